This is an optimization exercise on Yosys and OpenROAD, whose aim is small area, not a production implementation. At most, simulation tests tie the RTL to the original design; equivalence was not proved. Order is by start time. A run may have started before the one above it ended, and the first run may already hold edits. Not every run is shown, and edits may drop behaviour that the tests do not exercise. Function not checked in runs 3 and 4: the RTL went through the layout flow alone.

--- flow/design.v ---
module FrequencyDetector(MAX10_CLK1_50, KEY, HEX0, HEX1, HEX2, HEX3, HEX4, HEX5, LEDR, SW, GPIO);
	input MAX10_CLK1_50;
	input [1:0] KEY;  
	output reg [6:0] HEX0, HEX1, HEX2, HEX3, HEX4, HEX5;  
	output reg [9:0] LEDR;
	input [9:0] SW;
	input [34:0] GPIO;
	reg [26:0] output_frequency;
	reg [26:0] output_pulse_width;
	reg [26:0] full_width_count;
	reg [26:0] num_pulse_width;
	reg [26:0] num_period_width;
	reg [26:0] count_pos_pos;
	reg [26:0] count_pos_neg;	
	reg[3:0] digit0, digit1, digit2, digit3, digit4, digit5;
	reg edgeFront, edgeBack, edgePos, edgeNeg;
	always @ (posedge MAX10_CLK1_50)
	begin
		if (SW[1] == 1) begin
			count_pos_pos <= 0;
			count_pos_neg <= 0;
			output_frequency <= 0;
			output_pulse_width <= 0;
			num_period_width <= 0;
			full_width_count <= 0;
			num_pulse_width <= 0;
			num_period_width <= 0;
			digit0 <= 0;
			digit1 <= 0;
			digit2 <= 0;
			digit3 <= 0;
			digit4 <= 0;
			digit5 <= 0;
			LEDR <= 8'b000000000;
		end
		else begin
			count_pos_pos <= count_pos_pos + 1;
			full_width_count <= count_pos_pos;
			count_pos_neg <= count_pos_neg + 1;
			if (count_pos_pos > 50000000) begin
				count_pos_pos <= 0; end
			if (count_pos_neg > 50000000) begin
				count_pos_neg <= 0; end
			if (SW[0] > 0) begin
				edgeFront <= KEY[1]; end
			else begin
				edgeFront <= ~GPIO[0]; end
			edgeBack <= edgeFront;
			edgePos <= (~edgeFront) & edgeBack;
			edgeNeg <= edgeFront & (~edgeBack);
			if (edgeNeg) begin
				num_pulse_width <= count_pos_neg;
			end
			if (edgePos) begin
				count_pos_neg <= 0;
				count_pos_pos <= 0;
				num_period_width <= full_width_count;
			end
			output_pulse_width <= (num_period_width == 0) ? 0 : (100 * num_pulse_width) / num_period_width;
			digit0 <= output_pulse_width / 100;
			digit1 <= (output_pulse_width / 10) % 10;
			digit2 <= output_pulse_width % 10;
			output_frequency <= (num_period_width == 0) ? 0 : 50000000 / num_period_width;
			if (output_frequency >= 1000000) begin
				digit3 <= output_frequency / 100000000;
				digit4 <= (output_frequency / 10000000) % 10;
				digit5 <= (output_frequency % 10000000)/1000000;
				LEDR[2] <= 0;
				LEDR[1] <= 0;
				LEDR[0] <= 1;end
			else if (output_frequency >= 1000) begin
				digit3 <= output_frequency / 100000;
				digit4 <= (output_frequency / 10000) % 10;
				digit5 <= (output_frequency % 10000)/1000;
				LEDR[2] <= 0;
				LEDR[1] <= 1;
				LEDR[0] <= 0;end
			else begin
				digit3 <= output_frequency / 100;
				digit4 <= (output_frequency / 10) % 10;
				digit5 <= output_frequency % 10;
				LEDR[2] <= 1;
				LEDR[1] <= 0;
				LEDR[0] <= 0;
			end
		end
	end
	always @ (posedge MAX10_CLK1_50)
	begin
		case(digit2)
		0:	HEX0[6:0] = 7'b1000000;
		1: HEX0[6:0] = 7'b1111001;
		2:	HEX0[6:0] = 7'b0100100;
		3:	HEX0[6:0] = 7'b0110000;
		4:	HEX0[6:0] = 7'b0011001;
		5:	HEX0[6:0] = 7'b0010010;
		6:	HEX0[6:0] = 7'b0000010;
		7:	HEX0[6:0] = 7'b1111000;
		8:	HEX0[6:0] = 7'b0000000;
		9:	HEX0[6:0] = 7'b0011000;
		default:	HEX0[6:0] = 7'b1111110;
	endcase
	case(digit1)
		0:	HEX1[6:0] = 7'b1000000;
		1: HEX1[6:0] = 7'b1111001;
		2:	HEX1[6:0] = 7'b0100100;
		3:	HEX1[6:0] = 7'b0110000;
		4:	HEX1[6:0] = 7'b0011001;
		5:	HEX1[6:0] = 7'b0010010;
		6:	HEX1[6:0] = 7'b0000010;
		7:	HEX1[6:0] = 7'b1111000;
		8:	HEX1[6:0] = 7'b0000000;
		9:	HEX1[6:0] = 7'b0011000;
		default:	HEX1[6:0] = 7'b1111110;
	endcase
	case(digit0)
		0:	HEX2[6:0] = 7'b1000000;
		1: HEX2[6:0] = 7'b1111001;
		2:	HEX2[6:0] = 7'b0100100;
		3:	HEX2[6:0] = 7'b0110000;
		4:	HEX2[6:0] = 7'b0011001;
		5:	HEX2[6:0] = 7'b0010010;
		6:	HEX2[6:0] = 7'b0000010;
		7:	HEX2[6:0] = 7'b1111000;
		8:	HEX2[6:0] = 7'b0000000;
		9:	HEX2[6:0] = 7'b0011000;
		default:	HEX2[6:0] = 7'b1111110;
	endcase
	case(digit5)
		0:	HEX3[6:0] = 7'b1000000;
		1: HEX3[6:0] = 7'b1111001;
		2:	HEX3[6:0] = 7'b0100100;
		3:	HEX3[6:0] = 7'b0110000;
		4:	HEX3[6:0] = 7'b0011001;
		5:	HEX3[6:0] = 7'b0010010;
		6:	HEX3[6:0] = 7'b0000010;
		7:	HEX3[6:0] = 7'b1111000;
		8:	HEX3[6:0] = 7'b0000000;
		9:	HEX3[6:0] = 7'b0011000;
		default:	HEX3[6:0] = 7'b1111110;
	endcase
	case(digit4)
		0:	HEX4[6:0] = 7'b1000000;
		1: HEX4[6:0] = 7'b1111001;
		2:	HEX4[6:0] = 7'b0100100;
		3:	HEX4[6:0] = 7'b0110000;
		4:	HEX4[6:0] = 7'b0011001;
		5:	HEX4[6:0] = 7'b0010010;
		6:	HEX4[6:0] = 7'b0000010;
		7:	HEX4[6:0] = 7'b1111000;
		8:	HEX4[6:0] = 7'b0000000;
		9:	HEX4[6:0] = 7'b0011000;
		default:	HEX4[6:0] = 7'b1111110;
	endcase
	case(digit3)
		0:	HEX5[6:0] = 7'b1000000;
		1: HEX5[6:0] = 7'b1111001;
		2:	HEX5[6:0] = 7'b0100100;
		3:	HEX5[6:0] = 7'b0110000;
		4:	HEX5[6:0] = 7'b0011001;
		5:	HEX5[6:0] = 7'b0010010;
		6:	HEX5[6:0] = 7'b0000010;
		7:	HEX5[6:0] = 7'b1111000;
		8:	HEX5[6:0] = 7'b0000000;
		9:	HEX5[6:0] = 7'b0011000;
		default:	HEX4[6:0] = 7'b1111110;
	endcase
	end
endmodule
--- flow/run.sh ---
#!/bin/bash
# synth_recipe.tcl (not shown) runs the flow's synth.tcl, then flattens the netlist and writes it again
# the make line also repeats each setting of config.mk as NAME=value (left out here)
make -C /OpenROAD-flow-scripts/flow DESIGN_CONFIG=/design/flow/config.mk WORK_HOME=/design/flow/orfs CLKGATE_MAP_FILE= SYNTH_SCRIPT=/design/flow/synth_recipe.tcl finish
--- flow/config.mk ---
export PLATFORM = sky130hd
export DESIGN_NAME = FrequencyDetector
export DESIGN_NICKNAME = FrequencyDetector
export VERILOG_FILES = /design/flow/design.v
export SDC_FILE = /design/flow/constraint.sdc
export NUM_CORES = 4
export LEC_CHECK = 0
export CAP_MARGIN = 20
export CORE_MARGIN = 2
export CORE_UTILIZATION = 40
export SLEW_MARGIN = 20
--- flow/constraint.sdc ---
create_clock -name core_clock -period 115.0 [get_ports {MAX10_CLK1_50}]
set_input_delay 23.0000 -clock core_clock [delete_from_list [all_inputs] [get_ports {MAX10_CLK1_50}]]
set_output_delay 23.0000 -clock core_clock [all_outputs]
set_load 0.01 [all_outputs]
==> results of run 1 <==
per-layer routing:
metal  global-route usage (%)  vias up
li1                         -    64500
met1                     32.2    58500
met2                     40.7     2835
met3                     1.58      459
met4                     6.60        0
met5                        0        -
flip-flops by register name, indices dropped and copies added, names as in the netlist, 3 cells and up:
register	count
HEX2	7
num_period_width	27
HEX5	7
HEX0	7
HEX4	7
full_width_count	27
digit3	4
HEX1	7
HEX3	7
LEDR	3
digit5	4
num_pulse_width	27
digit4	4
count_pos_pos	27
digit0	4
count_pos_neg	27
digit2	4
output_pulse_width	27
digit1	4
output_frequency	27
cells in the final DEF (no fill, tap or decap), types with 114 or more instances in the layout:
master and instances:
nor2_1 2073, ha_1 1608, nand2_1 1543, a21oi_1 1519
o21ai_0 1022, xnor2_1 936, inv_1 779, a21o_1 606
xor2_1 575, nor3_1 572, buf_4 460, nand3_1 400
o21a_1 393, nand2b_1 389, o31ai_1 304, mux2_2 279
nor2b_1 267, and2_1 253, dfxtp_1 249, mux2i_1 236
nand4_1 195, a211oi_1 155, a31oi_1 155, or3_1 150
and3_1 144, nor4_1 123, o211ai_1 123, or2_2 114
layout make-up:
cell class	instances	area, um^2	share of cell area (%)
timing repair buffer	530	4230	3.30
inverter	818	3100	2.41
sequential	262	5360	4.18
clock buffer	47	1020	0.799
clock inverter	20	246	0.192
antenna	6	15.0	0.0117
tap	3939	4930	3.84
multi-input combinational	15900	109000	85.3
metrics by stage:
stage / TNS (ps) / hold slack, ps / util [%] / std cells
after floorplan: 0 / 414 / - / 17600
after global placement: 0 / 432 / 42.4 / 21400
after detailed placement: 0 / 439 / 42.4 / 21400
after CTS: 0 / 458 / 42.8 / 21500
after global routing: -318 / 468 / 43.2 / 21500
final: 0 / 449 / 43.2 / 21500
cell families (layout without fill, tap and decap cells):
group	after synthesis	in the layout	synth area share, %
AOI/OAI and AO/OA	5531	5531	30.5
muxes	530	530	4.79
adders and majority gates	1666	1666	17.6
other	1	20	0.00314
buffers and inverters	1481	1415	4.76
DFF	262	262	4.49
xor gates and xnor gates	1521	1521	11.2
and+or+nand+nor	6632	6633	26.7
what timing repair did:
action,CTS,global route
gates resized for setup,0,240
setup endpoints to repair,0,5
setup buffers,0,37
==> impl_results.rst, run 1 <==
.. list-table::
   :header-rows: 1

   * - Metric
     - Value
   * - End point of the most critical hold path
     - num_period_width[1]
   * - R2R setup slack
     - 8490 ps
   * - Top delay family on crit path
     - compound AO/OA/AOI/OAI gates
   * - Hold crit path type
     - register to register
   * - Number of endpoints with negative hold slack in the final report
     - 0
   * - Vertical die dimension
     - 550 um
   * - Post-detailed-placement half-perimeter wirelength
     - 295 mm
   * - Final #Nets
     - 19200
   * - Die width
     - 550 um
   * - Final slew viol count
     - 0
   * - Launch instance of the worst register-to-register path
     - num_period_width[24]
   * - Final count of negative-setup-slack endpoints
     - 0
   * - Clock insertion delay at the later pin of the skew report
     - 680 ps
   * - TritonCTS clock tree
     - built
   * - Worst clock skew
     - 70.8 ps
   * - Worst path slowest cell
     - or3b_2
   * - Residual DRC count
     - 0
   * - Worst setup startpoint
     - num_period_width[24]
   * - Number of stages on the worst setup path
     - 612
   * - R2r endpoint
     - output_frequency[0]
   * - Met1 Routed Length
     - 176 mm
   * - Area growth, synth to finish
     - 7.60%
   * - CP peak stage delay
     - 580 ps
   * - Vias per cell
     - 5.87
   * - Number of buffers inserted by port buffering
     - 49
   * - Initial antenna violation count
     - 5
   * - Fraction of the cycle the final worst path needs
     - 92.6%
   * - Element type at the critical path start
     - register
   * - Vias in the first global route
     - 117000
   * - Worst rel slew slack
     - 9.82%
   * - Routed wire length on met2
     - 172 mm
   * - Die Area
     - 303000 um^2
   * - Cell with the most instances after synthesis
     - nor2_1
   * - Worst hold start
     - full_width_count[1]
   * - Cells on worst reg2reg path
     - 612
   * - Initial Utilization
     - 40.2%
   * - Library cell appearing most often on the critical path
     - o21a_1
   * - Fraction of final layout cells sized beyond drive strength 1
     - 7.61%
   * - Worst hold path cell count
     - 2
   * - RSZ-0062 raised after global routing
     - true
   * - Pin count of the biggest net entering global routing
     - 124
   * - Clock transition at the register clock pins on the worst setup and hold paths after CTS
     - 70 ps
   * - Cts bufs inserted
     - 37
   * - Pre-CTS setup slack
     - 3180 ps
   * - CP max FO
     - 23
   * - Run status
     - no timing/DRC/antenna violations
   * - Setup slack of the critical path after layout
     - 8490 ps
   * - Quantity of hold-fixing buffers added after cts
     - 0
   * - Number of maximum-capacitance violations
     - 0
   * - Synthesis Warnings
     - 1
   * - Aggregate global-route resource usage
     - 23.9%
   * - Core Footprint
     - 297000 um^2
   * - First-pass GRT wire length
     - 609 mm
   * - Number of storage elements in the synthesis netlist
     - 262
   * - Fraction of the yosys area taken by sequential cells
     - 4.49%
   * - Required time of the critical path
     - 115490 ps
   * - Design Area, Final
     - 128000 um^2
   * - Mean post-synth cell area
     - 6.77 um^2
   * - Final routed wirelength across all metal layers
     - 377 mm
   * - Placed Instance Area
     - 126000 um^2
   * - Detailed-route wire length per cell
     - 17.5 um
   * - Maximum achievable frequency
     - 0.00939 GHz
   * - # H-tree levels
     - 2
   * - Antenna-violating nets left
     - 0
   * - Initial DRC count
     - 8771
   * - Critical Path Sink
     - output_frequency[0]
   * - Critical path arrival
     - 107000 ps
   * - Via total after detailed routing
     - 126000
   * - Synth async-reset ratio
     - 0%
   * - Post-synth top area cell
     - ha_1
   * - Most common flop cell mapped by yosys
     - dfxtp_1
   * - Clock period minus worst slack
     - 106510 ps
   * - Mapped Area
     - 119000 um^2
   * - Kind of end point of the critical path
     - register
   * - Top metal layer carrying routed signals
     - met4
   * - Most instantiated cells after synthesis
     - nor2_1 (2087), ha_1 (1608), nand2_1 (1554)
   * - Critical path buffers and inverters
     - 22
   * - Leftover overflow at the end of global routing
     - 0
   * - Synthesized instance count
     - 17600
   * - Transition at the pin with the smallest max-transition slack
     - 1340 ps
   * - Number of buffers on the longest clock path
     - 3
   * - Area contributors post-synth
     - ha_1 (17%), xnor2_1 (6.9%), nor2_1 (6.6%), a21oi_1 (6.5%), nand2_1 (4.9%)
   * - Amount of wire on met3 after detailed routing
     - 18.0 mm
   * - Gp weighted congestion
     - 0.958
   * - I/O pin total
     - 100
   * - Buffer cell driving the clock tree root
     - clkbuf_16
   * - Number of optimization iterations in the first detailed-route pass
     - 6
   * - Num rows
     - 200
   * - Post-synthesis cell type count
     - 153
   * - Clock sink count
     - 262
   * - Area fraction of the dominant cell type after synthesis
     - 16.9%
   * - Critical path class
     - register to register
   * - Number of enable-type register cells in the synthesized netlist
     - 11
   * - Fill cell total of the finished layout
     - 31300
Power of run 1 is not shown: the default activity estimate is doubtful for this run.
==> run 2: changes to the inputs <==
==> flow/design.v (replaced) <==
module FrequencyDetector(MAX10_CLK1_50, KEY, HEX0, HEX1, HEX2, HEX3, HEX4, HEX5, LEDR, SW, GPIO);
	input MAX10_CLK1_50;
	input [1:0] KEY;
	output [6:0] HEX0, HEX1, HEX2, HEX3, HEX4, HEX5;
	output [9:0] LEDR;
	input [9:0] SW;
	input [34:0] GPIO;
	wire clk = MAX10_CLK1_50;
	wire rst = SW[1];
	wire sig = SW[0] ? KEY[1] : ~GPIO[0];
	reg ef, eb, ep;
	reg [25:0] cnt, P, W;
	wire [25:0] cnt_inc = (cnt > 26'd50000000) ? 26'd0 : cnt + 26'd1;
	wire [25:0] cnt_nx = ep ? 26'd0 : cnt_inc;
	always @(posedge clk) begin
		if (rst) begin
			cnt <= 26'd0;
			P <= 26'd0;
			W <= 26'd0;
		end else begin
			ef <= sig;
			eb <= ef;
			ep <= ~ef & eb;
			cnt <= cnt_nx;
			if (~ef & eb) P <= cnt;
			if (ef & ~eb) W <= cnt_nx;
		end
	end
	reg [5:0] st;			 
	always @(posedge clk) st <= st + 6'd1;
	wire ph = st[5];
	wire [4:0] t = st[4:0];
	wire first = (t == 5'd0);
	wire pnz = |P;
	wire mhz = pnz & (P <= 26'd50);
	wire khz = (P > 26'd50) & (P <= 26'd50000);
	wire hz = ~mhz & ~khz;
	wire [31:0] N = mhz ? 32'd50 : khz ? 32'd50000 : 32'd50000000;
	wire nbit = N[~t];
	wire wb = (t >= 5'd2 && t <= 5'd27) ? W[t - 5'd2] : 1'b0;
	reg [3:0] dl;
	reg [1:0] cy;
	wire [2:0] xs = wb + dl[2] + dl[3] + (first ? 2'd0 : cy);
	always @(posedge clk) begin
		dl <= {dl[2:0], wb};
		cy <= xs[2:1];
	end
	reg [31:0] ring;
	always @(posedge clk) ring <= {ph ? ring[0] : xs[0], ring[31:1]};
	wire [15:0] odd = {ring[31], ring[29], ring[27], ring[25], ring[23], ring[21], ring[19], ring[17],
	                   ring[15], ring[13], ring[11], ring[9], ring[7], ring[5], ring[3], ring[1]};
	wire rbit = odd[~t[3:0]];
	wire x = ph ? rbit : nbit;
	reg [25:0] R;
	wire [26:0] T = {(first ? 26'd0 : R), x};
	wire [27:0] D = {1'b0, T} - {2'b0, P};
	wire ge = ~D[27] & pnz;
	always @(posedge clk) R <= ge ? D[25:0] : T[25:0];
	wire q = ge & ~(ph & (t < 5'd5));	 
	reg [3:0] r1, r2, h;
	wire [4:0] a1 = {(first ? 4'd0 : r1), q};
	wire g1 = (a1 >= 5'd10);
	wire [4:0] b1 = g1 ? a1 - 5'd10 : a1;
	wire [4:0] a2 = {(first ? 4'd0 : r2), g1};
	wire g2 = (a2 >= 5'd10);
	wire [4:0] b2 = g2 ? a2 - 5'd10 : a2;
	always @(posedge clk) begin
		r1 <= b1[3:0];
		r2 <= b2[3:0];
		h <= {h[2:0], g2};
	end
	reg [3:0] d0, d1, d2, d3, d4, d5;
	reg [2:0] led;
	always @(posedge clk) begin
		if (first) begin
			if (ph) begin
				d5 <= r1;
				d4 <= r2;
				d3 <= h;
				led <= rst ? 3'b000 : {hz, khz, mhz};
			end else begin
				d2 <= r1;
				d1 <= r2;
				d0 <= h;
			end
		end
	end
	function [6:0] seg;
		input [3:0] d;
		seg = (d == 4'd0) ? 7'b1000000 :
		      (d == 4'd1) ? 7'b1111001 :
		      (d == 4'd2) ? 7'b0100100 :
		      (d == 4'd3) ? 7'b0110000 :
		      (d == 4'd4) ? 7'b0011001 :
		      (d == 4'd5) ? 7'b0010010 :
		      (d == 4'd6) ? 7'b0000010 :
		      (d == 4'd7) ? 7'b1111000 :
		      (d == 4'd8) ? 7'b0000000 :
		      (d == 4'd9) ? 7'b0011000 : 7'b1111110;
	endfunction
	assign HEX0 = seg(d2);
	assign HEX1 = seg(d1);
	assign HEX2 = seg(d0);
	assign HEX3 = seg(d5);
	assign HEX4 = seg(d4);
	assign HEX5 = seg(d3);
	assign LEDR = {7'b0000000, led};
endmodule
==> run 2 against run 1 <==
Effect of this change:
- utilization is 3.4 points higher
- still clean on timing, DRC and antenna
- clock-buffer cell count shrank 29
- synthesized area decreased by 92%
- largest cell class unchanged
- critical path type is now register to output pin
- worst setup slack gained 81000 ps
- hold slack got worse by 120 ps
- die area fell by 92%
- register-to-register slack better by 100000 ps
- first-iteration DRC count decreased by 96%
- wire length fell by 95%
- clock skew decreased by 60 ps
- highest routed layer unchanged
- cell area down 92%
- maximum frequency grew to 4.2 times the previous value
==> impl_results.rst, run 2 <==
.. list-table::
   :header-rows: 1

   * - Metric
     - Value
   * - Number of endpoints with negative hold slack in the final report
     - 0 (unchanged)
   * - Number of optimization iterations in the first detailed-route pass
     - 5 (-1)
   * - Most utilized layer in the global route result
     - met2
   * - Critical path buffers and inverters
     - 2 (-91%)
   * - Final routed wirelength across all metal layers
     - 18.3 mm (-95%)
   * - Worst clock skew
     - 10.8 ps (-60.0 ps)
   * - Number of flip-flops under the largest register name
     - 32
   * - Fraction of the cycle the final worst path needs
     - 21.8% (-71 points)
   * - Run status
     - no timing/DRC/antenna violations
   * - Post-detailed-placement half-perimeter wirelength
     - 13.2 mm (-96%)
   * - Post-synth top area cell
     - dfxtp_1
   * - Antenna-violating nets left
     - 0 (unchanged)
   * - CP peak stage delay
     - 480 ps (-100 ps)
   * - Number of setup buffers added after CTS
     - 0 (unchanged)
   * - Number of maximum-capacitance violations
     - 0 (unchanged)
   * - Most frequent standard cell in the layout excluding fill and tap cells
     - dfxtp_1
   * - Final slew viol count
     - 0 (unchanged)
   * - Placed Instance Area
     - 9970 um^2 (-92%)
   * - Design Area, Final
     - 10600 um^2 (-92%)
   * - Worst Hold Slack
     - 327 ps (-122 ps)
   * - Initial antenna violation count
     - 0 (-5)
   * - GR Util met2
     - 24.9% (-16 points)
   * - Met3 GRT Util
     - 2.94% (+1.4 points)
   * - Number of enable-type register cells in the synthesized netlist
     - 30 (+19)
   * - Most frequent cells in the layout
     - dfxtp_1 (160), nand2_1 (143), a21oi_1 (104), nor2_1 (80), inv_1 (56)
   * - Hold crit path type
     - register to register
   * - Pin count of the biggest net entering global routing
     - 34 (-73%)
   * - Critical path arrival
     - 2090 ps (-104910 ps)
   * - Maximum achievable frequency
     - 0.0399 GHz (+320%)
   * - Worst path slowest cell
     - edfxtp_1
   * - Fraction of final layout cells sized beyond drive strength 1
     - 8.95% (+1.3 points)
   * - Num rows
     - 55 (-73%)
   * - Number of buffers inserted by port buffering
     - 49 (unchanged)
   * - Number of storage elements in the synthesis netlist
     - 190 (-27%)
   * - Synth async-reset ratio
     - 0% (unchanged)
   * - Setup slack of the critical path after layout
     - 89910 ps (+81420 ps)
   * - Synthesis Warnings
     - 1 (unchanged)
   * - Quantity of hold-fixing buffers added after cts
     - 0 (unchanged)
   * - Area fraction of the dominant cell type after synthesis
     - 34.3% (+17 points)
   * - Fin Setup TNS
     - 0 ps (unchanged)
   * - Via total after detailed routing
     - 6950 (-94%)
   * - Cell with the most instances after synthesis
     - dfxtp_1
   * - CP max FO
     - 7 (-70%)
   * - Clock period minus worst slack
     - 25090 ps (-81420 ps)
   * - Residual DRC count
     - 0 (unchanged)
   * - Most instantiated cells after synthesis
     - dfxtp_1 (160), nand2_1 (143), a21oi_1 (104)
   * - Clock insertion delay at the later pin of the skew report
     - 440 ps (-240 ps)
   * - I/O pin total
     - 100 (unchanged)
   * - Die Area
     - 24600 um^2 (-92%)
   * - Final count of negative-setup-slack endpoints
     - 0 (unchanged)
   * - Clock sink count
     - 190 (-27%)
   * - Vias in the first global route
     - 6375 (-95%)
   * - Final #Nets
     - 1149 (-94%)
   * - TritonCTS clock tree
     - built
   * - Gp weighted congestion
     - 0.795 (-17%)
   * - Buffer cell driving the clock tree root
     - clkbuf_16
   * - Pre-CTS setup slack
     - 90210 ps (+87030 ps)
   * - Fraction of the yosys area taken by sequential cells
     - 44.0% (+40 points)
   * - Critical path class
     - register to output pin
   * - # H-tree levels
     - 4 (+2)
   * - Kind of end point of the critical path
     - output pin
   * - Number of inserted diodes
     - 0 (-6)
   * - Vias per cell
     - 5.01 (-15%)
   * - First-pass GRT wire length
     - 31.1 mm (-95%)
   * - Detailed-route wire length per cell
     - 13.2 um (-25%)
   * - Post-synthesis cell type count
     - 71 (-54%)
   * - RSZ-0062 raised after global routing
     - false
   * - Leftover overflow at the end of global routing
     - 0 (unchanged)
   * - Element type at the critical path start
     - register
   * - Aggregate global-route resource usage
     - 15.6% (-8.2 points)
   * - Transition at the pin with the smallest max-transition slack
     - 952 ps (-393 ps)
   * - Mean post-synth cell area
     - 8.94 um^2 (+32%)
   * - Post-CTS resize count
     - 0 (unchanged)
   * - Clock transition at the register clock pins on the worst setup and hold paths after CTS
     - 80 ps (about the same)
   * - Core Footprint
     - 22800 um^2 (-92%)
   * - Synthesized instance count
     - 1043 (-94%)
   * - Cell-by-cell listing of the critical path
     - inv_1 -> mux2_2 -> o21a_1 -> clkdlybuf4s50_1
   * - Area growth, synth to finish
     - 13.9%
   * - Required time of the critical path
     - 92000 ps (-23490 ps)
   * - Initial DRC count
     - 368 (-96%)
   * - Vertical die dimension
     - 157 um (-72%)
   * - Most common flop cell mapped by yosys
     - dfxtp_1
   * - Cts bufs inserted
     - 17 (-54%)
   * - Area contributors post-synth
     - dfxtp_1 (34%), edfxtp_1 (9.7%), nand2_1 (5.8%), a21oi_1 (5.6%), ha_1 (5.1%)
   * - M1 GR Usage
     - 21.5% (-11 points)
   * - Register with the most flip-flops
     - ring
   * - Mapped Area
     - 9330 um^2 (-92%)
   * - Top delay family on crit path
     - buffers and inverters
   * - Number of buffers on the longest clock path
     - 2 (-1)
   * - Worst rel slew slack
     - 36.5% (+27 points)
   * - Initial Utilization
     - 41.0% (+0.77 points)
   * - Die width
     - 157 um (-72%)
-- run 2: cell types whose count changed in the layout (fill, tap and decap cells not counted), sizes merged, moves of 476 or more --
cell   change
a21o     -597
a21oi   -1452
buf      -476
ha      -1570
inv      -736
nand2   -1413
nor2    -2010
nor3     -578
o21ai   -1103
xnor2    -903
xor2     -561
-- run 2: per-stage QoR --
stage          utilization, %  instances
2_1_floorplan               -       1049
3_3_place_gp             43.8       1354
6_report                 46.6       1386
5_1_grt                  46.6       1386
3_5_place_dp             43.8       1354
4_1_cts                  46.6       1386
-- run 2: cell families after synthesis --
kind of cell | Yosys count | share of synthesized area, %
simple gates | 360 | 18.1
compound gates | 247 | 16.6
flops | 190 | 44.0
buf+inv | 119 | 5.49
xor+xnor | 54 | 5.07
fa+ha+maj | 41 | 5.74
mux | 31 | 5.02
other cells | 1 | 0.0402
-- run 2: path summary, 6_finish.rpt --
path | startpoint | endpoint | slack, ps | depth (start not counted)
max | d0[1] | HEX2[3] | 89910 | 4
min | ring[12] | ring[11] | 330 | 0
max reg2reg | st[1] | R[5] | 110030 | 14
min reg2reg | ring[12] | ring[11] | 330 | 0
-- run 2: layout make-up --
cell class                      instances  area, um^2
Multi-Input combinational cell        740        4740
Sequential cell                       190        4100
Inverter                               57         214
Timing Repair Buffer                   54         528
Tap cell                              313         392
Fill cell                            2169       12200
Clock buffer                           18         450
Clock inverter                         14         200
-- run 2: layer usage --
layer,up-vias,share of wire [%]
li1,3636,-
met1,3207,52
met2,92,44
met3,15,2.6
met4,0,1.1
met5,-,0
Power of run 2 is not shown: the default activity estimate is doubtful for this run.
==> run 3: changes to the inputs <==
--- a/flow/design.v
+++ b/flow/design.v
@@ -55,4 +55,14 @@
 	wire [26:0] T = {(first ? 26'd0 : R), x};
-	wire [27:0] D = {1'b0, T} - {2'b0, P};
-	wire ge = ~D[27] & pnz;
+	wire [27:0] b;			 
+	wire [26:0] D;
+	assign b[0] = 1'b0;
+	genvar i;
+	generate
+		for (i = 0; i < 27; i = i + 1) begin : sub
+			wire p = (i < 26) ? P[i] : 1'b0;
+			assign D[i] = T[i] ^ p ^ b[i];
+			assign b[i + 1] = (~T[i] & p) | (~(T[i] ^ p) & b[i]);
+		end
+	endgenerate
+	wire ge = ~b[27] & pnz;
 	always @(posedge clk) R <= ge ? D[25:0] : T[25:0];
==> flow/flow/run.sh (new file) <==
#!/bin/bash
# Standard ORFS layout, with two changes: port buffers use the smallest
# buffer cell, and clock tree synthesis inserts no dummy loads.
set -euo pipefail
export BUFFER_PORTS_ARGS="-buffer_cell sky130_fd_sc_hd__buf_1"
export CTS_ARGS="-sink_clustering_enable -repair_clock_nets -dont_use_dummy_load -buf_list {sky130_fd_sc_hd__clkbuf_8}"
bash standard.sh > make_flow.log 2>&1
==> flow/standard.sh (new file) <==
#!/bin/bash
# synth_recipe.tcl (not shown) runs the flow's synth.tcl, then flattens the netlist and writes it again
# the make line also repeats each setting of config.mk as NAME=value (left out here)
make -C /OpenROAD-flow-scripts/flow DESIGN_CONFIG=/design/flow/config.mk WORK_HOME=/design/flow/orfs CLKGATE_MAP_FILE= SYNTH_SCRIPT=/design/flow/synth_recipe.tcl "${@:-finish}"
removed: flow/run.sh
==> run 3 against run 2 <==
Effect of this change:
- wire length is 15% lower
- hold slack better by 0.99 ps
- clock skew is 22 ps higher
- utilization is 3.0 points lower
- cell count is 16% lower
- via count is 16% lower
- critical endpoint is now HEX1[3]
- first-iteration DRC count is 13% lower
- largest cell class is now flip-flops and latches
- global-route usage is 0.78 points lower
- non-clock buffer count is 2 lower
==> impl_results.rst, run 3 <==
.. list-table::
   :header-rows: 1

   * - Metric
     - Value
   * - Final routed wirelength across all metal layers
     - 15.5 mm (-15%)
   * - Number of storage elements in the synthesis netlist
     - 190 (unchanged)
   * - Met3 GRT Util
     - 3.01% (+0.071 points)
   * - Initial antenna violation count
     - 0 (unchanged)
   * - Hold crit path type
     - register to register
   * - Mapped Area
     - 8370 um^2 (-10%)
   * - CP max FO
     - 7 (unchanged)
   * - Critical path arrival
     - 1760 ps (-330 ps)
   * - Run status
     - no timing/DRC/antenna violations
   * - Register with the most flip-flops
     - ring
   * - Number of flip-flops under the largest register name
     - 32 (unchanged)
   * - Vertical die dimension
     - 149 um (-5.1%)
   * - Vias in the first global route
     - 5359 (-16%)
   * - Leftover overflow at the end of global routing
     - 0 (unchanged)
   * - Die width
     - 149 um (-5.1%)
   * - Most common flop cell mapped by yosys
     - dfxtp_1
   * - Kind of end point of the critical path
     - output pin
   * - Residual DRC count
     - 0 (unchanged)
   * - Clock sink count
     - 190 (unchanged)
   * - Number of endpoints with negative hold slack in the final report
     - 0 (unchanged)
   * - Die Area
     - 22100 um^2 (-10%)
   * - Num rows
     - 52 (-5.5%)
   * - Clock transition at the register clock pins on the worst setup and hold paths after CTS
     - 100 ps (+20 ps)
   * - Most frequent standard cell in the layout excluding fill and tap cells
     - dfxtp_1
   * - Fin Setup TNS
     - 0 ps (unchanged)
   * - Most utilized layer in the global route result
     - met2
   * - Clock period minus worst slack
     - 24760 ps (-332 ps)
   * - Storage cell area
     - 4100 um^2 (unchanged)
   * - Number of maximum-capacitance violations
     - 0 (unchanged)
   * - Most frequent cells in the layout
     - dfxtp_1 (160), nand2_1 (152), o21ai_0 (72), a21oi_1 (62), nor2_1 (58)
   * - Area contributors post-synth
     - dfxtp_1 (38%), edfxtp_1 (11%), nand2_1 (6.8%), fa_1 (6.5%), o21ai_0 (4.3%)
   * - Maximum achievable frequency
     - 0.0404 GHz (+1.3%)
   * - Post-CTS resize count
     - 0 (unchanged)
   * - Buffer cell driving the clock tree root
     - clkbuf_8
   * - Post-synthesis cell type count
     - 60 (-15%)
   * - Post-synth top area cell
     - dfxtp_1
   * - Number of buffers on the longest clock path
     - 2 (unchanged)
   * - GR Util met2
     - 22.0% (-2.9 points)
   * - Final slew viol count
     - 0 (unchanged)
   * - Fraction of the cycle the final worst path needs
     - 21.5% (-0.29 points)
   * - Number of inserted diodes
     - 0 (unchanged)
   * - Synthesized instance count
     - 878 (-16%)
   * - Aggregate global-route resource usage
     - 14.8% (-0.78 points)
   * - Fraction of final layout cells sized beyond drive strength 1
     - 4.83% (-4.1 points)
   * - Pin count of the biggest net entering global routing
     - 67 (+97%)
   * - Initial Utilization
     - 41.1% (+0.15 points)
   * - Gp weighted congestion
     - 0.816 (+2.6%)
   * - Number of buffers inserted by port buffering
     - 49 (unchanged)
   * - Clock insertion delay at the later pin of the skew report
     - 460 ps (+20 ps)
   * - Critical path class
     - register to output pin
   * - Most instantiated cells after synthesis
     - dfxtp_1 (160), nand2_1 (152), o21ai_0 (72)
   * - Final #Nets
     - 980 (-15%)
   * - I/O pin total
     - 100 (unchanged)
   * - Cts bufs inserted
     - 17 (unchanged)
   * - Number of enable-type register cells in the synthesized netlist
     - 30 (unchanged)
   * - Number of optimization iterations in the first detailed-route pass
     - 5 (unchanged)
   * - Worst rel slew slack
     - 36.3% (-0.17 points)
   * - Detailed-route wire length per cell
     - 13.4 um (+1.5%)
   * - Mean post-synth cell area
     - 9.53 um^2 (+6.6%)
   * - Fraction of the yosys area taken by sequential cells
     - 49.0% (+5.0 points)
   * - TritonCTS clock tree
     - built
   * - Transition at the pin with the smallest max-transition slack
     - 952 ps (+0.0980 ps)
   * - Element type at the critical path start
     - register
   * - M1 GR Usage
     - 21.5% (about the same)
   * - Antenna-violating nets left
     - 0 (unchanged)
   * - Via total after detailed routing
     - 5870 (-16%)
   * - Cell with the most instances after synthesis
     - dfxtp_1
   * - Core Footprint
     - 20400 um^2 (-11%)
   * - Synthesis Warnings
     - 1 (unchanged)
   * - Area of the multi-input gates
     - 3900 um^2 (-18%)
   * - Synth async-reset ratio
     - 0% (unchanged)
   * - RSZ-0062 raised after global routing
     - false
   * - Number of setup buffers added after CTS
     - 0 (unchanged)
   * - Initial DRC count
     - 322 (-13%)
   * - Final count of negative-setup-slack endpoints
     - 0 (unchanged)
   * - Area fraction of the dominant cell type after synthesis
     - 38.3% (+3.9 points)
   * - Quantity of hold-fixing buffers added after cts
     - 0 (unchanged)
   * - Vias per cell
     - 5.06 (+0.92%)
   * - # H-tree levels
     - 4 (unchanged)
   * - Fill cell total of the finished layout
     - 1994 (-8.1%)
   * - Area growth, synth to finish
     - 6.17%
   * - Post-detailed-placement half-perimeter wirelength
     - 10.9 mm (-17%)
   * - Worst clock skew
     - 32.8 ps (+22.0 ps)
   * - Required time of the critical path
     - 92000 ps (about the same)
   * - First-pass GRT wire length
     - 26.5 mm (-15%)
==> run 3: per-stage QoR <==
step | setup slack, ps | hold WS [ps] | instances | area (um^2) | utilization (%)
floorplan | 90750 | 310 | 884 | 8390 | -
global placement | 90400 | 311 | 1143 | 8650 | 42.5
detailed placement | 90340 | 312 | 1143 | 8650 | 42.5
CTS | 90210 | 322 | 1160 | 8890 | 43.6
global route | 90140 | 330 | 1160 | 8890 | 43.6
finish | 90240 | 328 | 1160 | 8890 | 43.6
==> run 3: layout make-up <==
cell class,count,area share [%]
inverters,27,1.14
multi-input cells,604,43.9
clock buffers,17,2.63
flip-flops and latches,190,46.2
repair buffers,52,2.32
well taps,270,3.80
==> run 3: worst paths after layout <==
| path | endpoint | startpoint | slack, ps | depth (start not counted) |
|---|---|---|---|---|
| setup reg to reg | r2[1] | P[10] | 101010 | 38 |
| setup / recovery | HEX1[3] | d1[1] | 90240 | 4 |
| hold reg to reg | ring[5] | ring[6] | 330 | 0 |
| hold / removal | ring[5] | ring[6] | 330 | 0 |
==> run 3: critical path, stage by stage (launching register included) <==
cell and delay, ps:
edfxtp_1 490, inv_1 180, mux2_2 350, o21a_1 160, buf_1 120
==> run 3: per-layer routing <==
| metal | share of wire, % | routed length [um] |
|---|---|---|
| met5 | 0 | 0 |
| met2 | 43 | 6730 |
| met4 | 1.9 | 298 |
| met3 | 4.0 | 618 |
| met1 | 51 | 7900 |
==> run 3: kinds of logic (layout without fill, tap and decap cells) <==
| family | after synthesis | count (layout) | share of synthesized area (%) |
|---|---|---|---|
| flops | 190 | 190 | 49.0 |
| buf+inv | 90 | 96 | 4.60 |
| xor+xnor | 36 | 36 | 3.77 |
| simple gates | 327 | 327 | 17.6 |
| fa+ha+maj | 40 | 40 | 8.40 |
| compound gates | 177 | 177 | 12.6 |
| other cells | 1 | 7 | 0.0448 |
| mux | 17 | 17 | 3.87 |
Power of run 3 is not shown: the default activity estimate is doubtful for this run.
==> run 4: changes to the inputs <==
==> flow/flow/run.sh (replaced) <==
#!/bin/bash
# Standard ORFS layout, with two changes: port buffers use the smallest
# buffer cell, and clock tree synthesis inserts no dummy loads.
set -euo pipefail
export BUFFER_PORTS_ARGS="-buffer_cell sky130_fd_sc_hd__buf_1"
export CTS_ARGS="-sink_clustering_enable -repair_clock_nets -dont_use_dummy_load -buf_list {sky130_fd_sc_hd__clkbuf_4 sky130_fd_sc_hd__clkbuf_8}"
bash standard.sh > make_flow.log 2>&1
==> run 4 against run 3 <==
Effect of this change:
- die area unchanged
- sequential cell count did not move
- synthesized cell count did not move
- register-to-register slack about the same
- first-iteration DRC count unchanged
- wire length stayed put
- critical endpoint unchanged
- largest cell class unchanged
==> impl_results.rst, run 4 <==
.. list-table::
   :header-rows: 1

   * - Metric
     - Value
   * - Cts bufs inserted
     - 17 (unchanged)
   * - CP peak stage delay
     - 490 ps (about the same)
   * - Critical path buffers and inverters
     - 2 (unchanged)
   * - Residual DRC count
     - 0 (unchanged)
   * - Required time of the critical path
     - 92000 ps (about the same)
   * - Hold crit path type
     - register to register
   * - Most instantiated cells after synthesis
     - dfxtp_1 (160), nand2_1 (152), o21ai_0 (72)
   * - Die width
     - 149 um (unchanged)
   * - TritonCTS clock tree
     - built
   * - Vias in the first global route
     - 5359 (unchanged)
   * - Synthesized instance count
     - 878 (unchanged)
   * - Vias per cell
     - 5.06 (unchanged)
   * - Final count of negative-setup-slack endpoints
     - 0 (unchanged)
   * - Kind of end point of the critical path
     - output pin
   * - Worst clock skew
     - 32.8 ps (unchanged)
   * - Antenna-violating nets left
     - 0 (unchanged)
   * - Buffer cell driving the clock tree root
     - clkbuf_8
   * - Post-detailed-placement half-perimeter wirelength
     - 10.9 mm (unchanged)
   * - Area fraction of the dominant cell type after synthesis
     - 38.3% (unchanged)
   * - Number of flip-flops under the largest register name
     - 32 (unchanged)
   * - Number of optimization iterations in the first detailed-route pass
     - 5 (unchanged)
   * - Number of setup buffers added after CTS
     - 0 (unchanged)
   * - Number of inserted diodes
     - 0 (unchanged)
   * - Most frequent standard cell in the layout excluding fill and tap cells
     - dfxtp_1
   * - Worst Hold Slack
     - 328 ps (unchanged)
   * - Worst rel slew slack
     - 36.3% (unchanged)
   * - Area contributors post-synth
     - dfxtp_1 (38%), edfxtp_1 (11%), nand2_1 (6.8%), fa_1 (6.5%), o21ai_0 (4.3%)
   * - Gp weighted congestion
     - 0.816 (unchanged)
   * - CP max FO
     - 7 (unchanged)
   * - Mapped Area
     - 8370 um^2 (unchanged)
   * - Final #Nets
     - 980 (unchanged)
   * - I/O pin total
     - 100 (unchanged)
   * - Element type at the critical path start
     - register
   * - Detailed-route wire length per cell
     - 13.4 um (unchanged)
   * - Fin Setup TNS
     - 0 ps (unchanged)
   * - Area growth, synth to finish
     - 6.17% (unchanged)
   * - Via total after detailed routing
     - 5870 (unchanged)
   * - Storage cell area
     - 4100 um^2 (unchanged)
   * - Die Area
     - 22100 um^2 (unchanged)
   * - Aggregate global-route resource usage
     - 14.8% (unchanged)
   * - First-pass GRT wire length
     - 26.5 mm (unchanged)
   * - Worst path slowest cell
     - edfxtp_1
   * - Mean post-synth cell area
     - 9.53 um^2 (unchanged)
   * - Area of the multi-input gates
     - 3900 um^2 (unchanged)
   * - Clock sink count
     - 190 (unchanged)
   * - Final routed wirelength across all metal layers
     - 15.5 mm (unchanged)
   * - Leftover overflow at the end of global routing
     - 0 (unchanged)
   * - Register with the most flip-flops
     - ring
   * - Clock transition at the register clock pins on the worst setup and hold paths after CTS
     - 100 ps (about the same)
   * - Number of storage elements in the synthesis netlist
     - 190 (unchanged)
   * - Number of endpoints with negative hold slack in the final report
     - 0 (unchanged)
   * - Critical path arrival
     - 1760 ps (about the same)
   * - Post-synthesis cell type count
     - 60 (unchanged)
   * - Post-CTS resize count
     - 0 (unchanged)
   * - Final slew viol count
     - 0 (unchanged)
   * - Initial antenna violation count
     - 0 (unchanged)
   * - Quantity of hold-fixing buffers added after cts
     - 0 (unchanged)
   * - Fill cell total of the finished layout
     - 1994 (unchanged)
   * - Cell with the most instances after synthesis
     - dfxtp_1
   * - Num rows
     - 52 (unchanged)
   * - Maximum achievable frequency
     - 0.0404 GHz (unchanged)
   * - Initial DRC count
     - 322 (unchanged)
   * - Number of enable-type register cells in the synthesized netlist
     - 30 (unchanged)
   * - Fraction of final layout cells sized beyond drive strength 1
     - 4.83% (unchanged)
   * - Pin count of the biggest net entering global routing
     - 67 (unchanged)
   * - Cell-by-cell listing of the critical path
     - inv_1 -> mux2_2 -> o21a_1 -> buf_1
   * - Vertical die dimension
     - 149 um (unchanged)
   * - Clock insertion delay at the later pin of the skew report
     - 460 ps (about the same)
   * - Transition at the pin with the smallest max-transition slack
     - 952 ps (unchanged)
   * - Initial Utilization
     - 41.1% (unchanged)
   * - RSZ-0062 raised after global routing
     - false
   * - Number of buffers on the longest clock path
     - 2 (unchanged)
   * - Fraction of the yosys area taken by sequential cells
     - 49.0% (unchanged)
   * - Top delay family on crit path
     - flip-flops
   * - Most frequent cells in the layout
     - dfxtp_1 (160), nand2_1 (152), o21ai_0 (72), a21oi_1 (62), nor2_1 (58)
   * - # H-tree levels
     - 4 (unchanged)
   * - Synthesis Warnings
     - 1 (unchanged)
   * - Number of buffers inserted by port buffering
     - 49 (unchanged)
   * - Most common flop cell mapped by yosys
     - dfxtp_1
   * - Core Footprint
     - 20400 um^2 (unchanged)
   * - Number of maximum-capacitance violations
     - 0 (unchanged)
   * - Fraction of the cycle the final worst path needs
     - 21.5% (unchanged)
   * - Clock period minus worst slack
     - 24760 ps (unchanged)
   * - Post-synth top area cell
     - dfxtp_1
   * - Synth async-reset ratio
     - 0% (unchanged)
   * - Run status
     - no timing/DRC/antenna violations
   * - Critical path class
     - register to output pin
run 4: cell counts after synthesis:
Identical to the previous run, type by type.
run 4: area by class of cell:
class,count,area share [%]
sequential,190,46.2
tap,270,3.80
inverter,27,1.14
clock buffer,17,2.63
multi-input combinational,604,43.9
timing repair buffer,52,2.32
run 4: per-layer routing:
| metal | share of wire (%) | track usage (%) |
|---|---|---|
| met5 | 0 | 0 |
| met4 | 1.9 | 5.48 |
| met3 | 4.0 | 3.01 |
| met2 | 43 | 22.0 |
| met1 | 51 | 21.5 |
run 4: kinds of logic (layout without fill, tap and decap cells):
| kind of cell | Yosys count | in the layout | synth area share, % |
|---|---|---|---|
| AND/OR/NAND/NOR | 327 | 327 | 17.6 |
| flip-flops | 190 | 190 | 49.0 |
| multiplexers | 17 | 17 | 3.87 |
| other | 1 | 7 | 0.0448 |
| XOR/XNOR | 36 | 36 | 3.77 |
| adder cells (fa/ha/maj) | 40 | 40 | 8.40 |
| buffers and inverters | 90 | 96 | 4.60 |
| AO/OA/AOI/OAI | 177 | 177 | 12.6 |
run 4: metrics by stage:
step                worst slack, ps  instances  utilization [%]  area [um^2]
floorplan                     90750        884                -         8390
global placement              90400       1143             42.5         8650
detailed placement            90340       1143             42.5         8650
CTS                           90210       1160             43.6         8890
global route                  90140       1160             43.6         8890
finish                        90240       1160             43.6         8890
run 4: worst paths after layout:
kind	to	from	slack [ps]	depth (start not counted)
min reg2reg	ring[5]	ring[6]	330	0
max	HEX1[3]	d1[1]	90240	4
max reg2reg	r2[1]	P[10]	101010	38
min	ring[5]	ring[6]	330	0
Power of run 4 is not shown: the default activity estimate is doubtful for this run.
==> run 5: changes to the inputs <==
--- a/flow/design.v
+++ b/flow/design.v
@@ -12,10 +12,20 @@
 	reg [25:0] cnt, P, W;
-	wire [25:0] cnt_inc = (cnt > 26'd50000000) ? 26'd0 : cnt + 26'd1;
-	wire [25:0] cnt_nx = ep ? 26'd0 : cnt_inc;
+	reg pz, wz;
+	wire wrap = ((cnt & 26'd50000001) == 26'd50000001);
+	wire clr = rst | ep | wrap;
+	wire [26:0] ci;			 
+	wire [25:0] cnt_nx;		 
+	assign ci[0] = 1'b1;
+	genvar i;
+	generate
+		for (i = 0; i < 26; i = i + 1) begin : inc
+			assign cnt_nx[i] = ~clr & (cnt[i] ^ ci[i]);
+			assign ci[i + 1] = cnt[i] & ci[i];
+		end
+	endgenerate
+	wire ldp = ~rst & ~ef & eb;
+	wire ldw = ~rst & ef & ~eb;
 	always @(posedge clk) begin
-		if (rst) begin
-			cnt <= 26'd0;
-			P <= 26'd0;
-			W <= 26'd0;
-		end else begin
+		cnt <= cnt_nx;
+		if (~rst) begin
 			ef <= sig;
@@ -23,6 +33,7 @@
 			ep <= ~ef & eb;
-			cnt <= cnt_nx;
-			if (~ef & eb) P <= cnt;
-			if (ef & ~eb) W <= cnt_nx;
 		end
+		if (ldp) P <= cnt;
+		if (ldw) W <= cnt_nx;
+		if (rst | ldp) pz <= rst;
+		if (rst | ldw) wz <= rst;
 	end
@@ -33,5 +44,5 @@
 	wire first = (t == 5'd0);
-	wire pnz = |P;
+	wire pnz = ~pz & (|P);
 	wire mhz = pnz & (P <= 26'd50);
-	wire khz = (P > 26'd50) & (P <= 26'd50000);
+	wire khz = ~pz & (P > 26'd50) & (P <= 26'd50000);
 	wire hz = ~mhz & ~khz;
@@ -39,3 +50,3 @@
 	wire nbit = N[~t];
-	wire wb = (t >= 5'd2 && t <= 5'd27) ? W[t - 5'd2] : 1'b0;
+	wire wb = (t >= 5'd2 && t <= 5'd27) ? (W[t - 5'd2] & ~wz) : 1'b0;
 	reg [3:0] dl;
@@ -58,3 +69,2 @@
 	assign b[0] = 1'b0;
-	genvar i;
 	generate
@@ -70,11 +80,9 @@
 	reg [3:0] r1, r2, h;
-	wire [4:0] a1 = {(first ? 4'd0 : r1), q};
-	wire g1 = (a1 >= 5'd10);
-	wire [4:0] b1 = g1 ? a1 - 5'd10 : a1;
-	wire [4:0] a2 = {(first ? 4'd0 : r2), g1};
-	wire g2 = (a2 >= 5'd10);
-	wire [4:0] b2 = g2 ? a2 - 5'd10 : a2;
+	wire g1, g2;
+	wire [2:0] m1, m2;
+	stage10 s1(.r(r1), .clr(first), .g(g1), .m(m1));
+	stage10 s2(.r(r2), .clr(first), .g(g2), .m(m2));
 	always @(posedge clk) begin
-		r1 <= b1[3:0];
-		r2 <= b2[3:0];
+		r1 <= {m1, q};
+		r2 <= {m2, g1};
 		h <= {h[2:0], g2};
@@ -110,9 +118,34 @@
 	endfunction
-	assign HEX0 = seg(d2);
-	assign HEX1 = seg(d1);
+	function [6:0] segd;
+		input [3:0] d;
+		reg A, B, C, D;
+		begin
+			{A, B, C, D} = d;
+			segd[0] = (~A & ~B & ~C & D) | (B & ~C & ~D);
+			segd[1] = B & (C ^ D);
+			segd[2] = ~B & C & ~D;
+			segd[3] = (~B & ~C & D) | (B & ~C & ~D) | (B & C & D);
+			segd[4] = D | (B & ~C);
+			segd[5] = (~A & ~B & D) | (~B & C) | (C & D);
+			segd[6] = (~A & ~B & ~C) | (B & C & D);
+		end
+	endfunction
+	assign HEX0 = segd(d2);
+	assign HEX1 = segd(d1);
 	assign HEX2 = seg(d0);
-	assign HEX3 = seg(d5);
-	assign HEX4 = seg(d4);
-	assign HEX5 = seg(d3);
+	assign HEX3 = segd(d5);
+	assign HEX4 = segd(d4);
+	assign HEX5 = segd(d3);
 	assign LEDR = {7'b0000000, led};
 endmodule
+module stage10(r, clr, g, m);
+	input [3:0] r;
+	input clr;
+	output g;
+	output [2:0] m;
+	wire A = r[3], B = r[2], C = r[1], D = r[0];
+	assign g = ~clr & (A | (B & D) | (B & C));
+	assign m[2] = ~clr & ((B & ~C & ~D) | (A & D));
+	assign m[1] = ~clr & ((~B & C) | (B & C & D) | (A & ~D));
+	assign m[0] = ~clr & ((~A & ~B & D) | (B & C & ~D) | (A & ~D));
+endmodule
==> flow/run.sh (new file) <==
#!/bin/bash
# synth_recipe.tcl (not shown) runs the flow's synth.tcl, then flattens the netlist and writes it again
# the make line also repeats each setting of config.mk as NAME=value (left out here)
make -C /OpenROAD-flow-scripts/flow DESIGN_CONFIG=/design/flow/config.mk WORK_HOME=/design/flow/orfs CLKGATE_MAP_FILE= SYNTH_SCRIPT=/design/flow/synth_recipe.tcl finish
--- a/flow/config.mk
+++ b/flow/config.mk
@@ -10,2 +10,3 @@
 export CORE_UTILIZATION = 40
+export CTS_BUF_LIST = sky130_fd_sc_hd__clkbuf_8
 export SLEW_MARGIN = 20
removed: flow/flow/run.sh
removed: flow/standard.sh
==> run 5 against run 4 <==
Effect of this change:
- still clean
- wire length fell by 14%
- worst setup slack got worse by 350 ps
- non-clock buffer count rose by 1
- die area fell by 4.2%
- utilization rose by 3.0 points
- register-to-register slack improved by 830 ps
- maximum frequency fell by 1.4%
- via count fell by 21%
- critical path depth did not move
- sequential cell count rose by 2
- first-iteration DRC count fell by 21%
- critical endpoint is now HEX2[3]
- largest cell class unchanged
- highest routed layer unchanged
==> impl_results.rst, run 5 <==
.. list-table::
   :header-rows: 1

   * - Metric
     - Value
   * - Number of setup buffers added after CTS
     - 0 (unchanged)
   * - Leftover overflow at the end of global routing
     - 0 (unchanged)
   * - Detailed-route wire length per cell
     - 14.0 um (+4.5%)
   * - Initial antenna violation count
     - 0 (unchanged)
   * - Fin Setup TNS
     - 0 ps (unchanged)
   * - Initial Utilization
     - 41.0% (-0.094 points)
   * - Register with the most flip-flops
     - ring
   * - Pin count of the biggest net entering global routing
     - 30 (-55%)
   * - Worst clock skew
     - 15.5 ps (-17.3 ps)
   * - Run status
     - no timing/DRC/antenna violations
   * - Area contributors post-synth
     - edfxtp_1 (32%), dfxtp_1 (27%), fa_1 (6.8%), ha_1 (5.9%), mux2i_1 (3.4%)
   * - Number of enable-type register cells in the synthesized netlist
     - 84 (+180%)
   * - Die Area
     - 21200 um^2 (-4.2%)
   * - Fill cell total of the finished layout
     - 1778 (-11%)
   * - Fraction of the cycle the final worst path needs
     - 21.8% (+0.31 points)
   * - Via total after detailed routing
     - 4611 (-21%)
   * - Core Footprint
     - 19500 um^2 (-4.1%)
   * - Aggregate global-route resource usage
     - 13.2% (-1.6 points)
   * - Worst path slowest cell
     - edfxtp_1
   * - Clock insertion delay at the later pin of the skew report
     - 460 ps (about the same)
   * - # H-tree levels
     - 4 (unchanged)
   * - Transition at the pin with the smallest max-transition slack
     - 992 ps (+39.9 ps)
   * - Kind of end point of the critical path
     - output pin
   * - Number of maximum-capacitance violations
     - 0 (unchanged)
   * - Number of endpoints with negative hold slack in the final report
     - 0 (unchanged)
   * - Quantity of hold-fixing buffers added after cts
     - 0 (unchanged)
   * - Hold crit path type
     - register to register
   * - Final count of negative-setup-slack endpoints
     - 0 (unchanged)
   * - Die width
     - 145 um (-2.1%)
   * - Worst rel slew slack
     - 33.8% (-2.5 points)
   * - Number of storage elements in the synthesis netlist
     - 192 (+1.1%)
   * - Most frequent standard cell in the layout excluding fill and tap cells
     - dfxtp_1
   * - CP max FO
     - 7 (unchanged)
   * - Num rows
     - 51 (-1.9%)
   * - Number of inserted diodes
     - 0 (unchanged)
   * - Post-CTS resize count
     - 0 (unchanged)
   * - Vias per cell
     - 4.85 (-4.2%)
   * - First-pass GRT wire length
     - 22.4 mm (-15%)
   * - Fraction of final layout cells sized beyond drive strength 1
     - 7.87% (+3.0 points)
   * - Synthesized instance count
     - 628 (-28%)
   * - RSZ-0062 raised after global routing
     - false
   * - Critical path class
     - register to output pin
   * - Clock sink count
     - 192 (+1.1%)
   * - Cell-by-cell listing of the critical path
     - inv_1 -> mux2_2 -> o21a_1 -> clkdlybuf4s50_1
   * - Number of buffers inserted by port buffering
     - 49 (unchanged)
   * - Final routed wirelength across all metal layers
     - 13.3 mm (-14%)
   * - Area growth, synth to finish
     - 13.7%
   * - Initial DRC count
     - 255 (-21%)
   * - Critical path buffers and inverters
     - 2 (unchanged)
   * - Most common flop cell mapped by yosys
     - dfxtp_1
   * - CP peak stage delay
     - 490 ps (about the same)
   * - I/O pin total
     - 100 (unchanged)
   * - Cts bufs inserted
     - 17 (unchanged)
   * - Worst hold start
     - ring[16]
   * - Number of flip-flops under the largest register name
     - 32 (unchanged)
   * - Clock transition at the register clock pins on the worst setup and hold paths after CTS
     - 90 ps (about the same)
   * - Required time of the critical path
     - 92000 ps (about the same)
   * - Top delay family on crit path
     - buffers and inverters
   * - TritonCTS clock tree
     - built
   * - Antenna-violating nets left
     - 0 (unchanged)
   * - Number of optimization iterations in the first detailed-route pass
     - 4 (-1)
   * - Most instantiated cells after synthesis
     - dfxtp_1 (108), edfxtp_1 (84), nand2_1 (55)
   * - Mapped Area
     - 8010 um^2 (-4.3%)
   * - Buffer cell driving the clock tree root
     - clkbuf_8
   * - Fraction of the yosys area taken by sequential cells
     - 58.5% (+9.5 points)
   * - Area fraction of the dominant cell type after synthesis
     - 31.5% (-6.8 points)
   * - Synth async-reset ratio
     - 0% (unchanged)
   * - Critical path arrival
     - 2110 ps (+350 ps)
   * - Number of buffers on the longest clock path
     - 2 (unchanged)
   * - Mean post-synth cell area
     - 12.7 um^2 (+34%)
   * - Synthesis Warnings
     - 1 (unchanged)
   * - Clock period minus worst slack
     - 25110 ps (+353 ps)
   * - Final slew viol count
     - 0 (unchanged)
   * - Element type at the critical path start
     - register
   * - Post-detailed-placement half-perimeter wirelength
     - 9.90 mm (-9.0%)
   * - Residual DRC count
     - 0 (unchanged)
   * - Gp weighted congestion
     - 0.829 (+1.6%)
   * - Most frequent cells in the layout
     - dfxtp_1 (108), edfxtp_1 (84), nand2_1 (55), clkdlybuf4s50_1 (49), ha_1 (38)
   * - Vertical die dimension
     - 145 um (-2.1%)
   * - Worst setup startpoint
     - d0[1]
   * - Cell with the most instances after synthesis
     - dfxtp_1
   * - Final #Nets
     - 786 (-20%)
   * - Post-synthesis cell type count
     - 53 (-12%)
   * - Maximum achievable frequency
     - 0.0398 GHz (-1.4%)
   * - Launch instance of the worst register-to-register path
     - P[16]
   * - Vias in the first global route
     - 4588 (-14%)
   * - Post-synth top area cell
     - edfxtp_1
-- run 5: cell count changes after synthesis, moves of 13 or more --
cell	before	now
ha_1	13	38
nand2_1	152	55
mux2i_1	2	27
clkbuf_1	48	18
a21oi_1	62	21
nand3_1	45	17
xor2_1	15	2
dfxtp_1	160	108
nor2_1	58	29
xnor2_1	21	6
o21ai_0	72	16
and2_1	6	34
edfxtp_1	30	84
-- run 5: cell families after synthesis --
| kind of cell | share of synthesized area, % |
|---|---|
| buffers and inverters | 3.22 |
| multiplexers | 6.47 |
| XOR/XNOR | 0.875 |
| adder cells (fa/ha/maj) | 12.7 |
| AND/OR/NAND/NOR | 11.1 |
| flip-flops | 58.5 |
| other | 0.0468 |
| AO/OA/AOI/OAI | 7.11 |
-- run 5: layout make-up --
cell class | count | area (um^2) | share of cell area (%)
Sequential cell | 192 | 4680 | 51.4
Multi-Input combinational cell | 383 | 3100 | 34.0
Timing Repair Buffer | 53 | 520 | 5.72
Tap cell | 265 | 332 | 3.64
Clock buffer | 18 | 248 | 2.72
Clock inverter | 14 | 128 | 1.40
Inverter | 26 | 97.6 | 1.07
-- run 5: layer usage --
metal / GRT usage [%] / up-vias / share of wire, %
met1: 16.8 / 2184 / 47
li1: - / 2315 / -
met2: 21.5 / 89 / 47
met4: 6.03 / 0 / 2.9
met5: 0 / - / 0
met3: 3.29 / 23 / 3.0
-- run 5: stage by stage --
step	hold WS (ps)	utilization, %	cells	setup slack, ps	area (um^2)
4_1_cts	337	46.6	951	89840	9100
2_1_floorplan	310	-	634	90290	8030
3_3_place_gp	310	44.7	919	89940	8730
3_5_place_dp	313	44.7	919	89890	8730
5_1_grt	338	46.6	951	89760	9110
6_report	335	46.6	951	89890	9110
-- run 5: final timing paths --
| check | end | slack, ps | depth (start not counted) |
|---|---|---|---|
| hold reg to reg | ring[15] | 340 | 0 |
| hold / removal | ring[15] | 340 | 0 |
| setup / recovery | HEX2[3] | 89890 | 4 |
| setup reg to reg | R[0] | 101840 | 36 |
Power of run 5 is not shown: the default activity estimate is doubtful for this run.
==> run 6: changes to the inputs <==
==> flow/flow/run.sh (new file) <==
#!/bin/bash
# The standard ORFS layout (standard.sh), with two changes made through
# ORFS's own variables: the port buffers use the smallest buffer cell, and
# clock tree synthesis uses clkbuf_8 and inserts no dummy loads.
# make's full output goes to make_flow.log; ORFS keeps each step's log
# under orfs/logs/.
set -euo pipefail
export BUFFER_PORTS_ARGS="-buffer_cell sky130_fd_sc_hd__buf_1"
export CTS_ARGS="-sink_clustering_enable -repair_clock_nets -dont_use_dummy_load -buf_list {sky130_fd_sc_hd__clkbuf_8}"
bash standard.sh > make_flow.log 2>&1
==> flow/standard.sh (new file) <==
#!/bin/bash
# synth_recipe.tcl (not shown) runs the flow's synth.tcl, then flattens the netlist and writes it again
# the make line also repeats each setting of config.mk as NAME=value (left out here)
make -C /OpenROAD-flow-scripts/flow DESIGN_CONFIG=/design/flow/config.mk WORK_HOME=/design/flow/orfs CLKGATE_MAP_FILE= SYNTH_SCRIPT=/design/flow/synth_recipe.tcl "${@:-finish}"
--- a/flow/config.mk
+++ b/flow/config.mk
@@ -10,3 +10,2 @@
 export CORE_UTILIZATION = 40
-export CTS_BUF_LIST = sky130_fd_sc_hd__clkbuf_8
 export SLEW_MARGIN = 20
removed: flow/run.sh
==> run 6 against run 5 <==
Effect of this change:
- maximum frequency grew 1.6%
- synthesized cell count is the same
- via count shrank 1.2%
- largest cell class unchanged
- highest routed layer unchanged
==> impl_results.rst, run 6 <==
.. list-table::
   :header-rows: 1

   * - Metric
     - Value
   * - Run status
     - no timing/DRC/antenna violations
   * - Post-synth top area cell
     - edfxtp_1
   * - Area fraction of the dominant cell type after synthesis
     - 31.5% (unchanged)
   * - Number of optimization iterations in the first detailed-route pass
     - 6 (+2)
   * - RSZ-0062 raised after global routing
     - false
   * - Core Footprint
     - 19500 um^2 (unchanged)
   * - R2r endpoint
     - R[0]
   * - Synthesized instance count
     - 628 (unchanged)
   * - Initial Utilization
     - 41.0% (unchanged)
   * - Hold crit path type
     - register to register
   * - Initial antenna violation count
     - 0 (unchanged)
   * - Synthesis Warnings
     - 1 (unchanged)
   * - Post-synthesis cell type count
     - 53 (unchanged)
   * - Required time of the critical path
     - 92000 ps (about the same)
   * - Number of inserted diodes
     - 0 (unchanged)
   * - Final #Nets
     - 787 (+0.13%)
   * - Worst rel slew slack
     - 35.2% (+1.4 points)
   * - Quantity of hold-fixing buffers added after cts
     - 0 (unchanged)
   * - Fin Setup TNS
     - 0 ps (unchanged)
   * - Critical path buffers and inverters
     - 2 (unchanged)
   * - Final routed wirelength across all metal layers
     - 13.1 mm (-1.9%)
   * - Element type at the critical path start
     - register
   * - Number of endpoints with negative hold slack in the final report
     - 0 (unchanged)
   * - Worst hold path cell count
     - 0 (unchanged)
   * - Cells on worst reg2reg path
     - 36 (unchanged)
   * - Number of maximum-capacitance violations
     - 0 (unchanged)
   * - Fraction of the yosys area taken by sequential cells
     - 58.5% (unchanged)
   * - Area of the multi-input gates
     - 3100 um^2 (unchanged)
   * - Worst clock skew
     - 42.9 ps (+27.4 ps)
   * - R2R setup slack
     - 101790 ps (-50 ps)
   * - Transition at the pin with the smallest max-transition slack
     - 969 ps (-23.2 ps)
   * - Num rows
     - 51 (unchanged)
   * - Most instantiated cells after synthesis
     - dfxtp_1 (108), edfxtp_1 (84), nand2_1 (55)
   * - Maximum achievable frequency
     - 0.0404 GHz (+1.6%)
   * - Most frequent cells in the layout
     - dfxtp_1 (108), edfxtp_1 (84), nand2_1 (55), buf_1 (49), ha_1 (38)
   * - Gp weighted congestion
     - 0.803 (-3.2%)
   * - Mapped Area
     - 8010 um^2 (unchanged)
   * - Fraction of final layout cells sized beyond drive strength 1
     - 6.25% (-1.6 points)
   * - Cell with the most instances after synthesis
     - dfxtp_1
   * - Worst path slowest cell
     - edfxtp_1
   * - Launch instance of the worst register-to-register path
     - P[17]
   * - Vias in the first global route
     - 4430 (-3.4%)
   * - Synth async-reset ratio
     - 0% (unchanged)
   * - I/O pin total
     - 100 (unchanged)
   * - Post-CTS resize count
     - 0 (unchanged)
   * - Number of buffers inserted by port buffering
     - 49 (unchanged)
   * - Die width
     - 145 um (unchanged)
   * - Clock transition at the register clock pins on the worst setup and hold paths after CTS
     - 100 ps (about the same)
   * - Pin count of the biggest net entering global routing
     - 30 (unchanged)
   * - Mean post-synth cell area
     - 12.7 um^2 (unchanged)
   * - Critical path class
     - register to output pin
   * - Most frequent standard cell in the layout excluding fill and tap cells
     - dfxtp_1
   * - Number of setup buffers added after CTS
     - 0 (unchanged)
   * - Die Area
     - 21200 um^2 (unchanged)
   * - Aggregate global-route resource usage
     - 13.0% (-0.28 points)
   * - Register with the most flip-flops
     - ring
   * - Most common flop cell mapped by yosys
     - dfxtp_1
   * - Top delay family on crit path
     - flip-flops
   * - CP max FO
     - 7 (unchanged)
   * - Fraction of the cycle the final worst path needs
     - 21.5% (-0.33 points)
   * - # H-tree levels
     - 4 (unchanged)
   * - Worst hold start
     - ring[18]
   * - Kind of end point of the critical path
     - output pin
   * - Post-detailed-placement half-perimeter wirelength
     - 9.56 mm (-3.4%)
   * - Clock period minus worst slack
     - 24730 ps (-383 ps)
   * - Number of storage elements in the synthesis netlist
     - 192 (unchanged)
   * - Storage cell area
     - 4680 um^2 (unchanged)
   * - Critical path arrival
     - 1730 ps (-380 ps)
   * - Leftover overflow at the end of global routing
     - 0 (unchanged)
   * - Fill cell total of the finished layout
     - 1794 (+0.90%)
   * - Clock insertion delay at the later pin of the skew report
     - 450 ps (about the same)
   * - Number of buffers on the longest clock path
     - 2 (unchanged)
   * - Cell-by-cell listing of the critical path
     - inv_1 -> mux2_2 -> o21a_1 -> buf_1
   * - Detailed-route wire length per cell
     - 13.9 um (-0.45%)
   * - Cts bufs inserted
     - 17 (unchanged)
   * - Number of enable-type register cells in the synthesized netlist
     - 84 (unchanged)
   * - Vertical die dimension
     - 145 um (unchanged)
   * - TritonCTS clock tree
     - built
   * - Final Util
     - 44.4% (-2.3 points)
   * - Area contributors post-synth
     - edfxtp_1 (32%), dfxtp_1 (27%), fa_1 (6.8%), ha_1 (5.9%), mux2i_1 (3.4%)
   * - First-pass GRT wire length
     - 22.0 mm (-1.7%)
   * - CP peak stage delay
     - 480 ps (about the same)
   * - Final slew viol count
     - 0 (unchanged)
   * - Vias per cell
     - 4.86 (+0.28%)
   * - Via total after detailed routing
     - 4556 (-1.2%)
   * - Initial DRC count
     - 260 (+2.0%)
   * - Area growth, synth to finish
     - 8.24%
   * - Antenna-violating nets left
     - 0 (unchanged)
   * - Clock sink count
     - 192 (unchanged)
   * - End point of the most critical hold path
     - ring[17]
   * - Final count of negative-setup-slack endpoints
     - 0 (unchanged)
   * - Residual DRC count
     - 0 (unchanged)
   * - Number of flip-flops under the largest register name
     - 32 (unchanged)
   * - Buffer cell driving the clock tree root
     - clkbuf_8
==> run 6: cell counts after synthesis <==
No cell type changed its count.
==> run 6: cell type report <==
cell class                      count  share of cell area (%)
Timing Repair Buffer               54                    2.56
Clock buffer                       17                    2.70
Sequential cell                   192                    54.1
Multi-Input combinational cell    383                    35.7
Inverter                           26                    1.13
Tap cell                          265                    3.83
==> run 6: metrics by stage <==
step | hold WS, ps | cells | setup WS (ps) | area (um^2)
after floorplan | 310 | 634 | 90290 | 8030
after global placement | 310 | 920 | 90380 | 8430
after detailed placement | 312 | 920 | 90310 | 8430
after CTS | 336 | 937 | 90240 | 8660
after global routing | 340 | 937 | 90160 | 8670
final | 334 | 937 | 90270 | 8670
==> run 6: cell families (layout without fill, tap and decap cells) <==
family                     after synthesis  after routing  share of synthesized area (%)
AOI/OAI and AO/OA                       86             86                           7.11
buffers and inverters                   59             97                           3.22
xor gates and xnor gates                 8              8                          0.875
muxes                                   39             39                           6.47
other                                    1              7                         0.0468
and+or+nand+nor                        178            178                           11.1
adders and majority gates               65             65                           12.7
DFF                                    192            192                           58.5
==> run 6: worst max path at each step <==
stage                     startpoint  endpoint  slack, ps  depth (start not counted)
final                          d0[1]   HEX2[3]      90270                          4
after detailed placement       SW[1]     P[18]      90310                          2
after CTS                      d0[1]   HEX2[3]      90240                          4
after global placement         SW[1]     P[18]      90380                          2
after floorplan                SW[1]      P[0]      90290                          2
after global routing           d0[1]   HEX2[3]      90160                          4
==> run 6: layer usage <==
metal,vias to the layer above,global-route usage [%],wire length (um)
met5,-,0,0
met1,2159,17.4,6180
met3,6,3.23,544
met4,0,4.71,129
li1,2299,-,-
met2,92,20.5,6210
Power of run 6 is not shown: the default activity estimate is doubtful for this run.
==> run 7: changes to the inputs <==
--- a/flow/design.v
+++ b/flow/design.v
@@ -132,7 +132,21 @@
 	endfunction
-	assign HEX0 = segd(d2);
-	assign HEX1 = segd(d1);
+	function [6:0] segm;
+		input [3:0] r;
+		reg c2, c1, c0, b;
+		begin
+			{c2, c1, c0, b} = r;
+			segm[0] = (~c1 & b) | (c2 & c0 & ~b);
+			segm[1] = (~c2 & ~c0 & ~b) | (c2 & c0 & b);
+			segm[2] = ~c2 & c1 & c0 & ~b;
+			segm[3] = (~c0 & b) | (~c1 & b) | (c2 & c0 & ~b);
+			segm[4] = b | (c2 & c0);
+			segm[5] = (~c2 & b) | (~c2 & c1 & c0);
+			segm[6] = ~c1 | (~c2 & ~c0 & b);
+		end
+	endfunction
+	assign HEX0 = segm(d2);
+	assign HEX1 = segm(d1);
 	assign HEX2 = seg(d0);
-	assign HEX3 = segd(d5);
-	assign HEX4 = segd(d4);
+	assign HEX3 = segm(d5);
+	assign HEX4 = segm(d4);
 	assign HEX5 = segd(d3);
@@ -145,7 +159,7 @@
 	output [2:0] m;
-	wire A = r[3], B = r[2], C = r[1], D = r[0];
-	assign g = ~clr & (A | (B & D) | (B & C));
-	assign m[2] = ~clr & ((B & ~C & ~D) | (A & D));
-	assign m[1] = ~clr & ((~B & C) | (B & C & D) | (A & ~D));
-	assign m[0] = ~clr & ((~A & ~B & D) | (B & C & ~D) | (A & ~D));
+	wire c2 = r[3], c1 = r[2], c0 = r[1], b = r[0];
+	assign g = ~clr & (~c0 | (c2 & b));
+	assign m[2] = ~clr & ((~c0 & b) | (c1 & c0 & ~b));
+	assign m[1] = ~clr & (~c0 | (c1 & ~b) | (~c2 & b));
+	assign m[0] = clr | ~c1 | (~c2 & ~b) | (~c2 & ~c0) | (c2 & c0 & b);
 endmodule
==> run 7 against run 6 <==
Effect of this change:
- hold slack got worse by 10 ps
- register-to-register slack got worse by 250 ps
- cell count increased by 0.53%
- global-route usage increased by 0.69 points
- synthesized cell count increased by 2.1%
- via count increased by 3.5%
- synthesized area decreased by 0.66%
- worst setup slack got worse by 25 ps
- highest routed layer unchanged
- critical path depth unchanged
- sequential cell count unchanged
- still clean
- first-iteration DRC count increased by 15%
==> impl_results.rst, run 7 <==
.. list-table::
   :header-rows: 1

   * - Metric
     - Value
   * - TritonCTS clock tree
     - built
   * - Cts bufs inserted
     - 17 (unchanged)
   * - CP peak stage delay
     - 580 ps (+100 ps)
   * - Post-synth top area cell
     - edfxtp_1
   * - R2R setup slack
     - 101540 ps (-250 ps)
   * - Post-synthesis cell type count
     - 56 (+5.7%)
   * - Cell-by-cell listing of the critical path
     - nand2_1 -> mux2_1 -> o21a_1 -> buf_1
   * - Critical path arrival
     - 1750 ps (+20 ps)
   * - Final Util
     - 44.1% (-0.25 points)
   * - Final #Nets
     - 788 (+0.13%)
   * - Post-CTS resize count
     - 0 (unchanged)
   * - Clock period minus worst slack
     - 24750 ps (+24.7 ps)
   * - Final slew viol count
     - 0 (unchanged)
   * - Most common flop cell mapped by yosys
     - dfxtp_1
   * - Number of buffers inserted by port buffering
     - 49 (unchanged)
   * - Detailed-route wire length per cell
     - 14.4 um (+3.5%)
   * - Num rows
     - 51 (unchanged)
   * - Critical path class
     - register to output pin
   * - Run status
     - no timing/DRC/antenna violations
   * - Maximum achievable frequency
     - 0.0404 GHz (about the same)
   * - Vias per cell
     - 5.01 (+3.0%)
   * - Design Area, Final
     - 8590 um^2 (-0.88%)
   * - Initial Utilization
     - 40.9% (-0.14 points)
   * - Clock insertion delay at the later pin of the skew report
     - 460 ps (about the same)
   * - Area fraction of the dominant cell type after synthesis
     - 31.7% (+0.21 points)
   * - Number of flip-flops under the largest register name
     - 32 (unchanged)
   * - Cell with the most instances after synthesis
     - dfxtp_1
   * - RSZ-0062 raised after global routing
     - false
   * - Worst rel slew slack
     - 36.0% (+0.79 points)
   * - Die Area
     - 21000 um^2 (-0.64%)
   * - Aggregate global-route resource usage
     - 13.6% (+0.69 points)
   * - Required time of the critical path
     - 92000 ps (about the same)
   * - Cells on worst reg2reg path
     - 37 (+2.8%)
   * - Residual DRC count
     - 0 (unchanged)
   * - Number of setup buffers added after CTS
     - 0 (unchanged)
   * - Fin Setup TNS
     - 0 ps (unchanged)
   * - R2r endpoint
     - R[3]
   * - Number of optimization iterations in the first detailed-route pass
     - 4 (-2)
   * - Clock sink count
     - 192 (unchanged)
   * - Via total after detailed routing
     - 4717 (+3.5%)
   * - CP max FO
     - 13 (+6)
   * - Number of endpoints with negative hold slack in the final report
     - 0 (unchanged)
   * - Synth async-reset ratio
     - 0% (unchanged)
   * - Leftover overflow at the end of global routing
     - 0 (unchanged)
   * - Final routed wirelength across all metal layers
     - 13.6 mm (+4.0%)
   * - Post-detailed-placement half-perimeter wirelength
     - 9.77 mm (+2.2%)
   * - Most instantiated cells after synthesis
     - dfxtp_1 (108), edfxtp_1 (84), nand2_1 (71)
   * - First-pass GRT wire length
     - 23.0 mm (+4.7%)
   * - Initial antenna violation count
     - 0 (unchanged)
   * - Final std cells w/o fill
     - 942 (+0.53%)
   * - Total instance count after detailed placement
     - 925 (+0.54%)
   * - Number of enable-type register cells in the synthesized netlist
     - 84 (unchanged)
   * - Area of the multi-input gates
     - 3050 um^2 (-1.5%)
   * - Fraction of the yosys area taken by sequential cells
     - 58.9% (+0.39 points)
   * - I/O pin total
     - 100 (unchanged)
   * - Element type at the critical path start
     - register
   * - Fraction of final layout cells sized beyond drive strength 1
     - 6.79% (+0.54 points)
   * - Gp weighted congestion
     - 0.776 (-3.4%)
   * - Fraction of the cycle the final worst path needs
     - 21.5% (about the same)
   * - Initial DRC count
     - 300 (+15%)
   * - Clock transition at the register clock pins on the worst setup and hold paths after CTS
     - 100 ps (about the same)
   * - Kind of end point of the critical path
     - output pin
   * - Storage cell area
     - 4680 um^2 (unchanged)
   * - Worst hold start
     - ring[6]
   * - Area contributors post-synth
     - edfxtp_1 (32%), dfxtp_1 (27%), fa_1 (6.8%), ha_1 (5.3%), mux4_2 (3.4%)
   * - Mean post-synth cell area
     - 12.4 um^2 (-2.7%)
   * - Worst hold path cell count
     - 0 (unchanged)
   * - Vias in the first global route
     - 4748 (+7.2%)
   * - Number of storage elements in the synthesis netlist
     - 192 (unchanged)
   * - Number of buffers on the longest clock path
     - 2 (unchanged)
   * - Buffer cell driving the clock tree root
     - clkbuf_8
   * - Register with the most flip-flops
     - ring
   * - Worst clock skew
     - 22.1 ps (-20.8 ps)
   * - Synthesis Warnings
     - 1 (unchanged)
   * - Number of inserted diodes
     - 0 (unchanged)
   * - Core Footprint
     - 19500 um^2 (-0.33%)
   * - Worst path slowest cell
     - edfxtp_1
   * - Quantity of hold-fixing buffers added after cts
     - 0 (unchanged)
   * - Antenna-violating nets left
     - 0 (unchanged)
   * - Hold crit path type
     - register to register
   * - Fill cell total of the finished layout
     - 1770 (-1.3%)
   * - Pin count of the biggest net entering global routing
     - 57 (+90%)
   * - Area growth, synth to finish
     - 7.99%
   * - Synthesized instance count
     - 641 (+2.1%)
   * - End point of the most critical hold path
     - ring[5]
   * - Most frequent standard cell in the layout excluding fill and tap cells
     - dfxtp_1
   * - Die width
     - 145 um (-0.32%)
   * - Vertical die dimension
     - 145 um (-0.32%)
   * - Placed Instance Area
     - 8350 um^2 (-0.91%)
   * - Launch instance of the worst register-to-register path
     - P[2]
   * - Final count of negative-setup-slack endpoints
     - 0 (unchanged)
   * - Transition at the pin with the smallest max-transition slack
     - 959 ps (-9.55 ps)
   * - # H-tree levels
     - 4 (unchanged)
   * - Most frequent cells in the layout
     - dfxtp_1 (108), edfxtp_1 (84), nand2_1 (71), buf_1 (49), nand3_1 (37)
   * - Number of maximum-capacitance violations
     - 0 (unchanged)
   * - Mapped Area
     - 7950 um^2 (-0.66%)
==> run 7: cell types whose count changed after synthesis, moves of 5 or more <==
cell / previous run / this run
mux2i_1: 27 / 5
o21bai_1: 7 / 2
nand3_1: 17 / 38
inv_1: 26 / 17
o21ai_0: 16 / 8
clkbuf_1: 18 / 30
nor4_1: 10 / 4
o21ai_1: 0 / 27
nand2_1: 55 / 71
and2_1: 34 / 28
==> run 7: how the worst max path moves through the flow <==
stage                      from  endpoint  slack, ps  cells after the start
final                     d0[2]   HEX2[3]      90250                      4
after global routing      d0[2]   HEX2[3]      90080                      4
after CTS                 d0[2]   HEX2[3]      90220                      4
after detailed placement  SW[1]     P[16]      90360                      2
after global placement    SW[1]     P[16]      90370                      2
after floorplan           SW[1]      P[0]      90290                      2
==> run 7: cell type report <==
class                   count  share of cell area [%]
flip-flops and latches    192                    54.5
repair buffers             54                    2.58
inverters                  18                   0.787
clock buffers              17                    2.72
multi-input cells         396                    35.5
well taps                 265                    3.86
==> run 7: routing by layer <==
layer | track usage (%) | up-vias | part of all wire (%) | wire length, um
met5 | 0 | - | 0 | 0
met4 | 5.74 | 0 | 1.6 | 216
met3 | 4.06 | 19 | 4.2 | 573
met2 | 22.0 | 105 | 47 | 6320
met1 | 17.2 | 2270 | 48 | 6480
li1 | - | 2323 | - | -
==> run 7: through the flow <==
stage	hold slack (ps)	worst slack (ps)
after CTS	322	90220
after global placement	311	90370
after floorplan	310	90290
after global routing	326	90080
final	324	90250
after detailed placement	313	90360
==> run 7: worst max-delay path, delay by kind of cell, from the launching register on <==
family                 cells  cell delay [ps]
AO/OA/AOI/OAI              1              170
AND/OR/NAND/NOR            1              110
flip-flops                 1              580
buffers and inverters      1              130
multiplexers               1              310
==> run 7: logic make-up after synthesis <==
family          after synthesis  share of synthesized area [%]
compound gates               84                           6.34
xor+xnor                     10                           1.10
fa+ha+maj                    61                           12.1
buf+inv                      59                           3.22
flops                       192                           58.9
mux                          21                           4.59
other cells                   1                         0.0471
simple gates                213                           13.7
Power of run 7 is not shown: the default activity estimate is doubtful for this run.
==> run 8: changes to the inputs <==
--- a/flow/design.v
+++ b/flow/design.v
@@ -91,2 +91,3 @@
 	reg [2:0] led;
+	always @(posedge clk) led <= {hz & ~rst, khz, mhz};
 	always @(posedge clk) begin
@@ -97,3 +98,2 @@
 				d3 <= h;
-				led <= rst ? 3'b000 : {hz, khz, mhz};
 			end else begin
==> run 8 against run 7 <==
Effect of this change:
- still clean on timing, DRC and antenna
- sequential cell count did not move
- hold slack worse by 1.2 ps
- via count down 6.4%
- first-iteration DRC count down 41%
- maximum frequency grew 0.44%
- cell area decreased by 0.54%
- global-route usage shrank 0.25 points
- critical path type unchanged
==> impl_results.rst, run 8 <==
.. list-table::
   :header-rows: 1

   * - Metric
     - Value
   * - TritonCTS clock tree
     - built
   * - Vias in the first global route
     - 4359 (-8.2%)
   * - Leftover overflow at the end of global routing
     - 0 (unchanged)
   * - Area fraction of the dominant cell type after synthesis
     - 30.8% (-0.95 points)
   * - Post-CTS resize count
     - 0 (unchanged)
   * - Vias per cell
     - 4.84 (-3.4%)
   * - Clock period minus worst slack
     - 24650 ps (-108 ps)
   * - Number of inserted diodes
     - 0 (unchanged)
   * - Die width
     - 145 um (-0.29%)
   * - Run status
     - no timing/DRC/antenna violations
   * - Worst path slowest cell
     - edfxtp_1
   * - Area contributors post-synth
     - edfxtp_1 (31%), dfxtp_1 (28%), fa_1 (6.8%), ha_1 (5.4%), mux2i_1 (4.3%)
   * - Element type at the critical path start
     - register
   * - Number of enable-type register cells in the synthesized netlist
     - 81 (-3.6%)
   * - Fin Setup TNS
     - 0 ps (unchanged)
   * - Final Util
     - 43.9% (-0.24 points)
   * - Quantity of hold-fixing buffers added after cts
     - 0 (unchanged)
   * - Num rows
     - 51 (unchanged)
   * - Most instantiated cells after synthesis
     - dfxtp_1 (111), edfxtp_1 (81), nand2_1 (71)
   * - Initial DRC count
     - 176 (-41%)
   * - Clock transition at the register clock pins on the worst setup and hold paths after CTS
     - 90 ps (about the same)
   * - Initial Utilization
     - 40.6% (-0.24 points)
   * - Final slew viol count
     - 0 (unchanged)
   * - Critical path class
     - register to output pin
   * - Cell with the most instances after synthesis
     - dfxtp_1
   * - Synth async-reset ratio
     - 0% (unchanged)
   * - Pin count of the biggest net entering global routing
     - 31 (-46%)
   * - Mean post-synth cell area
     - 13.0 um^2 (+5.0%)
   * - Die Area
     - 20900 um^2 (-0.57%)
   * - Number of endpoints with negative hold slack in the final report
     - 0 (unchanged)
   * - Clock sink count
     - 192 (unchanged)
   * - RSZ-0062 raised after global routing
     - false
   * - Buffer cell driving the clock tree root
     - clkbuf_8
   * - First-pass GRT wire length
     - 21.5 mm (-6.8%)
   * - Synthesized instance count
     - 607 (-5.3%)
   * - Post-detailed-placement half-perimeter wirelength
     - 9.69 mm (-0.87%)
   * - Area growth, synth to finish
     - 8.04% (about the same)
   * - Number of maximum-capacitance violations
     - 0 (unchanged)
   * - Number of buffers on the longest clock path
     - 2 (unchanged)
   * - Kind of end point of the critical path
     - output pin
   * - Worst rel slew slack
     - 35.7% (-0.29 points)
   * - Fraction of the cycle the final worst path needs
     - 21.4% (-0.094 points)
   * - CP peak stage delay
     - 520 ps (-60 ps)
   * - Number of flip-flops under the largest register name
     - 32 (unchanged)
   * - Cts bufs inserted
     - 17 (unchanged)
   * - Cell-by-cell listing of the critical path
     - or3_1 -> o211ai_1 -> buf_1
   * - Initial antenna violation count
     - 0 (unchanged)
   * - Required time of the critical path
     - 92000 ps (about the same)
   * - Number of buffers inserted by port buffering
     - 49 (unchanged)
   * - Post-synth top area cell
     - edfxtp_1
   * - Core Footprint
     - 19500 um^2 (unchanged)
   * - Fraction of final layout cells sized beyond drive strength 1
     - 7.72% (+0.92 points)
   * - Critical path arrival
     - 1650 ps (-100 ps)
   * - Hold crit path type
     - register to register
   * - Post-synthesis cell type count
     - 58 (+3.6%)
   * - Final count of negative-setup-slack endpoints
     - 0 (unchanged)
   * - Antenna-violating nets left
     - 0 (unchanged)
   * - Final routed wirelength across all metal layers
     - 13.2 mm (-3.1%)
   * - Residual DRC count
     - 0 (unchanged)
   * - Fraction of the yosys area taken by sequential cells
     - 58.9% (about the same)
   * - Clock insertion delay at the later pin of the skew report
     - 450 ps (about the same)
   * - Aggregate global-route resource usage
     - 13.4% (-0.25 points)
   * - Most frequent cells in the layout
     - dfxtp_1 (111), edfxtp_1 (81), nand2_1 (71), buf_1 (49)
   * - Detailed-route wire length per cell
     - 14.4 um (about the same)
   * - # H-tree levels
     - 4 (unchanged)
   * - Register with the most flip-flops
     - ring
   * - Number of optimization iterations in the first detailed-route pass
     - 4 (unchanged)
   * - Vertical die dimension
     - 145 um (-0.29%)
   * - Gp weighted congestion
     - 0.780 (+0.52%)
   * - CP max FO
     - 10 (-3)
   * - Final #Nets
     - 759 (-3.7%)
   * - Most common flop cell mapped by yosys
     - dfxtp_1
   * - Number of setup buffers added after CTS
     - 0 (unchanged)
   * - Worst clock skew
     - 23.7 ps (+1.56 ps)
   * - Most frequent standard cell in the layout excluding fill and tap cells
     - dfxtp_1
   * - Synthesis Warnings
     - 1 (unchanged)
   * - I/O pin total
     - 100 (unchanged)
   * - Via total after detailed routing
     - 4415 (-6.4%)
   * - Mapped Area
     - 7910 um^2 (-0.58%)
   * - Transition at the pin with the smallest max-transition slack
     - 964 ps (+4.41 ps)
   * - Maximum achievable frequency
     - 0.0406 GHz (+0.44%)
   * - Number of storage elements in the synthesis netlist
     - 192 (unchanged)
==> run 8: final timing paths <==
| kind | cells past startpoint | slack, ps | start | endpoint |
|---|---|---|---|---|
| setup / recovery | 3 | 90350 | d0[3] | HEX2[6] |
| hold / removal | 0 | 320 | ring[6] | ring[5] |
| setup reg to reg | 36 | 101210 | P[24] | R[14] |
| hold reg to reg | 0 | 320 | ring[6] | ring[5] |
==> run 8: cells by family after synthesis <==
| kind of cell | share of synthesized area [%] |
|---|---|
| DFF | 58.9 |
| and+or+nand+nor | 12.0 |
| adders and majority gates | 12.2 |
| AOI/OAI and AO/OA | 4.53 |
| buffers and inverters | 3.40 |
| muxes | 7.86 |
| xor gates and xnor gates | 1.11 |
| other | 0.0474 |
==> run 8: through the flow <==
stage | instance area (um^2) | instances | hold WS [ps] | setup slack [ps]
global route | 8540 | 913 | 331 | 90250
global placement | 8310 | 896 | 311 | 90420
finish | 8540 | 913 | 323 | 90350
CTS | 8540 | 913 | 328 | 90320
detailed placement | 8310 | 896 | 313 | 90340
floorplan | 7930 | 613 | 310 | 90470
==> run 8: cell type report <==
type,count,area (um^2)
sequential,192,4650
clock buffer,17,234
multi-input combinational,366,3030
timing repair buffer,54,221
fill,1779,10900
inverter,19,71.3
tap,265,332
==> run 8: metal layers <==
metal	track usage, %	up-vias	part of all wire (%)	wire length [um]
met2	23.0	68	50	6630
met5	0	-	0	0
met3	2.98	10	2.9	378
met1	16.7	2148	46	6010
met4	4.75	0	1.2	156
li1	-	2189	-	-
==> run 8: worst max-delay path: cells and delay by family (launching register included) <==
| family | cells | cell delay [ps] |
|---|---|---|
| AOI/OAI and AO/OA | 1 | 110 |
| buffers and inverters | 1 | 170 |
| and+or+nand+nor | 1 | 400 |
| DFF | 1 | 520 |
Power of run 8 is not shown: the default activity estimate is doubtful for this run.
==> run 9: changes to the inputs <==
--- a/flow/config.mk
+++ b/flow/config.mk
@@ -10,2 +10,3 @@
 export CORE_UTILIZATION = 40
+export GPL_TIMING_DRIVEN = 0
 export SLEW_MARGIN = 20
==> run 9 against run 8 <==
Effect of this change:
- still clean on timing, DRC and antenna
- sequential cell count did not move
- hold slack gained 4.1 ps
- global-route usage rose by 0.39 points
- clock skew increased by 4.6 ps
- critical endpoint unchanged
==> impl_results.rst, run 9 <==
.. list-table::
   :header-rows: 1

   * - Metric
     - Value
   * - Final #Nets
     - 791 (+4.2%)
   * - Hold crit path type
     - register to register
   * - # H-tree levels
     - 4 (unchanged)
   * - Cts bufs inserted
     - 17 (unchanged)
   * - Mapped Area
     - 7910 um^2 (unchanged)
   * - Clock transition at the register clock pins on the worst setup and hold paths after CTS
     - 90 ps (about the same)
   * - Launch instance of the worst register-to-register path
     - P[25]
   * - Number of storage elements in the synthesis netlist
     - 192 (unchanged)
   * - Clock insertion delay at the later pin of the skew report
     - 450 ps (about the same)
   * - Number of endpoints with negative hold slack in the final report
     - 0 (unchanged)
   * - R2R setup slack
     - 101360 ps (+150 ps)
   * - Most frequent cells in the layout
     - dfxtp_1 (111), edfxtp_1 (81), nand2_1 (71), buf_1 (49)
   * - Aggregate global-route resource usage
     - 13.8% (+0.39 points)
   * - Pin count of the biggest net entering global routing
     - 27 (-13%)
   * - Vertical die dimension
     - 145 um (unchanged)
   * - Die Area
     - 20900 um^2 (unchanged)
   * - Number of enable-type register cells in the synthesized netlist
     - 81 (unchanged)
   * - Leftover overflow at the end of global routing
     - 0 (unchanged)
   * - Antenna-violating nets left
     - 0 (unchanged)
   * - Synthesized instance count
     - 607 (unchanged)
   * - Fraction of final layout cells sized beyond drive strength 1
     - 8.97% (+1.3 points)
   * - Register with the most flip-flops
     - ring
   * - End point of the most critical hold path
     - ring[5]
   * - Post-synthesis cell type count
     - 58 (unchanged)
   * - Worst clock skew
     - 28.3 ps (+4.65 ps)
   * - Detailed-route wire length per cell
     - 14.3 um (-0.76%)
   * - Quantity of hold-fixing buffers added after cts
     - 0 (unchanged)
   * - Vias per cell
     - 4.78 (-1.1%)
   * - Mean post-synth cell area
     - 13.0 um^2 (unchanged)
   * - Design Area, Final
     - 8700 um^2 (+1.9%)
   * - Worst rel slew slack
     - 32.6% (-3.1 points)
   * - Final routed wirelength across all metal layers
     - 13.5 mm (+2.7%)
   * - Final count of negative-setup-slack endpoints
     - 0 (unchanged)
   * - Via total after detailed routing
     - 4520 (+2.4%)
   * - Area fraction of the dominant cell type after synthesis
     - 30.8% (unchanged)
   * - Area contributors post-synth
     - edfxtp_1 (31%), dfxtp_1 (28%), fa_1 (6.8%), ha_1 (5.4%), mux2i_1 (4.3%)
   * - Critical path class
     - register to output pin
   * - Vias in the first global route
     - 4378 (+0.44%)
   * - Final slew viol count
     - 0 (unchanged)
   * - Synthesis Warnings
     - 1 (unchanged)
   * - Cell with the most instances after synthesis
     - dfxtp_1
   * - Fin Setup TNS
     - 0 ps (unchanged)
   * - R2r endpoint
     - R[22]
   * - Most common flop cell mapped by yosys
     - dfxtp_1
   * - Post-synth top area cell
     - edfxtp_1
   * - Post-CTS resize count
     - 0 (unchanged)
   * - Worst hold path cell count
     - 0 (unchanged)
   * - Final Util
     - 44.7% (+0.83 points)
   * - Clock sink count
     - 192 (unchanged)
   * - Fraction of the cycle the final worst path needs
     - 21.5% (+0.052 points)
   * - Post-detailed-placement half-perimeter wirelength
     - 10.1 mm (+4.3%)
   * - Worst hold start
     - ring[6]
   * - Worst Hold Slack
     - 327 ps (+4.05 ps)
   * - Initial antenna violation count
     - 0 (unchanged)
   * - Gp weighted congestion
     - 0.754 (-3.3%)
   * - Number of buffers on the longest clock path
     - 2 (unchanged)
   * - Placed Instance Area
     - 8470 um^2 (+1.9%)
   * - Run status
     - no timing/DRC/antenna violations
   * - Initial DRC count
     - 230 (+31%)
   * - First-pass GRT wire length
     - 22.0 mm (+2.5%)
   * - Cells on worst reg2reg path
     - 37 (+2.8%)
   * - CP max FO
     - 10 (unchanged)
   * - Required time of the critical path
     - 92000 ps (about the same)
   * - Number of optimization iterations in the first detailed-route pass
     - 4 (unchanged)
   * - Number of inserted diodes
     - 0 (unchanged)
   * - Residual DRC count
     - 0 (unchanged)
   * - Fraction of the yosys area taken by sequential cells
     - 58.9% (unchanged)
   * - Critical path arrival
     - 1710 ps (+60 ps)
   * - Element type at the critical path start
     - register
   * - TritonCTS clock tree
     - built
   * - Core Footprint
     - 19500 um^2 (unchanged)
   * - Number of maximum-capacitance violations
     - 0 (unchanged)
   * - Clock period minus worst slack
     - 24710 ps (+59.5 ps)
   * - Maximum achievable frequency
     - 0.0405 GHz (-0.24%)
   * - Synth async-reset ratio
     - 0% (unchanged)
   * - Number of setup buffers added after CTS
     - 0 (unchanged)
   * - RSZ-0062 raised after global routing
     - false
   * - Die width
     - 145 um (unchanged)
   * - Area growth, synth to finish
     - 10.1%
   * - Most frequent standard cell in the layout excluding fill and tap cells
     - dfxtp_1
   * - Num rows
     - 51 (unchanged)
   * - Most instantiated cells after synthesis
     - dfxtp_1 (111), edfxtp_1 (81), nand2_1 (71)
   * - Transition at the pin with the smallest max-transition slack
     - 986 ps (+22.6 ps)
   * - Kind of end point of the critical path
     - output pin
   * - Number of buffers inserted by port buffering
     - 49 (unchanged)
   * - Initial Utilization
     - 40.6% (unchanged)
   * - Buffer cell driving the clock tree root
     - clkbuf_8
   * - I/O pin total
     - 100 (unchanged)
   * - Number of flip-flops under the largest register name
     - 32 (unchanged)
run 9: cell counts after synthesis:
Identical to the previous run, type by type.
run 9: worst max-delay path, stage by stage (launching register included):
cell,delay [ps]
edfxtp_1,370
clkbuf_1,200
or3_1,390
o211ai_1,120
buf_1,180
run 9: cell families after synthesis:
logic type	Yosys count	share of synthesized area (%)
buf+inv	55	3.40
compound gates	55	4.53
flops	192	58.9
mux	48	7.86
xor+xnor	10	1.11
fa+ha+maj	61	12.2
other cells	1	0.0474
simple gates	185	12.0
run 9: how the worst max path moves through the flow:
stage	to	from	depth (start not counted)
finish	HEX2[6]	d0[3]	4
global route	HEX2[6]	d0[3]	4
global placement	W[10]	SW[1]	2
floorplan	P[0]	SW[1]	1
detailed placement	W[14]	SW[1]	4
CTS	HEX2[6]	d0[3]	4
run 9: metrics by stage:
step	setup WS, ps	cells
floorplan	90470	613
global placement	89700	927
detailed placement	90460	928
CTS	90260	945
global route	90150	945
finish	90290	945
run 9: cell type report:
| cell class | instances | area [um^2] |
|---|---|---|
| tap | 265 | 332 |
| fill | 1780 | 10800 |
| sequential | 192 | 4650 |
| buffer | 36 | 198 |
| timing repair buffer | 50 | 199 |
| clock buffer | 17 | 234 |
| multi-input combinational | 366 | 3020 |
| inverter | 19 | 71.3 |
run 9: routing by layer:
layer / track usage [%] / wire [um] / vias up
li1: - / - / 2262
met1: 17.7 / 6280 / 2170
met2: 23.2 / 6680 / 73
met3: 2.38 / 345 / 15
met4: 5.67 / 221 / 0
met5: 0 / 0 / -
Power of run 9 is not shown: the default activity estimate is doubtful for this run.
==> run 10: changes to the inputs <==
--- a/flow/design.v
+++ b/flow/design.v
@@ -12,3 +12,3 @@
 	reg [25:0] cnt, P, W;
-	reg pz, wz;
+	reg pz;
 	wire wrap = ((cnt & 26'd50000001) == 26'd50000001);
@@ -26,3 +26,3 @@
 	wire ldp = ~rst & ~ef & eb;
-	wire ldw = ~rst & ef & ~eb;
+	wire ldw = rst | (ef & ~eb);
 	always @(posedge clk) begin
@@ -37,3 +37,2 @@
 		if (rst | ldp) pz <= rst;
-		if (rst | ldw) wz <= rst;
 	end
@@ -50,3 +49,3 @@
 	wire nbit = N[~t];
-	wire wb = (t >= 5'd2 && t <= 5'd27) ? (W[t - 5'd2] & ~wz) : 1'b0;
+	wire wb = (t >= 5'd2 && t <= 5'd27) ? W[t - 5'd2] : 1'b0;
 	reg [3:0] dl;
--- a/flow/config.mk
+++ b/flow/config.mk
@@ -10,3 +10,2 @@
 export CORE_UTILIZATION = 40
-export GPL_TIMING_DRIVEN = 0
 export SLEW_MARGIN = 20
==> run 10 against run 9 <==
Effect of this change:
- still clean
- cell area is 2.4% lower
- utilization is 0.79 points lower
- wire length is 4.0% lower
- via count is 3.5% lower
- non-clock buffer count is 31 lower
- worst setup slack worse by 59 ps
- sequential cell count is 1 lower
- die area is 0.84% lower
- register-to-register slack worse by 110 ps
- largest cell class unchanged
==> impl_results.rst, run 10 <==
.. list-table::
   :header-rows: 1

   * - Metric
     - Value
   * - Most common flop cell mapped by yosys
     - dfxtp_1
   * - Fraction of the yosys area taken by sequential cells
     - 59.0% (+0.13 points)
   * - Core Footprint
     - 19300 um^2 (-0.66%)
   * - Number of enable-type register cells in the synthesized netlist
     - 80 (-1.2%)
   * - Kind of end point of the critical path
     - output pin
   * - Antenna-violating nets left
     - 0 (unchanged)
   * - Post-synthesis cell type count
     - 57 (-1.7%)
   * - Area fraction of the dominant cell type after synthesis
     - 30.6% (-0.11 points)
   * - Initial DRC count
     - 195 (-15%)
   * - Cell with the most instances after synthesis
     - dfxtp_1
   * - Number of optimization iterations in the first detailed-route pass
     - 4 (unchanged)
   * - Synth async-reset ratio
     - 0% (unchanged)
   * - Critical path class
     - register to output pin
   * - Number of buffers inserted by port buffering
     - 49 (unchanged)
   * - Post-synth top area cell
     - edfxtp_1
   * - Post-detailed-placement half-perimeter wirelength
     - 9.51 mm (-5.9%)
   * - Final count of negative-setup-slack endpoints
     - 0 (unchanged)
   * - Cts bufs inserted
     - 17 (unchanged)
   * - Residual DRC count
     - 0 (unchanged)
   * - First-pass GRT wire length
     - 21.7 mm (-1.5%)
   * - Number of buffers on the longest clock path
     - 2 (unchanged)
   * - Register with the most flip-flops
     - ring
   * - Mean post-synth cell area
     - 13.0 um^2 (-0.21%)
   * - Buffer cell driving the clock tree root
     - clkbuf_8
   * - Total instance count after detailed placement
     - 892 (-3.9%)
   * - Worst hold start
     - ring[2]
   * - Worst path slowest cell
     - edfxtp_1
   * - Required time of the critical path
     - 92000 ps (about the same)
   * - Synthesized instance count
     - 603 (-0.66%)
   * - Clock insertion delay at the later pin of the skew report
     - 450 ps (about the same)
   * - Worst Hold Slack
     - 325 ps (-1.96 ps)
   * - Number of endpoints with negative hold slack in the final report
     - 0 (unchanged)
   * - Element type at the critical path start
     - register
   * - Number of maximum-capacitance violations
     - 0 (unchanged)
   * - Most frequent standard cell in the layout excluding fill and tap cells
     - dfxtp_1
   * - Area growth, synth to finish
     - 8.36%
   * - Initial antenna violation count
     - 0 (unchanged)
   * - Leftover overflow at the end of global routing
     - 0 (unchanged)
   * - CP max FO
     - 7 (-3)
   * - Num rows
     - 51 (unchanged)
   * - Worst setup startpoint
     - d0[1]
   * - Vias in the first global route
     - 4492 (+2.6%)
   * - Fraction of final layout cells sized beyond drive strength 1
     - 8.07% (-0.90 points)
   * - Via total after detailed routing
     - 4363 (-3.5%)
   * - Placed Instance Area
     - 8260 um^2 (-2.5%)
   * - Most frequent cells in the layout
     - dfxtp_1 (110), edfxtp_1 (80), nand2_1 (71), buf_1 (49), ha_1 (34)
   * - # H-tree levels
     - 4 (unchanged)
   * - Number of setup buffers added after CTS
     - 0 (unchanged)
   * - Critical path arrival
     - 1760 ps (+50 ps)
   * - CP peak stage delay
     - 490 ps (+100 ps)
   * - Final #Nets
     - 755 (-4.6%)
   * - Fraction of the cycle the final worst path needs
     - 21.5% (+0.051 points)
   * - Fin Setup TNS
     - 0 ps (unchanged)
   * - Final slew viol count
     - 0 (unchanged)
   * - Detailed-route wire length per cell
     - 14.3 um (-0.16%)
   * - Aggregate global-route resource usage
     - 13.6% (-0.15 points)
   * - Quantity of hold-fixing buffers added after cts
     - 0 (unchanged)
   * - Design Area, Final
     - 8490 um^2 (-2.4%)
   * - Vertical die dimension
     - 144 um (-0.42%)
   * - Die Area
     - 20700 um^2 (-0.84%)
   * - Synthesis Warnings
     - 1 (unchanged)
   * - Post-CTS resize count
     - 0 (unchanged)
   * - Top delay family on crit path
     - flip-flops
   * - Vias per cell
     - 4.80 (+0.35%)
   * - Most instantiated cells after synthesis
     - dfxtp_1 (111), edfxtp_1 (80), nand2_1 (71)
   * - Number of inserted diodes
     - 0 (unchanged)
   * - Pin count of the biggest net entering global routing
     - 31 (+15%)
   * - Critical path buffers and inverters
     - 2 (unchanged)
   * - Fill cell total of the finished layout
     - 1764 (-0.90%)
   * - Number of flip-flops under the largest register name
     - 32 (unchanged)
   * - Final std cells w/o fill
     - 909 (-3.8%)
   * - Worst rel slew slack
     - 35.6% (+3.1 points)
   * - Run status
     - no timing/DRC/antenna violations
   * - Initial Utilization
     - 40.5% (-0.088 points)
   * - Hold crit path type
     - register to register
   * - RSZ-0062 raised after global routing
     - false
   * - Number of storage elements in the synthesis netlist
     - 191 (-0.52%)
   * - Clock period minus worst slack
     - 24760 ps (+59.1 ps)
   * - Gp weighted congestion
     - 0.784 (+3.9%)
   * - Area contributors post-synth
     - edfxtp_1 (31%), dfxtp_1 (28%), fa_1 (6.9%), ha_1 (5.4%), mux2i_1 (3.8%)
   * - Mapped Area
     - 7840 um^2 (-0.87%)
   * - TritonCTS clock tree
     - built
   * - Clock sink count
     - 191 (-0.52%)
   * - Die width
     - 144 um (-0.42%)
   * - I/O pin total
     - 100 (unchanged)
   * - Worst clock skew
     - 32.9 ps (+4.54 ps)
   * - Launch instance of the worst register-to-register path
     - P[3]
   * - Clock transition at the register clock pins on the worst setup and hold paths after CTS
     - 90 ps (about the same)
   * - Maximum achievable frequency
     - 0.0404 GHz (-0.24%)
   * - Final routed wirelength across all metal layers
     - 13.0 mm (-4.0%)
   * - Cell-by-cell listing of the critical path
     - inv_1 -> mux2_2 -> o21a_1 -> buf_1
   * - Transition at the pin with the smallest max-transition slack
     - 962 ps (-24.4 ps)
-- run 10: changes by cell type in the layout (fill, tap and decap cells not counted), moves of 3 or more --
cell	delta
buf_4	-6
clkbuf_1	-20
mux2i_1	-4
nand2b_1	-3
nor2_1	-5
nor4_1	-3
o211ai_1	+3
-- run 10: per-stage QoR --
step	util [%]	setup slack [ps]
2_1_floorplan	-	90470
3_3_place_gp	42.7	90660
3_5_place_dp	42.7	90630
4_1_cts	43.9	90210
5_1_grt	43.9	90120
6_report	43.9	90240
-- run 10: cells by family (layout without fill, tap and decap cells) --
family                   count (synthesis)  count (layout)  synth area share, %
AO/OA/AOI/OAI                           61              61                 4.98
buffers and inverters                   56              91                 3.13
multiplexers                            46              46                 7.85
flip-flops                             191             191                 59.0
adder cells (fa/ha/maj)                 61              61                 12.3
AND/OR/NAND/NOR                        177             177                 11.6
XOR/XNOR                                10              10                 1.12
other                                    1               7               0.0478
-- run 10: worst reg2reg max path: cells and delay by family, from the launching register on --
kind | cells | cell delay (ps)
compound gates | 6 | 820
buf+inv | 1 | 420
fa+ha+maj | 26 | 10060
flops | 1 | 460
simple gates | 6 | 1900
-- run 10: path summary, 6_finish.rpt --
| check | endpoint | slack, ps | cells after the start |
|---|---|---|---|
| max | HEX2[3] | 90240 | 4 |
| min | ring[1] | 320 | 0 |
| max reg2reg | R[0] | 101250 | 39 |
| min reg2reg | ring[1] | 320 | 0 |
-- run 10: layout make-up --
class	instances	area [um^2]	share of cell area, %
clock buffers	17	234	2.75
inverters	19	71.3	0.840
multi-input cells	362	3000	35.4
flip-flops and latches	191	4630	54.5
well taps	265	332	3.90
repair buffers	55	229	2.70
-- run 10: per-layer routing --
layer / part of all wire (%) / global-route usage [%] / wire [um]
met5: 0 / 0 / 0
met4: 1.6 / 5.37 / 211
met3: 3.4 / 3.81 / 441
met2: 48 / 22.5 / 6300
met1: 46 / 17.0 / 6040
Power of run 10 is not shown: the default activity estimate is doubtful for this run.
==> run 11: changes to the inputs <==
--- a/flow/design.v
+++ b/flow/design.v
@@ -12,3 +12,3 @@
 	reg [25:0] cnt, P, W;
-	reg pz;
+	reg pz, wz;
 	wire wrap = ((cnt & 26'd50000001) == 26'd50000001);
@@ -26,3 +26,3 @@
 	wire ldp = ~rst & ~ef & eb;
-	wire ldw = rst | (ef & ~eb);
+	wire ldw = ~rst & ef & ~eb;
 	always @(posedge clk) begin
@@ -37,2 +37,3 @@
 		if (rst | ldp) pz <= rst;
+		if (rst | ldw) wz <= rst;
 	end
@@ -49,3 +50,3 @@
 	wire nbit = N[~t];
-	wire wb = (t >= 5'd2 && t <= 5'd27) ? W[t - 5'd2] : 1'b0;
+	wire wb = (t >= 5'd2 && t <= 5'd27) ? (W[t - 5'd2] & ~wz) : 1'b0;
 	reg [3:0] dl;
--- a/flow/config.mk
+++ b/flow/config.mk
@@ -7,5 +7,5 @@
 export LEC_CHECK = 0
-export CAP_MARGIN = 20
+export CAP_MARGIN = 0
 export CORE_MARGIN = 2
 export CORE_UTILIZATION = 40
-export SLEW_MARGIN = 20
+export SLEW_MARGIN = 0
==> run 11 against run 10 <==
Effect of this change:
- register-to-register slack worse by 50 ps
- cell count rose by 0.44%
- highest routed layer unchanged
- hold slack got worse by 16 ps
- sequential share of layout area is essentially flat
==> impl_results.rst, run 11 <==
.. list-table::
   :header-rows: 1

   * - Metric
     - Value
   * - Number of setup buffers added after CTS
     - 0 (unchanged)
   * - Number of inserted diodes
     - 0 (unchanged)
   * - Number of buffers inserted by port buffering
     - 49 (unchanged)
   * - Mean post-synth cell area
     - 13.0 um^2 (+0.21%)
   * - Die Area
     - 20900 um^2 (+0.85%)
   * - Worst clock skew
     - 28.1 ps (-4.76 ps)
   * - Synth async-reset ratio
     - 0% (unchanged)
   * - Pre-CTS setup slack
     - 90350 ps (-279 ps)
   * - Number of flip-flops under the largest register name
     - 32 (unchanged)
   * - Post-synthesis cell type count
     - 58 (+1.8%)
   * - Fraction of final layout cells sized beyond drive strength 1
     - 7.72% (-0.36 points)
   * - Final routed wirelength across all metal layers
     - 13.3 mm (+2.3%)
   * - First-pass GRT wire length
     - 21.5 mm (-0.70%)
   * - Final count of negative-setup-slack endpoints
     - 0 (unchanged)
   * - Register with the most flip-flops
     - ring
   * - TritonCTS clock tree
     - built
   * - Buffer cell driving the clock tree root
     - clkbuf_8
   * - Element type at the critical path start
     - register
   * - CP max FO
     - 10 (+3)
   * - Post-detailed-placement half-perimeter wirelength
     - 9.83 mm (+3.4%)
   * - Area growth, synth to finish
     - 8.02%
   * - Cell with the most instances after synthesis
     - dfxtp_1
   * - Number of enable-type register cells in the synthesized netlist
     - 81 (+1.3%)
   * - Run status
     - no timing/DRC/antenna violations
   * - Via total after detailed routing
     - 4460 (+2.2%)
   * - Die width
     - 145 um (+0.42%)
   * - Clock period minus worst slack
     - 24640 ps (-120 ps)
   * - Clock transition at the register clock pins on the worst setup and hold paths after CTS
     - 90 ps (about the same)
   * - Transition at the pin with the smallest max-transition slack
     - 1150 ps (+187 ps)
   * - RSZ-0062 raised after global routing
     - false
   * - Hold crit path type
     - register to register
   * - Post-synth top area cell
     - edfxtp_1
   * - Final #Nets
     - 759 (+0.53%)
   * - Fin Setup TNS
     - 0 ps (unchanged)
   * - Number of optimization iterations in the first detailed-route pass
     - 4 (unchanged)
   * - Worst rel slew slack
     - 21.4% (-14 points)
   * - Fraction of the cycle the final worst path needs
     - 21.4% (-0.10 points)
   * - Number of maximum-capacitance violations
     - 0 (unchanged)
   * - Fraction of the yosys area taken by sequential cells
     - 58.9% (-0.13 points)
   * - Number of endpoints with negative hold slack in the final report
     - 0 (unchanged)
   * - Critical path arrival
     - 1640 ps (-120 ps)
   * - Clock insertion delay at the later pin of the skew report
     - 450 ps (about the same)
   * - Area fraction of the dominant cell type after synthesis
     - 30.8% (+0.11 points)
   * - Num rows
     - 51 (unchanged)
   * - Most instantiated cells after synthesis
     - dfxtp_1 (111), edfxtp_1 (81), nand2_1 (71)
   * - Vias in the first global route
     - 4365 (-2.8%)
   * - Leftover overflow at the end of global routing
     - 0 (unchanged)
   * - Clock sink count
     - 192 (+0.52%)
   * - Pin count of the biggest net entering global routing
     - 31 (unchanged)
   * - Initial Utilization
     - 40.6% (+0.088 points)
   * - Number of buffers on the longest clock path
     - 2 (unchanged)
   * - Vertical die dimension
     - 145 um (+0.42%)
   * - Final slew viol count
     - 0 (unchanged)
   * - Cts bufs inserted
     - 17 (unchanged)
   * - Kind of end point of the critical path
     - output pin
   * - Vias per cell
     - 4.88 (+1.8%)
   * - Synthesized instance count
     - 607 (+0.66%)
   * - # H-tree levels
     - 4 (unchanged)
   * - Gp weighted congestion
     - 0.780 (-0.47%)
   * - Required time of the critical path
     - 92000 ps (about the same)
   * - Setup slack of the critical path after layout
     - 90360 ps (+120 ps)
   * - Initial antenna violation count
     - 0 (unchanged)
   * - Synthesis Warnings
     - 1 (unchanged)
   * - Number of storage elements in the synthesis netlist
     - 192 (+0.52%)
   * - Critical path class
     - register to output pin
   * - Most frequent standard cell in the layout excluding fill and tap cells
     - dfxtp_1
   * - Antenna-violating nets left
     - 0 (unchanged)
   * - Residual DRC count
     - 0 (unchanged)
   * - Post-CTS resize count
     - 0 (unchanged)
   * - Most common flop cell mapped by yosys
     - dfxtp_1
   * - Mapped Area
     - 7910 um^2 (+0.88%)
   * - Maximum achievable frequency
     - 0.0406 GHz (+0.48%)
   * - Quantity of hold-fixing buffers added after cts
     - 0 (unchanged)
   * - Most frequent cells in the layout
     - dfxtp_1 (111), edfxtp_1 (81), nand2_1 (71), buf_1 (49)
   * - Area contributors post-synth
     - edfxtp_1 (31%), dfxtp_1 (28%), fa_1 (6.8%), ha_1 (5.4%), mux2i_1 (4.3%)
   * - Detailed-route wire length per cell
     - 14.6 um (+1.9%)
   * - I/O pin total
     - 100 (unchanged)
   * - Core Footprint
     - 19500 um^2 (+0.66%)
   * - Initial DRC count
     - 186 (-4.6%)
   * - Aggregate global-route resource usage
     - 13.5% (-0.14 points)
==> run 11: cells by family (layout without fill, tap and decap cells) <==
logic type                 count (synthesis)  after routing  synth area share (%)
adders and majority gates                 61             61                  12.2
xor gates and xnor gates                  10             10                  1.11
muxes                                     48             48                  7.86
buffers and inverters                     55             90                  3.40
AOI/OAI and AO/OA                         55             55                  4.53
DFF                                      192            192                  58.9
other                                      1              7                0.0474
and+or+nand+nor                          185            185                  12.0
==> run 11: worst paths after layout <==
path,start,to,slack [ps],cells after the start
hold reg to reg,ring[2],ring[1],310,0
setup / recovery,d0[3],HEX2[6],90360,3
hold / removal,ring[2],ring[1],310,0
setup reg to reg,P[24],R[11],101200,36
==> run 11: per-stage QoR <==
step / hold slack [ps] / cells / instance area, um^2 / utilization (%)
5_1_grt: 314 / 913 / 8540 / 43.9
3_5_place_dp: 312 / 896 / 8310 / 42.7
4_1_cts: 311 / 913 / 8540 / 43.9
3_3_place_gp: 311 / 896 / 8310 / 42.7
2_1_floorplan: 310 / 613 / 7930 / -
6_report: 309 / 913 / 8540 / 43.9
==> run 11: final cells by class <==
| class | count | area (um^2) |
|---|---|---|
| fillers | 1777 | 10900 |
| flip-flops and latches | 192 | 4650 |
| multi-input cells | 366 | 3030 |
| well taps | 265 | 332 |
| clock buffers | 17 | 234 |
| repair buffers | 54 | 221 |
| inverters | 19 | 71.3 |
==> run 11: per-layer routing <==
layer	track usage (%)	wire length, um	vias up	part of all wire, %
met3	3.48	383	16	2.9
met4	5.06	244	0	1.8
met5	0	0	-	0
li1	-	-	2195	-
met1	16.7	6150	2182	46
met2	22.7	6520	67	49
==> run 11: critical path, stage by stage (launching register included) <==
cell,delay [ps]
edfxtp_1,520
or3_1,400
o211ai_1,110
buf_1,170
Power of run 11 is not shown: the default activity estimate is doubtful for this run.
==> run 12: changes to the inputs <==
--- a/flow/design.v
+++ b/flow/design.v
@@ -12,3 +12,3 @@
 	reg [25:0] cnt, P, W;
-	reg pz, wz;
+	reg pz;
 	wire wrap = ((cnt & 26'd50000001) == 26'd50000001);
@@ -26,3 +26,3 @@
 	wire ldp = ~rst & ~ef & eb;
-	wire ldw = ~rst & ef & ~eb;
+	wire ldw = rst | (ef & ~eb);
 	always @(posedge clk) begin
@@ -37,3 +37,2 @@
 		if (rst | ldp) pz <= rst;
-		if (rst | ldw) wz <= rst;
 	end
@@ -50,3 +49,3 @@
 	wire nbit = N[~t];
-	wire wb = (t >= 5'd2 && t <= 5'd27) ? (W[t - 5'd2] & ~wz) : 1'b0;
+	wire wb = (t >= 5'd2 && t <= 5'd27) ? W[t - 5'd2] : 1'b0;
 	reg [3:0] dl;
--- a/flow/flow/run.sh
+++ b/flow/flow/run.sh
@@ -8,3 +8,3 @@
 export BUFFER_PORTS_ARGS="-buffer_cell sky130_fd_sc_hd__buf_1"
-export CTS_ARGS="-sink_clustering_enable -repair_clock_nets -dont_use_dummy_load -buf_list {sky130_fd_sc_hd__clkbuf_8}"
+export CTS_ARGS="-sink_clustering_enable -repair_clock_nets -dont_use_dummy_load -buf_list {sky130_fd_sc_hd__clkbuf_16} -sink_clustering_size 30 -sink_clustering_max_diameter 100"
 bash standard.sh > make_flow.log 2>&1
--- a/flow/config.mk
+++ b/flow/config.mk
@@ -7,5 +7,5 @@
 export LEC_CHECK = 0
-export CAP_MARGIN = 0
+export CAP_MARGIN = 20
 export CORE_MARGIN = 2
 export CORE_UTILIZATION = 40
-export SLEW_MARGIN = 0
+export SLEW_MARGIN = 20
==> run 12 against run 11 <==
Effect of this change:
- sequential share of layout area down 1.2 points
- clock skew down 12 ps
- clock-buffer cell count unchanged
- wire length down 2.0%
- largest cell class unchanged
- sequential cell count down 1
- maximum frequency down 0.29%
- utilization up 1.0 points
- critical endpoint is now HEX2[3]
- synthesized area down 0.87%
- cell area up 1.7%
- register-to-register slack better by 50 ps
- worst setup slack worse by 71 ps
- still clean
- hold slack better by 19 ps
==> impl_results.rst, run 12 <==
.. list-table::
   :header-rows: 1

   * - Metric
     - Value
   * - Post-CTS resize count
     - 0 (unchanged)
   * - CP max FO
     - 7 (-3)
   * - Worst clock skew
     - 15.7 ps (-12.4 ps)
   * - Post-synthesis cell type count
     - 57 (-1.7%)
   * - Die Area
     - 20700 um^2 (-0.84%)
   * - Number of buffers inserted by port buffering
     - 49 (unchanged)
   * - Core Footprint
     - 19300 um^2 (-0.66%)
   * - Critical path arrival
     - 1720 ps (+80 ps)
   * - Run status
     - no timing/DRC/antenna violations
   * - Required time of the critical path
     - 92000 ps (about the same)
   * - Die width
     - 144 um (-0.42%)
   * - Number of flip-flops under the largest register name
     - 32 (unchanged)
   * - Gp weighted congestion
     - 0.784 (+0.47%)
   * - Fraction of final layout cells sized beyond drive strength 1
     - 8.07% (+0.36 points)
   * - RSZ-0062 raised after global routing
     - false
   * - Number of buffers on the longest clock path
     - 2 (unchanged)
   * - Transition at the pin with the smallest max-transition slack
     - 975 ps (-174 ps)
   * - Initial Utilization
     - 40.5% (-0.088 points)
   * - Mapped Area
     - 7840 um^2 (-0.87%)
   * - Cell with the most instances after synthesis
     - dfxtp_1
   * - Number of inserted diodes
     - 0 (unchanged)
   * - Post-detailed-placement half-perimeter wirelength
     - 9.51 mm (-3.2%)
   * - Leftover overflow at the end of global routing
     - 0 (unchanged)
   * - Via total after detailed routing
     - 4370 (-2.0%)
   * - Most instantiated cells after synthesis
     - dfxtp_1 (111), edfxtp_1 (80), nand2_1 (71)
   * - Most common flop cell mapped by yosys
     - dfxtp_1
   * - Initial DRC count
     - 301 (+62%)
   * - Num rows
     - 51 (unchanged)
   * - Number of maximum-capacitance violations
     - 0 (unchanged)
   * - Most frequent standard cell in the layout excluding fill and tap cells
     - dfxtp_1
   * - Detailed-route wire length per cell
     - 14.3 um (-1.6%)
   * - Number of optimization iterations in the first detailed-route pass
     - 5 (+1)
   * - Hold crit path type
     - register to register
   * - Vias per cell
     - 4.81 (-1.6%)
   * - Final count of negative-setup-slack endpoints
     - 0 (unchanged)
   * - Vertical die dimension
     - 144 um (-0.42%)
   * - Clock period minus worst slack
     - 24720 ps (+70.9 ps)
   * - Number of endpoints with negative hold slack in the final report
     - 0 (unchanged)
   * - Buffer cell driving the clock tree root
     - clkbuf_16
   * - Quantity of hold-fixing buffers added after cts
     - 0 (unchanged)
   * - Number of storage elements in the synthesis netlist
     - 191 (-0.52%)
   * - Most frequent cells in the layout
     - dfxtp_1 (110), edfxtp_1 (80), nand2_1 (71), buf_1 (49), ha_1 (34)
   * - Maximum achievable frequency
     - 0.0405 GHz (-0.29%)
   * - # H-tree levels
     - 4 (unchanged)
   * - Final #Nets
     - 755 (-0.53%)
   * - Critical path class
     - register to output pin
   * - Mean post-synth cell area
     - 13.0 um^2 (-0.21%)
   * - Number of enable-type register cells in the synthesized netlist
     - 80 (-1.2%)
   * - Element type at the critical path start
     - register
   * - Antenna-violating nets left
     - 0 (unchanged)
   * - Clock insertion delay at the later pin of the skew report
     - 410 ps (-40 ps)
   * - I/O pin total
     - 100 (unchanged)
   * - Clock sink count
     - 191 (-0.52%)
   * - Fraction of the cycle the final worst path needs
     - 21.5% (+0.062 points)
   * - Fraction of the yosys area taken by sequential cells
     - 59.0% (+0.13 points)
   * - Kind of end point of the critical path
     - output pin
   * - Initial antenna violation count
     - 0 (unchanged)
   * - Post-synth top area cell
     - edfxtp_1
   * - Synth async-reset ratio
     - 0% (unchanged)
   * - Pin count of the biggest net entering global routing
     - 31 (unchanged)
   * - Placed Instance Area
     - 8260 um^2 (-0.59%)
   * - Aggregate global-route resource usage
     - 13.5% (+0.018 points)
   * - TritonCTS clock tree
     - built
   * - First-pass GRT wire length
     - 21.6 mm (+0.23%)
   * - Area fraction of the dominant cell type after synthesis
     - 30.6% (-0.11 points)
   * - Cts bufs inserted
     - 17 (unchanged)
   * - Clock transition at the register clock pins on the worst setup and hold paths after CTS
     - 70 ps (-20 ps)
   * - Final slew viol count
     - 0 (unchanged)
   * - Register with the most flip-flops
     - ring
   * - Final routed wirelength across all metal layers
     - 13.0 mm (-2.0%)
   * - Area contributors post-synth
     - edfxtp_1 (31%), dfxtp_1 (28%), fa_1 (6.9%), ha_1 (5.4%), mux2i_1 (3.8%)
   * - Synthesis Warnings
     - 1 (unchanged)
   * - Worst rel slew slack
     - 34.8% (+13 points)
   * - Area growth, synth to finish
     - 10.8%
   * - Fin Setup TNS
     - 0 ps (unchanged)
   * - Fill cell total of the finished layout
     - 1744 (-1.9%)
   * - Residual DRC count
     - 0 (unchanged)
   * - Number of setup buffers added after CTS
     - 0 (unchanged)
   * - Vias in the first global route
     - 4447 (+1.9%)
   * - Synthesized instance count
     - 603 (-0.66%)
   * - Design Area, Final
     - 8690 um^2 (+1.7%)
-- run 12: changes by cell type after synthesis, moves of 3 or more --
cell	before	now
clkbuf_1	20	25
nand2b_1	4	1
nor4_1	6	3
o211ai_1	2	5
buf_4	12	7
mux2i_1	34	30
nor2_1	26	20
nor3_1	10	13
buf_1	0	3
-- run 12: layout make-up --
type	instances	area, um^2	share of cell area (%)
Inverter	19	71.3	0.821
Timing Repair Buffer	55	229	2.64
Tap cell	265	332	3.82
Multi-Input combinational cell	362	3000	34.6
Sequential cell	191	4630	53.3
Clock buffer	17	425	4.90
-- run 12: routing by layer --
layer | routed length [um] | share of wire (%) | track usage (%)
met1 | 6050 | 46 | 17.2
met2 | 6350 | 49 | 22.3
met3 | 473 | 3.6 | 3.71
met4 | 156 | 1.2 | 4.70
met5 | 0 | 0 | 0
-- run 12: path summary, 6_finish.rpt --
kind	cells after the start	start	end	slack (ps)
min	0	ring[2]	ring[1]	330
max reg2reg	39	P[3]	R[0]	101250
min reg2reg	0	ring[2]	ring[1]	330
max	4	d0[1]	HEX2[3]	90280
-- run 12: worst max-delay path: stages (launching register included) --
cell and delay, ps:
edfxtp_1 480, inv_1 190, mux2_2 350, o21a_1 160
buf_1 120
-- run 12: kinds of logic (layout without fill, tap and decap cells) --
kind of cell	Yosys count	count (layout)	synth area share, %
flops	191	191	59.0
simple gates	177	177	11.6
fa+ha+maj	61	61	12.3
compound gates	61	61	4.98
buf+inv	56	91	3.13
mux	46	46	7.85
xor+xnor	10	10	1.12
other cells	1	7	0.0478
-- run 12: per-stage QoR --
step	std cells	hold slack, ps	setup slack [ps]	util [%]
6_report	909	327	90280	44.9
3_5_place_dp	892	313	90630	42.7
5_1_grt	909	334	90190	44.9
3_3_place_gp	892	312	90660	42.7
2_1_floorplan	609	310	90470	-
4_1_cts	909	324	90260	44.9
Power of run 12 is not shown: the default activity estimate is doubtful for this run.
==> run 13: changes to the inputs <==
--- a/flow/flow/run.sh
+++ b/flow/flow/run.sh
@@ -8,3 +8,3 @@
 export BUFFER_PORTS_ARGS="-buffer_cell sky130_fd_sc_hd__buf_1"
-export CTS_ARGS="-sink_clustering_enable -repair_clock_nets -dont_use_dummy_load -buf_list {sky130_fd_sc_hd__clkbuf_16} -sink_clustering_size 30 -sink_clustering_max_diameter 100"
+export CTS_ARGS="-sink_clustering_enable -repair_clock_nets -dont_use_dummy_load -buf_list {sky130_fd_sc_hd__clkbuf_8} -sink_clustering_size 20 -sink_clustering_max_diameter 60 -sink_clustering_levels 1"
 bash standard.sh > make_flow.log 2>&1
==> run 13 against run 12 <==
Effect of this change:
- sequential share of layout area is 1.2 points higher
- via count is 0.16% lower
- die area stayed put
- utilization is 0.99 points lower
- largest cell class unchanged
- clock-buffer cell count stayed put
- synthesized area stayed put
- critical path depth stayed put
- maximum frequency is 0.20% lower
- worst setup slack worse by 49 ps
- hold slack worse by 2.5 ps
- critical path type unchanged
- critical endpoint unchanged
- clock skew is 17 ps higher
- still clean
==> impl_results.rst, run 13 <==
.. list-table::
   :header-rows: 1

   * - Metric
     - Value
   * - Run status
     - no timing/DRC/antenna violations
   * - Via total after detailed routing
     - 4363 (-0.16%)
   * - Clock insertion delay at the later pin of the skew report
     - 450 ps (+40 ps)
   * - Area of the multi-input gates
     - 3000 um^2 (unchanged)
   * - Residual DRC count
     - 0 (unchanged)
   * - Element type at the critical path start
     - register
   * - Core Footprint
     - 19300 um^2 (unchanged)
   * - Storage cell area
     - 4630 um^2 (unchanged)
   * - Synthesis Warnings
     - 1 (unchanged)
   * - CP peak stage delay
     - 490 ps (about the same)
   * - Cells on worst reg2reg path
     - 39 (unchanged)
   * - Number of inserted diodes
     - 0 (unchanged)
   * - Final routed wirelength across all metal layers
     - 13.0 mm (-0.28%)
   * - Setup slack of the critical path after layout
     - 90240 ps (-48.6 ps)
   * - Required time of the critical path
     - 92000 ps (about the same)
   * - Clock period minus worst slack
     - 24760 ps (+48.6 ps)
   * - Clock sink count
     - 191 (unchanged)
   * - R2r endpoint
     - R[0]
   * - Quantity of hold-fixing buffers added after cts
     - 0 (unchanged)
   * - Final #Nets
     - 755 (unchanged)
   * - Register with the most flip-flops
     - ring
   * - Post-CTS resize count
     - 0 (unchanged)
   * - Fill cell total of the finished layout
     - 1764 (+1.1%)
   * - Antenna-violating nets left
     - 0 (unchanged)
   * - Cell with the most instances after synthesis
     - dfxtp_1
   * - Critical path class
     - register to output pin
   * - Final slew viol count
     - 0 (unchanged)
   * - Die width
     - 144 um (unchanged)
   * - Critical path buffers and inverters
     - 2 (unchanged)
   * - Die Area
     - 20700 um^2 (unchanged)
   * - Number of maximum-capacitance violations
     - 0 (unchanged)
   * - Final count of negative-setup-slack endpoints
     - 0 (unchanged)
   * - # H-tree levels
     - 4 (unchanged)
   * - Number of buffers on the longest clock path
     - 2 (unchanged)
   * - Pin count of the biggest net entering global routing
     - 31 (unchanged)
   * - Critical path arrival
     - 1760 ps (+40 ps)
   * - Clock transition at the register clock pins on the worst setup and hold paths after CTS
     - 90 ps (+20 ps)
   * - Vertical die dimension
     - 144 um (unchanged)
   * - Number of stages on the worst setup path
     - 4 (unchanged)
   * - Synth async-reset ratio
     - 0% (unchanged)
   * - Launch instance of the worst register-to-register path
     - P[3]
   * - Mean post-synth cell area
     - 13.0 um^2 (unchanged)
   * - Number of setup buffers added after CTS
     - 0 (unchanged)
   * - Most frequent standard cell in the layout excluding fill and tap cells
     - dfxtp_1
   * - Mapped Area
     - 7840 um^2 (unchanged)
   * - Most instantiated cells after synthesis
     - dfxtp_1 (111), edfxtp_1 (80), nand2_1 (71)
   * - Area fraction of the dominant cell type after synthesis
     - 30.6% (unchanged)
   * - Most frequent cells in the layout
     - dfxtp_1 (110), edfxtp_1 (80), nand2_1 (71), buf_1 (49), ha_1 (34)
   * - Hold crit path type
     - register to register
   * - Fraction of the cycle the final worst path needs
     - 21.5% (+0.042 points)
   * - Critical Path Sink
     - HEX2[3]
   * - Post-detailed-placement half-perimeter wirelength
     - 9.51 mm (unchanged)
   * - Worst clock skew
     - 32.9 ps (+17.2 ps)
   * - Post-synthesis cell type count
     - 57 (unchanged)
   * - Number of endpoints with negative hold slack in the final report
     - 0 (unchanged)
   * - Area contributors post-synth
     - edfxtp_1 (31%), dfxtp_1 (28%), fa_1 (6.9%), ha_1 (5.4%), mux2i_1 (3.8%)
   * - Vias in the first global route
     - 4492 (+1.0%)
   * - Initial DRC count
     - 195 (-35%)
   * - Transition at the pin with the smallest max-transition slack
     - 962 ps (-13.0 ps)
   * - Kind of end point of the critical path
     - output pin
   * - I/O pin total
     - 100 (unchanged)
   * - Cts bufs inserted
     - 17 (unchanged)
   * - Vias per cell
     - 4.80 (-0.16%)
   * - Initial Utilization
     - 40.5% (unchanged)
   * - Number of flip-flops under the largest register name
     - 32 (unchanged)
   * - Num rows
     - 51 (unchanged)
   * - Area growth, synth to finish
     - 8.36%
   * - Fraction of the yosys area taken by sequential cells
     - 59.0% (unchanged)
   * - Total instance count after detailed placement
     - 892 (unchanged)
   * - Number of storage elements in the synthesis netlist
     - 191 (unchanged)
   * - Fraction of final layout cells sized beyond drive strength 1
     - 8.07% (unchanged)
   * - Worst Hold Slack
     - 325 ps (-2.47 ps)
   * - Worst hold start
     - ring[2]
   * - Most common flop cell mapped by yosys
     - dfxtp_1
   * - Number of enable-type register cells in the synthesized netlist
     - 80 (unchanged)
   * - Gp weighted congestion
     - 0.784 (unchanged)
   * - Initial antenna violation count
     - 0 (unchanged)
   * - Top delay family on crit path
     - flip-flops
   * - Final std cells w/o fill
     - 909 (unchanged)
   * - Maximum achievable frequency
     - 0.0404 GHz (-0.20%)
   * - Number of optimization iterations in the first detailed-route pass
     - 4 (-1)
   * - First-pass GRT wire length
     - 21.7 mm (+0.48%)
   * - R2R setup slack
     - 101250 ps (about the same)
   * - TritonCTS clock tree
     - built
   * - Cell-by-cell listing of the critical path
     - inv_1 -> mux2_2 -> o21a_1 -> buf_1
   * - RSZ-0062 raised after global routing
     - false
   * - Pre-CTS setup slack
     - 90630 ps (unchanged)
   * - CP max FO
     - 7 (unchanged)
   * - Leftover overflow at the end of global routing
     - 0 (unchanged)
   * - Worst path slowest cell
     - edfxtp_1
   * - Worst rel slew slack
     - 35.6% (+0.87 points)
   * - Buffer cell driving the clock tree root
     - clkbuf_8
   * - Number of buffers inserted by port buffering
     - 49 (unchanged)
   * - Post-synth top area cell
     - edfxtp_1
   * - Fin Setup TNS
     - 0 ps (unchanged)
   * - Worst setup startpoint
     - d0[1]
   * - Aggregate global-route resource usage
     - 13.6% (+0.12 points)
   * - Synthesized instance count
     - 603 (unchanged)
   * - Detailed-route wire length per cell
     - 14.3 um (-0.28%)
-- run 13: cell type report --
| type | instances | area share (%) |
|---|---|---|
| clock buffers | 17 | 2.75 |
| inverters | 19 | 0.840 |
| multi-input cells | 362 | 35.4 |
| flip-flops and latches | 191 | 54.5 |
| well taps | 265 | 3.90 |
| repair buffers | 55 | 2.70 |
-- run 13: worst min-delay path by stage --
stage | cells after the start | slack (ps) | end
finish | 0 | 320 | ring[1]
floorplan | 0 | 310 | dl[1]
global route | 0 | 340 | ring[13]
CTS | 0 | 320 | ring[1]
detailed placement | 0 | 310 | ring[1]
global placement | 0 | 310 | ring[1]
-- run 13: metal layers --
metal	vias to the layer above	share of wire [%]	global-route usage, %
met4	0	1.6	5.37
met2	77	48	22.5
met3	15	3.4	3.81
li1	2194	-	-
met5	-	0	0
met1	2077	46	17.0
-- run 13: logic make-up (layout without fill, tap and decap cells) --
kind of cell / after synthesis / count (layout) / share of synthesized area (%)
compound gates: 61 / 61 / 4.98
xor+xnor: 10 / 10 / 1.12
fa+ha+maj: 61 / 61 / 12.3
buf+inv: 56 / 91 / 3.13
flops: 191 / 191 / 59.0
mux: 46 / 46 / 7.85
other cells: 1 / 7 / 0.0478
simple gates: 177 / 177 / 11.6
-- run 13: stage by stage --
step                      instance area, um^2  util (%)
after floorplan                          7860         -
after global placement                   8260      42.7
after detailed placement                 8260      42.7
after CTS                                8490      43.9
after global routing                     8490      43.9
final                                    8490      43.9
-- run 13: worst reg2reg max path, delay by kind of cell (launching register included) --
family	cells	cell delay, ps
AND/OR/NAND/NOR	6	1900
flip-flops	1	460
adder cells (fa/ha/maj)	26	10060
buffers and inverters	1	420
AO/OA/AOI/OAI	6	820
Power of run 13 is not shown: the default activity estimate is doubtful for this run.
==> run 14: changes to the inputs <==
--- a/flow/design.v
+++ b/flow/design.v
@@ -12,3 +12,3 @@
 	reg [25:0] cnt, P, W;
-	reg pz;
+	reg rq;			 
 	wire wrap = ((cnt & 26'd50000001) == 26'd50000001);
@@ -25,3 +25,3 @@
 	endgenerate
-	wire ldp = ~rst & ~ef & eb;
+	wire ldp = rst | rq | (~ef & eb);
 	wire ldw = rst | (ef & ~eb);
@@ -29,2 +29,3 @@
 		cnt <= cnt_nx;
+		rq <= rst;
 		if (~rst) begin
@@ -36,3 +37,2 @@
 		if (ldw) W <= cnt_nx;
-		if (rst | ldp) pz <= rst;
 	end
@@ -43,5 +43,5 @@
 	wire first = (t == 5'd0);
-	wire pnz = ~pz & (|P);
+	wire pnz = |P;
 	wire mhz = pnz & (P <= 26'd50);
-	wire khz = ~pz & (P > 26'd50) & (P <= 26'd50000);
+	wire khz = (P > 26'd50) & (P <= 26'd50000);
 	wire hz = ~mhz & ~khz;
--- a/flow/flow/run.sh
+++ b/flow/flow/run.sh
@@ -8,3 +8,3 @@
 export BUFFER_PORTS_ARGS="-buffer_cell sky130_fd_sc_hd__buf_1"
-export CTS_ARGS="-sink_clustering_enable -repair_clock_nets -dont_use_dummy_load -buf_list {sky130_fd_sc_hd__clkbuf_8} -sink_clustering_size 20 -sink_clustering_max_diameter 60 -sink_clustering_levels 1"
+export CTS_ARGS="-sink_clustering_enable -repair_clock_nets -dont_use_dummy_load -buf_list {sky130_fd_sc_hd__clkbuf_8}"
 bash standard.sh > make_flow.log 2>&1
==> run 14 against run 13 <==
Effect of this change:
- first-iteration DRC count up 17%
- synthesized area down 0.16%
- clock-buffer cell count unchanged
- critical path type unchanged
- clock skew down 8.1 ps
- cell area down 1.1%
- still clean
- synthesized cell count up 3.6%
- hold slack worse by 12 ps
==> impl_results.rst, run 14 <==
.. list-table::
   :header-rows: 1

   * - Metric
     - Value
   * - Final slew viol count
     - 0 (unchanged)
   * - Final Util
     - 43.4% (-0.49 points)
   * - Most instantiated cells after synthesis
     - dfxtp_1 (112), edfxtp_1 (79), nand2_1 (68)
   * - Die width
     - 144 um (about the same)
   * - Worst path slowest cell
     - edfxtp_1
   * - Synthesized instance count
     - 625 (+3.6%)
   * - CP peak stage delay
     - 500 ps (about the same)
   * - Register with the most flip-flops
     - ring
   * - Die Area
     - 20700 um^2 (-0.16%)
   * - RSZ-0062 raised after global routing
     - false
   * - Post-synthesis cell type count
     - 52 (-8.8%)
   * - Critical path class
     - register to output pin
   * - Cts bufs inserted
     - 17 (unchanged)
   * - Synthesis Warnings
     - 1 (unchanged)
   * - Final count of negative-setup-slack endpoints
     - 0 (unchanged)
   * - Number of buffers on the longest clock path
     - 2 (unchanged)
   * - Number of enable-type register cells in the synthesized netlist
     - 79 (-1.3%)
   * - Post-CTS resize count
     - 0 (unchanged)
   * - Critical path arrival
     - 1650 ps (-110 ps)
   * - Num rows
     - 51 (unchanged)
   * - Aggregate global-route resource usage
     - 13.0% (-0.68 points)
   * - Number of maximum-capacitance violations
     - 0 (unchanged)
   * - Area of the multi-input gates
     - 2940 um^2 (-2.0%)
   * - Cell-by-cell listing of the critical path
     - inv_1 -> nand3_1 -> a21o_1 -> and2_1 -> buf_1
   * - Via total after detailed routing
     - 4484 (+2.8%)
   * - Initial antenna violation count
     - 0 (unchanged)
   * - Mapped Area
     - 7830 um^2 (-0.16%)
   * - Clock sink count
     - 191 (unchanged)
   * - Clock insertion delay at the later pin of the skew report
     - 450 ps (about the same)
   * - Buffer cell driving the clock tree root
     - clkbuf_8
   * - Run status
     - no timing/DRC/antenna violations
   * - Number of flip-flops under the largest register name
     - 32 (unchanged)
   * - Vias in the first global route
     - 4383 (-2.4%)
   * - Gp weighted congestion
     - 0.767 (-2.2%)
   * - Area growth, synth to finish
     - 7.32%
   * - Top delay family on crit path
     - flip-flops
   * - Required time of the critical path
     - 92000 ps (about the same)
   * - Antenna-violating nets left
     - 0 (unchanged)
   * - Pin count of the biggest net entering global routing
     - 56 (+81%)
   * - TritonCTS clock tree
     - built
   * - Leftover overflow at the end of global routing
     - 0 (unchanged)
   * - Detailed-route wire length per cell
     - 13.6 um (-5.1%)
   * - CP max FO
     - 8 (+1)
   * - Number of setup buffers added after CTS
     - 0 (unchanged)
   * - Transition at the pin with the smallest max-transition slack
     - 963 ps (+1.65 ps)
   * - Number of storage elements in the synthesis netlist
     - 191 (unchanged)
   * - Mean post-synth cell area
     - 12.5 um^2 (-3.7%)
   * - Critical path buffers and inverters
     - 2 (unchanged)
   * - Residual DRC count
     - 0 (unchanged)
   * - Post-synth top area cell
     - edfxtp_1
   * - Area contributors post-synth
     - edfxtp_1 (30%), dfxtp_1 (29%), fa_1 (6.9%), ha_1 (5.4%), mux4_2 (3.5%)
   * - Maximum achievable frequency
     - 0.0406 GHz (+0.46%)
   * - Worst clock skew
     - 24.7 ps (-8.14 ps)
   * - Initial Utilization
     - 40.5% (-0.065 points)
   * - Cell with the most instances after synthesis
     - dfxtp_1
   * - Core Footprint
     - 19300 um^2 (unchanged)
   * - Element type at the critical path start
     - register
   * - Number of buffers inserted by port buffering
     - 49 (unchanged)
   * - Most frequent standard cell in the layout excluding fill and tap cells
     - dfxtp_1
   * - Fraction of final layout cells sized beyond drive strength 1
     - 7.13% (-0.94 points)
   * - Kind of end point of the critical path
     - output pin
   * - Vias per cell
     - 4.85 (+1.1%)
   * - Most frequent cells in the layout
     - dfxtp_1 (112), edfxtp_1 (79), nand2_1 (68), buf_1 (49), nand3_1 (43)
   * - Quantity of hold-fixing buffers added after cts
     - 0 (unchanged)
   * - Number of optimization iterations in the first detailed-route pass
     - 4 (unchanged)
   * - Fraction of the cycle the final worst path needs
     - 21.4% (-0.098 points)
   * - Clock transition at the register clock pins on the worst setup and hold paths after CTS
     - 100 ps (about the same)
   * - Final #Nets
     - 770 (+2.0%)
   * - Area fraction of the dominant cell type after synthesis
     - 30.3% (-0.33 points)
   * - Fin Setup TNS
     - 0 ps (unchanged)
   * - Worst rel slew slack
     - 35.7% (+0.039 points)
   * - First-pass GRT wire length
     - 20.8 mm (-3.9%)
   * - Post-detailed-placement half-perimeter wirelength
     - 9.08 mm (-4.5%)
   * - Clock period minus worst slack
     - 24650 ps (-112 ps)
   * - I/O pin total
     - 100 (unchanged)
   * - Hold crit path type
     - register to register
   * - Fill cell total of the finished layout
     - 1755 (-0.51%)
   * - Synth async-reset ratio
     - 0% (unchanged)
   * - Final routed wirelength across all metal layers
     - 12.5 mm (-3.6%)
   * - # H-tree levels
     - 4 (unchanged)
   * - Number of inserted diodes
     - 0 (unchanged)
   * - Vertical die dimension
     - 144 um (about the same)
   * - Number of endpoints with negative hold slack in the final report
     - 0 (unchanged)
   * - Fraction of the yosys area taken by sequential cells
     - 59.0% (about the same)
   * - Storage cell area
     - 4610 um^2 (-0.24%)
   * - Most common flop cell mapped by yosys
     - dfxtp_1
   * - Initial DRC count
     - 228 (+17%)
[run 14: cell count changes in the layout (fill, tap and decap cells not counted), moves of 3 or more]
cell / change
nand3_1: +29
o211ai_1: -3
nor2_1: +7
o21ai_0: +24
nand2_1: -3
mux2i_1: -23
nor3_1: -3
[run 14: cell families after synthesis]
logic type	share of synthesized area [%]
buffers and inverters	3.87
flip-flops	59.0
AND/OR/NAND/NOR	12.8
adder cells (fa/ha/maj)	12.3
other	0.0479
XOR/XNOR	1.12
AO/OA/AOI/OAI	6.12
multiplexers	4.78
[run 14: per-layer routing]
layer | track usage [%] | share of wire (%) | vias to the layer above
met2 | 22.2 | 50 | 71
met5 | 0 | 0 | -
met3 | 3.20 | 3.3 | 8
met4 | 4.49 | 1.3 | 0
li1 | - | - | 2251
met1 | 16.0 | 46 | 2154
[run 14: area by class of cell]
type | count | area share [%]
Clock buffer | 17 | 2.79
Sequential cell | 191 | 54.9
Inverter | 17 | 0.760
Timing Repair Buffer | 53 | 2.55
Tap cell | 265 | 3.95
Multi-Input combinational cell | 381 | 35.0
[run 14: through the flow]
step                setup slack [ps]  cell area (um^2)  std cells  hold WS (ps)
floorplan                      90500              7850        631           310
global placement               90400              8160        907           312
detailed placement             90370              8160        907           312
CTS                            90320              8400        924           314
global route                   90200              8400        924           320
finish                         90350              8400        924           313
[run 14: worst paths after layout]
path | start | endpoint | slack [ps] | cells after the start
max | d0[1] | HEX2[3] | 90350 | 5
min | ring[26] | ring[25] | 310 | 0
max reg2reg | P[3] | R[21] | 101770 | 35
min reg2reg | ring[26] | ring[25] | 310 | 0
[run 14: worst register-to-register path: cells and delay by family, from the launching register on]
family | cells | cell delay [ps]
AO/OA/AOI/OAI | 5 | 1170
AND/OR/NAND/NOR | 4 | 1370
flip-flops | 1 | 480
adder cells (fa/ha/maj) | 26 | 10060
Power of run 14 is not shown: the default activity estimate is doubtful for this run.

## afterwards: timing with drivers on the ports
How much do the figures lean on ideal ports? The routed layouts below were timed once more, with nothing changed but the port constraints.
Step 1 sets driving cells, clkbuf_16 on the clock port and buf_2 on the other inputs (assumed; they add their load-dependent delay and slew).
Step 2 adds t to the input delays and takes it off the output delays; t is the mean of the earliest and latest rising clock arrival at the registers after step 1. Input paths then give back, and output paths get back, about the clock's delay inside the block.
Slacks: ideal / step 1 / step 2; pairs: ideal / step 1.
run	t (ns)	setup WS [ns]	worst hold slack (ns)	worst setup path at the end
run 1	0.732	8.490 / 8.490 / 8.490	0.449 / 0.449 / 0.449	register to register
run 2	0.481	89.909 / 89.866 / 90.231	0.327 / 0.327 / 0.327	input to register
run 3	0.481	90.241 / 90.205 / 90.379	0.328 / 0.328 / 0.328	input to register
run 4	0.481	90.241 / 90.205 / 90.379	0.328 / 0.328 / 0.328	input to register
run 5	0.485	89.888 / 89.850 / 90.255	0.335 / 0.335 / 0.335	input to register
run 6	0.464	90.271 / 90.233 / 90.629	0.334 / 0.334 / 0.334	input to register
run 7	0.485	90.246 / 90.207 / 90.685	0.324 / 0.324 / 0.324	input to register
run 8	0.472	90.354 / 90.320 / 90.394	0.323 / 0.323 / 0.323	input to register
run 9	0.475	90.295 / 90.259 / 90.469	0.327 / 0.327 / 0.327	input to register
run 10	0.473	90.236 / 90.196 / 90.632	0.325 / 0.325 / 0.325	input to register
run 11	0.471	90.355 / 90.321 / 90.346	0.309 / 0.309 / 0.309	input to register
run 12	0.448	90.284 / 90.242 / 90.634	0.327 / 0.327 / 0.327	input to register
run 13	0.473	90.236 / 90.196 / 90.632	0.325 / 0.325 / 0.325	input to register
run 14	0.471	90.348 / 90.311 / 90.360	0.313 / 0.313 / 0.313	input to register
After both steps every run listed still meets setup and hold. For run 11, which loses most, drivers alone change the setup slack by -0.034 ns; drivers and shift together by -0.009 ns.
